From an optimization exercise on the open Yosys and OpenROAD flow, aimed at small area, a short achievable clock period and few clock cycles; shortcuts taken in it are not production practice.
Where RTL was checked, it was by simulation tests only, not by an equivalence proof against the original.
Runs are listed by start time; runs that overlapped did not see each other's results, and the first one shown may already differ from the original design.
Some runs may be left out. An edit can pass the tests and still lose a function that they never use.
The RTL of runs 2, 10, 11, 15, 16, 18 and 19 was laid out without a check of its function.
Power and IR drop assume default switching activity.

--- flow/run.sh ---
#!/bin/bash
# synth_recipe.tcl (not shown) runs the flow's synth.tcl, then flattens the netlist and writes it again
# the make line also repeats each setting of config.mk as NAME=value (left out here)
make -C /OpenROAD-flow-scripts/flow DESIGN_CONFIG=/design/flow/config.mk WORK_HOME=/design/flow/orfs CLKGATE_MAP_FILE= SYNTH_SCRIPT=/design/flow/synth_recipe.tcl finish
--- flow/design.v ---
module adder #(parameter WIDTH = 32) (
    input       [WIDTH-1:0] a, b,
    output      [WIDTH-1:0] sum
);
assign sum = a + b;
endmodule
module alu #(parameter WIDTH = 32) (
    input       [WIDTH-1:0] a, b,        
    input       [3:0] alu_ctrl,          
    output reg  [WIDTH-1:0] alu_out,     
    output      zero                     
);
always @(a, b, alu_ctrl) begin
    case (alu_ctrl)
        4'b0000: alu_out <= a + b;        
        4'b0001: alu_out <= a + ~b + 1;   
        4'b0010: alu_out <= a & b;        
        4'b0011: alu_out <= a | b;        
        4'b0100: alu_out <= a << b[4:0];  
        4'b0101: begin                    
                    if (a[31] != b[31]) alu_out <= a[31] ? 1 : 0;
                    else alu_out <= a < b ? 1 : 0;
                end
        4'b0110: alu_out <= a ^ b;          
        4'b0111: alu_out <= a >> b[4:0];    
        4'b1000: alu_out <= $signed(a) >>> b[4:0];   
        4'b1001: alu_out <= a < b ? 1 : 0;  
        default: alu_out = 0;
    endcase
end
assign zero = (alu_out == 0) ? 1'b1 : 1'b0;
endmodule
module alu_decoder (
    input            opb5,
    input [2:0]      funct3,
    input            funct7b5,
    input [1:0]      ALUOp,
    output reg [3:0] ALUControl
);
always @(*) begin
    case (ALUOp)
        2'b00: ALUControl = 4'b0000;              
        2'b01:                                    
            case (funct3[2:1])
                2'b10:   ALUControl = 4'b0101;    
                2'b11:   ALUControl = 4'b1001;    
                default: ALUControl = 4'b0001;    
            endcase
        default:
            case (funct3)  
                3'b000: begin
                    if   (funct7b5 & opb5) ALUControl = 4'b0001;  
                    else ALUControl = 4'b0000;  
                end
                3'b001:  ALUControl = 4'b0100;  
                3'b010:  ALUControl = 4'b0101;  
                3'b011:  ALUControl = 4'b1001;  
                3'b100:  ALUControl = 4'b0110;  
                3'b101: begin
                    if (funct7b5) ALUControl = 4'b1000;  
                    else ALUControl = 4'b0111;           
                end
                3'b110:  ALUControl = 4'b0011;  
                3'b111:  ALUControl = 4'b0010;  
                default: ALUControl = 4'bxxxx;  
            endcase
    endcase
end
endmodule
module main_decoder (
    input  [6:0] op,
    input  [2:0] funct3,
    output [1:0] ResultSrc,
    output       MemWrite, 
	output		 Branch, 
	input		 ALUR31, 
	output 		 ALUSrc,
    output       RegWrite, 
	input 		 Zero, 
	output 		 Jump, Jalr,
    output reg   Take_Branch,
    output [1:0] ImmSrc,
    output [1:0] ALUOp, Store,
    output [2:0] Load
);
reg [16:0] controls;
always @(*) begin
    case (op)
        7'b0000011: begin  
                        case (funct3)                     
                        3'b000: controls = 17'b1_00_1_0_01_0_00_0_00_000_0;  
                        3'b001: controls = 17'b1_00_1_0_01_0_00_0_00_001_0;  
                        3'b010: controls = 17'b1_00_1_0_01_0_00_0_00_010_0;  
                        3'b100: controls = 17'b1_00_1_0_01_0_00_0_00_011_0;  
                        3'b101: controls = 17'b1_00_1_0_01_0_00_0_00_100_0;  
                        default: controls = 17'b0_00_0_0_00_0_00_0_00_000_0;  
                        endcase
                    end
        7'b0100011: begin
                        case (funct3)
                        3'b010: controls = 17'b0_01_1_1_00_0_00_0_00_000_0;  
                        3'b001: controls = 17'b0_01_1_1_00_0_00_0_01_000_0;  
                        3'b000: controls = 17'b0_01_1_1_00_0_00_0_10_000_0;  
                        default: controls = 17'b0_00_0_0_00_0_00_0_00_000_0;  
                        endcase
                    end
        7'b0110011: controls = 17'b1_00_0_0_00_0_10_0_00_010_0;  
        7'b1100011: controls = 17'b0_10_0_0_00_1_01_0_00_010_0;  
        7'b0010011: controls = 17'b1_00_1_0_00_0_10_0_00_010_0;  
        7'b1100111: controls = 17'b1_00_1_0_10_0_00_0_00_010_1;  
        7'b1101111: controls = 17'b1_11_0_0_10_0_00_1_00_010_0;  
        7'b0010111: controls = 17'b1_00_0_0_11_0_00_0_00_010_0;  
        7'b0110111: controls = 17'b1_00_0_0_11_0_00_0_00_010_0;  
        default:    controls = 17'b0_00_0_0_00_0_00_0_00_000_0;  
    endcase
    Take_Branch = 0;
    if (Branch) begin
        case (funct3)
            3'b000:  Take_Branch = Zero;     
            3'b001:  Take_Branch = ~Zero;    
            3'b100:  Take_Branch = ~Zero;    
            3'b101:  Take_Branch = Zero;     
            3'b110: Take_Branch = ~Zero;     
            3'b111: Take_Branch = Zero;      
            default: Take_Branch = 0;
        endcase
    end
end
assign {RegWrite, ImmSrc, ALUSrc, MemWrite, ResultSrc, Branch, ALUOp, Jump, Store, Load, Jalr} = controls;
endmodule
module controller (
    input [6:0]  op,
    input [2:0]  funct3,
    input        funct7b5,
    input        Zero, ALUR31,
    output [1:0] ResultSrc,
    output       MemWrite,
    output       PCSrc, Jalr, ALUSrc,
    output       RegWrite, Op5,
    output [1:0] ImmSrc, Store,
    output [2:0] Load,
    output [3:0] ALUControl
);
wire [1:0] ALUOp;
wire       Branch, Jump, Take_Branch;
main_decoder    md (
    .op(op),                .funct3(funct3), 
    .ResultSrc(ResultSrc),  .MemWrite(MemWrite), 
    .Branch(Branch),        .ALUR31(ALUR31),
    .ALUSrc(ALUSrc),        .RegWrite(RegWrite), 
    .Zero(Zero),            .Jump(Jump), 
    .Jalr(Jalr),            .Take_Branch(Take_Branch),
    .ImmSrc(ImmSrc),        .ALUOp(ALUOp),
    .Store(Store),          .Load(Load)
);
alu_decoder     ad (
    .opb5(op[5]),           .funct3(funct3), 
    .funct7b5(funct7b5),    .ALUOp(ALUOp), 
    .ALUControl(ALUControl)
);
assign PCSrc = (Take_Branch) | Jump;
assign Op5 = op[5];
endmodule
module imm_extend (
    input  [31:7]     instr,
    input  [1:0]     immsrc,
    output reg [31:0] immext
);
always @(*) begin
    case(immsrc)
        2'b00:   immext = {{20{instr[31]}}, instr[31:20]};
        2'b01:   immext = {{20{instr[31]}}, instr[31:25], instr[11:7]};
        2'b10:   immext = {{20{instr[31]}}, instr[7], instr[30:25], instr[11:8], 1'b0};
        2'b11:   immext = {{12{instr[31]}}, instr[19:12], instr[20], instr[30:21], 1'b0};
        default: immext = 32'bx;  
    endcase
end
endmodule
module load_extend (
    input [31:0] y,
    input [2:0] sel,
    output reg [31:0] data
);
always @(*) begin
    case (sel)
    3'b000: data = {{24{y[7]}}, y[7:0]};  
    3'b001: data = {{16{y[15]}}, y[15:0]};  
    3'b010: data = y;  
    3'b011: data = {24'b0, y[7:0]};  
    3'b100: data = {16'b0, y[15:0]};  
    default: data = y;
    endcase
end
endmodule
module store_extend (
    input   [31:0] y,
    input   [1:0] sel,
    output reg [31:0] data
);
always @(*) begin
    case(sel)
        2'b00: data = y;  
        2'b10: data = {24'b0, y[7:0]};  
        2'b01: data = {16'b0, y[15:0]};  
        default: data = y;
    endcase
end
endmodule
module mux2 #(parameter WIDTH = 32) (
    input       [WIDTH-1:0] d0, d1,
    input       sel,
    output      [WIDTH-1:0] y
);
assign y = sel ? d1 : d0;
endmodule
module mux4 #(parameter WIDTH = 32) (
    input       [WIDTH-1:0] d0, d1, d2, d3,
    input       [1:0] sel,
    output      [WIDTH-1:0] y
);
assign y = sel[1] ? (sel[0] ? d3 : d2) : (sel[0] ? d1 : d0);
endmodule
module reg_file #(parameter DATA_WIDTH = 32) (
    input       clk,
    input       wr_en,
    input       [4:0] rd_addr1, rd_addr2, wr_addr,
    input       [DATA_WIDTH-1:0] wr_data,
    output      [DATA_WIDTH-1:0] rd_data1, rd_data2
);
reg [DATA_WIDTH-1:0] reg_file_arr [0:31];
always @(posedge clk) begin
    if (wr_en) reg_file_arr[wr_addr] <= wr_data;
end
assign rd_data1 = ( rd_addr1 != 0 ) ? reg_file_arr[rd_addr1] : 0;
assign rd_data2 = ( rd_addr2 != 0 ) ? reg_file_arr[rd_addr2] : 0;
endmodule
module reset_ff #(parameter WIDTH = 32) (
    input       clk, rst,
    input       [WIDTH-1:0] d,
    output reg  [WIDTH-1:0] q
);
always @(posedge clk or posedge rst) begin
    if (rst) q <= 0;
    else     q <= d;
end
endmodule
module datapath (
    input         clk, reset,
    input   [1:0] ResultSrc,
    input         PCSrc, Jalr, ALUSrc,
    input         RegWrite, Op5,
    input   [1:0] ImmSrc, Store,
    input   [2:0] Load,
    input   [3:0] ALUControl,
    output        Zero, ALUR31,
    output [31:0] PC,
    input  [31:0] Instr,
    output [31:0] Mem_WrAddr, Mem_WrData,
    input  [31:0] ReadData
);
wire [31:0] PCNext, PCNextJalr, PCPlus4, PCTarget;
wire [31:0] ImmExt, SrcA, SrcB, Result, WriteData, ALUResult;
wire [31:0] ReadDataMem, AUIPc, URd;
reset_ff pcreg (
    .clk(clk),                  .rst(reset), 
    .d(PCNextJalr),    
    .q(PC)
);
adder pcadd4 (
    .a(PC),         .b(32'd4), 
    .sum(PCPlus4)
);
adder pcaddbranch (
    .a(PC),            .b(ImmExt), 
    .sum(PCTarget)
);
mux2 pcjalrmux(
    .d0(PCNext),        .d1(ALUResult), 
    .sel(Jalr),
    .y(PCNextJalr)
);
mux2 pcmux (
    .d0(PCPlus4),   .d1(PCTarget), 
    .sel(PCSrc), 
    .y(PCNext)
);
reg_file rf (
    .clk(clk),                  .wr_en(RegWrite), 
    .rd_addr1(Instr[19:15]),    .rd_addr2(Instr[24:20]), 
    .wr_addr(Instr[11:7]),      .wr_data(Result), 
    .rd_data1(SrcA), .rd_data2(WriteData)
);
imm_extend ext (
    .instr(Instr[31:7]),        .immsrc(ImmSrc), 
    .immext(ImmExt)
);
mux2 srcbmux (
    .d0(WriteData),     .d1(ImmExt), 
    .sel(ALUSrc), 
    .y(SrcB)
);
alu alu (
    .a(SrcA),                  .b(SrcB), 
    .alu_ctrl(ALUControl), 
    .alu_out(ALUResult),    .zero(Zero)
);
load_extend ldextd (
    .y(ReadData),       .sel(Load), 
    .data(ReadDataMem)
);
adder auipcadd  (
    .a(PC),     .b({Instr[31:12], 12'b0}), 
    .sum(AUIPc)
);
mux2  luipcmux(
    .d0(AUIPc),     .d1({Instr[31:12], 12'b0}), 
    .sel(Op5), 
    .y(URd)
);
mux4  resultmux (
    .d0(ALUResult),     .d1(ReadDataMem), 
    .d2(PCPlus4),       .d3(URd), 
    .sel(ResultSrc), 
    .y(Result)
);
store_extend strextd (
    .y(WriteData),      .sel(Store), 
    .data(Mem_WrData)
);
assign Mem_WrAddr = ALUResult;
assign ALUR31 = ALUResult[31];
endmodule
module riscv_cpu (
    input         clk, reset,
    output [31:0] PC,
    input  [31:0] Instr,
    output        MemWrite,
    output [31:0] Mem_WrAddr, Mem_WrData,
    input  [31:0] ReadData
);
wire       ALUSrc, RegWrite, Zero, ALUR31;
wire       PCSrc, Jalr, Jump, Op5;
wire [1:0] ResultSrc, ImmSrc, Store;
wire [3:0] ALUControl;
wire [2:0] Load;
controller  c  (
    .op(Instr[6:0]),        .funct3(Instr[14:12]), 
    .funct7b5(Instr[30]),   .Zero(Zero), 
    .ALUR31(ALUR31),
    .ResultSrc(ResultSrc),      .MemWrite(MemWrite), 
    .PCSrc(PCSrc),              .Jalr(Jalr), 
    .ALUSrc(ALUSrc),            .RegWrite(RegWrite),
    .Op5(Op5),                  .ImmSrc(ImmSrc), 
    .Store(Store),              .Load(Load), 
    .ALUControl(ALUControl)
);
datapath    dp (
    .clk(clk),                  .reset(reset),
    .ResultSrc(ResultSrc),      .PCSrc(PCSrc), 
    .Jalr(Jalr),                .ALUSrc(ALUSrc), 
    .RegWrite(RegWrite),        .Op5(Op5), 
    .ImmSrc(ImmSrc),            .Store(Store), 
    .Load(Load),                .ALUControl(ALUControl), 
    .Zero(Zero),                .ALUR31(ALUR31), 
    .PC(PC),                    .Instr(Instr),
    .Mem_WrAddr(Mem_WrAddr),    .Mem_WrData(Mem_WrData), 
    .ReadData(ReadData)
);
endmodule
--- flow/constraint.sdc ---
create_clock -name core_clock -period 12.0 [get_ports {clk}]
set_input_delay 2.4000 -clock core_clock [delete_from_list [all_inputs] [get_ports {clk}]]
set_output_delay 2.4000 -clock core_clock [all_outputs]
set_load 0.01 [all_outputs]
--- flow/config.mk ---
export PLATFORM = sky130hd
export DESIGN_NAME = riscv_cpu
export DESIGN_NICKNAME = riscv_cpu
export VERILOG_FILES = /design/flow/design.v
export SDC_FILE = /design/flow/constraint.sdc
export NUM_CORES = 8
export LEC_CHECK = 0
export CAP_MARGIN = 20
export CORE_MARGIN = 2
export CORE_UTILIZATION = 40
export SETUP_SLACK_MARGIN = 0.5
export SLEW_MARGIN = 20
==> results.yml, run 1 <==
global_route:
  grt_pass1_vias: 46540
  overflow: 0
  grt_max_degree: 90
  grt_pass1_wl_um: 364000
  track_usage: 0.320
  antenna_found_initial: 15
layout:
  multi_input_area_um2: 30200
  area_delta_synth_final_pct: 15.9
  final_cells: 7227
  seq_area_um2: 31500
  fill_cells: 13730
  final_util: 0.467
  drive_above_1_share: 0.226
  final_nets: 5295
sta:
  rsz0062_at_grt: "true"
  setup_viol: 0
  max_slew_margin: 0.222
  hold_viol: 0
  period_needed_ns: 11.43
  final.setup.tns_ns: 0
  clock.fmax_mhz: 87.5
  setup_slack_ns: 0.567
  fin_skew_ns: 0.0682
  min_period_over_period: 0.953
  finalMaxSlewViolations: 0
  tightestPinTransition_ns: 1.16
critical_path:
  regToRegSetupSlack_ns: 3.48
  cp_max_fo: 57
  required_ns: 9.60
  ff2ff_path_depth: 28
  reg2reg_to: "dp.pcreg.q[1]$_DFFE_PP0P_"
  max_stage_delay_ns: 0.59
  criticalPathCategory: "in -> out"
  cp-start-kind: "primary input"
  endpoint_kind: "primary output"
  crit_slowest_cell: "or3b_2"
  rr_startpoint: "dp.rf.reg_file_arr[23][0]$_DFFE_PP_"
  path_cells: "buf_8 -> buf_4 -> mux4_2 -> mux4_2 -> mux2i_1 -> or2_2 -> o21ai_0 -> ha_1 -> o21a_1 -> a21oi_1 -> a21oi_1 -> a211oi_1 -> a2bb2oi_1 -> o31ai_1 -> o41ai_2 -> buf_4 -> o2111ai_1 -> a31o_2 -> a2111o_1 -> nand3_1 -> or3b_2 -> clkdlybuf4s50_1"
  crit_arrival_ns: 9.03
die:
  die_h_um: 401
  initial_core_util: 0.403
  rows: 145
  core_um2: 156000
  die_w_um: 401
  io_pins: 163
  die_area_um2: 161000
cts:
  clkLatencyLatePin_ns: 0.76
  hold_buffers: 0
  cts-root-buf: "clkbuf_16"
  cts_tree: "done"
  clkSlewWorstSetupHoldPaths_ns: 0.06
  cts_sinks: 1055
  htreeDepth: 3
  cts_buffers: 112
  clk_path_buf_depth: 3
yosys:
  synth-xor-area-share: 0.0118
  ys_seq_area_frac: 0.500
  yosys.area_share.simple: 0.0890
  synth_nets: 5041
  synth_compound_area_frac: 0.111
  ys_ff_latch: 1055
  async_reset_ff_frac: 0.0303
  syn_area_um2: 63000
  synth_adder_area_share: 0.0311
  avgSynthCellArea_um2: 13.1
  synth_cell_type_count: 102
  synth_edf_count: 1023
  synth_top_family_by_area: "multiplexers"
  ys_warn_count: 8
  synth-main-ff-cell: "edfxtp_1"
  synth_mux_area_frac: 0.223
  syn_inst: 4821
run_status:
  status: "finished clean"
placement:
  routabilityCongestion: 1.05
  dp_hpwl_um: 175000
  place_ws_ns: 0.254
  io_buffer_count: 162
  dp_cells: 7014
route:
  vias_per_cell: 6.74
  wl_per_cell_um: 36.4
  routed_wl_um: 263000
  route.detailed.drc: 0
  first_iter_violations: 7296
  final_antenna_net_count: 0
  first_pass_iters: 6
  vias: 48736
power:
  power_leakage_nw: 25.2
  power.total_w: 0.0125
  power.density_nw_per_um2: 171
  peakVddDrop_uv: 122
job:
  drv_cap: 0
min_path:
  hold_end: "dp.pcreg.q[0]$_DFFE_PP0P_"
  min_path_type: "reg -> reg"
  holdCritStartpoint: "dp.pcreg.q[0]$_DFFE_PP0P_"
  min_path_cells: 3
-- flip-flops by register name, indices dropped and copies added (netlist names) --
register            count
dp.pcreg.q             32
dp.rf.reg_file_arr   1023
-- cells in the final DEF (no fill, tap or decap), drive strengths merged, types with 19 or more instances in the layout --
| master | netlist | routed |
|---|---|---|
| nor2 | 345 | 345 |
| nand2b | 29 | 29 |
| o31ai | 25 | 25 |
| and2 | 40 | 40 |
| a211oi | 64 | 64 |
| a21oi | 216 | 216 |
| clkdlybuf4s50 | 0 | 148 |
| inv | 122 | 128 |
| clkbuf | 188 | 137 |
| bufinv | 0 | 19 |
| nand3 | 118 | 118 |
| xor2 | 36 | 36 |
| nand4 | 36 | 36 |
| nor3 | 91 | 91 |
| ha | 150 | 150 |
| edfxtp | 1023 | 1023 |
| o211ai | 40 | 40 |
| a31oi | 33 | 33 |
| a221oi | 33 | 33 |
| or3 | 27 | 27 |
| mux2i | 294 | 294 |
| dfrtp | 32 | 32 |
| mux2 | 42 | 42 |
| o22ai | 40 | 40 |
| clkinv | 1 | 45 |
| o21ai | 221 | 221 |
| nand2 | 362 | 362 |
| nor2b | 29 | 29 |
| and3 | 36 | 36 |
| buf | 164 | 337 |
| xnor2 | 49 | 49 |
| mux4 | 472 | 472 |
| a22oi | 164 | 164 |
-- cells in the mapped netlist, types with 36 or more instances --
| cell type | instances | area share |
|---|---|---|
| a21oi_1 | 214 | 0.017 |
| mux4_2 | 472 | 0.17 |
| ha_1 | 150 | 0.030 |
| mux2i_1 | 292 | 0.046 |
| buf_2 | 60 | 0.0048 |
| o211ai_1 | 40 | 0.0048 |
| nor3_1 | 89 | 0.0071 |
| nand3_1 | 118 | 0.0094 |
| a211oi_1 | 63 | 0.0075 |
| and2_1 | 40 | 0.0040 |
| and3_1 | 36 | 0.0036 |
| inv_1 | 116 | 0.0069 |
| xnor2_1 | 49 | 0.0068 |
| clkbuf_1 | 188 | 0.011 |
| edfxtp_1 | 1023 | 0.49 |
| buf_1 | 70 | 0.0042 |
| o21ai_0 | 201 | 0.016 |
| o22ai_1 | 40 | 0.0040 |
| nand2_1 | 361 | 0.022 |
| xor2_1 | 36 | 0.0050 |
| a22oi_1 | 163 | 0.019 |
| nor2_1 | 344 | 0.021 |
| mux2_2 | 36 | 0.0064 |
| nand4_1 | 36 | 0.0036 |
-- critical path, delay by kind of cell --
family                   cells  cell delay, ns
AO/OA/AOI/OAI               11            2.52
adder cells (fa/ha/maj)      1            0.34
buffers and inverters        4            1.53
multiplexers                 3            1.17
AND/OR/NAND/NOR              3            0.91
-- layer usage --
layer  track usage  wire length, um
met4         0.177            17700
met1         0.428           100000
met5             0               84
met3        0.0710            29500
met2         0.483           116000
-- final cells by class --
cell class / count / share of cell area
Clock buffer: 135 / 0.0399
Sequential cell: 1055 / 0.432
Tap cell: 2058 / 0.0353
Timing Repair Buffer: 492 / 0.0609
Antenna cell: 1 / 0.0000343
Multi-Input combinational cell: 3291 / 0.413
Inverter: 123 / 0.00632
Clock inverter: 72 / 0.0125
-- cell families (layout without fill, tap and decap cells) --
group / count (synthesis) / after routing
and+or+nand+nor: 1196 / 1196
AOI/OAI and AO/OA: 1048 / 1048
xor gates and xnor gates: 85 / 85
other: 0 / 1
DFF: 1055 / 1055
buffers and inverters: 475 / 822
muxes: 808 / 808
adders and majority gates: 154 / 154
-- repair_timing --
item                       in CTS  in global routing
buffers inserted                0                  3
cloned                          0                  2
pin swaps                       0                  1
resized for setup               9                 21
setup endpoints to repair       4                 10
-- report_power, final --
part,internal [W],switching [W]
Sequential,0.00457,0.000142
Combinational,0.00143,0.00268
Clock,0.00214,0.00149
-- per-stage QoR --
stage | hold slack [ns] | area, um2
final | 0.775 | 73000
after floorplan | 0.688 | 63000
after global routing | 0.816 | 73000
after global placement | 0.741 | 68900
after detailed placement | 0.750 | 69000
after CTS | 0.756 | 72800
-- worst max-delay path by stage --
stage,slack (ns),from,cells after the start,endpoint
finish,0.57,Instr[21],22,Mem_WrAddr[30]
global route,0.47,Instr[20],23,Mem_WrAddr[30]
CTS,0.47,Instr[20],25,Mem_WrAddr[29]
detailed placement,0.25,Instr[18],22,Mem_WrAddr[30]
global placement,0.20,Instr[20],22,Mem_WrAddr[30]
floorplan,0.52,Instr[20],26,Mem_WrAddr[30]
Testbench counts, summed over its fixed seeds: cycles 731,729.
==> inputs of run 2 (changes only) <==
==> flow/design.v (replaced) <==
module reg_file (
    input             clk,
    input             we,
    input      [4:0]  wa,
    input      [31:0] wd,
    input      [31:1] s1, s2,      
    output reg [31:0] rd1, rd2,
    output     [31:0] x1           
);
wire [32*32-1:0] q;
assign q[31:0] = 32'b0;
genvar g;
generate
    for (g = 1; g < 32; g = g + 1) begin : r
        reg [31:0] x;
        always @(posedge clk)
            if (we && wa == g) x <= wd;
        assign q[g*32 +: 32] = x;
    end
endgenerate
assign x1 = q[63:32];
integer i;
always @(*) begin
    rd1 = 32'b0;
    rd2 = 32'b0;
    for (i = 1; i < 32; i = i + 1) begin
        rd1 = rd1 | (q[i*32 +: 32] & {32{s1[i]}});
        rd2 = rd2 | (q[i*32 +: 32] & {32{s2[i]}});
    end
end
endmodule
module riscv_cpu (
    input         clk, reset,
    output [31:0] PC,
    input  [31:0] Instr,
    output        MemWrite,
    output [31:0] Mem_WrAddr, Mem_WrData,
    input  [31:0] ReadData
);
reg  [31:0] pc_q;                     
reg  [31:0] ir;                       
reg         ir_v;
reg  [31:0] e_a, e_b, e_x;            
reg  [4:0]  e_rd;
reg  [1:0]  e_sz;                     
reg         e_wr, e_ld, e_st, e_jalr, e_jp;
reg         k_eq, k_ne, k_lt, k_ge, k_ltu, k_geu;    
reg         e_sub, e_sra, e_shl;
reg         r_sum, r_sh, r_slt, r_sltu, r_xor, r_or, r_and, r_link;
reg  [31:0] m_res, m_wd;
reg  [4:0]  m_rd;
reg  [2:0]  m_f3;
reg         m_wr, m_ld, m_mw;
assign PC         = pc_q;
assign Mem_WrAddr = m_res;
assign Mem_WrData = m_wd;
assign MemWrite   = m_mw;
wire [31:0] ldv = m_f3[1] ? ReadData :
                  m_f3[0] ? {{16{~m_f3[2] & ReadData[15]}}, ReadData[15:0]} :
                            {{24{~m_f3[2] & ReadData[7]}},  ReadData[7:0]};
wire [31:0] wb  = m_ld ? ldv : m_res;
wire [4:0] op  = ir[6:2];
wire [2:0] f3  = ir[14:12];
wire [4:0] rd  = ir[11:7];
wire [4:0] rs1 = ir[19:15];
wire [4:0] rs2 = ir[24:20];
wire d_jal  = op[4] & op[1];                     
wire d_jalr = op[4] & ~op[1] & op[0];            
wire d_br   = op[4] & ~op[0];                    
wire d_u    = ~op[4] & op[0];                    
wire d_lui  = d_u & op[3];
wire d_alu  = ~op[4] & ~op[0] & op[2];           
wire d_r    = d_alu & op[3];
wire d_ld   = ~op[4] & ~op[0] & ~op[2] & ~op[3];
wire d_st   = ~op[4] & ~op[0] & ~op[2] & op[3];
wire d_link = d_jal | d_jalr;
wire d_wr   = ~(d_br | d_st) & (rd != 5'd0);
wire use1   = ~(d_jal | d_u);
wire use2   = d_r | d_br | d_st;
wire [31:0] immI = {{20{ir[31]}}, ir[31:20]};
wire [31:0] immS = {{20{ir[31]}}, ir[31:25], ir[11:7]};
wire [31:0] immU = {ir[31:12], 12'b0};
wire [31:0] imm  = d_u ? immU : d_st ? immS : immI;
wire [31:0] immB = {{20{ir[31]}}, ir[7], ir[30:25], ir[11:8], 1'b0};
wire [31:0] immJ = {{12{ir[31]}}, ir[19:12], ir[20], ir[30:21], 1'b0};
wire [31:0] pc_d   = pc_q - 32'd4;                
wire [31:0] immT   = op[1] ? immJ : immB;
wire [31:0] t_s    = {~(pc_q[31:2] ^ immT[31:2]), pc_q[1:0] ^ immT[1:0]};
wire [31:0] t_c    = {pc_q[30:2] | immT[30:2], pc_q[1:0] & immT[1:0], 1'b0};
wire [31:0] target = t_s + t_c;
wire [31:0] pcp4   = pc_q + 32'd4;
wire [31:0] ex_res;
wire e_hit1 = e_wr & (e_rd == rs1);
wire e_hit2 = e_wr & (e_rd == rs2);
wire m_hit1 = m_wr & (m_rd == rs1);
wire m_hit2 = m_wr & (m_rd == rs2);
wire [31:0] dec1 = 32'b1 << rs1;
wire [31:0] dec2 = 32'b1 << rs2;
wire rf_a = ~d_u & ~e_hit1 & ~m_hit1;            
wire rf_b = ~e_hit2 & ~m_hit2;
wire [31:0] rf1, rf2, ra;
reg_file rf (
    .clk(clk), .we(m_wr), .wa(m_rd), .wd(wb),
    .s1(dec1[31:1] & {31{rf_a}}), .s2(dec2[31:1] & {31{rf_b}}),
    .rd1(rf1), .rd2(rf2), .x1(ra)
);
wire ex_a = ~d_u & e_hit1;
wire wb_a = ~d_u & ~e_hit1 & m_hit1;
wire pc_a = d_u & ~d_lui;
wire [31:0] a_in = rf1 | (ex_res & {32{ex_a}}) | (wb & {32{wb_a}}) | (pc_d & {32{pc_a}});
wire [31:0] v2   = rf2 | (ex_res & {32{e_hit2}}) | (wb & {32{~e_hit2 & m_hit2}});
wire stall = ir_v & e_ld & ((e_hit1 & use1) | (e_hit2 & use2));
wire p      = ir[31];                             
wire pred_j = ir_v & (d_jal | (d_br & p));
wire pred_r = ir_v & d_jalr & (rs1 == 5'd1);
wire [31:0] bx = e_b ^ {32{e_sub}};
wire [32:0] sum33 = {1'b0, e_a} + {1'b0, bx} + {32'b0, e_sub};
wire [31:0] sum = sum33[31:0];
wire lt_u = ~sum33[32];
wire lt_s = lt_u ^ e_a[31] ^ e_b[31];
wire eq   = (e_a == e_b);
wire br_miss = (eq & k_eq) | (~eq & k_ne) | (lt_s & k_lt) | (~lt_s & k_ge) |
               (lt_u & k_ltu) | (~lt_u & k_geu);
wire [31:0] kin  = e_a ^ e_b ^ pc_q;                                
wire [31:0] kout = (e_a & e_b) | ((e_a | e_b) & kin);               
wire jalr_ok   = ~kin[0] & ~|(kin[31:1] ^ kout[30:0]);
wire jalr_miss = e_jalr & ~(e_jp & jalr_ok);
wire redirect  = br_miss | jalr_miss;
wire [31:0] redirect_pc = e_jalr ? sum : e_x;
reg  [31:0] a_rev, s_rev;
wire [31:0] sh_in = e_shl ? a_rev : e_a;
wire [32:0] sh_x  = {e_sra & e_a[31], sh_in};
wire [32:0] sh_o  = $signed(sh_x) >>> e_b[4:0];
integer k;
always @(*) begin
    for (k = 0; k < 32; k = k + 1) begin
        a_rev[k] = e_a[31-k];
        s_rev[k] = sh_o[31-k];
    end
end
wire [31:0] shres = e_shl ? s_rev : sh_o[31:0];
assign ex_res = (sum   & {32{r_sum}}) |
                (shres & {32{r_sh}})  |
                {31'b0, (lt_s & r_slt) | (lt_u & r_sltu)} |
                ((e_a ^ e_b) & {32{r_xor}}) |
                ((e_a | e_b) & {32{r_or}})  |
                ((e_a & e_b) & {32{r_and}}) |
                (e_x   & {32{r_link}});
wire [31:0] pc_next = redirect ? redirect_pc :
                      stall    ? pc_q :
                      pred_j   ? target :
                      pred_r   ? ra : pcp4;
wire go = ir_v & ~redirect & ~stall;
wire gb = go & d_br;
wire b_eq  = f3 == 3'b000, b_ne  = f3 == 3'b001;
wire b_lt  = f3 == 3'b100, b_ge  = f3 == 3'b101;
wire b_ltu = f3 == 3'b110, b_geu = f3 == 3'b111;
always @(posedge clk or posedge reset) begin
    if (reset) begin
        pc_q   <= 32'b0;
        ir_v   <= 1'b0;
        e_wr   <= 1'b0;
        e_ld   <= 1'b0;
        e_st   <= 1'b0;
        e_jalr <= 1'b0;
        k_eq   <= 1'b0;
        k_ne   <= 1'b0;
        k_lt   <= 1'b0;
        k_ge   <= 1'b0;
        k_ltu  <= 1'b0;
        k_geu  <= 1'b0;
        m_wr   <= 1'b0;
        m_mw   <= 1'b0;
    end else begin
        pc_q   <= pc_next;
        ir_v   <= stall | ~(redirect | pred_j | pred_r);
        e_wr   <= go & d_wr;
        e_ld   <= go & d_ld;
        e_st   <= go & d_st;
        e_jalr <= go & d_jalr;
        k_eq   <= gb & ((b_eq & ~p) | (b_ne & p));
        k_ne   <= gb & ((b_ne & ~p) | (b_eq & p));
        k_lt   <= gb & ((b_lt & ~p) | (b_ge & p));
        k_ge   <= gb & ((b_ge & ~p) | (b_lt & p));
        k_ltu  <= gb & ((b_ltu & ~p) | (b_geu & p));
        k_geu  <= gb & ((b_geu & ~p) | (b_ltu & p));
        m_wr   <= e_wr;
        m_mw   <= e_st;
    end
end
always @(posedge clk) begin
    if (!stall) ir <= Instr;
    e_a    <= a_in;
    e_b    <= (d_r | d_br) ? v2 : imm;
    e_x    <= d_link ? pc_q : d_br ? (p ? pc_q : target) : v2;
    e_rd   <= rd;
    e_sz   <= f3[1:0];
    e_jp   <= pred_r;
    e_sub  <= d_br | (d_r & ir[30] & (f3 == 3'b000)) | (d_alu & (f3[2:1] == 2'b01));
    e_sra  <= ir[30];
    e_shl  <= ~f3[2];
    r_sum  <= ~d_alu & ~d_link | d_alu & (f3 == 3'b000);
    r_sh   <= d_alu & (f3[1:0] == 2'b01);
    r_slt  <= d_alu & (f3 == 3'b010);
    r_sltu <= d_alu & (f3 == 3'b011);
    r_xor  <= d_alu & (f3 == 3'b100);
    r_or   <= d_alu & (f3 == 3'b110);
    r_and  <= d_alu & (f3 == 3'b111);
    r_link <= d_link;
    m_res  <= ex_res;
    m_wd   <= {e_x[31:16] & {16{e_sz[1]}}, e_x[15:8] & {8{e_sz[1] | e_sz[0]}}, e_x[7:0]};
    m_rd   <= e_rd;
    m_f3   <= {~e_shl, e_sz};
    m_ld   <= e_ld;
end
endmodule
==> flow/flow/run.sh (new file) <==
#!/bin/bash
set -euo pipefail
bash standard.sh SETUP_SLACK_MARGIN=8.5 finish > flow.log 2>&1
==> flow/standard.sh (new file) <==
#!/bin/bash
# synth_recipe.tcl (not shown) runs the flow's synth.tcl, then flattens the netlist and writes it again
# the make line also repeats each setting of config.mk as NAME=value (left out here)
make -C /OpenROAD-flow-scripts/flow DESIGN_CONFIG=/design/flow/config.mk WORK_HOME=/design/flow/orfs CLKGATE_MAP_FILE= SYNTH_SCRIPT=/design/flow/synth_recipe.tcl "${@:-finish}"
removed: flow/run.sh
==> run 2 against run 1 <==
  * Via count is 32% higher
  * Still clean on timing, DRC and antenna
  * Critical endpoint is now e_b[30]$_DFF_P_
  * Sequential power increased by 26%
  * Cell area increased by 18%
==> results.yml, run 2 <==
cts:
  cts_sinks: 1255
  clkSlewWorstSetupHoldPaths_ns: 0.06
  cts_tree: "done"
  cts-root-buf: "clkbuf_16"
  hold_buffers: 0
  htreeDepth: 4
  cts_buffers: 143
  clk_path_buf_depth: 3
  clkLatencyLatePin_ns: 0.83
route:
  first_pass_iters: 17
  first_iter_violations: 15086
  vias: 64522
  final_antenna_net_count: 0
  route.detailed.drc: 0
  routed_wl_um: 409000
  wl_per_cell_um: 49.5
  vias_per_cell: 7.80
sta:
  tightestPinTransition_ns: 1.32
  max_slew_margin: 0.116
  finalMaxSlewViolations: 0
  final.setup.tns_ns: 0
  min_period_over_period: 0.349
  rsz0062_at_grt: "true"
  fin_skew_ns: 0.0488
  finalHoldWorstSlack_ns: 0.344
  period_needed_ns: 4.18
  clock.fmax_mhz: 239
  hold_viol: 0
  setup_viol: 0
  setup_slack_ns: 7.82
critical_path:
  crit_arrival_ns: 4.86
  required_ns: 12.67
  cp_max_fo: 16
  crit_slowest_cell: "nor4_4"
  path_cells: "buf_12 -> xor2_2 -> nor4_2 -> buf_4 -> and3_4 -> buf_8 -> buf_16 -> nor4_4 -> buf_12 -> a22oi_1 -> nand4_1 -> nor4_4 -> nand3_2 -> a221o_1"
  max_stage_delay_ns: 0.74
  cp-start-kind: "flop"
  endpoint_kind: "flop"
  criticalPathCategory: "reg -> reg"
yosys:
  synthTopCellsByCount: "edfxtp_1 (1022), a22oi_1 (591), clkbuf_1 (270)"
  ys_ff_latch: 1255
  netlist_top_cells_area: "edfxtp_1 (49%), a22oi_1 (7.0%), dfxtp_1 (6.0%)"
  synth_cell_type_count: 101
  ys_seq_area_frac: 0.564
  yosysTopAreaCell: "edfxtp_1"
  ys_warn_count: 2
  yosysTopAreaCellShare: 0.486
  syn_area_um2: 63100
  avgSynthCellArea_um2: 12.1
  synth_edf_count: 1022
  synth_nets: 5465
  synth-main-ff-cell: "edfxtp_1"
  synth.most_common_cell: "edfxtp_1"
  async_reset_ff_frac: 0.0359
  syn_inst: 5210
die:
  die_area_um2: 161000
  io_pins: 163
  initial_core_util: 0.404
  core_um2: 156000
  rows: 145
  die_h_um: 401
  die_w_um: 401
global_route:
  grt_pass1_wl_um: 517000
  grtUsageMet2: 0.645
  track_usage: 0.477
  grt_pass1_vias: 57431
  grt_max_degree: 61
  met3_usage: 0.269
  antenna_found_initial: 31
  met1_usage: 0.525
  top_usage_layer: "met2"
  overflow: 0
power:
  power_leakage_nw: 30.6
  power.density_nw_per_um2: 216
  peakVddDrop_uv: 169
layout:
  final_cell_mix: "edfxtp_1 (1022), a22oi_1 (559), buf_4 (537)"
  drive_above_1_share: 0.336
  largest_reg_flops: 992
  top_register: "rf.r.x"
  final_common_cell: "edfxtp_1"
  area_delta_synth_final_pct: 36.4
  final_nets: 6313
job:
  drv_cap: 0
placement:
  dp_hpwl_um: 237000
  place_ws_ns: 6.05
  io_buffer_count: 160
  routabilityCongestion: 1.06
min_path:
  min_path_type: "reg -> reg"
run_status:
  status: "finished clean"
[run 2: cell count changes after synthesis, moves of 59 or more]
cell | previous run | this run
nor2_1 | 344 | 231
nand4_1 | 36 | 173
mux4_2 | 472 | 41
nand2_1 | 361 | 261
a22o_1 | 15 | 175
xor2_1 | 36 | 95
a221oi_1 | 33 | 194
dfxtp_1 | 0 | 188
inv_1 | 116 | 207
clkbuf_1 | 188 | 270
o21ai_0 | 201 | 136
a22oi_1 | 163 | 591
mux2i_1 | 292 | 121
[run 2: power by group]
part	switching, W	internal (W)	total, W	leakage [nW]
combinational	0.00500	0.00309	0.00809	16.9
clock	0.00196	0.00259	0.00455	2.30
sequential	0.000425	0.00551	0.00593	11.4
[run 2: final timing paths]
path	start	to	slack [ns]	depth (start not counted)
max	ir[20]$_DFFE_PN_	e_b[30]$_DFF_P_	7.82	14
min	e_sz[0]$_DFF_P_	m_f3[0]$_DFF_P_	0.34	0
max reg2reg	ir[20]$_DFFE_PN_	e_b[30]$_DFF_P_	7.82	14
min reg2reg	e_sz[0]$_DFF_P_	m_f3[0]$_DFF_P_	0.34	0
max in group asynchronous	reset	pc_q[31]$_DFFE_PP0P_	9.20	3
min in group asynchronous	reset	e_wr$_DFF_PP0_	2.18	3
[run 2: final cells by class]
type	instances	area [um2]
repair buffers	1050	11700
fillers	12924	70300
multi-input cells	3382	30200
flip-flops and latches	1255	35700
inverters	216	971
well taps	2058	2570
repair inverters	10	71.3
diodes	43	108
clock buffers	179	3880
clock inverters	81	866
[run 2: cell families (layout without fill, tap and decap cells)]
group	after synthesis	in the layout	share of synthesized area
compound gates	1697	1703	0.202
flops	1255	1255	0.564
simple gates	1086	1086	0.0871
buf+inv	582	1536	0.0366
mux	207	210	0.0421
xor+xnor	194	194	0.0269
fa+ha+maj	189	189	0.0414
other cells	0	43	0
[run 2: worst max-delay path: cells and delay by family (launching register included)]
family / cells / cell delay, ns
XOR/XNOR: 1 / 0.18
AO/OA/AOI/OAI: 2 / 0.59
AND/OR/NAND/NOR: 6 / 1.94
flip-flops: 1 / 0.42
buffers and inverters: 5 / 0.90
[run 2: metal layers]
| metal | wire length [um] | share of wire |
|---|---|---|
| met1 | 127000 | 0.31 |
| met2 | 156000 | 0.38 |
| met3 | 72600 | 0.18 |
| met4 | 51600 | 0.13 |
| met5 | 2330 | 0.0057 |
[run 2: through the flow]
step            util  total power [W]  area, um2  cells
2_1_floorplan      -          0.00854      63800   5210
3_3_place_gp   0.443           0.0113      69300   7333
3_5_place_dp   0.443           0.0113      69300   7334
4_1_cts        0.525           0.0174      82200   8048
5_1_grt        0.550           0.0187      86000   8235
6_report       0.551           0.0186      86100   8274
[run 2: timing repair]
item | in CTS | in global routing
setup buffers | 411 | 162
gates resized for setup | 1340 | 417
pin swaps | 229 | 244
setup endpoints to repair | 1063 | 388
gates cloned | 43 | 20
==> inputs of run 3 (changes only) <==
--- a/flow/design.v
+++ b/flow/design.v
@@ -39,10 +39,10 @@
 );
 reg  [31:0] pc_q;                     
-reg  [31:0] ir;                       
-reg         ir_v;
+reg  [31:0] ir, d_pc;                 
+reg         ir_v, d_fp, d_fx;         
 reg  [31:0] e_a, e_b, e_x;            
 reg  [4:0]  e_rd;
 reg  [1:0]  e_sz;                     
-reg         e_wr, e_ld, e_st, e_jalr, e_jp;
+reg         e_wr, e_ld, e_st, e_jalr;
 reg         k_eq, k_ne, k_lt, k_ge, k_ltu, k_geu;    
 reg         e_sub, e_sra, e_shl;
@@ -60,4 +60,15 @@
                             {{24{~m_f3[2] & ReadData[7]}},  ReadData[7:0]};
 wire [31:0] wb  = m_ld ? ldv : m_res;
+wire        f_jal  = Instr[6] & Instr[3];
+wire        f_br   = Instr[6] & ~Instr[2];
+wire        f_jalr = Instr[6] & ~Instr[3] & Instr[2] & (Instr[19:15] == 5'd1);
+wire        f_pj   = f_jal | (f_br & Instr[31]);
+wire [11:0] f_off  = Instr[3] ? {Instr[20], Instr[30:21], 1'b0}
+                              : {Instr[7], Instr[30:25], Instr[11:8], 1'b0};
+wire        f_hi0  = Instr[3] ? (Instr[19:12] == {8{Instr[31]}}) : 1'b1;
+wire [12:0] f_lo   = {1'b0, pc_q[11:0]} + {1'b0, f_off};
+wire        f_short = f_hi0 & (f_lo[12] == Instr[31]);
+wire [31:0] f_tgt  = {pc_q[31:12], f_lo[11:0]};
+wire [31:0] pcp4   = pc_q + 32'd4;
 wire [4:0] op  = ir[6:2];
 wire [2:0] f3  = ir[14:12];
@@ -84,10 +95,6 @@
 wire [31:0] immB = {{20{ir[31]}}, ir[7], ir[30:25], ir[11:8], 1'b0};
 wire [31:0] immJ = {{12{ir[31]}}, ir[19:12], ir[20], ir[30:21], 1'b0};
-wire [31:0] pc_d   = pc_q - 32'd4;                
-wire [31:0] immT   = op[1] ? immJ : immB;
-wire [31:0] t_s    = {~(pc_q[31:2] ^ immT[31:2]), pc_q[1:0] ^ immT[1:0]};
-wire [31:0] t_c    = {pc_q[30:2] | immT[30:2], pc_q[1:0] & immT[1:0], 1'b0};
-wire [31:0] target = t_s + t_c;
-wire [31:0] pcp4   = pc_q + 32'd4;
+wire [31:0] d_tgt  = d_pc + (op[1] ? immJ : immB);
+wire [31:0] d_pcp4 = d_pc + 32'd4;
 wire [31:0] ex_res;
 wire e_hit1 = e_wr & (e_rd == rs1);
@@ -108,10 +115,9 @@
 wire wb_a = ~d_u & ~e_hit1 & m_hit1;
 wire pc_a = d_u & ~d_lui;
-wire [31:0] a_in = rf1 | (ex_res & {32{ex_a}}) | (wb & {32{wb_a}}) | (pc_d & {32{pc_a}});
+wire [31:0] a_in = rf1 | (ex_res & {32{ex_a}}) | (wb & {32{wb_a}}) | (d_pc & {32{pc_a}});
 wire [31:0] v2   = rf2 | (ex_res & {32{e_hit2}}) | (wb & {32{~e_hit2 & m_hit2}});
 wire stall = ir_v & e_ld & ((e_hit1 & use1) | (e_hit2 & use2));
-wire p      = ir[31];                             
-wire pred_j = ir_v & (d_jal | (d_br & p));
-wire pred_r = ir_v & d_jalr & (rs1 == 5'd1);
+wire p       = ir[31];                            
+wire d_redir = ir_v & d_fp & ~d_fx;
 wire [31:0] bx = e_b ^ {32{e_sub}};
 wire [32:0] sum33 = {1'b0, e_a} + {1'b0, bx} + {32'b0, e_sub};
@@ -122,8 +128,8 @@
 wire br_miss = (eq & k_eq) | (~eq & k_ne) | (lt_s & k_lt) | (~lt_s & k_ge) |
                (lt_u & k_ltu) | (~lt_u & k_geu);
-wire [31:0] kin  = e_a ^ e_b ^ pc_q;                                
+wire [31:0] kin  = e_a ^ e_b ^ d_pc;                                
 wire [31:0] kout = (e_a & e_b) | ((e_a | e_b) & kin);               
 wire jalr_ok   = ~kin[0] & ~|(kin[31:1] ^ kout[30:0]);
-wire jalr_miss = e_jalr & ~(e_jp & jalr_ok);
+wire jalr_miss = e_jalr & ~jalr_ok;
 wire redirect  = br_miss | jalr_miss;
 wire [31:0] redirect_pc = e_jalr ? sum : e_x;
@@ -149,6 +155,7 @@
 wire [31:0] pc_next = redirect ? redirect_pc :
                       stall    ? pc_q :
-                      pred_j   ? target :
-                      pred_r   ? ra : pcp4;
+                      d_redir  ? d_tgt :
+                      f_pj     ? f_tgt :
+                      f_jalr   ? ra : pcp4;
 wire go = ir_v & ~redirect & ~stall;
 wire gb = go & d_br;
@@ -174,5 +181,5 @@
     end else begin
         pc_q   <= pc_next;
-        ir_v   <= stall | ~(redirect | pred_j | pred_r);
+        ir_v   <= stall | ~(redirect | d_redir);
         e_wr   <= go & d_wr;
         e_ld   <= go & d_ld;
@@ -190,11 +197,15 @@
 end
 always @(posedge clk) begin
-    if (!stall) ir <= Instr;
+    if (!stall) begin
+        ir   <= Instr;
+        d_pc <= pc_q;
+        d_fp <= f_pj;
+        d_fx <= f_short;
+    end
     e_a    <= a_in;
     e_b    <= (d_r | d_br) ? v2 : imm;
-    e_x    <= d_link ? pc_q : d_br ? (p ? pc_q : target) : v2;
+    e_x    <= d_link ? d_pcp4 : d_br ? (p ? d_pcp4 : d_tgt) : v2;
     e_rd   <= rd;
     e_sz   <= f3[1:0];
-    e_jp   <= pred_r;
     e_sub  <= d_br | (d_r & ir[30] & (f3 == 3'b000)) | (d_alu & (f3[2:1] == 2'b01));
     e_sra  <= ir[30];
==> flow/flow/run.sh (replaced) <==
#!/bin/bash
# The standard layout (standard.sh), with timing repair aimed at a setup
# margin of 7.9 ns; the SDC and its clock period are unchanged.
# make's full output goes to flow.log in this folder.
set -euo pipefail
bash standard.sh SETUP_SLACK_MARGIN=7.9 finish > flow.log 2>&1
--- a/flow/config.mk
+++ b/flow/config.mk
@@ -8,5 +8,5 @@
 export CAP_MARGIN = 20
 export CORE_MARGIN = 2
-export CORE_UTILIZATION = 40
-export SETUP_SLACK_MARGIN = 0.5
+export CORE_UTILIZATION = 35
+export SETUP_SLACK_MARGIN = 5
 export SLEW_MARGIN = 20
==> run 3 against run 2 <==
  * Register-to-register slack got worse by 0.15 ns
  * Critical path type unchanged
  * Combinational power decreased by 23%
  * Clock power grew 2%
  * Largest cell class unchanged
  * Power shrank 7.2%
  * Flip-flop and latch count rose by 33
  * Fmax decreased by 3.5%
  * Critical path depth rose by 1
  * Highest routed layer unchanged
  * Routed wire length fell by 0.57%
  * Global-route usage fell by 7.3 points
  * Clock-buffer cell count unchanged
  * Sequential share of layout area grew 3.6 points
  * Sequential power grew 8.1%
==> results.yml, run 3 <==
global_route:
  grt_pass1_vias: 58528
  track_usage: 0.404
  grtUsageMet2: 0.542
  grt_pass1_wl_um: 525000
  met1_usage: 0.438
  met3_usage: 0.249
  antenna_found_initial: 55
  top_usage_layer: "met2"
  overflow: 0
  grt_max_degree: 71
sta:
  hold_viol: 0
  fin_skew_ns: 0.0755
  period_needed_ns: 4.34
  clock.fmax_mhz: 231
  finalMaxSlewViolations: 0
  setup_viol: 0
  min_period_over_period: 0.361
  rsz0062_at_grt: "true"
  max_slew_margin: 0.0690
  tightestPinTransition_ns: 1.39
  final.setup.tns_ns: 0
die:
  die_h_um: 437
  io_pins: 163
  initial_core_util: 0.351
  die_area_um2: 191000
  core_um2: 187000
  rows: 159
  die_w_um: 437
power:
  power.share.clock: 0.268
  power.density_nw_per_um2: 212
  pwr-share-comb: 0.361
  seq_power_share: 0.372
  switching_share: 0.400
  p_int_w: 0.0103
  power.switching_w: 0.00690
  peakVddDrop_uv: 172
  power_leakage_nw: 28.4
cts:
  htreeDepth: 4
  cts_sinks: 1288
  cts_buffers: 142
  cts_tree: "done"
  cts-root-buf: "clkbuf_16"
  clkLatencyLatePin_ns: 0.85
  clkSlewWorstSetupHoldPaths_ns: 0.06
  hold_buffers: 0
  clk_path_buf_depth: 3
layout:
  drive_above_1_share: 0.212
  final_common_cell: "edfxtp_1"
  design_area_um2: 81400
  largest_reg_flops: 992
  top_register: "rf.r.x"
  final_nets: 6170
  final_cell_mix: "edfxtp_1 (1056), a22oi_1 (491), buf_4 (409)"
  area_delta_synth_final_pct: 23.8
  seq_area_um2: 36700
  fill_cells: 17127
  multi_input_area_um2: 29800
yosys:
  syn_area_um2: 65800
  ys_seq_area_frac: 0.556
  synthTopCellsByCount: "edfxtp_1 (1056), a22oi_1 (496), nand2_1 (381)"
  avgSynthCellArea_um2: 12.0
  synth-main-ff-cell: "edfxtp_1"
  syn_inst: 5491
  synth_edf_count: 1056
  yosysTopAreaCellShare: 0.482
  synth_cell_type_count: 99
  ys_warn_count: 2
  netlist_top_cells_area: "edfxtp_1 (48%), dfxtp_1 (5.7%), a22oi_1 (5.7%)"
  synth_nets: 5729
  async_reset_ff_frac: 0.0349
  yosysTopAreaCell: "edfxtp_1"
  ys_ff_latch: 1288
  synth.most_common_cell: "edfxtp_1"
placement:
  placed_area_um2: 72100
  io_buffer_count: 160
  dp_hpwl_um: 249000
  routabilityCongestion: 1.07
route:
  routed_wl_um: 407000
  vias_per_cell: 7.63
  first_iter_violations: 16451
  route.detailed.drc: 0
  first_pass_iters: 17
  wl_per_cell_um: 47.3
  final_antenna_net_count: 0
  vias: 65545
critical_path:
  criticalPathCategory: "reg -> reg"
  crit_arrival_ns: 5.05
  cp-start-kind: "flop"
  endpoint_kind: "flop"
  required_ns: 12.71
  cp_max_fo: 21
run_status:
  status: "finished clean"
min_path:
  min_path_type: "reg -> reg"
job:
  drv_cap: 0
run 3: path summary, 6_finish.rpt:
kind                                  startpoint                    to  slack [ns]  cells past startpoint
worst max-delay path            ir[20]$_DFFE_PN_        e_x[0]$_DFF_P_        7.66                     15
worst min-delay path              e_st$_DFF_PP0_        m_mw$_DFF_PP0_        0.35                      0
worst max register to register  ir[20]$_DFFE_PN_        e_x[0]$_DFF_P_        7.66                     15
worst min register to register    e_st$_DFF_PP0_        m_mw$_DFF_PP0_        0.35                      0
max in group asynchronous                  reset  pc_q[10]$_DFFE_PP0P_        9.33                      3
min in group asynchronous                  reset  pc_q[26]$_DFFE_PP0P_        2.09                      3
run 3: logic make-up (layout without fill, tap and decap cells):
kind of cell	after synthesis	in the layout	share of synthesized area
other	0	51	0
AO/OA/AOI/OAI	1712	1729	0.197
XOR/XNOR	193	193	0.0257
buffers and inverters	549	1086	0.0339
adder cells (fa/ha/maj)	172	172	0.0366
multiplexers	219	219	0.0454
AND/OR/NAND/NOR	1358	1361	0.105
flip-flops	1288	1288	0.556
run 3: power by group through the flow:
| stage | logic (W) | registers, W | clock network (W) |
|---|---|---|---|
| 6_report | 0.00622 | 0.00641 | 0.00462 |
| 5_1_grt | 0.00627 | 0.00639 | 0.00475 |
| 4_1_cts | 0.00552 | 0.00642 | 0.00456 |
| 3_5_place_dp | 0.00502 | 0.00657 | 0 |
| 3_3_place_gp | 0.00498 | 0.00658 | 0 |
| 2_1_floorplan | 0.00272 | 0.00616 | 0 |
run 3: cell type report:
type,instances,share of cell area
Sequential cell,1288,0.451
Multi-Input combinational cell,3674,0.366
Timing Repair Buffer,663,0.0767
Clock buffer,179,0.0470
Tap cell,2495,0.0384
Clock inverter,81,0.0116
Inverter,163,0.00775
Antenna cell,51,0.00157
run 3: worst max-delay path, stage by stage (launching register included):
cell and delay (ns):
edfxtp_1 0.51, buf_12 0.23, xnor2_1 0.18, and2_1 0.39, and2_4 0.38, buf_4 0.17, buf_6 0.11, buf_12 0.15
buf_12 0.12, nor3_2 0.04, buf_4 0.31, a22oi_1 0.22, nand4_1 0.21, nor4_4 0.73, o21ai_2 0.13, mux2_2 0.29
run 3: what timing repair did:
action	in CTS	in global routing
cloned	26	7
setup buffers	115	118
endpoints found under the setup margin	227	127
resized for setup	347	216
pin swaps	74	72
run 3: per-layer routing:
metal | wire length (um) | vias up | share of wire
met5 | 1700 | - | 0.0042
met4 | 47800 | 47 | 0.12
met3 | 75100 | 2754 | 0.18
met2 | 156000 | 7957 | 0.38
met1 | 126000 | 31567 | 0.31
li1 | - | 23220 | -
run 3: through the flow:
step	hold slack, ns	util	setup slack (ns)	power, W	instances
detailed placement	0.337	0.385	5.95	0.0116	8017
floorplan	0.331	-	7.38	0.00888	5491
CTS	0.350	0.423	7.79	0.0165	8418
global placement	0.332	0.385	5.90	0.0116	8016
global route	0.382	0.434	7.78	0.0174	8554
finish	0.349	0.435	7.66	0.0172	8594
Testbench counts for the RTL of run 3, summed over its fixed seeds: cycles 811,556.
==> inputs of run 4 (changes only) <==
--- a/flow/design.v
+++ b/flow/design.v
@@ -1,2 +1,19 @@
+module alu_add (
+    input  [31:0] a, b,
+    input         sub,
+    output [31:0] sum,
+    output        cout
+);
+assign {cout, sum} = {1'b0, a} + {1'b0, b ^ {32{sub}}} + {32'b0, sub};
+endmodule
+module fetch_target (
+    input  [11:0] pc,
+    input  [31:0] instr,
+    output [11:0] lo
+);
+wire [11:0] off = instr[3] ? {instr[20], instr[30:21], 1'b0}
+                           : {instr[7], instr[30:25], instr[11:8], 1'b0};
+assign lo = pc + off;
+endmodule
 module reg_file (
     input             clk,
@@ -40,5 +57,8 @@
 reg  [31:0] pc_q;                     
 reg  [31:0] ir, d_pc;                 
-reg         ir_v, d_fp, d_fx;         
+reg         ir_v, d_fp;               
+reg  [7:0]  bht;                      
+reg  [2:0]  e_bi;                     
+reg         e_br, e_bp;               
 reg  [31:0] e_a, e_b, e_x;            
 reg  [4:0]  e_rd;
@@ -47,5 +67,6 @@
 reg         k_eq, k_ne, k_lt, k_ge, k_ltu, k_geu;    
 reg         e_sub, e_sra, e_shl;
-reg         r_sum, r_sh, r_slt, r_sltu, r_xor, r_or, r_and, r_link;
+reg         r_sum, r_sh, r_slt, r_sltu, r_link;
+reg  [3:0]  r_lt;                     
 reg  [31:0] m_res, m_wd;
 reg  [4:0]  m_rd;
@@ -63,11 +84,8 @@
 wire        f_br   = Instr[6] & ~Instr[2];
 wire        f_jalr = Instr[6] & ~Instr[3] & Instr[2] & (Instr[19:15] == 5'd1);
-wire        f_pj   = f_jal | (f_br & Instr[31]);
-wire [11:0] f_off  = Instr[3] ? {Instr[20], Instr[30:21], 1'b0}
-                              : {Instr[7], Instr[30:25], Instr[11:8], 1'b0};
-wire        f_hi0  = Instr[3] ? (Instr[19:12] == {8{Instr[31]}}) : 1'b1;
-wire [12:0] f_lo   = {1'b0, pc_q[11:0]} + {1'b0, f_off};
-wire        f_short = f_hi0 & (f_lo[12] == Instr[31]);
-wire [31:0] f_tgt  = {pc_q[31:12], f_lo[11:0]};
+wire        f_pj   = f_jal | (f_br & (Instr[31] | bht[pc_q[4:2]]));
+wire [11:0] f_lo;
+fetch_target ft (.pc(pc_q[11:0]), .instr(Instr), .lo(f_lo));
+wire [31:0] f_tgt  = {pc_q[31:12], f_lo};
 wire [31:0] pcp4   = pc_q + 32'd4;
 wire [4:0] op  = ir[6:2];
@@ -96,4 +114,7 @@
 wire [31:0] immJ = {{12{ir[31]}}, ir[19:12], ir[20], ir[30:21], 1'b0};
 wire [31:0] d_tgt  = d_pc + (op[1] ? immJ : immB);
+wire [12:0] d_lo   = {1'b0, d_pc[11:0]} + {1'b0, immJ[11:0] & {12{op[1]}} | immB[11:0] & {12{~op[1]}}};
+wire        d_hi0  = op[1] ? (ir[19:12] == {8{ir[31]}}) : 1'b1;
+wire        d_fx   = d_hi0 & (d_lo[12] == ir[31]);
 wire [31:0] d_pcp4 = d_pc + 32'd4;
 wire [31:0] ex_res;
@@ -118,38 +139,44 @@
 wire [31:0] v2   = rf2 | (ex_res & {32{e_hit2}}) | (wb & {32{~e_hit2 & m_hit2}});
 wire stall = ir_v & e_ld & ((e_hit1 & use1) | (e_hit2 & use2));
-wire p       = ir[31];                            
+wire p       = d_fp;                              
 wire d_redir = ir_v & d_fp & ~d_fx;
-wire [31:0] bx = e_b ^ {32{e_sub}};
-wire [32:0] sum33 = {1'b0, e_a} + {1'b0, bx} + {32'b0, e_sub};
-wire [31:0] sum = sum33[31:0];
-wire lt_u = ~sum33[32];
+wire [31:0] sum;
+wire        cout;
+alu_add add (.a(e_a), .b(e_b), .sub(e_sub), .sum(sum), .cout(cout));
+wire lt_u = ~cout;
 wire lt_s = lt_u ^ e_a[31] ^ e_b[31];
 wire eq   = (e_a == e_b);
 wire br_miss = (eq & k_eq) | (~eq & k_ne) | (lt_s & k_lt) | (~lt_s & k_ge) |
                (lt_u & k_ltu) | (~lt_u & k_geu);
-wire [31:0] kin  = e_a ^ e_b ^ d_pc;                                
-wire [31:0] kout = (e_a & e_b) | ((e_a | e_b) & kin);               
-wire jalr_ok   = ~kin[0] & ~|(kin[31:1] ^ kout[30:0]);
+wire jalr_ok   = (sum == d_pc);
 wire jalr_miss = e_jalr & ~jalr_ok;
 wire redirect  = br_miss | jalr_miss;
+wire br_taken  = e_bp ^ br_miss;
 wire [31:0] redirect_pc = e_jalr ? sum : e_x;
 reg  [31:0] a_rev, s_rev;
-wire [31:0] sh_in = e_shl ? a_rev : e_a;
-wire [32:0] sh_x  = {e_sra & e_a[31], sh_in};
-wire [32:0] sh_o  = $signed(sh_x) >>> e_b[4:0];
 integer k;
+wire        fill = e_sra & e_a[31];
+wire [31:0] s0 = e_shl ? a_rev : e_a;
+wire [31:0] s1 = e_b[4] ? {{16{fill}}, s0[31:16]} : s0;
+wire [31:0] s2 = e_b[3] ? {{8{fill}},  s1[31:8]}  : s1;
+wire [31:0] s3 = e_b[2] ? {{4{fill}},  s2[31:4]}  : s2;
+wire [31:0] s4 = e_b[1] ? {{2{fill}},  s3[31:2]}  : s3;
+wire [31:0] s5 = e_b[0] ? {fill,       s4[31:1]}  : s4;
 always @(*) begin
     for (k = 0; k < 32; k = k + 1) begin
         a_rev[k] = e_a[31-k];
-        s_rev[k] = sh_o[31-k];
-    end
-end
-wire [31:0] shres = e_shl ? s_rev : sh_o[31:0];
+        s_rev[k] = s5[31-k];
+    end
+end
+wire [31:0] shres = e_shl ? s_rev : s5;
+reg [31:0] lres;
+integer q;
+always @(*)
+    for (q = 0; q < 32; q = q + 1)
+        lres[q] = r_lt[{e_a[q], e_b[q]}];
 assign ex_res = (sum   & {32{r_sum}}) |
                 (shres & {32{r_sh}})  |
                 {31'b0, (lt_s & r_slt) | (lt_u & r_sltu)} |
-                ((e_a ^ e_b) & {32{r_xor}}) |
-                ((e_a | e_b) & {32{r_or}})  |
-                ((e_a & e_b) & {32{r_and}}) |
+                lres |
                 (e_x   & {32{r_link}});
 wire [31:0] pc_next = redirect ? redirect_pc :
@@ -172,4 +199,6 @@
         e_jalr <= 1'b0;
         k_eq   <= 1'b0;
+        e_br   <= 1'b0;
+        bht    <= 8'b0;
         k_ne   <= 1'b0;
         k_lt   <= 1'b0;
@@ -187,4 +216,6 @@
         e_jalr <= go & d_jalr;
         k_eq   <= gb & ((b_eq & ~p) | (b_ne & p));
+        e_br   <= gb;
+        if (e_br) bht[e_bi] <= br_taken;
         k_ne   <= gb & ((b_ne & ~p) | (b_eq & p));
         k_lt   <= gb & ((b_lt & ~p) | (b_ge & p));
@@ -201,9 +232,10 @@
         d_pc <= pc_q;
         d_fp <= f_pj;
-        d_fx <= f_short;
     end
     e_a    <= a_in;
     e_b    <= (d_r | d_br) ? v2 : imm;
     e_x    <= d_link ? d_pcp4 : d_br ? (p ? d_pcp4 : d_tgt) : v2;
+    e_bi   <= d_pc[4:2];
+    e_bp   <= p;
     e_rd   <= rd;
     e_sz   <= f3[1:0];
@@ -215,7 +247,6 @@
     r_slt  <= d_alu & (f3 == 3'b010);
     r_sltu <= d_alu & (f3 == 3'b011);
-    r_xor  <= d_alu & (f3 == 3'b100);
-    r_or   <= d_alu & (f3 == 3'b110);
-    r_and  <= d_alu & (f3 == 3'b111);
+    r_lt   <= {4{d_alu & f3[2] & (f3[1:0] != 2'b01)}} &
+              (f3[1] ? (f3[0] ? 4'b1000 : 4'b1110) : 4'b0110);
     r_link <= d_link;
     m_res  <= ex_res;
==> flow/flow/run.sh (replaced) <==
#!/bin/bash
# The standard layout (standard.sh) with these changes to how it is made:
#  - timing repair aims at a setup margin of 7.9 ns (the SDC, with its clock
#    period, is unchanged)
#  - port buffers start as buf_4 instead of the delay buffer ORFS picks
#  - CTS: clkbuf_8 sink buffers, no dummy loads
# make's full output goes to flow.log in this folder.
set -euo pipefail
bash standard.sh \
  SETUP_SLACK_MARGIN=7.9 \
  "BUFFER_PORTS_ARGS=-buffer_cell sky130_fd_sc_hd__buf_4" \
  "CTS_ARGS=-sink_clustering_enable -repair_clock_nets -dont_use_dummy_load -sink_clustering_buffer sky130_fd_sc_hd__clkbuf_8" \
  finish > flow.log 2>&1
==> run 4 against run 3 <==
  * Still clean
  * Register-to-register slack about the same
  * Critical path depth down 3
  * Routed wire length fell by 16%
  * Clock-buffer cell count increased by 32
  * Synthesized cell count fell by 5.2%
  * Power shrank 6.3%
  * Global-route usage decreased by 5.3 points
  * Sequential share of layout area up 2.8 points
  * Cell area down 5.3%
  * Flip-flop and latch count increased by 11
  * First-iteration DRC count down 23%
  * Clock power fell by 27%
  * Largest cell class unchanged
  * Largest power group unchanged
==> results.yml, run 4 <==
sta:
  clock.fmax_mhz: 219
  hold_viol: 0
  setup_viol: 0
  min_period_over_period: 0.380
  finalMaxSlewViolations: 0
  rsz0062_at_grt: "true"
  fin_skew_ns: 0.0816
  tightestPinTransition_ns: 1.29
  finalHoldWorstSlack_ns: 0.350
  final.setup.tns_ns: 0
  max_slew_margin: 0.137
  period_needed_ns: 4.57
power:
  peakVddDrop_uv: 150
  power_leakage_nw: 26.2
  power.density_nw_per_um2: 210
layout:
  seq_area_um2: 36900
  largest_reg_flops: 992
  final_common_cell: "edfxtp_1"
  multi_input_area_um2: 28100
  final_nets: 5807
  drive_above_1_share: 0.251
  final_cells: 8054
  area_delta_synth_final_pct: 21.4
  final_cell_mix: "edfxtp_1 (1055), buf_4 (522), a22oi_1 (500)"
  fill_cells: 16480
  design_area_um2: 77100
  top_register: "rf.r.x"
route:
  wl_per_cell_um: 42.6
  vias: 58921
  final_antenna_net_count: 0
  vias_per_cell: 7.32
  first_pass_iters: 14
  route.detailed.drc: 0
  first_iter_violations: 12741
  routed_wl_um: 343000
cts:
  hold_buffers: 0
  htreeDepth: 4
  clkSlewWorstSetupHoldPaths_ns: 0.06
  cts_buffers: 211
  clkLatencyLatePin_ns: 0.84
  cts_tree: "done"
  clk_path_buf_depth: 3
  cts-root-buf: "clkbuf_16"
  cts_sinks: 1299
die:
  die_h_um: 430
  die_area_um2: 185000
  rows: 156
  io_pins: 163
  die_w_um: 430
  core_um2: 181000
  initial_core_util: 0.351
yosys:
  ys_warn_count: 2
  avgSynthCellArea_um2: 12.2
  synth_cell_type_count: 90
  netlist_top_cells_area: "edfxtp_1 (50%), dfxtp_1 (6.0%), a22oi_1 (5.9%)"
  synth_nets: 5351
  synth_edf_count: 1055
  synth.most_common_cell: "edfxtp_1"
  yosysTopAreaCell: "edfxtp_1"
  yosysTopAreaCellShare: 0.499
  synth-main-ff-cell: "edfxtp_1"
  ys_ff_latch: 1299
  ys_seq_area_frac: 0.580
  async_reset_ff_frac: 0.0416
  syn_area_um2: 63500
  syn_inst: 5204
  synthTopCellsByCount: "edfxtp_1 (1055), a22oi_1 (501), clkbuf_1 (328)"
critical_path:
  cp_max_fo: 6
  endpoint_kind: "flop"
  ff2ff_path_depth: 14
  criticalPathCategory: "in -> reg"
  crit_arrival_ns: 5.21
  required_ns: 12.65
  cp-start-kind: "primary input"
placement:
  routabilityCongestion: 1.03
  dp_hpwl_um: 209000
  dp_cells: 7551
  placed_area_um2: 68900
  io_buffer_count: 160
global_route:
  track_usage: 0.351
  grt_pass1_vias: 54030
  antenna_found_initial: 34
  grt_pass1_wl_um: 448000
  overflow: 0
  grt_max_degree: 65
min_path:
  min_path_type: "reg -> reg"
  min_path_cells: 0
run_status:
  status: "finished clean"
job:
  drv_cap: 0
==> run 4: cell types whose count changed after synthesis, moves of 21 or more <==
cell      change
a21oi_1      +43
a222oi_1     +25
buf_2        -21
clkbuf_1     +39
fa_1         -31
ha_1         -60
inv_1        -74
mux2i_1      +63
mux4_1       -22
nand2_1     -149
nor2_1       +43
nor3_1       -21
nor4_1       -48
xor2_1       +37
==> run 4: worst paths after layout <==
| path | endpoint | slack (ns) | startpoint |
|---|---|---|---|
| max reg2reg | e_b[22]$_DFF_P_ | 7.65 | ir[24]$_DFFE_PN_ |
| min in group asynchronous | e_st$_DFF_PP0_ | 1.89 | reset |
| max in group asynchronous | pc_q[4]$_DFFE_PP0P_ | 9.50 | reset |
| min reg2reg | m_f3[0]$_DFF_P_ | 0.35 | e_sz[0]$_DFF_P_ |
| max | e_a[21]$_DFF_P_ | 7.43 | ReadData[7] |
| min | m_f3[0]$_DFF_P_ | 0.35 | e_sz[0]$_DFF_P_ |
==> run 4: layout make-up <==
cell class / instances / share of cell area
Sequential cell: 1299 / 0.478
Multi-Input combinational cell: 3437 / 0.365
Timing Repair Buffer: 621 / 0.0720
Clock buffer: 211 / 0.0402
Tap cell: 2370 / 0.0385
Inverter: 86 / 0.00466
Antenna cell: 26 / 0.000844
Timing Repair inverter: 4 / 0.000260
==> run 4: per-layer routing <==
layer / wire length [um] / track usage
met1: 110000 / 0.395
met2: 138000 / 0.498
met3: 57100 / 0.176
met4: 37200 / 0.283
met5: 1000 / 0.0200
==> run 4: cells by family after synthesis <==
logic type,synth area share
compound gates,0.202
flops,0.580
simple gates,0.0903
buf+inv,0.0292
mux,0.0483
xor+xnor,0.0339
fa+ha+maj,0.0163
==> run 4: timing repair <==
action,4_1_cts,5_1_grt
gates cloned,21,12
buffers inserted,137,92
endpoints found under the setup margin,227,133
gates resized for setup,348,206
pin swaps,129,142
==> run 4: power breakdown <==
part	internal (W)	leakage, nW	switching, W
logic	0.00221	12.7	0.00391
registers	0.00577	11.8	0.000908
clock network	0.00167	1.60	0.00168
==> run 4: critical path: stages <==
cell and delay [ns]:
buf_8 0.10, mux2i_4 0.16, o31ai_4 0.08, buf_12 0.18
buf_12 0.13, a21oi_4 0.15, nor2_4 0.09, a222oi_1 1.03
nand4_1 0.32, nor4_2 0.26, buf_4 0.22, o21ai_1 0.08
==> run 4: metrics by stage <==
step / utilization / setup slack [ns] / total power (W)
after floorplan: - / 7.18 / 0.00887
final: 0.427 / 7.43 / 0.0161
after CTS: 0.416 / 7.65 / 0.0152
after global placement: 0.381 / 5.81 / 0.0113
after detailed placement: 0.381 / 5.79 / 0.0113
after global routing: 0.427 / 7.54 / 0.0164
Testbench counts for the RTL of run 4, summed over its fixed seeds: cycles 780,720.
==> inputs of run 5 (changes only) <==
--- a/flow/design.v
+++ b/flow/design.v
@@ -15,4 +15,26 @@
                            : {instr[7], instr[30:25], instr[11:8], 1'b0};
 assign lo = pc + off;
+endmodule
+module compare (
+    input  [31:0] a, b,
+    output        eq, lt_u, lt_s
+);
+reg [31:0] l, e;
+integer s, i;
+always @(*) begin
+    l = ~a & b;
+    e = ~(a ^ b);
+    l[31] = 1'b0;              
+    e[31] = 1'b1;
+    for (s = 1; s < 32; s = s * 2)
+        for (i = 0; i + s < 32; i = i + 2 * s) begin
+            l[i + 2*s - 1] = l[i + 2*s - 1] | (e[i + 2*s - 1] & l[i + s - 1]);
+            e[i + 2*s - 1] = e[i + 2*s - 1] & e[i + s - 1];
+        end
+end
+wire e31 = ~(a[31] ^ b[31]);
+assign eq   = e31 & e[31];
+assign lt_u = (~a[31] & b[31]) | (e31 & l[31]);
+assign lt_s = (a[31] & ~b[31]) | (e31 & l[31]);
 endmodule
 module reg_file (
@@ -64,5 +86,5 @@
 reg  [4:0]  e_rd;
 reg  [1:0]  e_sz;                     
-reg         e_wr, e_ld, e_st, e_jalr;
+reg         e_wr, e_ld, e_st, e_jalr, e_j0;
 reg         k_eq, k_ne, k_lt, k_ge, k_ltu, k_geu;    
 reg         e_sub, e_sra, e_shl;
@@ -144,11 +166,9 @@
 wire        cout;
 alu_add add (.a(e_a), .b(e_b), .sub(e_sub), .sum(sum), .cout(cout));
-wire lt_u = ~cout;
-wire lt_s = lt_u ^ e_a[31] ^ e_b[31];
-wire eq   = (e_a == e_b);
+wire eq, lt_u, lt_s;
+compare cmp (.a(e_a), .b(e_b), .eq(eq), .lt_u(lt_u), .lt_s(lt_s));
 wire br_miss = (eq & k_eq) | (~eq & k_ne) | (lt_s & k_lt) | (~lt_s & k_ge) |
                (lt_u & k_ltu) | (~lt_u & k_geu);
-wire jalr_ok   = (sum == d_pc);
-wire jalr_miss = e_jalr & ~jalr_ok;
+wire jalr_miss = e_jalr & ~(e_j0 & (e_a == d_pc));
 wire redirect  = br_miss | jalr_miss;
 wire br_taken  = e_bp ^ br_miss;
@@ -237,8 +257,9 @@
     e_x    <= d_link ? d_pcp4 : d_br ? (p ? d_pcp4 : d_tgt) : v2;
     e_bi   <= d_pc[4:2];
+    e_j0   <= ir[31:20] == 12'b0;
     e_bp   <= p;
     e_rd   <= rd;
     e_sz   <= f3[1:0];
-    e_sub  <= d_br | (d_r & ir[30] & (f3 == 3'b000)) | (d_alu & (f3[2:1] == 2'b01));
+    e_sub  <= d_r & ir[30] & (f3 == 3'b000);
     e_sra  <= ir[30];
     e_shl  <= ~f3[2];
==> run 5 against run 4 <==
  * Still clean
  * Largest cell class unchanged
  * Worst hold slack got worse by 0.019 ns
  * Clock-buffer cell count up 5
  * Critical path type is now reg -> reg
  * Critical path depth shrank 3
  * Sequential share of layout area down 0.52 points
  * Via count up 13%
  * Critical endpoint is now e_b[11]$_DFF_P_
  * Clock skew is 0.032 ns higher
  * Cell area increased by 1.2%
==> results.yml, run 5 <==
run_status:
  status: "finished clean"
yosys:
  syn_area_um2: 66800
  synth_edf_count: 1055
  synthTopCellsByCount: "edfxtp_1 (1055), a22oi_1 (427), clkbuf_1 (357)"
  synth-xor-area-share: 0.0253
  ys_ff_latch: 1300
  synth_cell_type_count: 107
  synth_mux_area_frac: 0.0448
  syn_inst: 5697
  avgSynthCellArea_um2: 11.7
  synth_adder_area_share: 0.0217
  async_reset_ff_frac: 0.0415
  netlist_top_cells_area: "edfxtp_1 (47%), dfxtp_1 (5.7%), a22oi_1 (4.8%)"
  ys_warn_count: 3
  synth_top_family_by_area: "compound AO/OA/AOI/OAI gates"
  yosysTopAreaCellShare: 0.474
  ys_seq_area_frac: 0.552
  synth_compound_area_frac: 0.216
  yosysTopAreaCell: "edfxtp_1"
  synth_nets: 5877
  yosys.area_share.simple: 0.101
  synth-main-ff-cell: "edfxtp_1"
  synth.most_common_cell: "edfxtp_1"
global_route:
  grt_max_degree: 65
  grt_pass1_vias: 59131
  antenna_found_initial: 54
  overflow: 0
  grt_pass1_wl_um: 518000
  track_usage: 0.392
power:
  power_leakage_nw: 26.5
  peakVddDrop_uv: 186
  power.density_nw_per_um2: 197
cts:
  cts_sinks: 1300
  hold_buffers: 0
  clkLatencyLatePin_ns: 0.86
  clk_path_buf_depth: 3
  cts_buffers: 216
  cts_tree: "done"
  clkSlewWorstSetupHoldPaths_ns: 0.06
  htreeDepth: 4
  cts-root-buf: "clkbuf_16"
placement:
  routabilityCongestion: 1.08
  dp_hpwl_um: 246000
  io_buffer_count: 160
sta:
  max_slew_margin: 0.0311
  hold_viol: 0
  finalMaxSlewViolations: 0
  final.setup.tns_ns: 0
  min_period_over_period: 0.359
  period_needed_ns: 4.31
  tightestPinTransition_ns: 1.45
  rsz0062_at_grt: "true"
  fin_skew_ns: 0.114
  setup_viol: 0
  clock.fmax_mhz: 232
route:
  routed_wl_um: 402000
  first_pass_iters: 17
  final_antenna_net_count: 0
  vias_per_cell: 7.78
  first_iter_violations: 16875
  wl_per_cell_um: 47.0
  route.detailed.drc: 0
  vias: 66561
critical_path:
  crit_family: "buffers and inverters"
  cpMostUsedCell: "buf_6"
  crit_arrival_ns: 4.98
  cp_max_fo: 43
  regToRegSetupSlack_ns: 7.69
  criticalPathCategory: "reg -> reg"
  max_stage_delay_ns: 0.87
  crit_buf_inv: 3
  required_ns: 12.67
  path_cells: "buf_6 -> buf_4 -> nor4_2 -> buf_6 -> a22oi_1 -> nand3_1 -> nor4_4 -> a21oi_1 -> a21o_1"
  endpoint_kind: "flop"
  ff2ff_path_depth: 9
  rr_startpoint: "ir[24]$_DFFE_PN_"
  cp-start-kind: "flop"
  crit_slowest_cell: "nor4_4"
  reg2reg_to: "e_b[11]$_DFF_P_"
layout:
  largest_reg_flops: 992
  drive_above_1_share: 0.203
  top_register: "rf.r.x"
  final_common_cell: "edfxtp_1"
  final_cell_mix: "edfxtp_1 (1055), buf_4 (478), a22oi_1 (427)"
  final_util: 0.410
  final_nets: 6166
  area_delta_synth_final_pct: 16.7
min_path:
  holdCritStartpoint: "e_st$_DFF_PP0_"
  min_path_cells: 0
  min_path_type: "reg -> reg"
  hold_end: "m_mw$_DFF_PP0_"
die:
  core_um2: 190000
  die_w_um: 441
  die_area_um2: 194000
  initial_core_util: 0.352
  rows: 160
  io_pins: 163
  die_h_um: 441
job:
  drv_cap: 0
[run 5: power breakdown]
part	internal, W	switching [W]
Combinational	0.00171	0.00370
Clock	0.00170	0.00176
Sequential	0.00571	0.000796
[run 5: through the flow]
stage / instances / area [um2] / worst slack [ns] / total power [W] / hold WS, ns
after CTS: 8442 / 76800 / 7.84 / 0.0147 / 0.341
after global placement: 8162 / 72300 / 6.60 / 0.0111 / 0.337
after floorplan: 5697 / 67200 / 7.27 / 0.00879 / 0.331
after global routing: 8503 / 77800 / 7.82 / 0.0155 / 0.349
after detailed placement: 8163 / 72300 / 6.50 / 0.0112 / 0.347
final: 8551 / 78000 / 7.69 / 0.0154 / 0.331
[run 5: worst max path at each step]
stage	from	end	slack [ns]	cells past startpoint
floorplan	Instr[3]	pc_q[10]$_DFFE_PP0P_	7.27	13
global placement	ReadData[15]	e_b[16]$_DFF_P_	6.60	11
detailed placement	ReadData[15]	e_b[16]$_DFF_P_	6.50	11
CTS	ReadData[7]	e_b[24]$_DFF_P_	7.84	11
global route	ReadData[15]	e_b[20]$_DFF_P_	7.82	11
finish	ir[24]$_DFFE_PN_	e_b[11]$_DFF_P_	7.69	9
[run 5: per-layer routing]
layer / track usage / up-vias / routed length [um]
met4: 0.314 / 48 / 45100
li1: - / 23641 / -
met5: 0.0325 / - / 992
met3: 0.236 / 2733 / 76500
met1: 0.445 / 31801 / 129000
met2: 0.520 / 8338 / 151000
[run 5: cells by family (layout without fill, tap and decap cells)]
| family | after synthesis | count (layout) |
|---|---|---|
| adders and majority gates | 114 | 114 |
| other | 0 | 56 |
| DFF | 1300 | 1300 |
| AOI/OAI and AO/OA | 1945 | 1959 |
| muxes | 223 | 223 |
| and+or+nand+nor | 1332 | 1332 |
| xor gates and xnor gates | 193 | 193 |
| buffers and inverters | 590 | 863 |
[run 5: cell type report]
class	instances	area (um2)
Tap cell	2511	3140
Sequential cell	1300	36900
Antenna cell	56	140
Clock buffer	216	3160
Timing Repair Buffer	535	4570
Timing Repair inverter	1	5.00
Inverter	111	429
Multi-Input combinational cell	3821	29600
Fill cell	17847	112000
[run 5: repair_timing]
item                                    4_1_cts  5_1_grt
pin swaps                                    38       55
buffers inserted                             57       36
cloned                                        6       15
endpoints found under the setup margin      164      132
resized for setup                           146      112
Testbench counts for the RTL of run 5, summed over its fixed seeds: cycles 781,420.
==> inputs of run 6 (changes only) <==
--- a/flow/config.mk
+++ b/flow/config.mk
@@ -11,2 +11,4 @@
 export SETUP_SLACK_MARGIN = 5
 export SLEW_MARGIN = 20
+export SYNTH_HIERARCHICAL = 1
+export SYNTH_MINIMUM_KEEP_SIZE = 3000
==> run 6 against run 5 <==
  * Register-to-register slack gained 0.14 ns
  * Non-clock buffer count fell by 82
  * Die area shrank 2.7%
  * Critical path depth increased by 4
  * Routed wire length decreased by 27%
  * Core utilization shrank 0.56 points
  * Combinational power fell by 4.1%
  * Clock power shrank 4%
  * Worst hold slack improved by 0.022 ns
==> results.yml, run 6 <==
critical_path:
  endpoint_kind: "flop"
  crit_slowest_cell: "or4_4"
  rr_startpoint: "ir[23]$_DFFE_PN_"
  criticalPathCategory: "in -> reg"
  path_cells: "buf_12 -> buf_8 -> mux2_4 -> ha_4 -> a21oi_4 -> o211ai_1 -> or4_4 -> a31o_4 -> a21oi_2 -> xor2_1 -> o211ai_1 -> o211ai_1 -> a31oi_1"
  crit_arrival_ns: 4.98
  max_stage_delay_ns: 0.45
  cpMostUsedCell: "o211ai_1"
  ff2ff_path_depth: 17
  cp_max_fo: 4
  worstSetupStartpoint: "Instr[3]"
  required_ns: 12.67
  cp-start-kind: "primary input"
sta:
  fin_skew_ns: 0.130
  hold_viol: 0
  clock.fmax_mhz: 232
  finalMaxSlewViolations: 0
  min_period_over_period: 0.358
  max_slew_margin: 0.156
  final.setup.tns_ns: 0
  rsz0062_at_grt: "true"
  setup_viol: 0
  period_needed_ns: 4.30
  tightestPinTransition_ns: 1.27
power:
  peakVddDrop_uv: 150
  seq_power_share: 0.426
  power_leakage_nw: 25.4
  power.switching_w: 0.00572
  power.share.clock: 0.225
  power.total_w: 0.0149
  p_int_w: 0.00913
  switching_share: 0.385
  power.density_nw_per_um2: 198
  pwr-share-comb: 0.349
die:
  io_pins: 163
  die_area_um2: 189000
  initial_core_util: 0.351
  die_h_um: 435
  rows: 158
  core_um2: 185000
  die_w_um: 435
yosys:
  netlist_top_cells_area: "edfxtp_1 (49%), a22oi_1 (9.0%), dfxtp_1 (5.9%)"
  ys_seq_area_frac: 0.567
  syn_area_um2: 65000
  synth_cell_type_count: 88
  ys_ff_latch: 1300
  synth_nets: 5616
  synth_edf_count: 1055
  yosysTopAreaCellShare: 0.488
  ys_warn_count: 9
  yosysTopAreaCell: "edfxtp_1"
  synth.most_common_cell: "edfxtp_1"
  async_reset_ff_frac: 0.0415
  avgSynthCellArea_um2: 12.0
  synthTopCellsByCount: "edfxtp_1 (1055), a22oi_1 (778), clkbuf_1 (341)"
  synth-main-ff-cell: "edfxtp_1"
  syn_inst: 5437
layout:
  final_cells: 8141
  area_delta_synth_final_pct: 15.3
  largest_reg_flops: 992
  final_nets: 5836
  final_common_cell: "edfxtp_1"
  fill_cells: 17521
  top_register: "rf.r.x"
  final_cell_mix: "edfxtp_1 (1055), a22oi_1 (778), buf_4 (403)"
  drive_above_1_share: 0.205
route:
  vias_per_cell: 6.68
  final_antenna_net_count: 0
  route.detailed.drc: 0
  wl_per_cell_um: 35.8
  routed_wl_um: 292000
  vias: 54346
  first_iter_violations: 9243
  first_pass_iters: 9
cts:
  cts_tree: "done"
  clkLatencyLatePin_ns: 0.81
  clkSlewWorstSetupHoldPaths_ns: 0.06
  htreeDepth: 4
  cts_sinks: 1300
  cts-root-buf: "clkbuf_16"
  cts_buffers: 212
  clk_path_buf_depth: 3
global_route:
  antenna_found_initial: 10
  track_usage: 0.295
  grt_pass1_wl_um: 398000
  grt_max_degree: 69
  overflow: 0
  grt_pass1_vias: 50530
job:
  drv_cap: 0
run_status:
  status: "finished clean"
min_path:
  min_path_cells: 0
  holdCritStartpoint: "e_st$_DFF_PP0_"
  min_path_type: "reg -> reg"
placement:
  io_buffer_count: 160
  dp_hpwl_um: 193000
  routabilityCongestion: 1.00
  dp_cells: 7824
## run 6: final timing paths
| kind | to | slack [ns] |
|---|---|---|
| min in group asynchronous | pc_q[10]$_DFFE_PP0P_ | 1.93 |
| hold / removal | m_mw$_DFF_PP0_ | 0.35 |
| setup / recovery | pc_q[10]$_DFFE_PP0P_ | 7.70 |
| max in group asynchronous | pc_q[4]$_DFFE_PP0P_ | 9.45 |
| hold reg to reg | m_mw$_DFF_PP0_ | 0.35 |
| setup reg to reg | e_b[2]$_DFF_P_ | 7.83 |
## run 6: repair_timing
| action | CTS | global route |
|---|---|---|
| gates cloned | 4 | 3 |
| resized for setup | 176 | 97 |
| hold buffers | 0 | 0 |
| buffers inserted | 55 | 34 |
| endpoints found under the setup margin | 227 | 125 |
| pin swaps | 35 | 39 |
## run 6: area by class of cell
type                            instances  area, um2  area share
Antenna cell                            6       15.0    0.000200
Sequential cell                      1300      36900       0.492
Clock buffer                          212       3110      0.0415
Timing Repair inverter                  2       10.0    0.000134
Multi-Input combinational cell       3593      27500       0.367
Tap cell                             2480       3100      0.0414
Timing Repair Buffer                  453       3890      0.0519
Inverter                               95        368     0.00491
## run 6: kinds of logic after synthesis
family	count (synthesis)	synth area share
muxes	206	0.0411
xor gates and xnor gates	193	0.0260
AOI/OAI and AO/OA	1855	0.213
DFF	1300	0.567
and+or+nand+nor	1226	0.0954
buffers and inverters	544	0.0353
adders and majority gates	113	0.0221
## run 6: routing by layer
metal / vias to the layer above / track usage / share of wire
met5: - / 0 / 0.000045
met4: 2 / 0.161 / 0.067
met3: 815 / 0.0835 / 0.13
met2: 4177 / 0.451 / 0.44
met1: 27149 / 0.376 / 0.36
li1: 22203 / - / -
## run 6: stage by stage
step / instance area, um2 / util / setup WS [ns] / hold WS, ns
after floorplan: 65300 / - / 7.28 / 0.331
after global placement: 69500 / 0.376 / 6.18 / 0.340
after detailed placement: 69500 / 0.376 / 6.25 / 0.345
after CTS: 74000 / 0.400 / 7.72 / 0.354
after global routing: 74900 / 0.405 / 7.60 / 0.377
final: 74900 / 0.405 / 7.70 / 0.353
## run 6: modules after synthesis, one instance, submodules excluded
module,cell area (um2),copies in the design,flip-flops and latches
reg_file,40800,1,992
riscv_cpu,24100,1,308
## run 6: critical path, delay by kind of cell
family	cells	cell delay, ns
buf+inv	2	0.22
xor+xnor	1	0.08
simple gates	1	0.45
fa+ha+maj	1	0.18
compound gates	7	1.32
mux	1	0.31
## run 6: power groups by stage
stage          logic [W]  registers [W]  clock network (W)
2_1_floorplan    0.00258        0.00615                  0
3_3_place_gp     0.00461        0.00638                  0
3_5_place_dp     0.00465        0.00639                  0
4_1_cts          0.00487        0.00630            0.00336
5_1_grt          0.00538        0.00633            0.00356
6_report         0.00519        0.00632            0.00334
==> inputs of run 7 (changes only) <==
--- a/flow/design.v
+++ b/flow/design.v
@@ -6,13 +6,4 @@
 );
 assign {cout, sum} = {1'b0, a} + {1'b0, b ^ {32{sub}}} + {32'b0, sub};
-endmodule
-module fetch_target (
-    input  [11:0] pc,
-    input  [31:0] instr,
-    output [11:0] lo
-);
-wire [11:0] off = instr[3] ? {instr[20], instr[30:21], 1'b0}
-                           : {instr[7], instr[30:25], instr[11:8], 1'b0};
-assign lo = pc + off;
 endmodule
 module compare (
@@ -107,6 +98,7 @@
 wire        f_jalr = Instr[6] & ~Instr[3] & Instr[2] & (Instr[19:15] == 5'd1);
 wire        f_pj   = f_jal | (f_br & (Instr[31] | bht[pc_q[4:2]]));
-wire [11:0] f_lo;
-fetch_target ft (.pc(pc_q[11:0]), .instr(Instr), .lo(f_lo));
+wire [11:0] f_lo_j = pc_q[11:0] + {Instr[20], Instr[30:21], 1'b0};
+wire [11:0] f_lo_b = pc_q[11:0] + {Instr[7], Instr[30:25], Instr[11:8], 1'b0};
+wire [11:0] f_lo   = Instr[3] ? f_lo_j : f_lo_b;
 wire [31:0] f_tgt  = {pc_q[31:12], f_lo};
 wire [31:0] pcp4   = pc_q + 32'd4;
@@ -152,5 +144,5 @@
 reg_file rf (
     .clk(clk), .we(m_wr), .wa(m_rd), .wd(wb),
-    .s1(dec1[31:1] & {31{rf_a}}), .s2(dec2[31:1] & {31{rf_b}}),
+    .s1(dec1[31:1]), .s2(dec2[31:1]),
     .rd1(rf1), .rd2(rf2), .x1(ra)
 );
@@ -158,6 +150,6 @@
 wire wb_a = ~d_u & ~e_hit1 & m_hit1;
 wire pc_a = d_u & ~d_lui;
-wire [31:0] a_in = rf1 | (ex_res & {32{ex_a}}) | (wb & {32{wb_a}}) | (d_pc & {32{pc_a}});
-wire [31:0] v2   = rf2 | (ex_res & {32{e_hit2}}) | (wb & {32{~e_hit2 & m_hit2}});
+wire [31:0] a_in = (rf1 & {32{rf_a}}) | (ex_res & {32{ex_a}}) | (wb & {32{wb_a}}) | (d_pc & {32{pc_a}});
+wire [31:0] v2   = (rf2 & {32{rf_b}}) | (ex_res & {32{e_hit2}}) | (wb & {32{~e_hit2 & m_hit2}});
 wire stall = ir_v & e_ld & ((e_hit1 & use1) | (e_hit2 & use2));
 wire p       = d_fp;                              
==> run 7 against run 6 <==
  * Clock-buffer cell count up 5
  * Clock skew down 0.053 ns
  * Via count down 2.1%
  * Fmax up 2.0%
  * Cell area down 2.1%
  * Synthesized cell count down 0.79%
  * First-iteration DRC count up 0.17%
  * Clock power up 1%
  * Sequential power up 0.8%
  * Combinational power down 12%
  * Critical path type unchanged
==> results.yml, run 7 <==
route:
  final_antenna_net_count: 0
  vias_per_cell: 6.63
  routed_wl_um: 281000
  first_pass_iters: 11
  route.detailed.drc: 0
  vias: 53213
  first_iter_violations: 9259
  wl_per_cell_um: 35.0
sta:
  hold_viol: 0
  period_needed_ns: 4.22
  max_slew_margin: 0.106
  setup_viol: 0
  clock.fmax_mhz: 237
  min_period_over_period: 0.352
  finalMaxSlewViolations: 0
  fin_skew_ns: 0.0770
  tightestPinTransition_ns: 1.34
  rsz0062_at_grt: "true"
  final.setup.tns_ns: 0
critical_path:
  cp_max_fo: 6
  crit_slowest_cell: "a2111o_1"
  required_ns: 12.63
  path_cells: "buf_12 -> mux2i_4 -> inv_1 -> ha_1 -> a21o_1 -> a21oi_2 -> o21ai_2 -> a2111o_1 -> o311a_1 -> buf_4 -> xor2_1 -> a211oi_1 -> a211oi_1 -> a211oi_1 -> a21oi_1"
  criticalPathCategory: "in -> reg"
  max_stage_delay_ns: 0.39
  cpMostUsedCell: "a211oi_1"
  crit_arrival_ns: 4.85
  cp-start-kind: "primary input"
  endpoint_kind: "flop"
  regToRegSetupSlack_ns: 7.82
die:
  io_pins: 163
  die_area_um2: 188000
  die_h_um: 434
  rows: 157
  initial_core_util: 0.353
  die_w_um: 434
  core_um2: 183000
min_path:
  min_path_type: "reg -> reg"
layout:
  final_util: 0.400
  final_nets: 5733
  area_delta_synth_final_pct: 13.3
  largest_reg_flops: 992
  design_area_um2: 73400
  final_cell_mix: "edfxtp_1 (1055), a22oi_1 (786), buf_4 (356)"
  final_common_cell: "edfxtp_1"
  drive_above_1_share: 0.182
  top_register: "rf.r.x"
  fill_cells: 17505
cts:
  cts-root-buf: "clkbuf_16"
  htreeDepth: 4
  cts_buffers: 217
  clkSlewWorstSetupHoldPaths_ns: 0.07
  cts_sinks: 1300
  cts_tree: "done"
  clk_path_buf_depth: 3
  clkLatencyLatePin_ns: 0.80
placement:
  io_buffer_count: 160
  placed_area_um2: 69100
  dp_hpwl_um: 186000
  routabilityCongestion: 1.04
yosys:
  async_reset_ff_frac: 0.0415
  synth_cell_type_count: 89
  ys_warn_count: 9
  synth-main-ff-cell: "edfxtp_1"
  synth_nets: 5573
  ys_seq_area_frac: 0.569
  netlist_top_cells_area: "edfxtp_1 (49%), a22oi_1 (9.1%), dfxtp_1 (5.9%)"
  ys_ff_latch: 1300
  synth.most_common_cell: "edfxtp_1"
  yosysTopAreaCell: "edfxtp_1"
  synthTopCellsByCount: "edfxtp_1 (1055), a22oi_1 (786), clkbuf_1 (327)"
  yosysTopAreaCellShare: 0.489
  syn_inst: 5394
  synth_edf_count: 1055
  avgSynthCellArea_um2: 12.0
  syn_area_um2: 64700
global_route:
  grt_pass1_vias: 49270
  grt_pass1_wl_um: 385000
  overflow: 0
  track_usage: 0.290
  antenna_found_initial: 30
  grt_max_degree: 70
power:
  power_leakage_nw: 24.7
  peakVddDrop_uv: 130
  power.density_nw_per_um2: 195
run_status:
  status: "finished clean"
job:
  drv_cap: 0
==> run 7: cell types whose count changed in the layout (fill, tap and decap cells not counted), sizes merged, moves of 10 or more <==
cell	change
buf	-80
nor2	+52
mux2i	+40
a221oi	-30
a211oi	-21
o211ai	-19
and2	-18
nand2	-16
o221ai	+15
a21o	-14
a221o	+14
and3	-13
a21oi	+10
==> run 7: final timing paths <==
path	endpoint	start	depth (start not counted)
setup / recovery	pc_q[8]$_DFFE_PP0P_	Instr[3]	15
hold / removal	m_mw$_DFF_PP0_	e_st$_DFF_PP0_	0
setup reg to reg	e_b[25]$_DFF_P_	ir[20]$_DFFE_PN_	12
hold reg to reg	m_mw$_DFF_PP0_	e_st$_DFF_PP0_	0
max in group asynchronous	pc_q[3]$_DFFE_PP0P_	reset	3
min in group asynchronous	bht[3]$_DFFE_PP0P_	reset	3
==> run 7: repair_timing <==
item,CTS,global route
pin swaps,24,11
setup buffers,28,18
gates resized for setup,81,69
hold endpoints to repair,0,0
setup endpoints to repair,150,88
cloned,5,3
hold buffers,0,0
==> run 7: per-module statistics from Yosys, one instance, submodules excluded <==
module | times used | cells | flip-flops and latches
reg_file | 1 | 2540 | 992
riscv_cpu | 1 | 2854 | 308
==> run 7: area by class of cell <==
class | instances | area (um2) | area share
repair inverters | 1 | 7.51 | 0.000102
multi-input cells | 3563 | 26900 | 0.366
repair buffers | 369 | 2930 | 0.0399
well taps | 2464 | 3080 | 0.0420
flip-flops and latches | 1300 | 36900 | 0.503
diodes | 7 | 17.5 | 0.000239
clock buffers | 217 | 3180 | 0.0433
inverters | 102 | 387 | 0.00527
==> run 7: critical path, delay by kind of cell <==
kind	cells	cell delay (ns)
AO/OA/AOI/OAI	9	1.51
XOR/XNOR	1	0.13
adder cells (fa/ha/maj)	1	0.27
buffers and inverters	3	0.30
multiplexers	1	0.24
==> run 7: routing by layer <==
| layer | track usage | up-vias | part of all wire |
|---|---|---|---|
| met1 | 0.371 | 26566 | 0.36 |
| li1 | - | 21860 | - |
| met4 | 0.153 | 24 | 0.065 |
| met3 | 0.0856 | 698 | 0.14 |
| met2 | 0.441 | 4065 | 0.44 |
| met5 | 0 | - | 0.00058 |
==> run 7: logic make-up after synthesis <==
logic type	share of synthesized area
mux	0.0504
simple gates	0.0919
fa+ha+maj	0.0222
xor+xnor	0.0253
compound gates	0.206
buf+inv	0.0352
flops	0.569
==> run 7: power by group <==
| group | switching (W) | total, W | internal [W] |
|---|---|---|---|
| registers | 0.000643 | 0.00637 | 0.00573 |
| logic | 0.00310 | 0.00459 | 0.00150 |
| clock network | 0.00167 | 0.00338 | 0.00171 |
| total | 0.00541 | 0.0143 | 0.00893 |
==> run 7: stage by stage <==
step	power, W	hold WS [ns]	setup WS (ns)	instances
6_report	0.0143	0.363	7.78	8023
3_5_place_dp	0.0106	0.336	6.62	7744
2_1_floorplan	0.00852	0.331	7.13	5394
3_3_place_gp	0.0105	0.339	6.62	7742
4_1_cts	0.0141	0.362	7.78	7994
5_1_grt	0.0148	0.382	7.64	8016
Testbench counts for the RTL of run 7, summed over its fixed seeds: cycles 781,420.
==> inputs of run 8 (changes only) <==
--- a/flow/design.v
+++ b/flow/design.v
@@ -1,31 +1,11 @@
-module alu_add (
-    input  [31:0] a, b,
-    input         sub,
-    output [31:0] sum,
-    output        cout
-);
-assign {cout, sum} = {1'b0, a} + {1'b0, b ^ {32{sub}}} + {32'b0, sub};
-endmodule
-module compare (
-    input  [31:0] a, b,
-    output        eq, lt_u, lt_s
-);
-reg [31:0] l, e;
-integer s, i;
-always @(*) begin
-    l = ~a & b;
-    e = ~(a ^ b);
-    l[31] = 1'b0;              
-    e[31] = 1'b1;
-    for (s = 1; s < 32; s = s * 2)
-        for (i = 0; i + s < 32; i = i + 2 * s) begin
-            l[i + 2*s - 1] = l[i + 2*s - 1] | (e[i + 2*s - 1] & l[i + s - 1]);
-            e[i + 2*s - 1] = e[i + 2*s - 1] & e[i + s - 1];
-        end
-end
-wire e31 = ~(a[31] ^ b[31]);
-assign eq   = e31 & e[31];
-assign lt_u = (~a[31] & b[31]) | (e31 & l[31]);
-assign lt_s = (a[31] & ~b[31]) | (e31 & l[31]);
+module pc_pick (
+    input  [31:0] early,          
+    input  [19:0] hi,             
+    input  [11:0] lo_j, lo_b,     
+    input         sel_j, sel_b,
+    output [31:0] pc
+);
+assign pc[31:12] = (sel_j | sel_b) ? hi : early[31:12];
+assign pc[11:0]  = sel_j ? lo_j : sel_b ? lo_b : early[11:0];
 endmodule
 module reg_file (
@@ -100,6 +80,4 @@
 wire [11:0] f_lo_j = pc_q[11:0] + {Instr[20], Instr[30:21], 1'b0};
 wire [11:0] f_lo_b = pc_q[11:0] + {Instr[7], Instr[30:25], Instr[11:8], 1'b0};
-wire [11:0] f_lo   = Instr[3] ? f_lo_j : f_lo_b;
-wire [31:0] f_tgt  = {pc_q[31:12], f_lo};
 wire [31:0] pcp4   = pc_q + 32'd4;
 wire [4:0] op  = ir[6:2];
@@ -155,9 +133,22 @@
 wire p       = d_fp;                              
 wire d_redir = ir_v & d_fp & ~d_fx;
-wire [31:0] sum;
-wire        cout;
-alu_add add (.a(e_a), .b(e_b), .sub(e_sub), .sum(sum), .cout(cout));
-wire eq, lt_u, lt_s;
-compare cmp (.a(e_a), .b(e_b), .eq(eq), .lt_u(lt_u), .lt_s(lt_s));
+wire [31:0] sum = e_a + (e_b ^ {32{e_sub}}) + {31'b0, e_sub};
+reg [31:0] cl, ce;
+integer cs, ci;
+always @(*) begin
+    cl = ~e_a & e_b;
+    ce = ~(e_a ^ e_b);
+    cl[31] = 1'b0;             
+    ce[31] = 1'b1;
+    for (cs = 1; cs < 32; cs = cs * 2)
+        for (ci = 0; ci + cs < 32; ci = ci + 2 * cs) begin
+            cl[ci + 2*cs - 1] = cl[ci + 2*cs - 1] | (ce[ci + 2*cs - 1] & cl[ci + cs - 1]);
+            ce[ci + 2*cs - 1] = ce[ci + 2*cs - 1] & ce[ci + cs - 1];
+        end
+end
+wire ce31 = ~(e_a[31] ^ e_b[31]);
+wire eq   = ce31 & ce[31];
+wire lt_u = (~e_a[31] & e_b[31]) | (ce31 & cl[31]);
+wire lt_s = (e_a[31] & ~e_b[31]) | (ce31 & cl[31]);
 wire br_miss = (eq & k_eq) | (~eq & k_ne) | (lt_s & k_lt) | (~lt_s & k_ge) |
                (lt_u & k_ltu) | (~lt_u & k_geu);
@@ -192,9 +183,15 @@
                 lres |
                 (e_x   & {32{r_link}});
-wire [31:0] pc_next = redirect ? redirect_pc :
-                      stall    ? pc_q :
-                      d_redir  ? d_tgt :
-                      f_pj     ? f_tgt :
-                      f_jalr   ? ra : pcp4;
+wire [31:0] pc_early = redirect ? redirect_pc :
+                       stall    ? pc_q :
+                       d_redir  ? d_tgt :
+                       f_jalr   ? ra : pcp4;
+wire        f_ok = ~redirect & ~stall & ~d_redir;
+wire [31:0] pc_next;
+pc_pick pick (
+    .early(pc_early), .hi(pc_q[31:12]), .lo_j(f_lo_j), .lo_b(f_lo_b),
+    .sel_j(f_ok & f_jal), .sel_b(f_ok & f_br & (Instr[31] | bht[pc_q[4:2]])),
+    .pc(pc_next)
+);
 wire go = ir_v & ~redirect & ~stall;
 wire gb = go & d_br;
--- a/flow/config.mk
+++ b/flow/config.mk
@@ -12,3 +12,3 @@
 export SLEW_MARGIN = 20
 export SYNTH_HIERARCHICAL = 1
-export SYNTH_MINIMUM_KEEP_SIZE = 3000
+export SYNTH_MINIMUM_KEEP_SIZE = 20
==> run 8 against run 7 <==
  * Still clean on timing, DRC and antenna
  * Largest power group unchanged
  * Flip-flop and latch count unchanged
  * Via count increased by 0.68%
  * Critical endpoint is now e_x[24]$_DFF_P_
  * Core utilization about the same
==> results.yml, run 8 <==
cts:
  clk_path_buf_depth: 3
  clkSlewWorstSetupHoldPaths_ns: 0.05
  htreeDepth: 4
  cts_sinks: 1300
  cts_tree: "done"
  clkLatencyLatePin_ns: 0.82
  cts-root-buf: "clkbuf_16"
  cts_buffers: 210
route:
  vias: 53574
  wl_met3_um: 38000
  first_pass_iters: 9
  met2_length_um: 127000
  wl_per_cell_um: 35.4
  highest_layer: "met5"
  final_antenna_net_count: 0
  wirelength_met1_um: 106000
  first_iter_violations: 9251
  route.detailed.drc: 0
  routed_wl_um: 287000
  vias_per_cell: 6.60
yosys:
  ys_seq_area_frac: 0.562
  ys_warn_count: 8
  yosysTopAreaCellShare: 0.483
  syn_area_um2: 65600
  netlist_top_cells_area: "edfxtp_1 (48%), a22oi_1 (8.9%), dfxtp_1 (5.8%)"
  ys_ff_latch: 1300
  avgSynthCellArea_um2: 12.0
  synth_cell_type_count: 90
  synth_edf_count: 1055
  synth_nets: 5644
  synthTopCellsByCount: "edfxtp_1 (1055), a22oi_1 (777), clkbuf_1 (330)"
  yosysTopAreaCell: "edfxtp_1"
  async_reset_ff_frac: 0.0415
  synth-main-ff-cell: "edfxtp_1"
  synth.most_common_cell: "edfxtp_1"
  syn_inst: 5460
layout:
  final_cells: 8115
  area_delta_synth_final_pct: 13.3
  final_nets: 5806
  design_area_um2: 74400
  final_common_cell: "edfxtp_1"
  fill_cells: 17669
  largest_reg_flops: 992
  top_register: "rf.r.x"
  drive_above_1_share: 0.187
  final_cell_mix: "edfxtp_1 (1055), a22oi_1 (775), buf_4 (358)"
sta:
  tightestPinTransition_ns: 1.31
  finalMaxSlewViolations: 0
  finalHoldWorstSlack_ns: 0.391
  min_period_over_period: 0.345
  hold_viol: 0
  rsz0062_at_grt: "true"
  setup_viol: 0
  max_slew_margin: 0.117
  period_needed_ns: 4.14
  clock.fmax_mhz: 241
  final.setup.tns_ns: 0
  fin_skew_ns: 0.0947
power:
  power.density_nw_per_um2: 198
  peakVddDrop_uv: 162
  power_leakage_nw: 25.3
critical_path:
  endpoint_kind: "flop"
  cp-start-kind: "primary input"
  rr_startpoint: "ir[20]$_DFFE_PN_"
  cp_max_fo: 33
  crit_arrival_ns: 4.82
  worstSetupStartpoint: "ReadData[7]"
  criticalPathCategory: "in -> reg"
  required_ns: 12.68
placement:
  dp_hpwl_um: 190000
  placed_area_um2: 70000
  dp_cells: 7830
  routabilityCongestion: 1.02
  io_buffer_count: 160
global_route:
  grt_pass1_vias: 49659
  overflow: 0
  track_usage: 0.289
  grt_pass1_wl_um: 392000
  grt_max_degree: 65
  antenna_found_initial: 27
die:
  rows: 158
  initial_core_util: 0.353
  io_pins: 163
  die_h_um: 437
  die_area_um2: 191000
  core_um2: 186000
  die_w_um: 437
job:
  drv_cap: 0
min_path:
  holdCritStartpoint: "e_sz[0]$_DFF_P_"
  min_path_type: "reg -> reg"
run_status:
  status: "finished clean"
==> run 8: cell types whose count changed after synthesis, sizes merged, moves of 10 or more <==
cell / delta
a21oi: -42
o211ai: +33
mux2: +31
mux2i: +27
o221ai: -15
nand3: -15
a221o: +12
o21ai: +18
buf: +10
nor2: -24
and3: +10
nand2: +15
o22ai: -15
xnor2: +27
==> run 8: what timing repair did <==
item | CTS | global route
hold buffers | 0 | 0
gates cloned | 10 | 4
buffers inserted | 31 | 13
pin swaps | 17 | 13
endpoints found under the setup margin | 168 | 100
gates resized for setup | 81 | 73
==> run 8: worst max-delay path: stages <==
cell and delay, ns:
buf_4 0.20, mux2i_1 0.12, o31a_4 0.54, a21oi_4 0.83, mux2i_1 0.20, nand2_1 0.14
o21ai_2 0.15, a21oi_1 0.20
==> run 8: layout make-up <==
class | count | area [um2] | area share
Timing Repair Buffer | 385 | 3170 | 0.0427
Clock buffer | 210 | 3080 | 0.0414
Antenna cell | 15 | 37.5 | 0.000505
Multi-Input combinational cell | 3620 | 27700 | 0.372
Inverter | 105 | 407 | 0.00547
Tap cell | 2480 | 3100 | 0.0417
Sequential cell | 1300 | 36900 | 0.496
==> run 8: final timing paths <==
kind / endpoint / slack [ns] / cells past startpoint
worst max register to register: e_b[19]$_DFF_P_ / 7.88 / 11
worst min register to register: m_f3[0]$_DFF_P_ / 0.39 / 0
worst min-delay path: m_f3[0]$_DFF_P_ / 0.39 / 0
min in group asynchronous: e_wr$_DFF_PP0_ / 1.88 / 3
worst max-delay path: e_x[24]$_DFF_P_ / 7.86 / 8
max in group asynchronous: pc_q[3]$_DFF_PP0_ / 9.51 / 3
==> run 8: per-module statistics from Yosys, one instance, submodules excluded <==
module	flip-flops and latches	cell area, um2	times used
pc_pick	0	587	1
riscv_cpu	308	24200	1
reg_file	992	40800	1
==> run 8: cells by family (layout without fill, tap and decap cells) <==
logic type / Yosys count / count (layout) / share of synthesized area
compound gates: 1772 / 1783 / 0.201
flops: 1300 / 1300 / 0.562
simple gates: 1191 / 1192 / 0.0910
buf+inv: 552 / 700 / 0.0358
mux: 311 / 311 / 0.0587
xor+xnor: 216 / 216 / 0.0288
fa+ha+maj: 118 / 118 / 0.0230
other cells: 0 / 15 / 0
==> run 8: layer usage <==
metal	vias up	GRT usage
met4	14	0.133
met5	-	0
met3	682	0.0856
li1	22079	-
met1	26926	0.374
met2	3873	0.444
==> run 8: report_power, final <==
group,internal [W],switching [W]
combinational,0.00168,0.00328
sequential,0.00574,0.000653
clock,0.00166,0.00167
==> run 8: stage by stage <==
stage	utilization	setup WS [ns]	power, W
5_1_grt	0.400	7.84	0.0151
6_report	0.400	7.86	0.0147
3_3_place_gp	0.376	6.55	0.0110
4_1_cts	0.397	7.81	0.0145
2_1_floorplan	-	7.67	0.00879
3_5_place_dp	0.377	6.48	0.0110
Testbench counts for the RTL of run 8, summed over its fixed seeds: cycles 781,420.
==> inputs of run 9 (changes only) <==
==> flow/flow/run.sh (replaced) <==
#!/bin/bash
# The standard layout (standard.sh), run in two parts, with these changes
# to how it is made (the SDC, with its clock period, is unchanged):
#  - timing repair aims at a setup margin of 7.9 ns up to CTS, and of 8.3 ns
#    at global routing (to leave room for what detailed routing adds)
#  - port buffers start as buf_4 instead of the delay buffer ORFS picks
#  - CTS: clkbuf_8 sink buffers, no dummy loads
# make's full output goes to flow_cts.log and flow_finish.log in this folder.
set -euo pipefail
COMMON=(
  "BUFFER_PORTS_ARGS=-buffer_cell sky130_fd_sc_hd__buf_4"
  "CTS_ARGS=-sink_clustering_enable -repair_clock_nets -dont_use_dummy_load -sink_clustering_buffer sky130_fd_sc_hd__clkbuf_8"
)
bash standard.sh "${COMMON[@]}" SETUP_SLACK_MARGIN=7.9 cts > flow_cts.log 2>&1
bash standard.sh "${COMMON[@]}" SETUP_SLACK_MARGIN=8.3 finish > flow_finish.log 2>&1
==> run 9 against run 8 <==
  * Still clean on timing, DRC and antenna
  * Critical path depth grew 8
  * Non-clock buffer count grew 188
  * Synthesized cell count stayed put
  * Global-route usage stayed put
  * Fmax grew 5.0%
  * Power grew 5.0%
  * Cell area is 4.3% higher
  * Clock skew decreased by 0.0020 ns
  * Flip-flop and latch count did not move
  * Core utilization is 1.7 points higher
  * Register-to-register slack better by 0.18 ns
  * Clock-buffer cell count did not move
  * Largest cell class unchanged
==> results.yml, run 9 <==
critical_path:
  crit_arrival_ns: 4.60
  rr_startpoint: "e_sub$_DFF_P_"
  worstSetupStartpoint: "e_sub$_DFF_P_"
  cp-start-kind: "flop"
  crit_slowest_cell: "dfxtp_4"
  required_ns: 12.65
  cp_max_fo: 15
  max_stage_delay_ns: 0.39
  endpoint_kind: "flop"
  regToRegSetupSlack_ns: 8.06
  path_cells: "buf_12 -> buf_12 -> xor2_1 -> ha_2 -> a21o_1 -> a31o_2 -> a31oi_4 -> a31oi_4 -> buf_12 -> a31oi_4 -> o21ai_0 -> xor2_1 -> a221oi_2 -> buf_4 -> o21ai_2 -> a221o_1"
  crit_buf_inv: 4
  ff2ff_path_depth: 16
  reg2reg_to: "e_b[29]$_DFF_P_"
  criticalPathCategory: "reg -> reg"
  crit_family: "compound AO/OA/AOI/OAI gates"
sta:
  max_slew_margin: 0.218
  tightestPinTransition_ns: 1.16
  clock.fmax_mhz: 253
  finalHoldWorstSlack_ns: 0.398
  final.setup.tns_ns: 0
  rsz0062_at_grt: "true"
  finalMaxSlewViolations: 0
  hold_viol: 0
  period_needed_ns: 3.94
  min_period_over_period: 0.329
  setup_viol: 0
  fin_skew_ns: 0.0926
run_status:
  status: "finished clean"
global_route:
  met3_usage: 0.0856
  antenna_found_initial: 26
  grt_max_degree: 65
  overflow: 0
  track_usage: 0.289
  top_usage_layer: "met2"
  grtUsageMet2: 0.444
  grt_pass1_vias: 49659
  met1_usage: 0.374
  grt_pass1_wl_um: 392000
cts:
  clk_path_buf_depth: 3
  clkLatencyLatePin_ns: 0.83
  cts-root-buf: "clkbuf_16"
  clkSlewWorstSetupHoldPaths_ns: 0.06
  cts_buffers: 210
  htreeDepth: 4
  cts_tree: "done"
  cts_sinks: 1300
yosys:
  yosysTopAreaCellShare: 0.483
  syn_area_um2: 65600
  netlist_top_cells_area: "edfxtp_1 (48%), a22oi_1 (8.9%), dfxtp_1 (5.8%)"
  synth_cell_type_count: 90
  synth-main-ff-cell: "edfxtp_1"
  ys_warn_count: 8
  yosysTopAreaCell: "edfxtp_1"
  avgSynthCellArea_um2: 12.0
  synth_nets: 5644
  syn_inst: 5460
  ys_seq_area_frac: 0.562
  ys_ff_latch: 1300
  synthTopCellsByCount: "edfxtp_1 (1055), a22oi_1 (777), clkbuf_1 (330)"
  async_reset_ff_frac: 0.0415
  synth.most_common_cell: "edfxtp_1"
  synth_edf_count: 1055
min_path:
  min_path_type: "reg -> reg"
  holdCritStartpoint: "e_sz[0]$_DFF_P_"
  min_path_cells: 0
  hold_end: "m_f3[0]$_DFF_P_"
die:
  rows: 158
  core_um2: 186000
  die_area_um2: 191000
  io_pins: 163
  die_w_um: 437
  initial_core_util: 0.353
  die_h_um: 437
power:
  power.switching_w: 0.00588
  power.density_nw_per_um2: 199
  power.share.clock: 0.217
  switching_share: 0.381
  seq_power_share: 0.411
  power.total_w: 0.0154
  pwr-share-comb: 0.372
  power_leakage_nw: 26.7
  p_int_w: 0.00955
  peakVddDrop_uv: 163
route:
  first_pass_iters: 13
  first_iter_violations: 9397
  vias: 55029
  final_antenna_net_count: 0
  wl_per_cell_um: 35.6
  route.detailed.drc: 0
  vias_per_cell: 6.62
  routed_wl_um: 296000
layout:
  final_cell_mix: "edfxtp_1 (1055), a22oi_1 (775), buf_4 (464)"
  area_delta_synth_final_pct: 18.2
  final_nets: 5999
  final_util: 0.417
  largest_reg_flops: 992
  drive_above_1_share: 0.248
  top_register: "rf.r.x"
  final_common_cell: "edfxtp_1"
placement:
  io_buffer_count: 160
  dp_hpwl_um: 190000
  routabilityCongestion: 1.02
job:
  drv_cap: 0
## run 9: how the worst max path moves through the flow
stage | to | slack (ns) | depth (start not counted)
floorplan | e_x[21]$_DFF_P_ | 7.67 | 6
global placement | e_wr$_DFF_PP0_ | 6.55 | 11
detailed placement | e_wr$_DFF_PP0_ | 6.48 | 11
CTS | e_b[16]$_DFF_P_ | 7.81 | 12
global route | e_b[29]$_DFF_P_ | 7.99 | 16
finish | e_b[29]$_DFF_P_ | 8.06 | 16
## run 9: routing by layer
metal,vias up,share of wire
met2,4189,0.44
met4,18,0.058
met3,792,0.14
met1,27542,0.37
met5,-,0.00036
li1,22488,-
## run 9: cells by family (layout without fill, tap and decap cells)
family	Yosys count	in the layout	share of synthesized area
AO/OA/AOI/OAI	1772	1786	0.201
flip-flops	1300	1300	0.562
AND/OR/NAND/NOR	1191	1194	0.0910
buffers and inverters	552	888	0.0358
multiplexers	311	311	0.0587
XOR/XNOR	216	216	0.0288
adder cells (fa/ha/maj)	118	118	0.0230
other	0	15	0
## run 9: timing repair
action                     in CTS  in global routing
gates cloned                   10                 20
buffers inserted               31                190
pin swaps                      17                 99
setup endpoints to repair     168                285
hold buffers                    0                  0
gates resized for setup        81                476
## run 9: stage by stage
step	cell area [um2]	std cells	setup slack, ns
after CTS	73800	8081	7.81
after detailed placement	70000	7830	6.48
after floorplan	65900	5460	7.67
final	77600	8308	8.06
after global placement	70000	7829	6.55
after global routing	77500	8295	7.99
## run 9: modules after synthesis (local to each module, per instance)
module / cells inside / times used
reg_file: 2540 / 1
riscv_cpu: 2857 / 1
pc_pick: 63 / 1
## run 9: power groups by stage
stage / Clock (W) / Combinational (W) / Sequential, W
after floorplan: 0 / 0.00264 / 0.00616
after global placement: 0 / 0.00449 / 0.00646
after detailed placement: 0 / 0.00453 / 0.00646
after CTS: 0.00337 / 0.00471 / 0.00637
after global routing: 0.00355 / 0.00593 / 0.00634
final: 0.00335 / 0.00574 / 0.00633
## run 9: final cells by class
cell class              instances  area (um2)
diodes                         15        37.5
clock buffers                 210        3080
fillers                     17383      108000
inverters                     105         417
multi-input cells            3625       28700
flip-flops and latches       1300       37100
well taps                    2480        3100
repair buffers                573        5160
==> inputs of run 10 (changes only) <==
--- a/flow/design.v
+++ b/flow/design.v
@@ -110,5 +110,5 @@
 wire        d_fx   = d_hi0 & (d_lo[12] == ir[31]);
 wire [31:0] d_pcp4 = d_pc + 32'd4;
-wire [31:0] ex_res;
+wire [31:0] ex_res, sum;
 wire e_hit1 = e_wr & (e_rd == rs1);
 wire e_hit2 = e_wr & (e_rd == rs2);
@@ -128,10 +128,13 @@
 wire wb_a = ~d_u & ~e_hit1 & m_hit1;
 wire pc_a = d_u & ~d_lui;
-wire [31:0] a_in = (rf1 & {32{rf_a}}) | (ex_res & {32{ex_a}}) | (wb & {32{wb_a}}) | (d_pc & {32{pc_a}});
-wire [31:0] v2   = (rf2 & {32{rf_b}}) | (ex_res & {32{e_hit2}}) | (wb & {32{~e_hit2 & m_hit2}});
+wire [31:0] ex_oth;
+wire [31:0] a_in = (rf1 & {32{rf_a}}) | (sum & {32{ex_a & r_sum}}) | (ex_oth & {32{ex_a}}) |
+                   (wb & {32{wb_a}}) | (d_pc & {32{pc_a}});
+wire [31:0] v2   = (rf2 & {32{rf_b}}) | (sum & {32{e_hit2 & r_sum}}) | (ex_oth & {32{e_hit2}}) |
+                   (wb & {32{~e_hit2 & m_hit2}});
 wire stall = ir_v & e_ld & ((e_hit1 & use1) | (e_hit2 & use2));
 wire p       = d_fp;                              
 wire d_redir = ir_v & d_fp & ~d_fx;
-wire [31:0] sum = e_a + (e_b ^ {32{e_sub}}) + {31'b0, e_sub};
+assign sum = e_a + (e_b ^ {32{e_sub}}) + {31'b0, e_sub};
 reg [31:0] cl, ce;
 integer cs, ci;
@@ -178,4 +181,8 @@
     for (q = 0; q < 32; q = q + 1)
         lres[q] = r_lt[{e_a[q], e_b[q]}];
+assign ex_oth = (shres & {32{r_sh}})  |
+                {31'b0, (lt_s & r_slt) | (lt_u & r_sltu)} |
+                lres |
+                (e_x   & {32{r_link}});
 assign ex_res = (sum   & {32{r_sum}}) |
                 (shres & {32{r_sh}})  |
==> run 10 against run 9 <==
  * Now fails the layout checks on max-capacitance violations, max-slew violations
  * Die area increased by 1.4%
  * Clock-buffer cell count increased by 14
  * Non-clock buffer count increased by 29
  * Combinational power increased by 6.3%
  * Largest power group unchanged
==> results.yml, run 10 <==
cts:
  cts_buffers: 224
  clk_path_buf_depth: 3
  cts_sinks: 1300
  cts_tree: "done"
  clkLatencyLatePin_ns: 0.82
  hold_buffers: 0
  clkSlewWorstSetupHoldPaths_ns: 0.06
  htreeDepth: 4
  cts-root-buf: "clkbuf_16"
route:
  vias_per_cell: 6.68
  final_antenna_net_count: 0
  routed_wl_um: 301000
  first_pass_iters: 10
  wl_per_cell_um: 35.5
  first_iter_violations: 9237
  route.detailed.drc: 0
  vias: 56617
die:
  io_pins: 163
  die_h_um: 440
  die_w_um: 440
  initial_core_util: 0.351
  rows: 160
  core_um2: 190000
  die_area_um2: 194000
yosys:
  async_reset_ff_frac: 0.0415
  netlist_top_cells_area: "edfxtp_1 (48%), a22oi_1 (8.7%), dfxtp_1 (5.7%)"
  yosysTopAreaCell: "edfxtp_1"
  ys_warn_count: 8
  synth-main-ff-cell: "edfxtp_1"
  synth_edf_count: 1055
  ys_seq_area_frac: 0.554
  synthTopCellsByCount: "edfxtp_1 (1055), a22oi_1 (774), clkbuf_1 (333)"
  ys_ff_latch: 1300
  yosysTopAreaCellShare: 0.476
  syn_area_um2: 66600
  syn_inst: 5581
  synth_cell_type_count: 101
  synth.most_common_cell: "edfxtp_1"
  avgSynthCellArea_um2: 11.9
  synth_nets: 5765
sta:
  hold_viol: 0
  min_period_over_period: 0.338
  final.setup.tns_ns: 0
  setup_viol: 0
  tightestPinTransition_ns: 1.58
  rsz0062_at_grt: "true"
  finalMaxSlewViolations: 3
  period_needed_ns: 4.05
  fin_skew_ns: 0.0928
  clock.fmax_mhz: 247
  max_slew_margin: -0.0622
critical_path:
  crit_family: "compound AO/OA/AOI/OAI gates"
  endpoint_kind: "flop"
  crit_arrival_ns: 4.73
  crit_buf_inv: 2
  max_stage_delay_ns: 0.56
  required_ns: 12.68
  cp-start-kind: "flop"
  crit_slowest_cell: "a2111o_2"
  criticalPathCategory: "reg -> reg"
  path_cells: "buf_12 -> buf_6 -> mux2i_4 -> fa_2 -> nor2b_4 -> o31a_1 -> o211ai_4 -> a211oi_4 -> or3_4 -> a211o_4 -> a2111o_2 -> or2_4 -> a221o_1"
  cp_max_fo: 7
  regToRegSetupSlack_ns: 7.95
layout:
  area_delta_synth_final_pct: 18.7
  top_register: "rf.r.x"
  final_nets: 6138
  drive_above_1_share: 0.255
  final_common_cell: "edfxtp_1"
  final_cell_mix: "edfxtp_1 (1055), a22oi_1 (773), buf_4 (488)"
  design_area_um2: 79000
  final_cells: 8474
  largest_reg_flops: 992
placement:
  routabilityCongestion: 1.04
  io_buffer_count: 160
  dp_cells: 7951
  placed_area_um2: 70700
  dp_hpwl_um: 192000
run_status:
  status: "finished with violations"
  checkFailReasons: "max-capacitance violations, max-slew violations"
power:
  switching_share: 0.386
  power_leakage_nw: 27.0
  power.density_nw_per_um2: 202
  power.switching_w: 0.00615
  pwr-share-comb: 0.383
  peakVddDrop_uv: 166
  p_int_w: 0.00978
  power.share.clock: 0.218
  seq_power_share: 0.399
global_route:
  overflow: 0
  track_usage: 0.291
  grt_pass1_vias: 50799
  grt_pass1_wl_um: 398000
  antenna_found_initial: 24
  grt_max_degree: 72
job:
  drv_cap: 1
min_path:
  min_path_type: "reg -> reg"
## run 10: Yosys stat by module, one instance, submodules excluded
module | times used | flops+latches | cells inside
pc_pick | 1 | 0 | 63
reg_file | 1 | 992 | 2540
riscv_cpu | 1 | 308 | 2978
## run 10: cells by family after synthesis
logic type,share of synthesized area
buffers and inverters,0.0402
and+or+nand+nor,0.0918
adders and majority gates,0.0226
AOI/OAI and AO/OA,0.209
xor gates and xnor gates,0.0267
DFF,0.554
muxes,0.0557
## run 10: metrics by stage
stage          setup WS (ns)   util  total power (W)  hold slack (ns)
6_report                7.95  0.417           0.0159            0.347
5_1_grt                 7.91  0.417           0.0163            0.363
4_1_cts                 7.78  0.394           0.0147            0.347
3_5_place_dp            6.64  0.373           0.0112            0.337
3_3_place_gp            6.65  0.373           0.0111            0.333
2_1_floorplan           7.62      -          0.00895            0.331
## run 10: path summary, 6_finish.rpt
check	depth (start not counted)	from	endpoint
max in group asynchronous	3	reset	pc_q[27]$_DFF_PP0_
min in group asynchronous	3	reset	pc_q[0]$_DFF_PP0_
worst max register to register	13	e_sub$_DFF_P_	e_b[24]$_DFF_P_
worst min register to register	0	e_st$_DFF_PP0_	m_mw$_DFF_PP0_
worst max-delay path	13	e_sub$_DFF_P_	e_b[24]$_DFF_P_
worst min-delay path	0	e_st$_DFF_PP0_	m_mw$_DFF_PP0_
## run 10: area by class of cell
type / count / area, um2
fillers: 17678 / 111000
flip-flops and latches: 1300 / 37100
multi-input cells: 3706 / 29600
repair buffers: 602 / 5420
clock buffers: 224 / 3270
well taps: 2511 / 3140
inverters: 120 / 470
diodes: 11 / 27.5
## run 10: timing repair
item,in CTS,in global routing
pin swaps,17,126
setup endpoints to repair,205,320
setup buffers,35,223
gates cloned,9,20
gates resized for setup,94,512
## run 10: worst register-to-register path, stage by stage (launching register included)
cell and delay, ns:
dfxtp_4 0.42, buf_12 0.18, buf_6 0.13, mux2i_4 0.18
fa_2 0.28, nor2b_4 0.05, o31a_1 0.32, o211ai_4 0.30
a211oi_4 0.15, or3_4 0.41, a211o_4 0.36, a2111o_2 0.56
or2_4 0.28, a221o_1 0.28
## run 10: layer usage
metal / wire length [um] / track usage / vias to the layer above
li1: - / - / 23045
met1: 108000 / 0.374 / 28005
met2: 130000 / 0.440 / 4618
met3: 41700 / 0.0847 / 933
met4: 21200 / 0.158 / 16
met5: 145 / 0 / -
## run 10: power by group through the flow
stage	Clock (W)	Combinational (W)	Sequential [W]
floorplan	0	0.00279	0.00616
global placement	0	0.00461	0.00651
finish	0.00347	0.00610	0.00636
CTS	0.00349	0.00483	0.00643
detailed placement	0	0.00466	0.00651
global route	0.00367	0.00627	0.00636
==> inputs of run 11 (changes only) <==
--- a/flow/design.v
+++ b/flow/design.v
@@ -51,4 +51,6 @@
 reg  [31:0] ir, d_pc;                 
 reg         ir_v, d_fp;               
+reg  [3:0]  d_h1, d_h2;               
+reg  [7:0]  d_l1, d_l2;               
 reg  [7:0]  bht;                      
 reg  [2:0]  e_bi;                     
@@ -102,5 +104,5 @@
 wire [31:0] immS = {{20{ir[31]}}, ir[31:25], ir[11:7]};
 wire [31:0] immU = {ir[31:12], 12'b0};
-wire [31:0] imm  = d_u ? immU : d_st ? immS : immI;
+wire [31:0] imm  = d_u ? immU : d_st ? immS : d_jal ? immJ : immI;
 wire [31:0] immB = {{20{ir[31]}}, ir[7], ir[30:25], ir[11:8], 1'b0};
 wire [31:0] immJ = {{12{ir[31]}}, ir[19:12], ir[20], ir[30:21], 1'b0};
@@ -115,7 +117,13 @@
 wire m_hit1 = m_wr & (m_rd == rs1);
 wire m_hit2 = m_wr & (m_rd == rs2);
-wire [31:0] dec1 = 32'b1 << rs1;
-wire [31:0] dec2 = 32'b1 << rs2;
-wire rf_a = ~d_u & ~e_hit1 & ~m_hit1;            
+reg  [31:0] dec1, dec2;
+integer di;
+always @(*)
+    for (di = 0; di < 32; di = di + 1) begin
+        dec1[di] = d_h1[di >> 3] & d_l1[di & 7];
+        dec2[di] = d_h2[di >> 3] & d_l2[di & 7];
+    end
+wire a_pc = d_u | d_jal;                         
+wire rf_a = ~a_pc & ~e_hit1 & ~m_hit1;           
 wire rf_b = ~e_hit2 & ~m_hit2;
 wire [31:0] rf1, rf2, ra;
@@ -125,7 +133,7 @@
     .rd1(rf1), .rd2(rf2), .x1(ra)
 );
-wire ex_a = ~d_u & e_hit1;
-wire wb_a = ~d_u & ~e_hit1 & m_hit1;
-wire pc_a = d_u & ~d_lui;
+wire ex_a = ~a_pc & e_hit1;
+wire wb_a = ~a_pc & ~e_hit1 & m_hit1;
+wire pc_a = a_pc & ~d_lui;
 wire [31:0] ex_oth;
 wire [31:0] a_in = (rf1 & {32{rf_a}}) | (sum & {32{ex_a & r_sum}}) | (ex_oth & {32{ex_a}}) |
@@ -134,5 +142,5 @@
                    (wb & {32{~e_hit2 & m_hit2}});
 wire stall = ir_v & e_ld & ((e_hit1 & use1) | (e_hit2 & use2));
-wire p       = d_fp;                              
+wire p       = d_fp & d_fx;                       
 wire d_redir = ir_v & d_fp & ~d_fx;
 assign sum = e_a + (e_b ^ {32{e_sub}}) + {31'b0, e_sub};
@@ -192,5 +200,5 @@
 wire [31:0] pc_early = redirect ? redirect_pc :
                        stall    ? pc_q :
-                       d_redir  ? d_tgt :
+                       d_redir  ? d_pcp4 :
                        f_jalr   ? ra : pcp4;
 wire        f_ok = ~redirect & ~stall & ~d_redir;
@@ -230,5 +238,5 @@
         e_ld   <= go & d_ld;
         e_st   <= go & d_st;
-        e_jalr <= go & d_jalr;
+        e_jalr <= go & (d_jalr | (d_jal & ~d_fx));
         k_eq   <= gb & ((b_eq & ~p) | (b_ne & p));
         e_br   <= gb;
@@ -248,4 +256,8 @@
         d_pc <= pc_q;
         d_fp <= f_pj;
+        d_h1 <= 4'b1 << Instr[19:18];
+        d_l1 <= 8'b1 << Instr[17:15];
+        d_h2 <= 4'b1 << Instr[24:23];
+        d_l2 <= 8'b1 << Instr[22:20];
     end
     e_a    <= a_in;
@@ -253,5 +265,5 @@
     e_x    <= d_link ? d_pcp4 : d_br ? (p ? d_pcp4 : d_tgt) : v2;
     e_bi   <= d_pc[4:2];
-    e_j0   <= ir[31:20] == 12'b0;
+    e_j0   <= d_jalr & (ir[31:20] == 12'b0);
     e_bp   <= p;
     e_rd   <= rd;
==> run 11 against run 10 <==
  * The run now finishes clean
  * Cell count decreased by 1.6%
  * Area after synthesis increased by 0.57%
  * Non-clock buffer count decreased by 66
  * Highest routed layer unchanged
  * Sequential power increased by 3%
  * Synthesized cell count decreased by 1.5%
  * Routed wire length decreased by 3.2%
  * Sequential share of layout area increased by 1.5 points
  * Critical path depth decreased by 4
  * Core utilization decreased by 0.61 points
==> results.yml, run 11 <==
yosys:
  yosysTopAreaCell: "edfxtp_1"
  yosys.area_share.simple: 0.0937
  synth_mux_area_frac: 0.0632
  syn_area_um2: 66900
  async_reset_ff_frac: 0.0408
  yosysTopAreaCellShare: 0.484
  synthTopCellsByCount: "edfxtp_1 (1079), a22oi_1 (769), clkbuf_1 (332)"
  avgSynthCellArea_um2: 12.2
  synth_nets: 5682
  synth-xor-area-share: 0.0275
  synth_compound_area_frac: 0.197
  synth_cell_type_count: 97
  netlist_top_cells_area: "edfxtp_1 (48%), a22oi_1 (8.6%), dfxtp_1 (5.7%)"
  ys_seq_area_frac: 0.561
  ys_warn_count: 8
  synth_edf_count: 1079
  syn_inst: 5498
  synth.most_common_cell: "edfxtp_1"
  synth-main-ff-cell: "edfxtp_1"
  ys_ff_latch: 1324
  synth_top_family_by_area: "compound AO/OA/AOI/OAI gates"
  synth_adder_area_share: 0.0225
die:
  rows: 160
  core_um2: 190000
  die_h_um: 441
  die_area_um2: 195000
  initial_core_util: 0.352
  io_pins: 163
  die_w_um: 441
layout:
  largest_reg_flops: 992
  final_cell_mix: "edfxtp_1 (1079), a22oi_1 (769), buf_4 (434)"
  area_delta_synth_final_pct: 16.7
  final_util: 0.411
  final_common_cell: "edfxtp_1"
  top_register: "rf.r.x"
  final_nets: 6002
  drive_above_1_share: 0.228
cts:
  cts-root-buf: "clkbuf_16"
  clk_path_buf_depth: 3
  htreeDepth: 4
  hold_buffers: 0
  cts_sinks: 1324
  cts_buffers: 217
  clkSlewWorstSetupHoldPaths_ns: 0.05
  cts_tree: "done"
  clkLatencyLatePin_ns: 0.81
critical_path:
  reg2reg_to: "e_x[14]$_DFF_P_"
  cp_max_fo: 6
  crit_arrival_ns: 4.68
  criticalPathCategory: "reg -> reg"
  endpoint_kind: "flop"
  rr_startpoint: "ir[27]$_DFFE_PN_"
  required_ns: 12.57
  cp-start-kind: "flop"
  ff2ff_path_depth: 9
  regToRegSetupSlack_ns: 7.89
sta:
  setup_viol: 0
  fin_skew_ns: 0.0770
  finalMaxSlewViolations: 0
  max_slew_margin: 0.0979
  clock.fmax_mhz: 243
  period_needed_ns: 4.11
  tightestPinTransition_ns: 1.35
  final.setup.tns_ns: 0
  hold_viol: 0
  rsz0062_at_grt: "true"
  finalHoldWorstSlack_ns: 0.343
  min_period_over_period: 0.343
min_path:
  min_path_cells: 0
  holdCritStartpoint: "e_st$_DFF_PP0_"
  min_path_type: "reg -> reg"
  hold_end: "m_mw$_DFF_PP0_"
route:
  wl_per_cell_um: 34.9
  final_antenna_net_count: 0
  vias_per_cell: 6.62
  routed_wl_um: 291000
  vias: 55159
  route.detailed.drc: 0
  first_pass_iters: 7
  first_iter_violations: 9052
global_route:
  grt_max_degree: 78
  grt_pass1_vias: 50173
  track_usage: 0.284
  overflow: 0
  grt_pass1_wl_um: 392000
  antenna_found_initial: 29
job:
  drv_cap: 0
power:
  power_leakage_nw: 26.9
  power.total_w: 0.0157
  power.density_nw_per_um2: 201
  peakVddDrop_uv: 163
placement:
  routabilityCongestion: 0.993
  dp_hpwl_um: 190000
  io_buffer_count: 160
run_status:
  status: "finished clean"
[run 11: changes by cell type after synthesis, moves of 23 or more]
cell / before / now
edfxtp_1: 1055 / 1079
nor2_1: 295 / 215
and2_1: 31 / 85
a211oi_1: 68 / 35
a21oi_1: 263 / 240
mux2i_1: 166 / 200
[run 11: worst max path at each step]
stage                                 from                 end  cells after the start
after detailed placement   e_a[17]$_DFF_P_  pc_q[25]$_DFF_PP0_                     14
after global placement     e_a[17]$_DFF_P_  pc_q[24]$_DFF_PP0_                     14
after CTS                   e_b[3]$_DFF_P_  pc_q[27]$_DFF_PP0_                     15
final                     ir[27]$_DFFE_PN_     e_x[14]$_DFF_P_                      9
after global routing       e_a[23]$_DFF_P_  pc_q[12]$_DFF_PP0_                     15
after floorplan               ReadData[15]     e_b[16]$_DFF_P_                      7
[run 11: per-layer routing]
layer | wire length [um] | part of all wire | GRT usage | vias to the layer above
met2 | 127000 | 0.44 | 0.431 | 4009
li1 | - | - | - | 22646
met1 | 109000 | 0.38 | 0.374 | 27710
met3 | 36900 | 0.13 | 0.0769 | 782
met5 | 67 | 0.00023 | 0 | -
met4 | 17600 | 0.061 | 0.141 | 12
[run 11: cell type report]
type	instances	area (um2)
fillers	17847	112000
flip-flops and latches	1324	37800
multi-input cells	3636	28800
repair buffers	536	4760
clock buffers	217	3180
well taps	2511	3140
inverters	102	403
diodes	8	20.0
repair inverters	1	5.00
[run 11: repair_timing]
action                                  in CTS  in global routing
setup buffers                               24                152
pin swaps                                   16                 60
endpoints found under the setup margin     171                304
gates cloned                                10                 13
resized for setup                          120                396
[run 11: logic make-up (layout without fill, tap and decap cells)]
kind of cell | count (synthesis) | in the layout
compound gates | 1758 | 1766
xor+xnor | 210 | 210
fa+ha+maj | 118 | 118
buf+inv | 548 | 856
flops | 1324 | 1324
mux | 337 | 337
other cells | 0 | 8
simple gates | 1203 | 1205
[run 11: metrics by stage]
stage,worst slack (ns),cell area (um2),instances
after CTS,7.89,75100,8157
after global placement,6.59,71200,7906
after global routing,7.93,78100,8327
after floorplan,7.43,67100,5498
after detailed placement,6.52,71200,7906
final,7.89,78100,8335
[run 11: modules after synthesis, one instance, submodules excluded]
module	cells	flops+latches	area, um2	times used
riscv_cpu	2895	332	25500	1
pc_pick	63	0	587	1
reg_file	2540	992	40800	1
[run 11: power by group]
group / switching [W] / internal, W
Sequential: 0.000627 / 0.00592
Clock: 0.00172 / 0.00171
Combinational: 0.00362 / 0.00213
Total: 0.00597 / 0.00976
[run 11: critical path, cell delays in order, from the launching register on]
cell and delay (ns):
edfxtp_1 0.70, ha_1 0.38, a211oi_1 0.38, o211ai_1 0.24
a41o_1 0.32, a21oi_4 0.21, o22ai_4 0.11, or2_4 0.31
o211ai_1 1.05, o21ai_0 0.22
==> inputs of run 12 (changes only) <==
==> flow/design.v: back to that of run 8 <==
--- a/flow/flow/run.sh
+++ b/flow/flow/run.sh
@@ -6,4 +6,5 @@
 #  - port buffers start as buf_4 instead of the delay buffer ORFS picks
 #  - CTS: clkbuf_8 sink buffers, no dummy loads
+#  - one more round of timing repair after global routing (flow/grt_extra.tcl)
 # make's full output goes to flow_cts.log and flow_finish.log in this folder.
 set -euo pipefail
@@ -13,3 +14,3 @@
 )
 bash standard.sh "${COMMON[@]}" SETUP_SLACK_MARGIN=7.9 cts > flow_cts.log 2>&1
-bash standard.sh "${COMMON[@]}" SETUP_SLACK_MARGIN=8.3 finish > flow_finish.log 2>&1
+bash standard.sh "${COMMON[@]}" SETUP_SLACK_MARGIN=8.3 "POST_GLOBAL_ROUTE_TCL=$PWD/flow/grt_extra.tcl" finish > flow_finish.log 2>&1
==> flow/flow/grt_extra.tcl (new file) <==
# one more round of timing repair on the global-routing parasitics
puts "extra timing repair after global routing"
log_cmd global_route -start_incremental
log_cmd estimate_parasitics -global_routing
repair_timing -setup_margin $::env(SETUP_SLACK_MARGIN) -hold_margin 0 -repair_tns 100 -verbose
log_cmd detailed_placement
log_cmd global_route -end_incremental
log_cmd estimate_parasitics -global_routing
report_worst_slack -max
==> run 12 against run 11 <==
  * Critical endpoint is now e_a[23]$_DFF_P_
  * Register-to-register slack gained 0.27 ns
  * Power shrank 0.89%
  * Die area shrank 2.0%
  * Clock skew grew 0.012 ns
  * Setup slack gained 0.27 ns
  * Routed wire length grew 2.3%
  * Highest routed layer unchanged
  * Critical path depth grew 6
  * Largest cell class unchanged
  * Cell area grew 0.19%
  * Combinational power grew 3%
  * Global-route usage grew 0.51 points
  * Sequential share of layout area shrank 1.0 points
==> results.yml, run 12 <==
global_route:
  track_usage: 0.289
  grt_max_degree: 65
  grt_pass1_wl_um: 392000
  antenna_found_initial: 26
  grt_pass1_vias: 49659
  overflow: 0
sta:
  finalMaxSlewViolations: 0
  clock.fmax_mhz: 260
  period_needed_ns: 3.84
  tightestPinTransition_ns: 1.18
  fin_skew_ns: 0.0887
  hold_viol: 0
  min_period_over_period: 0.320
  final.setup.tns_ns: 0
  setup_viol: 0
  finalHoldWorstSlack_ns: 0.400
  max_slew_margin: 0.208
critical_path:
  crit_slowest_cell: "ha_2"
  crit_arrival_ns: 4.46
  worstSetupStartpoint: "e_sub$_DFF_P_"
  max_stage_delay_ns: 0.39
  path_cells: "buf_12 -> buf_4 -> xor2_1 -> ha_2 -> nand4_1 -> a211o_1 -> a31o_4 -> a31oi_4 -> buf_12 -> buf_4 -> a21oi_4 -> and3_1 -> o21ai_1 -> o2111ai_2 -> a221o_1"
  required_ns: 12.62
  regToRegSetupSlack_ns: 8.16
  crit_family: "compound AO/OA/AOI/OAI gates"
  criticalPathCategory: "reg -> reg"
  crit_buf_inv: 4
  cp-start-kind: "flop"
  rr_startpoint: "e_sub$_DFF_P_"
  cp_max_fo: 15
  endpoint_kind: "flop"
route:
  vias: 55472
  final_antenna_net_count: 0
  first_iter_violations: 9931
  wl_per_cell_um: 35.6
  routed_wl_um: 298000
  first_pass_iters: 8
  route.detailed.drc: 0
  vias_per_cell: 6.63
yosys:
  yosysTopAreaCell: "edfxtp_1"
  synth.most_common_cell: "edfxtp_1"
  ys_warn_count: 8
  yosysTopAreaCellShare: 0.483
  synth_edf_count: 1055
  ys_seq_area_frac: 0.562
  ys_ff_latch: 1300
  async_reset_ff_frac: 0.0415
  avgSynthCellArea_um2: 12.0
  syn_area_um2: 65600
  synth_cell_type_count: 90
  synth_nets: 5644
  synthTopCellsByCount: "edfxtp_1 (1055), a22oi_1 (777), clkbuf_1 (330)"
  synth-main-ff-cell: "edfxtp_1"
  syn_inst: 5460
  netlist_top_cells_area: "edfxtp_1 (48%), a22oi_1 (8.9%), dfxtp_1 (5.8%)"
layout:
  final_cells: 8364
  multi_input_area_um2: 28800
  final_common_cell: "edfxtp_1"
  final_util: 0.421
  drive_above_1_share: 0.257
  area_delta_synth_final_pct: 19.3
  final_nets: 6056
  largest_reg_flops: 992
  seq_area_um2: 37100
  fill_cells: 17327
  top_register: "rf.r.x"
  final_cell_mix: "edfxtp_1 (1055), a22oi_1 (775), buf_4 (506)"
  design_area_um2: 78200
power:
  power.density_nw_per_um2: 199
  power_leakage_nw: 27.1
  peakVddDrop_uv: 167
cts:
  cts_buffers: 210
  cts-root-buf: "clkbuf_16"
  clkLatencyLatePin_ns: 0.83
  clk_path_buf_depth: 3
  ctsResizeCount: 81
  cts_sinks: 1300
  htreeDepth: 4
  clkSlewWorstSetupHoldPaths_ns: 0.06
  cts_setup_buffers: 31
  cts_tree: "done"
  hold_buffers: 0
die:
  core_um2: 186000
  rows: 158
  initial_core_util: 0.353
  die_h_um: 437
  die_area_um2: 191000
  die_w_um: 437
  io_pins: 163
placement:
  io_buffer_count: 160
  dp_cells: 7830
  dp_hpwl_um: 190000
  placed_area_um2: 70000
  routabilityCongestion: 1.02
run_status:
  status: "finished clean"
min_path:
  holdCritStartpoint: "e_sz[0]$_DFF_P_"
  min_path_type: "reg -> reg"
job:
  drv_cap: 0
-- run 12: layout make-up --
class	count	area share
sequential	1300	0.474
multi-input combinational	3625	0.368
timing repair buffer	630	0.0731
tap	2480	0.0397
clock buffer	210	0.0394
inverter	105	0.00536
antenna	14	0.000448
-- run 12: worst reg2reg max path, cell delays in order (launching register included) --
cell and delay (ns):
dfxtp_4 0.37, buf_12 0.16, buf_4 0.17, xor2_1 0.15
ha_2 0.39, nand4_1 0.13, a211o_1 0.30, a31o_4 0.24
a31oi_4 0.18, buf_12 0.14, buf_4 0.12, a21oi_4 0.07
and3_1 0.19, o21ai_1 0.35, o2111ai_2 0.36, a221o_1 0.39
-- run 12: stage by stage --
stage                     setup WS (ns)  total power [W]
final                              8.16           0.0156
after CTS                          7.81           0.0145
after detailed placement           6.48           0.0110
after global placement             6.55           0.0110
after floorplan                    7.67          0.00879
-- run 12: path summary, 6_finish.rpt --
check                      cells after the start           endpoint
setup reg to reg                              15    e_a[23]$_DFF_P_
hold reg to reg                                0    m_f3[0]$_DFF_P_
setup / recovery                              15    e_a[23]$_DFF_P_
max in group asynchronous                      3  pc_q[2]$_DFF_PP0_
min in group asynchronous                      3     e_wr$_DFF_PP0_
hold / removal                                 0    m_f3[0]$_DFF_P_
-- run 12: cell families (layout without fill, tap and decap cells) --
kind of cell               after synthesis  in the layout  share of synthesized area
buffers and inverters                  552            945                     0.0358
AOI/OAI and AO/OA                     1772           1786                      0.201
DFF                                   1300           1300                      0.562
and+or+nand+nor                       1191           1194                     0.0910
muxes                                  311            311                     0.0587
xor gates and xnor gates               216            216                     0.0288
adders and majority gates              118            118                     0.0230
other                                    0             14                          0
-- run 12: routing by layer --
| metal | track usage | share of wire |
|---|---|---|
| met5 | 0 | 0.00043 |
| met4 | 0.133 | 0.060 |
| met3 | 0.0856 | 0.13 |
| met2 | 0.444 | 0.44 |
| met1 | 0.374 | 0.37 |
-- run 12: where the power goes --
part / internal [W] / switching, W / leakage [nW]
combinational: 0.00222 / 0.00369 / 13.6
clock: 0.00166 / 0.00168 / 1.60
sequential: 0.00577 / 0.000559 / 11.9
-- run 12: per-module statistics from Yosys, one instance, submodules excluded --
module	flops+latches	cell area (um2)	times used	cells inside
reg_file	992	40800	1	2540
riscv_cpu	308	24200	1	2857
pc_pick	0	587	1	63
Testbench counts for the RTL of run 12, summed over its fixed seeds: cycles 781,420.
==> inputs of run 13 (changes only) <==
==> flow/flow/run.sh (replaced) <==
#!/bin/bash
# The standard layout (standard.sh), run in two parts, with these changes
# to how it is made (the SDC, with its clock period, is unchanged):
#  - timing repair aims at a setup margin of 7.9 ns up to CTS, and of 8.3 ns
#    at global routing (to leave room for what detailed routing adds)
#  - port buffers start as buf_4 instead of the delay buffer ORFS picks
#  - CTS: clkbuf_16 sink buffers on clusters of up to 16 flip-flops, no dummy loads
# make's full output goes to flow_cts.log and flow_finish.log in this folder.
set -euo pipefail
COMMON=(
  "BUFFER_PORTS_ARGS=-buffer_cell sky130_fd_sc_hd__buf_4"
  "CTS_ARGS=-sink_clustering_enable -repair_clock_nets -dont_use_dummy_load -sink_clustering_buffer sky130_fd_sc_hd__clkbuf_16 -sink_clustering_size 16 -sink_clustering_max_diameter 100"
)
bash standard.sh "${COMMON[@]}" SETUP_SLACK_MARGIN=7.9 cts > flow_cts.log 2>&1
bash standard.sh "${COMMON[@]}" SETUP_SLACK_MARGIN=8.3 finish > flow_finish.log 2>&1
removed: flow/flow/grt_extra.tcl
==> run 13 against run 12 <==
  * Flip-flop and latch count unchanged
  * Non-clock buffer count is 58 lower
  * Clock-buffer cell count shrank 116
  * Register-to-register slack worse by 0.02 ns
  * Worst hold slack got worse by 0.038 ns
  * Power is 3.9% lower
  * Critical endpoint is now e_b[23]$_DFF_P_
  * Highest routed layer unchanged
==> results.yml, run 13 <==
sta:
  clock.fmax_mhz: 258
  fin_skew_ns: 0.122
  hold_viol: 0
  period_needed_ns: 3.88
  finalHoldWorstSlack_ns: 0.363
  min_period_over_period: 0.323
  final.setup.tns_ns: 0
  finalMaxSlewViolations: 0
  max_slew_margin: 0.173
  tightestPinTransition_ns: 1.23
  rsz0062_at_grt: "true"
  setup_slack_ns: 8.12
  setup_viol: 0
die:
  io_pins: 163
  die_w_um: 437
  die_h_um: 437
  core_um2: 186000
  initial_core_util: 0.353
  die_area_um2: 191000
  rows: 158
cts:
  cts_sinks: 1300
  cts_buffers: 94
  cts-root-buf: "clkbuf_16"
  cts_tree: "done"
  htreeDepth: 3
  clkLatencyLatePin_ns: 0.80
  clkSlewWorstSetupHoldPaths_ns: 0.07
  clk_path_buf_depth: 3
layout:
  final_cells: 8187
  final_common_cell: "edfxtp_1"
  largest_reg_flops: 992
  final_cell_mix: "edfxtp_1 (1055), a22oi_1 (775), buf_4 (478)"
  design_area_um2: 76800
  top_register: "rf.r.x"
  area_delta_synth_final_pct: 17.0
  drive_above_1_share: 0.231
  final_nets: 5883
  fill_cells: 17509
job:
  drv_cap: 0
yosys:
  synth.most_common_cell: "edfxtp_1"
  synth_top_family_by_area: "compound AO/OA/AOI/OAI gates"
  yosysTopAreaCell: "edfxtp_1"
  ys_warn_count: 8
  synthTopCellsByCount: "edfxtp_1 (1055), a22oi_1 (777), clkbuf_1 (330)"
  synth-main-ff-cell: "edfxtp_1"
  synth_adder_area_share: 0.0230
  syn_area_um2: 65600
  netlist_top_cells_area: "edfxtp_1 (48%), a22oi_1 (8.9%), dfxtp_1 (5.8%)"
  synth_nets: 5644
  async_reset_ff_frac: 0.0415
  synth_mux_area_frac: 0.0587
  synth_compound_area_frac: 0.201
  synth_cell_type_count: 90
  syn_inst: 5460
  ys_ff_latch: 1300
  ys_seq_area_frac: 0.562
  yosys.area_share.simple: 0.0910
  yosysTopAreaCellShare: 0.483
  avgSynthCellArea_um2: 12.0
  synth-xor-area-share: 0.0288
  synth_edf_count: 1055
run_status:
  status: "finished clean"
global_route:
  grt_pass1_wl_um: 390000
  track_usage: 0.287
  grt_pass1_vias: 48895
  antenna_found_initial: 20
  overflow: 0
  grt_max_degree: 65
critical_path:
  max_stage_delay_ns: 0.77
  endpoint_kind: "flop"
  crit_slowest_cell: "a211oi_1"
  criticalPathCategory: "in -> reg"
  required_ns: 12.56
  crit_family: "compound AO/OA/AOI/OAI gates"
  path_cells: "buf_6 -> mux2i_4 -> o31a_4 -> a21oi_2 -> buf_4 -> a211oi_1 -> o31ai_1"
  cp-start-kind: "primary input"
  cp_max_fo: 33
  crit_buf_inv: 2
  crit_arrival_ns: 4.43
power:
  power.density_nw_per_um2: 195
  power_leakage_nw: 26.3
  peakVddDrop_uv: 161
route:
  first_iter_violations: 9218
  wl_per_cell_um: 35.8
  routed_wl_um: 293000
  vias_per_cell: 6.63
  final_antenna_net_count: 0
  vias: 54270
  first_pass_iters: 9
  route.detailed.drc: 0
placement:
  io_buffer_count: 160
  dp_cells: 7830
  placed_area_um2: 70000
  routabilityCongestion: 1.02
  place_ws_ns: 6.48
  dp_hpwl_um: 190000
min_path:
  min_path_type: "reg -> reg"
==> run 13: cell count changes in the layout (fill, tap and decap cells not counted), moves of 4 or more <==
| cell | before | now |
|---|---|---|
| clkbuf_16 | 32 | 106 |
| dfxtp_2 | 28 | 32 |
| clkbuf_8 | 193 | 1 |
| buf_12 | 33 | 23 |
| buf_4 | 506 | 478 |
| buf_6 | 69 | 48 |
| diode_2 | 14 | 10 |
| dfxtp_1 | 127 | 137 |
| mux2i_2 | 14 | 9 |
| mux2i_1 | 165 | 170 |
| a31oi_1 | 18 | 22 |
| a31oi_2 | 11 | 7 |
| dfxtp_4 | 36 | 22 |
==> run 13: where the power goes <==
| part | leakage [nW] | switching (W) | internal [W] |
|---|---|---|---|
| combinational | 13.3 | 0.00363 | 0.00210 |
| sequential | 11.9 | 0.000547 | 0.00575 |
| clock | 1.16 | 0.00157 | 0.00138 |
==> run 13: final cells by class <==
class,count,area [um2],share of cell area
multi-input combinational,3625,28800,0.375
timing repair buffer,572,5080,0.0662
clock buffer,94,2350,0.0306
inverter,105,423,0.00551
antenna,10,25.0,0.000326
sequential,1300,37000,0.482
timing repair inverter,1,5.00,0.0000652
tap,2480,3100,0.0404
==> run 13: stage by stage <==
stage	total power [W]	util
after CTS	0.0140	0.393
after global placement	0.0110	0.376
after floorplan	0.00879	-
final	0.0150	0.413
after global routing	0.0153	0.413
after detailed placement	0.0110	0.377
==> run 13: cell families (layout without fill, tap and decap cells) <==
| group | Yosys count | in the layout |
|---|---|---|
| AOI/OAI and AO/OA | 1772 | 1786 |
| xor gates and xnor gates | 216 | 216 |
| adders and majority gates | 118 | 118 |
| buffers and inverters | 552 | 772 |
| DFF | 1300 | 1300 |
| muxes | 311 | 311 |
| other | 0 | 10 |
| and+or+nand+nor | 1191 | 1194 |
==> run 13: layer usage <==
layer  wire length [um]  GRT usage  up-vias
li1                   -          -    22264
met1             108000      0.377    27256
met2             129000      0.441     3969
met3              38100     0.0780      769
met4              17600      0.131       12
met5                 71          0        -
==> run 13: worst paths after layout <==
check,slack [ns],cells after the start,startpoint,to
max in group asynchronous,9.43,3,reset,pc_q[27]$_DFF_PP0_
worst max register to register,8.14,11,ir[22]$_DFFE_PN_,e_b[23]$_DFF_P_
worst max-delay path,8.12,7,ReadData[7],e_b[23]$_DFF_P_
worst min register to register,0.36,0,e_sz[0]$_DFF_P_,m_f3[0]$_DFF_P_
worst min-delay path,0.36,0,e_sz[0]$_DFF_P_,m_f3[0]$_DFF_P_
min in group asynchronous,1.92,3,reset,e_wr$_DFF_PP0_
==> run 13: repair_timing <==
item	in CTS	in global routing
gates resized for setup	77	461
cloned	12	18
hold buffers	0	0
setup buffers	35	186
pin swaps	17	115
endpoints found under the setup margin	170	318
==> run 13: Yosys stat by module (local to each module, per instance) <==
module | flops+latches | cells | copies in the design
pc_pick | 0 | 63 | 1
reg_file | 992 | 2540 | 1
riscv_cpu | 308 | 2857 | 1
==> inputs of run 14 (changes only) <==
--- a/flow/flow/run.sh
+++ b/flow/flow/run.sh
@@ -6,4 +6,5 @@
 #  - port buffers start as buf_4 instead of the delay buffer ORFS picks
 #  - CTS: clkbuf_16 sink buffers on clusters of up to 16 flip-flops, no dummy loads
+#  - one more round of timing repair after global routing (flow/grt_extra.tcl)
 # make's full output goes to flow_cts.log and flow_finish.log in this folder.
 set -euo pipefail
@@ -13,3 +14,3 @@
 )
 bash standard.sh "${COMMON[@]}" SETUP_SLACK_MARGIN=7.9 cts > flow_cts.log 2>&1
-bash standard.sh "${COMMON[@]}" SETUP_SLACK_MARGIN=8.3 finish > flow_finish.log 2>&1
+bash standard.sh "${COMMON[@]}" SETUP_SLACK_MARGIN=8.3 "POST_GLOBAL_ROUTE_TCL=$PWD/flow/grt_extra.tcl" finish > flow_finish.log 2>&1
==> flow/flow/grt_extra.tcl (new file) <==
# one more round of timing repair on the global-routing parasitics
puts "extra timing repair after global routing"
log_cmd global_route -start_incremental
log_cmd estimate_parasitics -global_routing
repair_timing -setup_margin $::env(SETUP_SLACK_MARGIN) -hold_margin 0 -repair_tns 100 -verbose
log_cmd detailed_placement
log_cmd global_route -end_incremental
log_cmd estimate_parasitics -global_routing
report_worst_slack -max
==> run 14 against run 13 <==
  * Clock-buffer cell count did not move
  * Clock power hardly changed
  * Flip-flop and latch count unchanged
  * Highest routed layer unchanged
  * Synthesized cell count unchanged
  * Global-route usage did not move
  * Combinational power is 2% higher
  * Worst hold slack got worse by 0.0035 ns
  * First-iteration DRC count increased by 0.30%
==> results.yml, run 14 <==
layout:
  top_register: "rf.r.x"
  area_delta_synth_final_pct: 17.7
  final_common_cell: "edfxtp_1"
  final_cell_mix: "edfxtp_1 (1055), a22oi_1 (775), buf_4 (491)"
  final_cells: 8209
  drive_above_1_share: 0.238
  final_util: 0.415
  largest_reg_flops: 992
  fill_cells: 17461
  final_nets: 5906
die:
  die_area_um2: 191000
  io_pins: 163
  core_um2: 186000
  initial_core_util: 0.353
  die_w_um: 437
  die_h_um: 437
  rows: 158
cts:
  clkLatencyLatePin_ns: 0.79
  clk_path_buf_depth: 3
  cts_sinks: 1300
  cts_tree: "done"
  cts_setup_buffers: 35
  cts_buffers: 94
  hold_buffers: 0
  ctsResizeCount: 77
  cts-root-buf: "clkbuf_16"
  clkSlewWorstSetupHoldPaths_ns: 0.08
  htreeDepth: 3
global_route:
  grt_max_degree: 65
  track_usage: 0.287
  overflow: 0
  antenna_found_initial: 20
  grt_pass1_vias: 48895
  grt_pass1_wl_um: 390000
critical_path:
  cp-start-kind: "primary input"
  cp_max_fo: 33
  endpoint: "e_b[29]$_DFF_P_"
  path_cells: "buf_12 -> mux2i_4 -> o31a_4 -> buf_6 -> a21oi_2 -> buf_12 -> mux2_4 -> nand2_2 -> o21ai_4 -> a221o_1"
  crit_slowest_cell: "o31a_4"
  endpoint_kind: "flop"
  regToRegSetupSlack_ns: 8.23
  crit_arrival_ns: 4.39
  reg2reg_to: "e_a[0]$_DFF_P_"
  rr_startpoint: "ir[16]$_DFFE_PN_"
  criticalPathCategory: "in -> reg"
  cpMostUsedCell: "buf_12"
  max_stage_delay_ns: 0.34
  worstSetupStartpoint: "ReadData[7]"
  required_ns: 12.60
  ff2ff_path_depth: 11
yosys:
  ys_ff_latch: 1300
  async_reset_ff_frac: 0.0415
  syn_inst: 5460
  syn_area_um2: 65600
  synth.most_common_cell: "edfxtp_1"
  synth_cell_type_count: 90
  ys_warn_count: 8
  synth_edf_count: 1055
  yosysTopAreaCell: "edfxtp_1"
  netlist_top_cells_area: "edfxtp_1 (48%), a22oi_1 (8.9%), dfxtp_1 (5.8%)"
  synth-main-ff-cell: "edfxtp_1"
  synth_nets: 5644
  yosysTopAreaCellShare: 0.483
  synthTopCellsByCount: "edfxtp_1 (1055), a22oi_1 (777), clkbuf_1 (330)"
  ys_seq_area_frac: 0.562
  avgSynthCellArea_um2: 12.0
sta:
  min_period_over_period: 0.316
  hold_viol: 0
  final.setup.tns_ns: 0
  setup_slack_ns: 8.21
  finalMaxSlewViolations: 0
  fin_skew_ns: 0.116
  clock.fmax_mhz: 264
  max_slew_margin: 0.155
  period_needed_ns: 3.79
  tightestPinTransition_ns: 1.25
  finalHoldWorstSlack_ns: 0.359
  setup_viol: 0
route:
  final_antenna_net_count: 0
  first_iter_violations: 9246
  routed_wl_um: 294000
  vias: 54467
  vias_per_cell: 6.64
  first_pass_iters: 9
  wl_per_cell_um: 35.8
  route.detailed.drc: 0
power:
  power.switching_w: 0.00578
  seq_power_share: 0.417
  peakVddDrop_uv: 162
  switching_share: 0.383
  pwr-share-comb: 0.387
  power.share.clock: 0.195
  power_leakage_nw: 26.4
  power.density_nw_per_um2: 195
  p_int_w: 0.00930
job:
  drv_cap: 0
placement:
  io_buffer_count: 160
  dp_cells: 7830
  place_ws_ns: 6.48
  routabilityCongestion: 1.02
  dp_hpwl_um: 190000
min_path:
  min_path_type: "reg -> reg"
  holdCritStartpoint: "e_sz[0]$_DFF_P_"
run_status:
  status: "finished clean"
run 14: cell types whose count changed in the layout (fill, tap and decap cells not counted), moves of 3 or more:
cell     change
buf_4       +13
buf_6        +7
buf_12       +5
a31oi_1      -3
a31oi_2      +3
ha_4         +3
run 14: metal layers:
layer	wire [um]	global-route usage	up-vias
met4	18100	0.131	10
met1	109000	0.377	27198
met2	129000	0.441	4139
met5	63	0	-
met3	38400	0.0780	801
li1	-	-	22319
run 14: critical path, delay by kind of cell:
family                 cells  cell delay [ns]
AO/OA/AOI/OAI              4             0.84
buffers and inverters      3             0.43
multiplexers               2             0.59
AND/OR/NAND/NOR            1             0.09
run 14: final cells by class:
cell class | instances | area [um2] | area share
Timing Repair Buffer | 595 | 5330 | 0.0690
Timing Repair inverter | 1 | 5.00 | 0.0000648
Multi-Input combinational cell | 3625 | 28900 | 0.375
Inverter | 105 | 430 | 0.00558
Tap cell | 2480 | 3100 | 0.0402
Antenna cell | 9 | 22.5 | 0.000292
Clock buffer | 94 | 2350 | 0.0305
Sequential cell | 1300 | 37000 | 0.480
run 14: power by group through the flow:
stage                     clock network [W]  logic (W)  registers [W]
after global placement                    0    0.00449        0.00646
final                               0.00295    0.00584        0.00629
after detailed placement                  0    0.00453        0.00646
after floorplan                           0    0.00264        0.00616
after CTS                           0.00296    0.00469        0.00636
run 14: worst min-delay path by stage:
| stage | end | slack [ns] | depth (start not counted) |
|---|---|---|---|
| 2_1_floorplan | m_mw$_DFF_PP0_ | 0.33 | 0 |
| 4_1_cts | m_f3[0]$_DFF_P_ | 0.36 | 0 |
| 3_3_place_gp | m_f3[0]$_DFF_P_ | 0.38 | 0 |
| 6_report | m_f3[0]$_DFF_P_ | 0.36 | 0 |
| 3_5_place_dp | m_f3[0]$_DFF_P_ | 0.36 | 0 |
run 14: through the flow:
step	total power (W)	area, um2
finish	0.0151	77200
CTS	0.0140	73000
detailed placement	0.0110	70000
global placement	0.0110	70000
floorplan	0.00879	65900
run 14: per-module statistics from Yosys (local to each module, per instance):
module | cells inside | times used | area [um2] | flops+latches
pc_pick | 63 | 1 | 587 | 0
riscv_cpu | 2857 | 1 | 24200 | 308
reg_file | 2540 | 1 | 40800 | 992
run 14: logic make-up (layout without fill, tap and decap cells):
kind of cell               after synthesis  after routing  synth area share
other                                    0              9                 0
AOI/OAI and AO/OA                     1772           1786             0.201
buffers and inverters                  552            795            0.0358
DFF                                   1300           1300             0.562
muxes                                  311            311            0.0587
xor gates and xnor gates               216            216            0.0288
and+or+nand+nor                       1191           1194            0.0910
adders and majority gates              118            118            0.0230
==> inputs of run 15 (changes only) <==
--- a/flow/design.v
+++ b/flow/design.v
@@ -99,4 +99,5 @@
 wire use1   = ~(d_jal | d_u);
 wire use2   = d_r | d_br | d_st;
+wire d_sub  = d_r & ir[30] & (f3 == 3'b000);       
 wire [31:0] immI = {{20{ir[31]}}, ir[31:20]};
 wire [31:0] immS = {{20{ir[31]}}, ir[31:25], ir[11:7]};
@@ -133,5 +134,5 @@
 wire p       = d_fp;                              
 wire d_redir = ir_v & d_fp & ~d_fx;
-wire [31:0] sum = e_a + (e_b ^ {32{e_sub}}) + {31'b0, e_sub};
+wire [31:0] sum = e_a + e_b + {31'b0, e_sub};      
 reg [31:0] cl, ce;
 integer cs, ci;
@@ -243,5 +244,5 @@
     end
     e_a    <= a_in;
-    e_b    <= (d_r | d_br) ? v2 : imm;
+    e_b    <= (d_r | d_br) ? v2 ^ {32{d_sub}} : imm;
     e_x    <= d_link ? d_pcp4 : d_br ? (p ? d_pcp4 : d_tgt) : v2;
     e_bi   <= d_pc[4:2];
@@ -250,5 +251,5 @@
     e_rd   <= rd;
     e_sz   <= f3[1:0];
-    e_sub  <= d_r & ir[30] & (f3 == 3'b000);
+    e_sub  <= d_sub;
     e_sra  <= ir[30];
     e_shl  <= ~f3[2];
==> run 15 against run 14 <==
  * Area after synthesis increased by 0.54%
  * Sequential share of layout area shrank 1.6 points
  * Register-to-register slack worse by 0.23 ns
  * Routed wire length increased by 5.0%
  * Synthesized cell count increased by 1.6%
  * Core utilization increased by 1.0 points
  * Worst hold slack better by 0.0082 ns
  * Cell count is 2.4% higher
  * First-iteration DRC count increased by 12%
  * Clock power decreased by 2%
  * Cell area increased by 3.4%
  * Critical path type is now reg -> reg
  * Critical endpoint is now e_x[19]$_DFF_P_
  * Highest routed layer unchanged
==> results.yml, run 15 <==
run_status:
  status: "finished clean"
die:
  io_pins: 163
  rows: 159
  die_area_um2: 192000
  die_h_um: 438
  core_um2: 188000
  initial_core_util: 0.352
  die_w_um: 438
cts:
  hold_buffers: 0
  cts-root-buf: "clkbuf_16"
  htreeDepth: 3
  cts_setup_buffers: 50
  cts_sinks: 1300
  ctsResizeCount: 159
  clkSlewWorstSetupHoldPaths_ns: 0.08
  cts_buffers: 92
  cts_tree: "done"
  clkLatencyLatePin_ns: 0.80
  clk_path_buf_depth: 3
sta:
  setup_slack_ns: 8.00
  period_needed_ns: 4.00
  fin_skew_ns: 0.119
  max_slew_margin: 0.202
  setup_viol: 0
  min_period_over_period: 0.333
  finalHoldWorstSlack_ns: 0.367
  finalMaxSlewViolations: 0
  tightestPinTransition_ns: 1.18
  hold_viol: 0
  clock.fmax_mhz: 250
  final.setup.tns_ns: 0
global_route:
  antenna_found_initial: 26
  grt_pass1_wl_um: 398000
  track_usage: 0.293
  grt_pass1_vias: 49764
  grt_max_degree: 81
  overflow: 0
yosys:
  ys_warn_count: 8
  syn_area_um2: 66000
  yosysTopAreaCellShare: 0.480
  ys_seq_area_frac: 0.559
  netlist_top_cells_area: "edfxtp_1 (48%), a22oi_1 (8.9%), dfxtp_1 (5.8%)"
  synth_nets: 5731
  synthTopCellsByCount: "edfxtp_1 (1055), a22oi_1 (778), clkbuf_1 (343)"
  synth.most_common_cell: "edfxtp_1"
  synth-main-ff-cell: "edfxtp_1"
  async_reset_ff_frac: 0.0415
  avgSynthCellArea_um2: 11.9
  ys_ff_latch: 1300
  synth_cell_type_count: 104
  yosysTopAreaCell: "edfxtp_1"
  synth_edf_count: 1055
  syn_inst: 5546
layout:
  top_register: "rf.r.x"
  largest_reg_flops: 992
  final_cell_mix: "edfxtp_1 (1055), a22oi_1 (777), buf_4 (536)"
  fill_cells: 17293
  area_delta_synth_final_pct: 21.0
  seq_area_um2: 37000
  final_common_cell: "edfxtp_1"
  drive_above_1_share: 0.260
  multi_input_area_um2: 30000
  final_nets: 6082
route:
  wl_per_cell_um: 36.7
  first_iter_violations: 10339
  vias: 56437
  routed_wl_um: 309000
  route.detailed.drc: 0
  vias_per_cell: 6.72
  first_pass_iters: 10
  final_antenna_net_count: 0
critical_path:
  required_ns: 12.57
  crit_slowest_cell: "o211ai_1"
  cp_max_fo: 5
  crit_buf_inv: 4
  crit_family: "compound AO/OA/AOI/OAI gates"
  cpMostUsedCell: "buf_6"
  crit_arrival_ns: 4.57
  endpoint_kind: "flop"
  criticalPathCategory: "reg -> reg"
  max_stage_delay_ns: 0.51
  path_cells: "mux2_4 -> ha_4 -> inv_2 -> fa_2 -> nor2b_2 -> o31a_1 -> o41ai_4 -> o31ai_4 -> a311oi_4 -> buf_6 -> buf_4 -> buf_6 -> o21bai_4 -> a21oi_2 -> xnor2_2 -> o211ai_1 -> o21ai_1"
  cp-start-kind: "flop"
placement:
  routabilityCongestion: 1.05
  place_ws_ns: 6.50
  dp_hpwl_um: 192000
  io_buffer_count: 160
power:
  p_int_w: 0.00955
  power.total_w: 0.0157
  peakVddDrop_uv: 178
  pwr-share-comb: 0.414
  power.share.clock: 0.185
  power.density_nw_per_um2: 196
  seq_power_share: 0.401
  switching_share: 0.390
  power.switching_w: 0.00611
  power_leakage_nw: 27.2
min_path:
  min_path_type: "reg -> reg"
job:
  drv_cap: 0
run 15: changes by cell type after synthesis, moves of 14 or more:
cell	before	now
inv_1	97	119
a21oi_1	223	254
nor2_1	282	297
nor4_1	8	22
o22ai_1	13	29
o21ai_0	169	188
mux2_2	58	28
run 15: per-module statistics from Yosys (local to each module, per instance):
module | cell area (um2) | copies in the design | cells | flip-flops and latches
reg_file | 40800 | 1 | 2540 | 992
riscv_cpu | 24500 | 1 | 2943 | 308
pc_pick | 587 | 1 | 63 | 0
run 15: final timing paths:
path,start,endpoint,slack [ns],cells after the start
min,e_st$_DFF_PP0_,m_mw$_DFF_PP0_,0.37,0
min reg2reg,e_st$_DFF_PP0_,m_mw$_DFF_PP0_,0.37,0
max reg2reg,ir[3]$_DFFE_PN_,e_x[19]$_DFF_P_,8.00,17
max,ir[3]$_DFFE_PN_,e_x[19]$_DFF_P_,8.00,17
min in group asynchronous,reset,m_mw$_DFF_PP0_,1.93,3
max in group asynchronous,reset,pc_q[26]$_DFF_PP0_,9.38,3
run 15: power by group through the flow:
stage / logic [W] / registers (W) / clock network, W
final: 0.00648 / 0.00628 / 0.00290
after CTS: 0.00485 / 0.00630 / 0.00290
after detailed placement: 0.00456 / 0.00640 / 0
after global placement: 0.00452 / 0.00640 / 0
after floorplan: 0.00260 / 0.00615 / 0
run 15: cell type report:
| type | count | area share |
|---|---|---|
| Inverter | 124 | 0.00616 |
| Multi-Input combinational cell | 3677 | 0.376 |
| Clock buffer | 92 | 0.0288 |
| Antenna cell | 14 | 0.000439 |
| Timing Repair Buffer | 702 | 0.0861 |
| Tap cell | 2495 | 0.0391 |
| Sequential cell | 1300 | 0.463 |
run 15: cells by family (layout without fill, tap and decap cells):
kind of cell,Yosys count,in the layout,share of synthesized area
buffers and inverters,584,918,0.0380
adders and majority gates,119,119,0.0231
and+or+nand+nor,1240,1241,0.0936
other,0,14,0
xor gates and xnor gates,203,203,0.0270
DFF,1300,1300,0.559
muxes,281,281,0.0552
AOI/OAI and AO/OA,1819,1833,0.204
run 15: stage by stage:
step / instances / area [um2] / util
6_report: 8404 / 79800 / 0.425
4_1_cts: 8088 / 74000 / 0.395
3_5_place_dp: 7933 / 70400 / 0.375
3_3_place_gp: 7931 / 70400 / 0.375
2_1_floorplan: 5546 / 66300 / -
run 15: layer usage:
layer  up-vias  track usage  wire (um)
li1      22795            -          -
met1     28011        0.381     111000
met2      4673        0.441     131000
met3       938       0.0892      45000
met4        20        0.150      22100
met5         -            0        128
run 15: worst register-to-register path: stages, from the launching register on:
cell and delay [ns]:
edfxtp_1 0.48, mux2_4 0.35, ha_4 0.17, inv_2 0.05, fa_2 0.21, nor2b_2 0.05, o31a_1 0.29, o41ai_4 0.36
o31ai_4 0.11, a311oi_4 0.29, buf_6 0.18, buf_4 0.12, buf_6 0.13, o21bai_4 0.06, a21oi_2 0.17, xnor2_2 0.16
o211ai_1 0.52, o21ai_1 0.13
==> inputs of run 16 (changes only) <==
--- a/flow/design.v
+++ b/flow/design.v
@@ -8,4 +8,17 @@
 assign pc[31:12] = (sel_j | sel_b) ? hi : early[31:12];
 assign pc[11:0]  = sel_j ? lo_j : sel_b ? lo_b : early[11:0];
+endmodule
+module opsel (
+    input  [31:0] rf1, rf2,           
+    input  [31:0] ex, wb,             
+    input  [31:0] pc, imm, alt,       
+    input         a_rf, a_ex, a_wb, a_pc,
+    input         b_rf, b_ex, b_wb, b_imm,
+    input         x_rf, x_ex, x_wb, x_alt,
+    output [31:0] a, b, x
+);
+assign a = (rf1 & {32{a_rf}}) | (ex & {32{a_ex}}) | (wb & {32{a_wb}}) | (pc  & {32{a_pc}});
+assign b = (rf2 & {32{b_rf}}) | (ex & {32{b_ex}}) | (wb & {32{b_wb}}) | (imm & {32{b_imm}});
+assign x = (rf2 & {32{x_rf}}) | (ex & {32{x_ex}}) | (wb & {32{x_wb}}) | (alt & {32{x_alt}});
 endmodule
 module reg_file (
@@ -99,5 +112,4 @@
 wire use1   = ~(d_jal | d_u);
 wire use2   = d_r | d_br | d_st;
-wire d_sub  = d_r & ir[30] & (f3 == 3'b000);       
 wire [31:0] immI = {{20{ir[31]}}, ir[31:20]};
 wire [31:0] immS = {{20{ir[31]}}, ir[31:25], ir[11:7]};
@@ -129,10 +141,20 @@
 wire wb_a = ~d_u & ~e_hit1 & m_hit1;
 wire pc_a = d_u & ~d_lui;
-wire [31:0] a_in = (rf1 & {32{rf_a}}) | (ex_res & {32{ex_a}}) | (wb & {32{wb_a}}) | (d_pc & {32{pc_a}});
-wire [31:0] v2   = (rf2 & {32{rf_b}}) | (ex_res & {32{e_hit2}}) | (wb & {32{~e_hit2 & m_hit2}});
+wire p       = d_fp;                              
+wire use_b = d_r | d_br;                          
+wire use_x = ~d_link & ~d_br;                     
+wire m_only2 = ~e_hit2 & m_hit2;
+wire [31:0] a_in, b_in, x_in;
+opsel ops (
+    .rf1(rf1), .rf2(rf2), .ex(ex_res), .wb(wb),
+    .pc(d_pc), .imm(imm), .alt((d_link | p) ? d_pcp4 : d_tgt),
+    .a_rf(rf_a), .a_ex(ex_a), .a_wb(wb_a), .a_pc(pc_a),
+    .b_rf(use_b & rf_b), .b_ex(use_b & e_hit2), .b_wb(use_b & m_only2), .b_imm(~use_b),
+    .x_rf(use_x & rf_b), .x_ex(use_x & e_hit2), .x_wb(use_x & m_only2), .x_alt(~use_x),
+    .a(a_in), .b(b_in), .x(x_in)
+);
 wire stall = ir_v & e_ld & ((e_hit1 & use1) | (e_hit2 & use2));
-wire p       = d_fp;                              
 wire d_redir = ir_v & d_fp & ~d_fx;
-wire [31:0] sum = e_a + e_b + {31'b0, e_sub};      
+wire [31:0] sum = e_a + (e_b ^ {32{e_sub}}) + {31'b0, e_sub};
 reg [31:0] cl, ce;
 integer cs, ci;
@@ -244,6 +266,6 @@
     end
     e_a    <= a_in;
-    e_b    <= (d_r | d_br) ? v2 ^ {32{d_sub}} : imm;
-    e_x    <= d_link ? d_pcp4 : d_br ? (p ? d_pcp4 : d_tgt) : v2;
+    e_b    <= b_in;
+    e_x    <= x_in;
     e_bi   <= d_pc[4:2];
     e_j0   <= ir[31:20] == 12'b0;
@@ -251,5 +273,5 @@
     e_rd   <= rd;
     e_sz   <= f3[1:0];
-    e_sub  <= d_sub;
+    e_sub  <= d_r & ir[30] & (f3 == 3'b000);
     e_sra  <= ir[30];
     e_shl  <= ~f3[2];
==> run 16 against run 15 <==
  * The layout now fails its checks (max-capacitance violations, max-slew violations)
  * Cell count is 2.0% lower
  * Core utilization is 0.93 points lower
  * Sequential power is 1% higher
  * Sequential share of layout area is 1.7 points higher
  * Power is 3.7% lower
  * Die area is 1.4% lower
  * Global-route usage is 2.5 points lower
  * Clock-buffer cell count is 2 higher
  * Fmax is 5.8% lower
  * Combinational power is about 10% lower
  * Cell area is 3.5% lower
  * Highest routed layer unchanged
==> results.yml, run 16 <==
run_status:
  status: "finished with violations"
  checkFailReasons: "max-capacitance violations, max-slew violations"
critical_path:
  endpoint: "pc_q[31]$_DFF_PP0_"
  reg2reg_to: "pc_q[31]$_DFF_PP0_"
  crit_family: "compound AO/OA/AOI/OAI gates"
  cp.depth: 17
  crit_buf_inv: 1
  max_stage_delay_ns: 0.54
  cp-start-kind: "flop"
  worstSetupStartpoint: "ir[14]$_DFFE_PN_"
  ff2ff_path_depth: 17
  crit_slowest_cell: "edfxtp_1"
  path_cells: "or3_4 -> o41ai_4 -> nand2_4 -> buf_4 -> nand2_2 -> ha_4 -> a21oi_4 -> o21ai_2 -> nor4_2 -> o41ai_2 -> a311oi_4 -> o21bai_1 -> a21oi_2 -> xnor2_2 -> mux2i_1 -> a32oi_1 -> mux2_4"
  criticalPathCategory: "reg -> reg"
  rr_startpoint: "ir[14]$_DFFE_PN_"
  endpoint_kind: "flop"
  cp_max_fo: 8
  required_ns: 12.60
  crit_arrival_ns: 4.84
  regToRegSetupSlack_ns: 7.75
sta:
  min_period_over_period: 0.354
  final.setup.tns_ns: 0
  max_slew_margin: -0.362
  setup_slack_ns: 7.75
  clock.fmax_mhz: 235
  setup_viol: 0
  period_needed_ns: 4.25
  fin_skew_ns: 0.0853
  finalMaxSlewViolations: 6
  tightestPinTransition_ns: 2.02
  hold_viol: 0
cts:
  clk_path_buf_depth: 3
  clkSlewWorstSetupHoldPaths_ns: 0.08
  cts_setup_buffers: 36
  cts_tree: "done"
  cts_sinks: 1300
  cts_buffers: 94
  htreeDepth: 3
  ctsResizeCount: 111
  cts-root-buf: "clkbuf_16"
  hold_buffers: 0
  clkLatencyLatePin_ns: 0.77
power:
  power.density_nw_per_um2: 196
  pwr-share-comb: 0.386
  peakVddDrop_uv: 128
  power.switching_w: 0.00562
  switching_share: 0.373
  power_leakage_nw: 26.7
  power.share.clock: 0.194
  p_int_w: 0.00945
  seq_power_share: 0.420
yosys:
  synth-main-ff-cell: "edfxtp_1"
  syn_area_um2: 65000
  ys_ff_latch: 1300
  async_reset_ff_frac: 0.0415
  synth_edf_count: 1055
  yosysTopAreaCellShare: 0.487
  synth_cell_type_count: 91
  synth_nets: 5645
  netlist_top_cells_area: "edfxtp_1 (49%), a22oi_1 (11%), dfxtp_1 (5.9%)"
  synth.most_common_cell: "edfxtp_1"
  syn_inst: 5461
  yosysTopAreaCell: "edfxtp_1"
  avgSynthCellArea_um2: 11.9
  synthTopCellsByCount: "edfxtp_1 (1055), a22oi_1 (966), nand2_1 (360)"
  ys_seq_area_frac: 0.567
  ys_warn_count: 8
layout:
  seq_area_um2: 37000
  area_delta_synth_final_pct: 18.4
  fill_cells: 17313
  top_register: "rf.r.x"
  final_nets: 5931
  largest_reg_flops: 992
  design_area_um2: 77000
  multi_input_area_um2: 28500
  final_common_cell: "edfxtp_1"
  final_util: 0.416
  final_cell_mix: "edfxtp_1 (1055), a22oi_1 (951), buf_4 (470)"
  drive_above_1_share: 0.234
global_route:
  grt_max_degree: 72
  grt_pass1_vias: 49092
  antenna_found_initial: 18
  grt_pass1_wl_um: 368000
  track_usage: 0.269
  overflow: 0
die:
  core_um2: 185000
  die_w_um: 435
  rows: 158
  die_area_um2: 189000
  initial_core_util: 0.351
  io_pins: 163
  die_h_um: 435
route:
  routed_wl_um: 279000
  route.detailed.drc: 0
  first_iter_violations: 8787
  met2_length_um: 123000
  vias_per_cell: 6.53
  final_antenna_net_count: 0
  first_pass_iters: 9
  vias: 53735
  wirelength_met1_um: 101000
  highest_layer: "met5"
  wl_per_cell_um: 33.9
  wl_met3_um: 36800
placement:
  io_buffer_count: 160
  routabilityCongestion: 0.982
  dp_hpwl_um: 174000
  place_ws_ns: 6.48
  placed_area_um2: 69300
min_path:
  holdCritStartpoint: "e_st$_DFF_PP0_"
  min_path_type: "reg -> reg"
job:
  drv_cap: 2
run 16: stage by stage:
step / instances / hold slack [ns] / total power (W)
floorplan: 5461 / 0.331 / 0.00877
global placement: 7827 / 0.336 / 0.0107
detailed placement: 7828 / 0.336 / 0.0107
CTS: 7960 / 0.353 / 0.0138
finish: 8233 / 0.350 / 0.0151
run 16: worst register-to-register path, cell delays in order (launching register included):
cell,delay [ns]
edfxtp_1,0.54
or3_4,0.43
o41ai_4,0.41
nand2_4,0.18
buf_4,0.20
nand2_2,0.11
ha_4,0.25
a21oi_4,0.16
o21ai_2,0.10
nor4_2,0.31
o41ai_2,0.16
a311oi_4,0.25
o21bai_1,0.13
a21oi_2,0.18
xnor2_2,0.15
mux2i_1,0.21
a32oi_1,0.08
mux2_4,0.28
run 16: logic make-up (layout without fill, tap and decap cells):
logic type	Yosys count	count (layout)	synth area share
buffers and inverters	504	779	0.0348
muxes	240	240	0.0424
AOI/OAI and AO/OA	1838	1846	0.211
xor gates and xnor gates	209	209	0.0281
other	0	8	0
adders and majority gates	118	118	0.0232
and+or+nand+nor	1252	1253	0.0941
DFF	1300	1300	0.567
run 16: final cells by class:
type | count | area share
multi-input cells | 3666 | 0.370
flip-flops and latches | 1300 | 0.481
inverters | 88 | 0.00450
diodes | 8 | 0.000260
well taps | 2480 | 0.0403
repair buffers | 597 | 0.0735
clock buffers | 94 | 0.0305
run 16: how the worst min path moves through the flow:
| stage | endpoint | slack [ns] | cells past startpoint |
|---|---|---|---|
| after floorplan | m_mw$_DFF_PP0_ | 0.33 | 0 |
| after global placement | m_mw$_DFF_PP0_ | 0.34 | 0 |
| after detailed placement | m_mw$_DFF_PP0_ | 0.34 | 0 |
| after CTS | m_mw$_DFF_PP0_ | 0.35 | 0 |
| final | m_mw$_DFF_PP0_ | 0.35 | 0 |
run 16: per-module statistics from Yosys (local to each module, per instance):
module	cells	flip-flops and latches	area, um2
pc_pick	63	0	587
riscv_cpu	2534	308	21500
reg_file	2540	992	40800
opsel	324	0	2080
run 16: layer usage:
layer / vias to the layer above / track usage
li1: 22294 / -
met1: 26630 / 0.344
met2: 4012 / 0.418
met3: 795 / 0.0652
met4: 4 / 0.145
met5: - / 0
run 16: power by group through the flow:
stage                     logic [W]  registers, W  clock network [W]
after floorplan             0.00252       0.00625                  0
after global placement      0.00415       0.00650                  0
after detailed placement    0.00422       0.00651                  0
after CTS                   0.00440       0.00641            0.00295
final                       0.00581       0.00634            0.00293
==> inputs of run 17 (changes only) <==
--- a/flow/design.v
+++ b/flow/design.v
@@ -8,17 +8,4 @@
 assign pc[31:12] = (sel_j | sel_b) ? hi : early[31:12];
 assign pc[11:0]  = sel_j ? lo_j : sel_b ? lo_b : early[11:0];
-endmodule
-module opsel (
-    input  [31:0] rf1, rf2,           
-    input  [31:0] ex, wb,             
-    input  [31:0] pc, imm, alt,       
-    input         a_rf, a_ex, a_wb, a_pc,
-    input         b_rf, b_ex, b_wb, b_imm,
-    input         x_rf, x_ex, x_wb, x_alt,
-    output [31:0] a, b, x
-);
-assign a = (rf1 & {32{a_rf}}) | (ex & {32{a_ex}}) | (wb & {32{a_wb}}) | (pc  & {32{a_pc}});
-assign b = (rf2 & {32{b_rf}}) | (ex & {32{b_ex}}) | (wb & {32{b_wb}}) | (imm & {32{b_imm}});
-assign x = (rf2 & {32{x_rf}}) | (ex & {32{x_ex}}) | (wb & {32{x_wb}}) | (alt & {32{x_alt}});
 endmodule
 module reg_file (
@@ -141,18 +128,8 @@
 wire wb_a = ~d_u & ~e_hit1 & m_hit1;
 wire pc_a = d_u & ~d_lui;
+wire [31:0] a_in = (rf1 & {32{rf_a}}) | (ex_res & {32{ex_a}}) | (wb & {32{wb_a}}) | (d_pc & {32{pc_a}});
+wire [31:0] v2   = (rf2 & {32{rf_b}}) | (ex_res & {32{e_hit2}}) | (wb & {32{~e_hit2 & m_hit2}});
+wire stall = ir_v & e_ld & ((e_hit1 & use1) | (e_hit2 & use2));
 wire p       = d_fp;                              
-wire use_b = d_r | d_br;                          
-wire use_x = ~d_link & ~d_br;                     
-wire m_only2 = ~e_hit2 & m_hit2;
-wire [31:0] a_in, b_in, x_in;
-opsel ops (
-    .rf1(rf1), .rf2(rf2), .ex(ex_res), .wb(wb),
-    .pc(d_pc), .imm(imm), .alt((d_link | p) ? d_pcp4 : d_tgt),
-    .a_rf(rf_a), .a_ex(ex_a), .a_wb(wb_a), .a_pc(pc_a),
-    .b_rf(use_b & rf_b), .b_ex(use_b & e_hit2), .b_wb(use_b & m_only2), .b_imm(~use_b),
-    .x_rf(use_x & rf_b), .x_ex(use_x & e_hit2), .x_wb(use_x & m_only2), .x_alt(~use_x),
-    .a(a_in), .b(b_in), .x(x_in)
-);
-wire stall = ir_v & e_ld & ((e_hit1 & use1) | (e_hit2 & use2));
 wire d_redir = ir_v & d_fp & ~d_fx;
 wire [31:0] sum = e_a + (e_b ^ {32{e_sub}}) + {31'b0, e_sub};
@@ -266,6 +243,6 @@
     end
     e_a    <= a_in;
-    e_b    <= b_in;
-    e_x    <= x_in;
+    e_b    <= (d_r | d_br) ? v2 : imm;
+    e_x    <= d_link ? d_pcp4 : d_br ? (p ? d_pcp4 : d_tgt) : v2;
     e_bi   <= d_pc[4:2];
     e_j0   <= ir[31:20] == 12'b0;
--- a/flow/flow/run.sh
+++ b/flow/flow/run.sh
@@ -2,5 +2,5 @@
 # The standard layout (standard.sh), run in two parts, with these changes
 # to how it is made (the SDC, with its clock period, is unchanged):
-#  - timing repair aims at a setup margin of 7.9 ns up to CTS, and of 8.3 ns
+#  - timing repair aims at a setup margin of 8.1 ns up to CTS, and of 8.3 ns
 #    at global routing (to leave room for what detailed routing adds)
 #  - port buffers start as buf_4 instead of the delay buffer ORFS picks
@@ -13,4 +13,4 @@
   "CTS_ARGS=-sink_clustering_enable -repair_clock_nets -dont_use_dummy_load -sink_clustering_buffer sky130_fd_sc_hd__clkbuf_16 -sink_clustering_size 16 -sink_clustering_max_diameter 100"
 )
-bash standard.sh "${COMMON[@]}" SETUP_SLACK_MARGIN=7.9 cts > flow_cts.log 2>&1
+bash standard.sh "${COMMON[@]}" SETUP_SLACK_MARGIN=8.1 cts > flow_cts.log 2>&1
 bash standard.sh "${COMMON[@]}" SETUP_SLACK_MARGIN=8.3 "POST_GLOBAL_ROUTE_TCL=$PWD/flow/grt_extra.tcl" finish > flow_finish.log 2>&1
==> run 17 against run 16 <==
  * Now clean on timing, DRC and antenna
  * Synthesized cell count hardly changed
  * Cell count is 0.30% higher
  * Register-to-register slack better by 0.46 ns
  * Non-clock buffer count is 36 higher
  * Clock power hardly changed
  * Global-route usage is 2.6 points higher
  * Cell area is 1.0% higher
  * Setup slack better by 0.46 ns
  * Die area is 0.88% higher
  * Via count is 3.3% higher
  * Flip-flop and latch count stayed put
  * Largest cell class unchanged
==> results.yml, run 17 <==
min_path:
  min_path_type: "reg -> reg"
yosys:
  syn_area_um2: 65600
  netlist_top_cells_area: "edfxtp_1 (48%), a22oi_1 (8.9%), dfxtp_1 (5.8%)"
  avgSynthCellArea_um2: 12.0
  ys_seq_area_frac: 0.562
  ys_warn_count: 8
  async_reset_ff_frac: 0.0415
  synth_cell_type_count: 90
  yosysTopAreaCellShare: 0.483
  ys_ff_latch: 1300
  synth-main-ff-cell: "edfxtp_1"
  synth_edf_count: 1055
  synth.most_common_cell: "edfxtp_1"
  synth_nets: 5644
  yosysTopAreaCell: "edfxtp_1"
  syn_inst: 5460
  synthTopCellsByCount: "edfxtp_1 (1055), a22oi_1 (777), clkbuf_1 (330)"
sta:
  final.setup.tns_ns: 0
  tightestPinTransition_ns: 1.25
  setup_slack_ns: 8.21
  setup_viol: 0
  period_needed_ns: 3.79
  finalMaxSlewViolations: 0
  max_slew_margin: 0.160
  min_period_over_period: 0.316
  fin_skew_ns: 0.111
  clock.fmax_mhz: 264
  hold_viol: 0
power:
  switching_share: 0.387
  power_leakage_nw: 26.7
  power.share.clock: 0.193
  seq_power_share: 0.417
  pwr-share-comb: 0.390
  p_int_w: 0.00933
  peakVddDrop_uv: 154
  power.switching_w: 0.00590
  power.density_nw_per_um2: 196
cts:
  cts-root-buf: "clkbuf_16"
  cts_tree: "done"
  cts_setup_buffers: 78
  cts_sinks: 1300
  ctsResizeCount: 131
  htreeDepth: 3
  clkLatencyLatePin_ns: 0.77
  clk_path_buf_depth: 3
  hold_buffers: 0
  clkSlewWorstSetupHoldPaths_ns: 0.08
  cts_buffers: 94
die:
  core_um2: 186000
  die_w_um: 437
  die_h_um: 437
  die_area_um2: 191000
  initial_core_util: 0.353
  rows: 158
  io_pins: 163
route:
  vias: 55486
  final_antenna_net_count: 0
  wl_per_cell_um: 36.5
  first_pass_iters: 10
  first_iter_violations: 10147
  vias_per_cell: 6.72
  route.detailed.drc: 0
  routed_wl_um: 301000
layout:
  seq_area_um2: 37100
  drive_above_1_share: 0.245
  area_delta_synth_final_pct: 18.6
  final_nets: 5956
  top_register: "rf.r.x"
  fill_cells: 17184
  final_common_cell: "edfxtp_1"
  largest_reg_flops: 992
  multi_input_area_um2: 29100
  final_cell_mix: "edfxtp_1 (1055), a22oi_1 (775), buf_4 (516)"
critical_path:
  path_cells: "buf_4 -> or3_1 -> nor2_4 -> buf_8 -> a221oi_2 -> nand3_1 -> or4_1 -> mux2i_1 -> o221ai_1"
  criticalPathCategory: "reg -> reg"
  crit_family: "simple AND/OR/NAND/NOR gates"
  crit_arrival_ns: 4.35
  required_ns: 12.56
  cp_max_fo: 27
  cp-start-kind: "flop"
  max_stage_delay_ns: 0.73
  endpoint_kind: "flop"
  crit_slowest_cell: "or4_1"
  crit_buf_inv: 2
global_route:
  antenna_found_initial: 28
  grt_pass1_vias: 49424
  grt_pass1_wl_um: 399000
  met1_usage: 0.381
  grtUsageMet2: 0.438
  track_usage: 0.295
  top_usage_layer: "met2"
  met3_usage: 0.108
  overflow: 0
  grt_max_degree: 65
placement:
  io_buffer_count: 160
  place_ws_ns: 6.67
  dp_hpwl_um: 187000
  routabilityCongestion: 1.00
job:
  drv_cap: 0
run_status:
  status: "finished clean"
[run 17: cell count changes after synthesis, sizes merged, moves of 31 or more]
cell    delta
o211ai    +38
a22oi    -189
a221o     +42
clkbuf    +48
mux2i     +31
nand2     -94
[run 17: worst register-to-register path, stage by stage, from the launching register on]
cell and delay, ns:
edfxtp_1 0.48, buf_4 0.18, or3_1 0.41, nor2_4 0.20, buf_8 0.29, a221oi_2 0.36, nand3_1 0.20, or4_1 0.73
mux2i_1 0.58, o221ai_1 0.19
[run 17: cell type report]
cell class | count | area share
antenna | 8 | 0.000257
inverter | 105 | 0.00531
timing repair buffer | 633 | 0.0742
clock buffer | 94 | 0.0302
multi-input combinational | 3638 | 0.374
tap | 2480 | 0.0399
sequential | 1300 | 0.476
[run 17: path summary, 6_finish.rpt]
kind	cells past startpoint	end	startpoint	slack, ns
setup / recovery	9	e_a[27]$_DFF_P_	ir[16]$_DFFE_PN_	8.21
setup reg to reg	9	e_a[27]$_DFF_P_	ir[16]$_DFFE_PN_	8.21
max in group asynchronous	3	pc_q[25]$_DFF_PP0_	reset	9.47
min in group asynchronous	3	pc_q[10]$_DFF_PP0_	reset	1.93
hold / removal	0	m_mw$_DFF_PP0_	e_st$_DFF_PP0_	0.35
hold reg to reg	0	m_mw$_DFF_PP0_	e_st$_DFF_PP0_	0.35
[run 17: logic make-up after synthesis]
group | Yosys count | share of synthesized area
buffers and inverters | 552 | 0.0358
XOR/XNOR | 216 | 0.0288
AO/OA/AOI/OAI | 1772 | 0.201
AND/OR/NAND/NOR | 1191 | 0.0910
multiplexers | 311 | 0.0587
adder cells (fa/ha/maj) | 118 | 0.0230
flip-flops | 1300 | 0.562
[run 17: routing by layer]
metal	part of all wire	vias to the layer above
li1	-	22442
met2	0.42	4588
met3	0.15	931
met4	0.066	26
met1	0.36	27499
met5	0.00050	-
[run 17: per-stage QoR]
step | area (um2) | cells | hold WS (ns) | power [W] | utilization
detailed placement | 70000 | 7809 | 0.342 | 0.0110 | 0.377
floorplan | 66100 | 5460 | 0.331 | 0.00882 | -
finish | 77800 | 8258 | 0.354 | 0.0152 | 0.419
global placement | 70000 | 7808 | 0.337 | 0.0109 | 0.376
CTS | 73800 | 8005 | 0.359 | 0.0142 | 0.397
[run 17: power groups by stage]
stage               Combinational [W]  Clock, W  Sequential [W]
finish                        0.00594   0.00294         0.00636
CTS                           0.00485   0.00295         0.00639
detailed placement            0.00445         0         0.00652
global placement              0.00440         0         0.00651
floorplan                     0.00266         0         0.00615
[run 17: modules after synthesis, one instance, submodules excluded]
module	copies in the design	cell area, um2
reg_file	1	40800
pc_pick	1	587
riscv_cpu	1	24200
Testbench counts for the RTL of run 17, summed over its fixed seeds: cycles 781,420.
==> inputs of run 18 (changes only) <==
--- a/flow/design.v
+++ b/flow/design.v
@@ -110,5 +110,5 @@
 wire        d_fx   = d_hi0 & (d_lo[12] == ir[31]);
 wire [31:0] d_pcp4 = d_pc + 32'd4;
-wire [31:0] ex_res;
+wire [31:0] ex_res, sum;
 wire e_hit1 = e_wr & (e_rd == rs1);
 wire e_hit2 = e_wr & (e_rd == rs2);
@@ -128,10 +128,13 @@
 wire wb_a = ~d_u & ~e_hit1 & m_hit1;
 wire pc_a = d_u & ~d_lui;
-wire [31:0] a_in = (rf1 & {32{rf_a}}) | (ex_res & {32{ex_a}}) | (wb & {32{wb_a}}) | (d_pc & {32{pc_a}});
-wire [31:0] v2   = (rf2 & {32{rf_b}}) | (ex_res & {32{e_hit2}}) | (wb & {32{~e_hit2 & m_hit2}});
+wire [31:0] ex_oth;
+wire [31:0] a_in = (rf1 & {32{rf_a}}) | (sum & {32{ex_a & r_sum}}) | (ex_oth & {32{ex_a}}) |
+                   (wb & {32{wb_a}}) | (d_pc & {32{pc_a}});
+wire [31:0] v2   = (rf2 & {32{rf_b}}) | (sum & {32{e_hit2 & r_sum}}) | (ex_oth & {32{e_hit2}}) |
+                   (wb & {32{~e_hit2 & m_hit2}});
 wire stall = ir_v & e_ld & ((e_hit1 & use1) | (e_hit2 & use2));
 wire p       = d_fp;                              
 wire d_redir = ir_v & d_fp & ~d_fx;
-wire [31:0] sum = e_a + (e_b ^ {32{e_sub}}) + {31'b0, e_sub};
+assign sum = e_a + (e_b ^ {32{e_sub}}) + {31'b0, e_sub};
 reg [31:0] cl, ce;
 integer cs, ci;
@@ -178,4 +181,8 @@
     for (q = 0; q < 32; q = q + 1)
         lres[q] = r_lt[{e_a[q], e_b[q]}];
+assign ex_oth = (shres & {32{r_sh}})  |
+                {31'b0, (lt_s & r_slt) | (lt_u & r_sltu)} |
+                lres |
+                (e_x   & {32{r_link}});
 assign ex_res = (sum   & {32{r_sum}}) |
                 (shres & {32{r_sh}})  |
--- a/flow/flow/run.sh
+++ b/flow/flow/run.sh
@@ -2,5 +2,5 @@
 # The standard layout (standard.sh), run in two parts, with these changes
 # to how it is made (the SDC, with its clock period, is unchanged):
-#  - timing repair aims at a setup margin of 8.1 ns up to CTS, and of 8.3 ns
+#  - timing repair aims at a setup margin of 7.9 ns up to CTS, and of 8.3 ns
 #    at global routing (to leave room for what detailed routing adds)
 #  - port buffers start as buf_4 instead of the delay buffer ORFS picks
@@ -13,4 +13,4 @@
   "CTS_ARGS=-sink_clustering_enable -repair_clock_nets -dont_use_dummy_load -sink_clustering_buffer sky130_fd_sc_hd__clkbuf_16 -sink_clustering_size 16 -sink_clustering_max_diameter 100"
 )
-bash standard.sh "${COMMON[@]}" SETUP_SLACK_MARGIN=8.1 cts > flow_cts.log 2>&1
+bash standard.sh "${COMMON[@]}" SETUP_SLACK_MARGIN=7.9 cts > flow_cts.log 2>&1
 bash standard.sh "${COMMON[@]}" SETUP_SLACK_MARGIN=8.3 "POST_GLOBAL_ROUTE_TCL=$PWD/flow/grt_extra.tcl" finish > flow_finish.log 2>&1
==> run 18 against run 17 <==
  * The layout now fails its checks (max-capacitance violations, max-slew violations)
  * Sequential share of layout area decreased by 0.52 points
  * Die area increased by 1.4%
  * Clock skew grew 0.046 ns
  * Critical path depth up 8
  * Sequential power hardly changed
  * Setup slack worse by 0.17 ns
  * Via count is 1.3% higher
  * Power rose by 1.9%
  * Worst hold slack worse by 0.0022 ns
  * Cell area up 1.1%
  * Largest power group unchanged
==> results.yml, run 18 <==
cts:
  cts-root-buf: "clkbuf_16"
  clkLatencyLatePin_ns: 0.79
  htreeDepth: 3
  ctsResizeCount: 98
  cts_tree: "done"
  cts_sinks: 1300
  cts_setup_buffers: 34
  clkSlewWorstSetupHoldPaths_ns: 0.08
  clk_path_buf_depth: 3
  hold_buffers: 0
  cts_buffers: 96
route:
  route.detailed.drc: 0
  first_pass_iters: 11
  first_iter_violations: 9386
  highest_layer: "met5"
  final_antenna_net_count: 0
  wl_per_cell_um: 35.8
  wl_met3_um: 41200
  vias_per_cell: 6.71
  vias: 56210
  wirelength_met1_um: 107000
  routed_wl_um: 300000
  met2_length_um: 130000
die:
  core_um2: 190000
  initial_core_util: 0.351
  die_h_um: 440
  die_w_um: 440
  io_pins: 163
  die_area_um2: 194000
  rows: 160
critical_path:
  required_ns: 12.60
  regToRegSetupSlack_ns: 8.04
  endpoint_kind: "flop"
  cpMostUsedCell: "buf_4"
  criticalPathCategory: "reg -> reg"
  ff2ff_path_depth: 17
  crit_slowest_cell: "dfxtp_4"
  cp-start-kind: "flop"
  rr_startpoint: "e_sub$_DFF_P_"
  cp_max_fo: 7
  crit_arrival_ns: 4.56
  path_cells: "buf_12 -> buf_4 -> xor2_2 -> ha_4 -> buf_6 -> o211ai_1 -> a32oi_2 -> buf_4 -> o41ai_4 -> o211ai_1 -> buf_4 -> a31oi_4 -> o211a_1 -> a311o_2 -> a221oi_4 -> buf_4 -> a31oi_1"
  max_stage_delay_ns: 0.41
  reg2reg_to: "e_b[31]$_DFF_P_"
sta:
  setup_slack_ns: 8.04
  hold_viol: 0
  setup_viol: 0
  clock.fmax_mhz: 252
  period_needed_ns: 3.96
  fin_skew_ns: 0.157
  min_period_over_period: 0.330
  tightestPinTransition_ns: 1.93
  max_slew_margin: -0.300
  final.setup.tns_ns: 0
  finalMaxSlewViolations: 9
layout:
  final_util: 0.415
  drive_above_1_share: 0.245
  top_register: "rf.r.x"
  fill_cells: 17613
  area_delta_synth_final_pct: 18.2
  final_nets: 6041
  final_cell_mix: "edfxtp_1 (1055), a22oi_1 (773), buf_4 (511)"
  final_common_cell: "edfxtp_1"
  largest_reg_flops: 992
yosys:
  syn_inst: 5581
  yosysTopAreaCell: "edfxtp_1"
  synth_cell_type_count: 101
  synth_edf_count: 1055
  ys_seq_area_frac: 0.554
  synthTopCellsByCount: "edfxtp_1 (1055), a22oi_1 (774), clkbuf_1 (333)"
  synth.most_common_cell: "edfxtp_1"
  netlist_top_cells_area: "edfxtp_1 (48%), a22oi_1 (8.7%), dfxtp_1 (5.7%)"
  synth-main-ff-cell: "edfxtp_1"
  avgSynthCellArea_um2: 11.9
  async_reset_ff_frac: 0.0415
  ys_ff_latch: 1300
  synth_nets: 5765
  ys_warn_count: 8
  syn_area_um2: 66600
  yosysTopAreaCellShare: 0.476
placement:
  routabilityCongestion: 1.04
  dp_hpwl_um: 192000
  place_ws_ns: 6.64
  io_buffer_count: 160
job:
  drv_cap: 3
global_route:
  track_usage: 0.286
  grt_pass1_wl_um: 392000
  overflow: 0
  grt_max_degree: 72
  grt_pass1_vias: 49498
  antenna_found_initial: 26
min_path:
  holdCritStartpoint: "e_st$_DFF_PP0_"
  min_path_cells: 0
  min_path_type: "reg -> reg"
  hold_end: "m_mw$_DFF_PP0_"
run_status:
  checkFailReasons: "max-capacitance violations, max-slew violations"
  status: "finished with violations"
power:
  peakVddDrop_uv: 113
  power.density_nw_per_um2: 197
  power.total_w: 0.0155
  power_leakage_nw: 26.7
[run 18: changes by cell type after synthesis, sizes merged, moves of 10 or more]
cell | before | now
a211oi | 41 | 70
a21oi | 224 | 263
and3 | 35 | 25
buf | 117 | 132
inv | 105 | 117
mux2 | 83 | 65
mux2i | 184 | 166
mux4 | 44 | 54
nand2 | 266 | 246
nor2 | 283 | 296
nor4 | 8 | 19
o211ai | 64 | 46
o21ai | 188 | 177
[run 18: layout make-up]
| cell class | count | area [um2] | share of cell area |
|---|---|---|---|
| tap | 2511 | 3140 | 0.0399 |
| antenna | 13 | 32.5 | 0.000414 |
| clock buffer | 96 | 2400 | 0.0305 |
| sequential | 1300 | 37100 | 0.471 |
| multi-input combinational | 3706 | 29800 | 0.379 |
| inverter | 120 | 473 | 0.00601 |
| timing repair buffer | 633 | 5770 | 0.0733 |
[run 18: through the flow]
stage                     hold slack [ns]  instances  instance area [um2]
after detailed placement            0.337       7951                70700
after global placement              0.333       7949                70600
final                               0.352       8379                78700
after floorplan                     0.331       5581                66800
after CTS                           0.351       8086                73800
[run 18: per-module statistics from Yosys, one instance, submodules excluded]
| module | cells | copies in the design |
|---|---|---|
| pc_pick | 63 | 1 |
| riscv_cpu | 2978 | 1 |
| reg_file | 2540 | 1 |
[run 18: critical path: cells and delay by family (launching register included)]
family                     cells  cell delay (ns)
AOI/OAI and AO/OA              9             1.99
xor gates and xnor gates       1             0.18
DFF                            1             0.41
adders and majority gates      1             0.31
buffers and inverters          6             0.91
[run 18: how the worst max path moves through the flow]
stage / endpoint / slack [ns] / from / cells after the start
final: e_b[31]$_DFF_P_ / 8.04 / e_sub$_DFF_P_ / 17
after CTS: e_b[13]$_DFF_P_ / 7.66 / ReadData[7] / 7
after detailed placement: pc_q[0]$_DFF_PP0_ / 6.64 / Instr[18] / 9
after global placement: pc_q[0]$_DFF_PP0_ / 6.65 / Instr[18] / 9
after floorplan: e_b[29]$_DFF_P_ / 7.62 / ReadData[15] / 6
[run 18: power by group]
part | total [W] | internal, W | switching [W]
registers | 0.00635 | 0.00576 | 0.000587
logic | 0.00621 | 0.00231 | 0.00389
clock network | 0.00297 | 0.00140 | 0.00156
total | 0.0155 | 0.00948 | 0.00605
[run 18: cell families (layout without fill, tap and decap cells)]
logic type                 after synthesis  count (layout)  synth area share
AOI/OAI and AO/OA                     1871            1884             0.209
buffers and inverters                  590             849            0.0402
xor gates and xnor gates               203             203            0.0267
adders and majority gates              118             118            0.0226
DFF                                   1300            1300             0.554
and+or+nand+nor                       1214            1216            0.0918
other                                    0              13                 0
muxes                                  285             285            0.0557
[run 18: per-layer routing]
| layer | global-route usage | vias up |
|---|---|---|
| met5 | 0 | - |
| met4 | 0.154 | 20 |
| met3 | 0.0798 | 920 |
| met2 | 0.435 | 4340 |
| met1 | 0.367 | 28081 |
| li1 | - | 22849 |
==> inputs of run 19 (changes only) <==
--- a/flow/design.v
+++ b/flow/design.v
@@ -110,5 +110,5 @@
 wire        d_fx   = d_hi0 & (d_lo[12] == ir[31]);
 wire [31:0] d_pcp4 = d_pc + 32'd4;
-wire [31:0] ex_res, sum;
+wire [31:0] ex_res;
 wire e_hit1 = e_wr & (e_rd == rs1);
 wire e_hit2 = e_wr & (e_rd == rs2);
@@ -128,13 +128,12 @@
 wire wb_a = ~d_u & ~e_hit1 & m_hit1;
 wire pc_a = d_u & ~d_lui;
-wire [31:0] ex_oth;
-wire [31:0] a_in = (rf1 & {32{rf_a}}) | (sum & {32{ex_a & r_sum}}) | (ex_oth & {32{ex_a}}) |
-                   (wb & {32{wb_a}}) | (d_pc & {32{pc_a}});
-wire [31:0] v2   = (rf2 & {32{rf_b}}) | (sum & {32{e_hit2 & r_sum}}) | (ex_oth & {32{e_hit2}}) |
-                   (wb & {32{~e_hit2 & m_hit2}});
+wire [31:0] a_in = (rf1 & {32{rf_a}}) | (ex_res & {32{ex_a}}) | (wb & {32{wb_a}}) | (d_pc & {32{pc_a}});
+wire [31:0] v2   = (rf2 & {32{rf_b}}) | (ex_res & {32{e_hit2}}) | (wb & {32{~e_hit2 & m_hit2}});
 wire stall = ir_v & e_ld & ((e_hit1 & use1) | (e_hit2 & use2));
 wire p       = d_fp;                              
 wire d_redir = ir_v & d_fp & ~d_fx;
-assign sum = e_a + (e_b ^ {32{e_sub}}) + {31'b0, e_sub};
+wire [31:0] sum_a = e_a + e_b;
+wire [31:0] sum_s = e_a - e_b;
+wire [31:0] sum = e_sub ? sum_s : sum_a;
 reg [31:0] cl, ce;
 integer cs, ci;
@@ -181,8 +180,4 @@
     for (q = 0; q < 32; q = q + 1)
         lres[q] = r_lt[{e_a[q], e_b[q]}];
-assign ex_oth = (shres & {32{r_sh}})  |
-                {31'b0, (lt_s & r_slt) | (lt_u & r_sltu)} |
-                lres |
-                (e_x   & {32{r_link}});
 assign ex_res = (sum   & {32{r_sum}}) |
                 (shres & {32{r_sh}})  |
==> run 19 against run 18 <==
  * The run now finishes clean
  * Global-route usage grew 1.5 points
  * Highest routed layer unchanged
  * Critical path depth grew 3
  * Non-clock buffer count grew 103
  * Power grew 0.70%
==> results.yml, run 19 <==
cts:
  cts_sinks: 1300
  cts_tree: "done"
  cts_buffers: 94
  clkLatencyLatePin_ns: 0.79
  clkSlewWorstSetupHoldPaths_ns: 0.08
  cts-root-buf: "clkbuf_16"
  htreeDepth: 3
  ctsResizeCount: 247
  cts_setup_buffers: 102
  hold_buffers: 0
  clk_path_buf_depth: 3
layout:
  largest_reg_flops: 992
  area_delta_synth_final_pct: 20.7
  final_nets: 6200
  multi_input_area_um2: 30800
  top_register: "rf.r.x"
  drive_above_1_share: 0.267
  final_util: 0.424
  final_common_cell: "edfxtp_1"
  seq_area_um2: 37000
  final_cell_mix: "edfxtp_1 (1055), a22oi_1 (772), buf_4 (590)"
  fill_cells: 17420
yosys:
  synthTopCellsByCount: "edfxtp_1 (1055), a22oi_1 (780), clkbuf_1 (334)"
  ys_ff_latch: 1300
  yosysTopAreaCellShare: 0.476
  netlist_top_cells_area: "edfxtp_1 (48%), a22oi_1 (8.8%), dfxtp_1 (5.7%)"
  syn_inst: 5629
  ys_seq_area_frac: 0.553
  synth_cell_type_count: 106
  async_reset_ff_frac: 0.0415
  ys_warn_count: 8
  synth_nets: 5815
  synth-main-ff-cell: "edfxtp_1"
  yosysTopAreaCell: "edfxtp_1"
  avgSynthCellArea_um2: 11.8
  synth.most_common_cell: "edfxtp_1"
  syn_area_um2: 66600
  synth_edf_count: 1055
sta:
  setup_slack_ns: 7.72
  min_period_over_period: 0.357
  period_needed_ns: 4.28
  final.setup.tns_ns: 0
  tightestPinTransition_ns: 1.21
  finalMaxSlewViolations: 0
  clock.fmax_mhz: 234
  max_slew_margin: 0.183
  fin_skew_ns: 0.123
  hold_viol: 0
  setup_viol: 0
global_route:
  grt_pass1_vias: 50984
  track_usage: 0.300
  grtUsageMet2: 0.456
  grt_max_degree: 83
  met3_usage: 0.0793
  top_usage_layer: "met2"
  overflow: 0
  grt_pass1_wl_um: 410000
  antenna_found_initial: 21
  met1_usage: 0.389
job:
  drv_cap: 0
placement:
  io_buffer_count: 160
  place_ws_ns: 6.22
  dp_hpwl_um: 198000
  routabilityCongestion: 1.03
critical_path:
  required_ns: 12.68
  cpMostUsedCell: "buf_4"
  ff2ff_path_depth: 20
  crit_slowest_cell: "or4_4"
  cp-start-kind: "flop"
  endpoint_kind: "flop"
  crit_arrival_ns: 4.96
  criticalPathCategory: "reg -> reg"
  cp_max_fo: 4
  crit_family: "compound AO/OA/AOI/OAI gates"
  max_stage_delay_ns: 0.50
  cp.depth: 20
  crit_buf_inv: 5
  path_cells: "buf_6 -> or4_4 -> nor4_4 -> buf_4 -> and3_4 -> nor2_1 -> xnor2_1 -> ha_2 -> nor2_2 -> nor2_1 -> o41ai_2 -> buf_4 -> a311oi_4 -> o21a_4 -> o211ai_1 -> buf_4 -> a211oi_4 -> buf_6 -> a21oi_4 -> a221o_1"
die:
  io_pins: 163
  rows: 160
  die_area_um2: 194000
  initial_core_util: 0.351
  die_w_um: 440
  die_h_um: 440
  core_um2: 190000
route:
  route.detailed.drc: 0
  first_iter_violations: 10240
  routed_wl_um: 311000
  wl_per_cell_um: 36.5
  final_antenna_net_count: 0
  vias: 57490
  vias_per_cell: 6.74
  first_pass_iters: 9
power:
  peakVddDrop_uv: 133
  power.density_nw_per_um2: 194
  power_leakage_nw: 27.5
min_path:
  min_path_type: "reg -> reg"
  min_path_cells: 0
run_status:
  status: "finished clean"
==> run 19: changes by cell type after synthesis, moves of 12 or more <==
cell / before / now
buf_6: 30 / 14
nand2_1: 245 / 276
nor2_1: 295 / 314
o21ai_0: 164 / 148
o221ai_1: 24 / 36
o31ai_1: 26 / 10
==> run 19: where the power goes <==
| part | internal (W) | leakage [nW] | switching, W |
|---|---|---|---|
| Combinational | 0.00243 | 14.5 | 0.00406 |
| Sequential | 0.00572 | 11.8 | 0.000472 |
| Clock | 0.00138 | 1.16 | 0.00156 |
==> run 19: kinds of logic after synthesis <==
| kind of cell | count (synthesis) | share of synthesized area |
|---|---|---|
| compound gates | 1866 | 0.210 |
| xor+xnor | 206 | 0.0272 |
| fa+ha+maj | 120 | 0.0230 |
| buf+inv | 576 | 0.0374 |
| flops | 1300 | 0.553 |
| mux | 287 | 0.0531 |
| simple gates | 1274 | 0.0956 |
==> run 19: per-stage QoR <==
| stage | hold slack, ns | area, um2 | total power [W] | instances |
|---|---|---|---|---|
| after CTS | 0.325 | 75700 | 0.0145 | 8258 |
| after global placement | 0.358 | 71100 | 0.0111 | 8045 |
| after floorplan | 0.331 | 66900 | 0.00884 | 5629 |
| after detailed placement | 0.366 | 71100 | 0.0111 | 8045 |
| final | 0.313 | 80400 | 0.0156 | 8535 |
==> run 19: cell type report <==
| class | count | share of cell area |
|---|---|---|
| sequential | 1300 | 0.460 |
| multi-input combinational | 3768 | 0.383 |
| timing repair buffer | 736 | 0.0822 |
| tap | 2511 | 0.0391 |
| clock buffer | 94 | 0.0293 |
| inverter | 114 | 0.00562 |
| antenna | 12 | 0.000374 |
==> run 19: Yosys stat by module (local to each module, per instance) <==
module / flip-flops and latches / cells inside
reg_file: 992 / 2540
riscv_cpu: 308 / 3026
pc_pick: 0 / 63
==> run 19: final timing paths <==
kind                            startpoint  slack [ns]           endpoint
setup / recovery           e_b[12]$_DFF_P_        7.72    e_b[29]$_DFF_P_
hold / removal              e_ld$_DFF_PP0_        0.31       m_ld$_DFF_P_
setup reg to reg           e_b[12]$_DFF_P_        7.72    e_b[29]$_DFF_P_
hold reg to reg             e_ld$_DFF_PP0_        0.31       m_ld$_DFF_P_
max in group asynchronous            reset        9.40  pc_q[2]$_DFF_PP0_
min in group asynchronous            reset        1.90   e_jalr$_DFF_PP0_
==> run 19: worst register-to-register path, cell delays in order (launching register included) <==
cell and delay [ns]:
dfxtp_2 0.32, buf_6 0.12, or4_4 0.50, nor4_4 0.23, buf_4 0.19, and3_4 0.19
nor2_1 0.05, xnor2_1 0.15, ha_2 0.36, nor2_2 0.06, nor2_1 0.12, o41ai_2 0.09
buf_4 0.15, a311oi_4 0.28, o21a_4 0.22, o211ai_1 0.09, buf_4 0.19, a211oi_4 0.21
buf_6 0.16, a21oi_4 0.13, a221o_1 0.35
==> run 19: metal layers <==
metal	part of all wire	vias up
met5	0.00015	-
met3	0.13	909
met1	0.36	28778
met4	0.070	8
li1	-	23244
met2	0.43	4551

[static timing again, ports no longer ideal]
In the flow no input, the clock included, has a driving cell. The finished layouts below were timed again as built, in two steps.
Step 1 assumes that a clkbuf_16 drives the clock port and a buf_2 every other input.
Step 2, shift: input delay + t, output delay - t, t = (earliest + latest rising clock arrival at the registers) / 2. This alone moves slack from input paths to output paths.
Slacks: ideal / step 1 / step 2; pairs: ideal / step 1.
| run | shift t [ns] | slack for setup (ns) | worst register clock-pin slew, ns |
|---|---|---|---|
| run 1 | 0.795 | 0.567 / 0.508 / 0.508 | 0.07 / 0.07 |
| run 2 | 0.891 | 7.816 / 7.816 / 6.967 | 0.07 / 0.07 |
| run 3 | 0.897 | 7.664 / 7.664 / 6.878 | 0.07 / 0.07 |
| run 4 | 0.866 | 7.435 / 7.472 / 6.606 | 0.07 / 0.07 |
| run 5 | 0.889 | 7.690 / 7.690 / 6.986 | 0.07 / 0.07 |
| run 6 | 0.826 | 7.698 / 7.733 / 6.907 | 0.07 / 0.07 |
| run 7 | 0.849 | 7.781 / 7.781 / 6.932 | 0.07 / 0.07 |
| run 8 | 0.858 | 7.858 / 7.879 / 7.060 | 0.07 / 0.07 |
| run 9 | 0.868 | 8.055 / 8.055 / 7.316 | 0.08 / 0.08 |
| run 10 | 0.853 | 7.946 / 7.946 / 7.314 | 0.06 / 0.06 |
| run 11 | 0.858 | 7.890 / 7.890 / 7.358 | 0.07 / 0.07 |
| run 12 | 0.867 | 8.156 / 8.126 / 7.376 | 0.08 / 0.08 |
| run 13 | 0.821 | 8.124 / 8.143 / 7.357 | 0.09 / 0.09 |
| run 14 | 0.820 | 8.206 / 8.154 / 7.409 | 0.09 / 0.09 |
| run 15 | 0.821 | 7.999 / 7.999 / 7.424 | 0.09 / 0.09 |
| run 16 | 0.819 | 7.752 / 7.752 / 7.506 | 0.09 / 0.09 |
| run 17 | 0.806 | 8.211 / 8.148 / 7.492 | 0.09 / 0.09 |
| run 18 | 0.798 | 8.038 / 8.038 / 7.412 | 0.10 / 0.10 |
| run 19 | 0.814 | 7.721 / 7.721 / 7.064 | 0.08 / 0.08 |
